Background: an optimization exercise with open tools, aiming at small area and a short achievable clock period. Do not read the settings as production practice.
RTL that was checked went through simulation tests only; none was proved equivalent to the original.
Runs are listed by start time; runs that overlapped did not see each other's results, and the first one shown may already differ from the original design.
Some runs may be left out. An edit can pass the tests and still lose a function that they never use.
No functional check of the RTL was part of run 1.

==> flow/design.v <==
module instruction_decoder (
    input  logic [31:0] instr,
    output logic is_set_height,
    output logic is_set_weight,
    output logic is_calc_bmi,
    output logic is_calc_bmr,
    output logic [31:25] funct7,  
    output logic [31:20] imm,  
    output logic [24:20] rs2,    
    output logic [19:15] rs1,   
    output logic [11:7] rd  
);
    logic [6:0] opcode;
    assign opcode = instr[6:0];
    logic [14:12] w_h;
    assign w_h = instr[14:12];
    assign is_set_height = (opcode == 7'b0001011) & (w_h == 3'b000);
    assign is_set_weight = (opcode == 7'b0001011) & (w_h == 3'b001);
    assign is_calc_bmi   = (opcode == 7'b0001101);
    assign is_calc_bmr   = (opcode == 7'b0001110);
    assign imm = instr[31:20];
    assign rd = instr[11:7];
    assign rs2 = instr[24:20];
    assign rs1 = instr[19:15];
    assign funct7 = (is_calc_bmr)?instr[31:25]:7'b0;
endmodule
module memory (
    input  logic        clk,
    input  logic        reset,
    input  logic        we_height,
    input  logic        we_weight,
    input  logic [4:0]  user_index,
    input  logic [31:0] data_in,
    output logic [31:0] height_out,
    output logic [31:0] weight_out
);
    reg [31:0] mem_height [0:31];
    reg [31:0] mem_weight [0:31];
    always @(posedge clk or posedge reset) begin
         if (reset) begin
           for (int i = 0; i < 32; i++) begin
                mem_height[i] <= 32'd0;     
                mem_weight[i] <= 32'd0;      
            end
        end else begin
            if (we_height) mem_height[user_index] <= data_in;
            if (we_weight) mem_weight[user_index] <= data_in;
        end
    end
    assign height_out = mem_height[user_index];
    assign weight_out = mem_weight[user_index];
endmodule
module alu (
    input logic is_calc_bmi,
    input logic is_calc_bmr,
    input logic [31:0] height,   
    input logic [31:0] weight,   
    input logic [6:0] funct7,    
    output logic [31:0] result
);
    logic [31:0] bmi;
    logic [31:0] bmr;
    logic [31:0] height_mm;
    logic [31:0] height_m2;
    logic [31:0] weight_x10000;  
    logic [5:0] age;
    logic gender;  
    assign gender = funct7[6];
    assign age = funct7[5:0];
    always@(*)begin
        height_mm = height * 10;  
        height_m2 = (height_mm * height_mm) / 10000;  
        weight_x10000 = weight * 10000;
        bmi = 0;
        bmr = 0;
        if (is_calc_bmi) begin
            if (height_m2 != 0)
                bmi = weight_x10000 / height_m2;   
            else
                bmi = 0;
            result = bmi;
        end
        else if (is_calc_bmr) begin
            bmr = (10 * weight) + (625 * height / 100) - (5 * age);
            if (gender)
                bmr = bmr + 5;
            else
                bmr = bmr - 161;
            result = bmr;
        end
        else begin
            result = 0;   
        end
    end
endmodule
module top (
    input  logic        clk,
    input  logic        reset,
    input  logic [31:0] instr,
    output logic [31:0] result
);
    logic is_set_height;
    logic is_set_weight;
    logic is_calc_bmi;
    logic is_calc_bmr;
    logic [31:25] gender_age;
    logic [31:20] imm;  
    logic [24:20] rs2;    
    logic [19:15] rs1;   
    logic [11:7] rd;  
    logic [31:0] height_out;
    logic [31:0] weight_out;
    logic [31:0] alu_result;
    logic [4:0]  user_index;
    instruction_decoder u_decoder(.instr(instr),
        .is_set_height(is_set_height),
        .is_set_weight(is_set_weight),
        .is_calc_bmi(is_calc_bmi),
        .is_calc_bmr(is_calc_bmr),
        .funct7(gender_age),  
        .imm(imm),  
        .rs2(rs2),    
        .rs1(rs1),   
        .rd(rd)  
        );
    logic [31:0] imm_extended;
    assign imm_extended = {{20{imm[31]}}, imm};  
    assign user_index = (is_set_height | is_set_weight) ? rd : rs1;
    memory user_memory(.clk(clk),
        .reset(reset),
        .we_height(is_set_height),
        .we_weight(is_set_weight),
        .user_index(user_index),
        .data_in(imm_extended),
        .height_out(height_out),
        .weight_out(weight_out));
    alu health_alu (
        .is_calc_bmi(is_calc_bmi),
        .is_calc_bmr(is_calc_bmr),
        .height(height_out),
        .weight(weight_out),
        .funct7(gender_age),
        .result(alu_result)
    );
    always @(posedge clk or posedge reset) begin
        if (reset)
            result <= 32'd0;
        else
            result <= alu_result;
    end
endmodule
==> flow/run.sh <==
#!/bin/bash
# synth_recipe.tcl (not shown) runs the flow's synth.tcl, then flattens the netlist and writes it again
# the make line also repeats each setting of config.mk as NAME=value (left out here)
make -C /OpenROAD-flow-scripts/flow DESIGN_CONFIG=/design/flow/config.mk WORK_HOME=/design/flow/orfs CLKGATE_MAP_FILE= SYNTH_SCRIPT=/design/flow/synth_recipe.tcl finish
==> flow/config.mk <==
export PLATFORM = sky130hd
export DESIGN_NAME = top
export DESIGN_NICKNAME = top
export VERILOG_FILES = /design/flow/design.v
export SDC_FILE = /design/flow/constraint.sdc
export NUM_CORES = 4
export LEC_CHECK = 0
export CAP_MARGIN = 20
export CORE_MARGIN = 2
export CORE_UTILIZATION = 40
export SLEW_MARGIN = 20
==> flow/constraint.sdc <==
create_clock -name core_clock -period 250.0 [get_ports {clk}]
set_input_delay 50.0000 -clock core_clock [delete_from_list [all_inputs] [get_ports {clk}]]
set_output_delay 50.0000 -clock core_clock [all_outputs]
set_load 0.01 [all_outputs]
==> results of run 1 <==
==> cell families (layout without fill, tap and decap cells) <==
group	Yosys count	count (layout)	synth area share, %
buffers and inverters	1567	1399	6.35
muxes	987	987	9.09
and+or+nand+nor	4568	4568	19.9
adders and majority gates	1189	1189	14.5
xor gates and xnor gates	1258	1258	9.62
AOI/OAI and AO/OA	4018	4018	24.2
DFF	800	800	16.3
other	0	7	0
==> per-layer routing <==
layer	vias up	part of all wire, %	track usage [%]
li1	52300	-	-
met1	55000	44	36.9
met2	4156	45	43.2
met3	760	7.1	3.69
met4	12	3.8	9.21
met5	-	0.018	0
==> state kept, by name, indices dropped and copies added (netlist names) <==
signal                  flops
user_memory.mem_height    384
user_memory.mem_weight    384
result                     32
==> layout by cell type, fill, tap and decap left out, drive strengths merged, types with 85 or more instances in the layout <==
cell type	netlist	layout
and3	141	141
nor2	1314	1314
mux2i	108	108
dfrtp	800	800
xnor2	876	876
o21ai	559	559
o21bai	185	185
nor3	403	403
nand4	289	289
and2	140	140
a22o	85	85
nor4	132	132
clkbuf	406	132
a31oi	150	150
a21oi	1148	1148
nand2	965	965
a221oi	112	112
nor2b	99	99
xor2	379	379
or3	129	129
ha	782	782
nand2b	130	130
mux2	878	878
o21a	147	147
a22oi	158	158
nand3	357	357
or2	93	93
o211ai	94	94
inv	900	905
buf	234	264
fa	395	395
a21o	373	373
a211oi	119	119
==> cell type report <==
cell class	instances	area [um^2]
Antenna cell	7	17.5
Timing Repair Buffer	317	2570
Fill cell	30900	175000
Clock inverter	37	452
Tap cell	4100	5130
Sequential cell	800	20000
Multi-Input combinational cell	12000	95400
Clock buffer	132	2780
Inverter	913	3530
==> stage by stage <==
stage	std cells	setup WS (ps)	utilization, %
finish	18300	39430	42.5
global route	18300	27180	42.5
CTS	18300	41220	42.5
detailed placement	18100	40930	41.5
global placement	18100	43390	41.5
floorplan	14400	56450	-
==> results by group, run 1 <==
Yosys
  • Warnings, synthesis: 5
  • Register bit total from synthesis: 800
  • Leading area contributor after synthesis: dfrtp_1
  • EDFF count, synth: 0
  • Most common cell in the netlist: nor2_1
  • Synth cell count leaders: nor2_1 (1262), a21oi_1 (1102), nand2_1 (931)
  • Syn_nets: 15600
  • Syn Inst Count: 14400
  • Syn_area_per_cell: 8.52 um^2
  • Async SR Flop Fraction: 100%
  • Primary FF master, synth: dfrtp_1
  • Cell variety after synth: 235
  • Sequential share of the synthesized area: 16.3%
  • Synth Cell Area: 123000 um^2
  • Area share of the largest cell type after synthesis: 16.3%
  • Top area cells in the synthesized netlist: dfrtp_1 (16%), ha_1 (8.0%), mux2_2 (7.8%)

Worst hold path
  • Worst Hold Path Cells: 1
  • Hold Path Class: flop to flop
  • HP Start: user_memory.mem_weight[24][2]
  • WHS Endpoint: user_memory.mem_weight[24][2]

Clock tree
  • CTS Buffer Depth: 4
  • CTS tree: built
  • Clock-pin slew on the worst setup and hold paths: 80 ps
  • Hold-fix buffers at CTS: 0
  • Clock root buffer: clkbuf_16
  • Clk sink count: 800
  • Worst-Skew Late Latency: 880 ps
  • Post-CTS resize count: 0
  • Num CTS Buffers: 95
  • Postcts setup bufs: 0
  • H-tree depth: 3

Drt
  • WL/cell: 23.6 um
  • Drt drc: 0
  • Post-Route WL: 432 mm
  • Via density: 6.13
  • Iteration-0 DRC Markers: 11100
  • Drt pass-1 iters: 9
  • Routed Antenna Nets: 0
  • Via count: 112000

Setup path
  • WP depth: 668
  • Crit path to: result[0]
  • Critical R2R Capture: result[0]
  • Crit-path most repeated cell: a21oi_1
  • Reg2reg setup slack: 91090 ps
  • Crit path max fanout: 60
  • Worst Reg2Reg Path Length in Cells: 660
  • Crit path capture type: flop
  • CP Data Arrival Time: 211320 ps
  • Startpoint Class: input pin
  • Slowest stage delay, CP: 920 ps
  • Critical-path top delay cell: or3_2
  • Crit Path Category: input pin to flop
  • Worst path required time: 250750 ps
  • Worst reg2reg startpoint: user_memory.mem_height[4][3]
  • CP Launch Point: instr[1]
  • Worst path bufs/invs: 71
  • Worst path top cell family by delay: compound AO/OA/AOI/OAI gates

Place
  • Cell area after placement: 127000 um^2
  • Port bufs: 65
  • GP Congestion: 0.992
  • DP HPWL: 331 mm

Timing
  • Final hold vios: 0
  • Tmin final: 210570 ps
  • Worst clock skew: 166 ps
  • Hold Slack: 506 ps
  • Final period util: 84.2%
  • Slew headroom: 18.2%
  • Worst-Margin Slew: 1220 ps
  • Final setup fails: 0
  • RSZ-0062 raised after global routing: false
  • Final Slew Violations: 0
  • TNS Setup: 0 ps
  • Achievable frequency: 4.75 MHz

Floorplan
  • Initial core utilization: 40.1%
  • Die Height: 557 um
  • # IOs: 66
  • Die area: 311000 um^2
  • Row cnt: 203
  • Chip width: 557 um
  • Core Region: 305000 um^2

Final layout
  • Nets@finish: 15400
  • Proportion of layout cells with a drive suffix above 1: 17.6%
  • Area Overhead vs Synth: 5.99%
  • Design area: 130000 um^2

Global route
  • Initial antenna violation count: 22
  • First-pass GRT wire length: 659 mm
  • Pin count of the biggest net entering global routing: 188
  • Gr ovfl total: 0
  • GRT Overall Usage: 26.9%
  • Vias in the first global route: 108000

Status
  • Status: timing/DRC/antenna clean

Job
  • Maxcap violations: 0
Power of run 1 is not shown: the default activity estimate is doubtful for this run.
==> run 2, diff against run 1 <==
==> flow/design.v (replaced) <==
module instruction_decoder (
    input  logic [31:0] instr,
    output logic        set_h,
    output logic        set_w,
    output logic        is_bmi,
    output logic        is_bmr
);
    logic set_op;
    assign set_op = (instr[6:0] == 7'b0001011);
    assign set_h  = set_op & (instr[14:12] == 3'b000);
    assign set_w  = set_op & (instr[14:12] == 3'b001);
    assign is_bmi = (instr[6:0] == 7'b0001101);
    assign is_bmr = (instr[6:0] == 7'b0001110);
endmodule
module memory (
    input  logic        clk,
    input  logic        reset,
    input  logic        set_h,
    input  logic        set_w,
    input  logic [4:0]  wr_idx,
    input  logic [4:0]  rd_idx,
    input  logic [11:0] imm,
    output logic [11:0] h,
    output logic [11:0] w
);
    logic [31:0] valid;
    logic [32*12-1:0] hflat, wflat;
    logic [11:0] hd, wd;
    logic        set_any;
    assign set_any = set_h | set_w;
    assign hd = set_h ? imm : 12'd0;
    assign wd = set_w ? imm : 12'd0;
    always @(posedge clk or posedge reset) begin
        if (reset)
            valid <= 32'd0;
        else if (set_any)
            valid[wr_idx] <= 1'b1;
    end
    genvar i;
    generate
        for (i = 0; i < 32; i = i + 1) begin : rec
            logic [11:0] hq, wq;
            always @(posedge clk) begin
                if (set_any && wr_idx == i) begin
                    if (set_h || !valid[i]) hq <= hd;
                    if (set_w || !valid[i]) wq <= wd;
                end
            end
            assign hflat[i*12 +: 12] = hq;
            assign wflat[i*12 +: 12] = wq;
        end
    endgenerate
    assign h = valid[rd_idx] ? hflat[rd_idx*12 +: 12] : 12'd0;
    assign w = valid[rd_idx] ? wflat[rd_idx*12 +: 12] : 12'd0;
endmodule
module alu (
    input  logic        is_bmi,
    input  logic        is_bmr,
    input  logic [11:0] h,
    input  logic [11:0] w,
    input  logic [6:0]  funct7,
    output logic [31:0] y
);
    logic        neg;
    logic [16:0] t, t3;
    logic [31:0] p, w32, bmr, bmi, n;
    logic [10:0] ap;
    logic [22:0] x;
    logic [15:0] d;
    logic        dz;
    assign neg = h[11];
    assign w32 = {{20{w[11]}}, w};
    assign t   = {{5{h[11]}}, h} * 17'd25;
    assign t3  = t + (neg ? 17'd3 : 17'd0);
    assign p   = (neg ? 32'd42949672 : 32'd0) + {{17{t3[16]}}, t3[16:2]};
    assign bmr = w32 * 32'd10 + p - {26'd0, funct7[5:0]} * 32'd5
               + (funct7[6] ? 32'd5 : 32'hFFFFFF5F);
    assign ap  = h[10:0] ^ {11{neg}};
    assign dz  = (~neg & (h < 12'd10)) | (neg & (h > 12'hFF6));   
    logic sq_1;
    logic sq_2;
    assign sq_1 = (ap[0] & ap[9]) ^ (ap[1] & ap[8]);
    assign sq_2 = (ap[0] & ap[9]) & (ap[1] & ap[8]);
    logic sq_3;
    logic sq_4;
    assign sq_3 = (ap[0] & ap[10]) ^ (ap[1] & ap[9]);
    assign sq_4 = (ap[0] & ap[10]) & (ap[1] & ap[9]);
    logic sq_5;
    logic sq_6;
    assign sq_5 = (ap[1] & ap[10]) ^ (ap[2] & ap[9]);
    assign sq_6 = (ap[1] & ap[10]) & (ap[2] & ap[9]);
    logic sq_7;
    logic sq_8;
    assign sq_7 = (ap[0] & ap[5]) ^ (ap[1] & ap[4]);
    assign sq_8 = (ap[0] & ap[5]) & (ap[1] & ap[4]);
    logic sq_9;
    logic sq_10;
    assign sq_9 = (ap[0] & ap[6]) ^ (ap[1] & ap[5]);
    assign sq_10 = (ap[0] & ap[6]) & (ap[1] & ap[5]);
    logic sq_11;
    logic sq_12;
    assign sq_11 = (ap[0] & ap[7]) ^ (ap[1] & ap[6]) ^ (ap[2] & ap[5]);
    assign sq_12 = ((ap[0] & ap[7]) & (ap[1] & ap[6])) | ((ap[2] & ap[5]) & ((ap[0] & ap[7]) ^ (ap[1] & ap[6])));
    logic sq_13;
    logic sq_14;
    assign sq_13 = (ap[3] & ap[4]) ^ ap[4];
    assign sq_14 = (ap[3] & ap[4]) & ap[4];
    logic sq_15;
    logic sq_16;
    assign sq_15 = (ap[0] & ap[8]) ^ (ap[1] & ap[7]) ^ (ap[2] & ap[6]);
    assign sq_16 = ((ap[0] & ap[8]) & (ap[1] & ap[7])) | ((ap[2] & ap[6]) & ((ap[0] & ap[8]) ^ (ap[1] & ap[7])));
    logic sq_17;
    logic sq_18;
    assign sq_17 = (ap[3] & ap[5]) ^ (neg & ap[8]);
    assign sq_18 = (ap[3] & ap[5]) & (neg & ap[8]);
    logic sq_19;
    logic sq_20;
    assign sq_19 = (ap[2] & ap[7]) ^ (ap[3] & ap[6]) ^ (ap[4] & ap[5]);
    assign sq_20 = ((ap[2] & ap[7]) & (ap[3] & ap[6])) | ((ap[4] & ap[5]) & ((ap[2] & ap[7]) ^ (ap[3] & ap[6])));
    logic sq_21;
    logic sq_22;
    assign sq_21 = ap[5] ^ (neg & ap[9]) ^ sq_1;
    assign sq_22 = (ap[5] & (neg & ap[9])) | (sq_1 & (ap[5] ^ (neg & ap[9])));
    logic sq_23;
    logic sq_24;
    assign sq_23 = (ap[2] & ap[8]) ^ (ap[3] & ap[7]) ^ (ap[4] & ap[6]);
    assign sq_24 = ((ap[2] & ap[8]) & (ap[3] & ap[7])) | ((ap[4] & ap[6]) & ((ap[2] & ap[8]) ^ (ap[3] & ap[7])));
    logic sq_25;
    logic sq_26;
    assign sq_25 = (neg & ap[10]) ^ sq_2 ^ sq_3;
    assign sq_26 = ((neg & ap[10]) & sq_2) | (sq_3 & ((neg & ap[10]) ^ sq_2));
    logic sq_27;
    logic sq_28;
    assign sq_27 = (ap[3] & ap[8]) ^ (ap[4] & ap[7]) ^ (ap[5] & ap[6]);
    assign sq_28 = ((ap[3] & ap[8]) & (ap[4] & ap[7])) | ((ap[5] & ap[6]) & ((ap[3] & ap[8]) ^ (ap[4] & ap[7])));
    logic sq_29;
    logic sq_30;
    assign sq_29 = ap[6] ^ sq_4 ^ sq_5;
    assign sq_30 = (ap[6] & sq_4) | (sq_5 & (ap[6] ^ sq_4));
    logic sq_31;
    logic sq_32;
    assign sq_31 = (ap[2] & ap[10]) ^ (ap[3] & ap[9]) ^ (ap[4] & ap[8]);
    assign sq_32 = ((ap[2] & ap[10]) & (ap[3] & ap[9])) | ((ap[4] & ap[8]) & ((ap[2] & ap[10]) ^ (ap[3] & ap[9])));
    logic sq_33;
    logic sq_34;
    assign sq_33 = (ap[5] & ap[7]) ^ sq_6;
    assign sq_34 = (ap[5] & ap[7]) & sq_6;
    logic sq_35;
    logic sq_36;
    assign sq_35 = (ap[3] & ap[10]) ^ (ap[4] & ap[9]) ^ (ap[5] & ap[8]);
    assign sq_36 = ((ap[3] & ap[10]) & (ap[4] & ap[9])) | ((ap[5] & ap[8]) & ((ap[3] & ap[10]) ^ (ap[4] & ap[9])));
    logic sq_37;
    logic sq_38;
    assign sq_37 = (ap[6] & ap[7]) ^ ap[7];
    assign sq_38 = (ap[6] & ap[7]) & ap[7];
    logic sq_39;
    logic sq_40;
    assign sq_39 = (ap[4] & ap[10]) ^ (ap[5] & ap[9]);
    assign sq_40 = (ap[4] & ap[10]) & (ap[5] & ap[9]);
    logic sq_41;
    logic sq_42;
    assign sq_41 = (ap[5] & ap[10]) ^ (ap[6] & ap[9]);
    assign sq_42 = (ap[5] & ap[10]) & (ap[6] & ap[9]);
    logic sq_43;
    logic sq_44;
    assign sq_43 = (ap[0] & ap[3]) ^ (ap[1] & ap[2]);
    assign sq_44 = (ap[0] & ap[3]) & (ap[1] & ap[2]);
    logic sq_45;
    logic sq_46;
    assign sq_45 = (ap[0] & ap[4]) ^ (ap[1] & ap[3]);
    assign sq_46 = (ap[0] & ap[4]) & (ap[1] & ap[3]);
    logic sq_47;
    logic sq_48;
    assign sq_47 = (ap[2] & ap[3]) ^ ap[3] ^ (neg & ap[5]);
    assign sq_48 = ((ap[2] & ap[3]) & ap[3]) | ((neg & ap[5]) & ((ap[2] & ap[3]) ^ ap[3]));
    logic sq_49;
    logic sq_50;
    assign sq_49 = (ap[2] & ap[4]) ^ (neg & ap[6]) ^ sq_8;
    assign sq_50 = ((ap[2] & ap[4]) & (neg & ap[6])) | (sq_8 & ((ap[2] & ap[4]) ^ (neg & ap[6])));
    logic sq_51;
    logic sq_52;
    assign sq_51 = (neg & ap[7]) ^ sq_10 ^ sq_11;
    assign sq_52 = ((neg & ap[7]) & sq_10) | (sq_11 & ((neg & ap[7]) ^ sq_10));
    logic sq_53;
    logic sq_54;
    assign sq_53 = sq_12 ^ sq_14 ^ sq_15;
    assign sq_54 = (sq_12 & sq_14) | (sq_15 & (sq_12 ^ sq_14));
    logic sq_55;
    logic sq_56;
    assign sq_55 = sq_16 ^ sq_18 ^ sq_19;
    assign sq_56 = (sq_16 & sq_18) | (sq_19 & (sq_16 ^ sq_18));
    logic sq_57;
    logic sq_58;
    assign sq_57 = sq_20 ^ sq_22 ^ sq_23;
    assign sq_58 = (sq_20 & sq_22) | (sq_23 & (sq_20 ^ sq_22));
    logic sq_59;
    logic sq_60;
    assign sq_59 = sq_24 ^ sq_26 ^ sq_27;
    assign sq_60 = (sq_24 & sq_26) | (sq_27 & (sq_24 ^ sq_26));
    logic sq_61;
    logic sq_62;
    assign sq_61 = sq_28 ^ sq_30 ^ sq_31;
    assign sq_62 = (sq_28 & sq_30) | (sq_31 & (sq_28 ^ sq_30));
    logic sq_63;
    logic sq_64;
    assign sq_63 = sq_32 ^ sq_34 ^ sq_35;
    assign sq_64 = (sq_32 & sq_34) | (sq_35 & (sq_32 ^ sq_34));
    logic sq_65;
    logic sq_66;
    assign sq_65 = (ap[6] & ap[8]) ^ sq_36 ^ sq_38;
    assign sq_66 = ((ap[6] & ap[8]) & sq_36) | (sq_38 & ((ap[6] & ap[8]) ^ sq_36));
    logic sq_67;
    logic sq_68;
    assign sq_67 = (ap[7] & ap[8]) ^ ap[8] ^ sq_40;
    assign sq_68 = ((ap[7] & ap[8]) & ap[8]) | (sq_40 & ((ap[7] & ap[8]) ^ ap[8]));
    logic sq_69;
    logic sq_70;
    assign sq_69 = (ap[6] & ap[10]) ^ (ap[7] & ap[9]);
    assign sq_70 = (ap[6] & ap[10]) & (ap[7] & ap[9]);
    logic sq_71;
    logic sq_72;
    assign sq_71 = (ap[7] & ap[10]) ^ (ap[8] & ap[9]);
    assign sq_72 = (ap[7] & ap[10]) & (ap[8] & ap[9]);
    logic sq_73;
    logic sq_74;
    assign sq_73 = (ap[0] & ap[1]) ^ ap[1];
    assign sq_74 = (ap[0] & ap[1]) & ap[1];
    logic sq_75;
    logic sq_76;
    assign sq_75 = (ap[0] & ap[2]) ^ (neg & ap[2]);
    assign sq_76 = (ap[0] & ap[2]) & (neg & ap[2]);
    logic sq_77;
    logic sq_78;
    assign sq_77 = ap[2] ^ (neg & ap[3]) ^ sq_43;
    assign sq_78 = (ap[2] & (neg & ap[3])) | (sq_43 & (ap[2] ^ (neg & ap[3])));
    logic sq_79;
    logic sq_80;
    assign sq_79 = (neg & ap[4]) ^ sq_44 ^ sq_45;
    assign sq_80 = ((neg & ap[4]) & sq_44) | (sq_45 & ((neg & ap[4]) ^ sq_44));
    logic sq_81;
    logic sq_82;
    assign sq_81 = sq_7 ^ sq_46 ^ sq_47;
    assign sq_82 = (sq_7 & sq_46) | (sq_47 & (sq_7 ^ sq_46));
    logic sq_83;
    logic sq_84;
    assign sq_83 = sq_9 ^ sq_48 ^ sq_49;
    assign sq_84 = (sq_9 & sq_48) | (sq_49 & (sq_9 ^ sq_48));
    logic sq_85;
    logic sq_86;
    assign sq_85 = sq_13 ^ sq_50 ^ sq_51;
    assign sq_86 = (sq_13 & sq_50) | (sq_51 & (sq_13 ^ sq_50));
    logic sq_87;
    logic sq_88;
    assign sq_87 = sq_17 ^ sq_52 ^ sq_53;
    assign sq_88 = (sq_17 & sq_52) | (sq_53 & (sq_17 ^ sq_52));
    logic sq_89;
    logic sq_90;
    assign sq_89 = sq_21 ^ sq_54 ^ sq_55;
    assign sq_90 = (sq_21 & sq_54) | (sq_55 & (sq_21 ^ sq_54));
    logic sq_91;
    logic sq_92;
    assign sq_91 = sq_25 ^ sq_56 ^ sq_57;
    assign sq_92 = (sq_25 & sq_56) | (sq_57 & (sq_25 ^ sq_56));
    logic sq_93;
    logic sq_94;
    assign sq_93 = sq_29 ^ sq_58 ^ sq_59;
    assign sq_94 = (sq_29 & sq_58) | (sq_59 & (sq_29 ^ sq_58));
    logic sq_95;
    logic sq_96;
    assign sq_95 = sq_33 ^ sq_60 ^ sq_61;
    assign sq_96 = (sq_33 & sq_60) | (sq_61 & (sq_33 ^ sq_60));
    logic sq_97;
    logic sq_98;
    assign sq_97 = sq_37 ^ sq_62 ^ sq_63;
    assign sq_98 = (sq_37 & sq_62) | (sq_63 & (sq_37 ^ sq_62));
    logic sq_99;
    logic sq_100;
    assign sq_99 = sq_39 ^ sq_64 ^ sq_65;
    assign sq_100 = (sq_39 & sq_64) | (sq_65 & (sq_39 ^ sq_64));
    logic sq_101;
    logic sq_102;
    assign sq_101 = sq_41 ^ sq_66 ^ sq_67;
    assign sq_102 = (sq_41 & sq_66) | (sq_67 & (sq_41 ^ sq_66));
    logic sq_103;
    logic sq_104;
    assign sq_103 = sq_42 ^ sq_68 ^ sq_69;
    assign sq_104 = (sq_42 & sq_68) | (sq_69 & (sq_42 ^ sq_68));
    logic sq_105;
    logic sq_106;
    assign sq_105 = ap[9] ^ sq_70 ^ sq_71;
    assign sq_106 = (ap[9] & sq_70) | (sq_71 & (ap[9] ^ sq_70));
    logic sq_107;
    logic sq_108;
    assign sq_107 = (ap[8] & ap[10]) ^ sq_72;
    assign sq_108 = (ap[8] & ap[10]) & sq_72;
    logic sq_109;
    logic sq_110;
    assign sq_109 = (ap[9] & ap[10]) ^ ap[10];
    assign sq_110 = (ap[9] & ap[10]) & ap[10];
    logic [22:0] sq_ra, sq_rb, sq_sum;
    assign sq_ra = {1'b0, sq_110, sq_108, sq_106, sq_104, sq_102, sq_100, sq_98, sq_96, sq_94, sq_92, sq_90, sq_88, sq_86, sq_84, sq_82, sq_80, sq_78, sq_76, sq_74, (neg & ap[1]), (neg & ap[0]), ap[0]};
    assign sq_rb = {1'b0, 1'b0, sq_109, sq_107, sq_105, sq_103, sq_101, sq_99, sq_97, sq_95, sq_93, sq_91, sq_89, sq_87, sq_85, sq_83, sq_81, sq_79, sq_77, sq_75, sq_73, 1'b0, neg};
    assign sq_sum = sq_ra + sq_rb;
    assign x = sq_sum[22:0];
    logic dv_1;
    logic dv_2;
    assign dv_1 = (~x[15]) ^ (~x[12]);
    assign dv_2 = (~x[15]) & (~x[12]);
    logic dv_3;
    logic dv_4;
    assign dv_3 = (~x[16]) ^ (~x[13]);
    assign dv_4 = (~x[16]) & (~x[13]);
    logic dv_5;
    logic dv_6;
    assign dv_5 = (~x[17]) ^ (~x[14]) ^ (~x[12]);
    assign dv_6 = ((~x[17]) & (~x[14])) | ((~x[12]) & ((~x[17]) ^ (~x[14])));
    logic dv_7;
    logic dv_8;
    assign dv_7 = (~x[18]) ^ (~x[15]);
    assign dv_8 = (~x[18]) & (~x[15]);
    logic dv_9;
    logic dv_10;
    assign dv_9 = (~x[19]) ^ (~x[16]);
    assign dv_10 = (~x[19]) & (~x[16]);
    logic dv_11;
    logic dv_12;
    assign dv_11 = (~x[20]) ^ (~x[17]);
    assign dv_12 = (~x[20]) & (~x[17]);
    logic dv_13;
    logic dv_14;
    assign dv_13 = (~x[21]) ^ (~x[18]);
    assign dv_14 = (~x[21]) & (~x[18]);
    logic dv_15;
    logic dv_16;
    assign dv_15 = (~x[22]) ^ (~x[19]);
    assign dv_16 = (~x[22]) & (~x[19]);
    logic dv_17;
    logic dv_18;
    assign dv_17 = (~x[20]) ^ (~x[18]);
    assign dv_18 = (~x[20]) & (~x[18]);
    logic dv_19;
    logic dv_20;
    assign dv_19 = (~x[21]) ^ (~x[19]);
    assign dv_20 = (~x[21]) & (~x[19]);
    logic dv_21;
    logic dv_22;
    assign dv_21 = (~x[22]) ^ (~x[20]);
    assign dv_22 = (~x[22]) & (~x[20]);
    logic dv_23;
    logic dv_24;
    assign dv_23 = (~x[10]) ^ (~x[7]);
    assign dv_24 = (~x[10]) & (~x[7]);
    logic dv_25;
    logic dv_26;
    assign dv_25 = (~x[11]) ^ (~x[8]) ^ (~x[6]);
    assign dv_26 = ((~x[11]) & (~x[8])) | ((~x[6]) & ((~x[11]) ^ (~x[8])));
    logic dv_27;
    logic dv_28;
    assign dv_27 = (~x[12]) ^ (~x[9]);
    assign dv_28 = (~x[12]) & (~x[9]);
    logic dv_29;
    logic dv_30;
    assign dv_29 = (~x[13]) ^ (~x[10]) ^ (~x[8]);
    assign dv_30 = ((~x[13]) & (~x[10])) | ((~x[8]) & ((~x[13]) ^ (~x[10])));
    logic dv_31;
    logic dv_32;
    assign dv_31 = (~x[14]) ^ (~x[11]) ^ (~x[9]);
    assign dv_32 = ((~x[14]) & (~x[11])) | ((~x[9]) & ((~x[14]) ^ (~x[11])));
    logic dv_33;
    logic dv_34;
    assign dv_33 = (~x[10]) ^ x[5] ^ x[2];
    assign dv_34 = ((~x[10]) & x[5]) | (x[2] & ((~x[10]) ^ x[5]));
    logic dv_35;
    logic dv_36;
    assign dv_35 = x[0] ^ 1'b1;
    assign dv_36 = x[0] & 1'b1;
    logic dv_37;
    logic dv_38;
    assign dv_37 = (~x[11]) ^ x[6] ^ x[3];
    assign dv_38 = ((~x[11]) & x[6]) | (x[3] & ((~x[11]) ^ x[6]));
    logic dv_39;
    logic dv_40;
    assign dv_39 = x[1] ^ dv_2 ^ dv_3;
    assign dv_40 = (x[1] & dv_2) | (dv_3 & (x[1] ^ dv_2));
    logic dv_41;
    logic dv_42;
    assign dv_41 = x[7] ^ x[4] ^ x[2];
    assign dv_42 = (x[7] & x[4]) | (x[2] & (x[7] ^ x[4]));
    logic dv_43;
    logic dv_44;
    assign dv_43 = 1'b1 ^ dv_4 ^ dv_5;
    assign dv_44 = (1'b1 & dv_4) | (dv_5 & (1'b1 ^ dv_4));
    logic dv_45;
    logic dv_46;
    assign dv_45 = (~x[13]) ^ x[8] ^ x[5];
    assign dv_46 = ((~x[13]) & x[8]) | (x[5] & ((~x[13]) ^ x[8]));
    logic dv_47;
    logic dv_48;
    assign dv_47 = x[3] ^ dv_6 ^ dv_7;
    assign dv_48 = (x[3] & dv_6) | (dv_7 & (x[3] ^ dv_6));
    logic dv_49;
    logic dv_50;
    assign dv_49 = (~x[14]) ^ x[9] ^ x[6];
    assign dv_50 = ((~x[14]) & x[9]) | (x[6] & ((~x[14]) ^ x[9]));
    logic dv_51;
    logic dv_52;
    assign dv_51 = x[4] ^ dv_8 ^ dv_9;
    assign dv_52 = (x[4] & dv_8) | (dv_9 & (x[4] ^ dv_8));
    logic dv_53;
    logic dv_54;
    assign dv_53 = (~x[15]) ^ x[10] ^ x[7];
    assign dv_54 = ((~x[15]) & x[10]) | (x[7] & ((~x[15]) ^ x[10]));
    logic dv_55;
    logic dv_56;
    assign dv_55 = x[5] ^ dv_10 ^ dv_11;
    assign dv_56 = (x[5] & dv_10) | (dv_11 & (x[5] ^ dv_10));
    logic dv_57;
    logic dv_58;
    assign dv_57 = (~x[16]) ^ x[11] ^ x[8];
    assign dv_58 = ((~x[16]) & x[11]) | (x[8] & ((~x[16]) ^ x[11]));
    logic dv_59;
    logic dv_60;
    assign dv_59 = x[6] ^ dv_12 ^ dv_13;
    assign dv_60 = (x[6] & dv_12) | (dv_13 & (x[6] ^ dv_12));
    logic dv_61;
    logic dv_62;
    assign dv_61 = (~x[17]) ^ x[12] ^ x[9];
    assign dv_62 = ((~x[17]) & x[12]) | (x[9] & ((~x[17]) ^ x[12]));
    logic dv_63;
    logic dv_64;
    assign dv_63 = x[7] ^ dv_14 ^ dv_15;
    assign dv_64 = (x[7] & dv_14) | (dv_15 & (x[7] ^ dv_14));
    logic dv_65;
    logic dv_66;
    assign dv_65 = x[13] ^ x[10] ^ x[8];
    assign dv_66 = (x[13] & x[10]) | (x[8] & (x[13] ^ x[10]));
    logic dv_67;
    logic dv_68;
    assign dv_67 = 1'b1 ^ dv_16 ^ dv_17;
    assign dv_68 = (1'b1 & dv_16) | (dv_17 & (1'b1 ^ dv_16));
    logic dv_69;
    logic dv_70;
    assign dv_69 = x[14] ^ x[11] ^ x[9];
    assign dv_70 = (x[14] & x[11]) | (x[9] & (x[14] ^ x[11]));
    logic dv_71;
    logic dv_72;
    assign dv_71 = 1'b1 ^ dv_18 ^ dv_19;
    assign dv_72 = (1'b1 & dv_18) | (dv_19 & (1'b1 ^ dv_18));
    logic dv_73;
    logic dv_74;
    assign dv_73 = x[15] ^ x[12] ^ x[10];
    assign dv_74 = (x[15] & x[12]) | (x[10] & (x[15] ^ x[12]));
    logic dv_75;
    logic dv_76;
    assign dv_75 = 1'b1 ^ dv_20 ^ dv_21;
    assign dv_76 = (1'b1 & dv_20) | (dv_21 & (1'b1 ^ dv_20));
    logic dv_77;
    logic dv_78;
    assign dv_77 = (~x[21]) ^ x[16] ^ x[13];
    assign dv_78 = ((~x[21]) & x[16]) | (x[13] & ((~x[21]) ^ x[16]));
    logic dv_79;
    logic dv_80;
    assign dv_79 = x[11] ^ dv_22;
    assign dv_80 = x[11] & dv_22;
    logic dv_81;
    logic dv_82;
    assign dv_81 = (~x[22]) ^ x[17] ^ x[14];
    assign dv_82 = ((~x[22]) & x[17]) | (x[14] & ((~x[22]) ^ x[17]));
    logic dv_83;
    logic dv_84;
    assign dv_83 = x[12] ^ 1'b1;
    assign dv_84 = x[12] & 1'b1;
    logic dv_85;
    logic dv_86;
    assign dv_85 = x[18] ^ x[15];
    assign dv_86 = x[18] & x[15];
    logic dv_87;
    logic dv_88;
    assign dv_87 = x[19] ^ x[16];
    assign dv_88 = x[19] & x[16];
    logic dv_89;
    logic dv_90;
    assign dv_89 = x[20] ^ x[17];
    assign dv_90 = x[20] & x[17];
    logic dv_91;
    logic dv_92;
    assign dv_91 = x[21] ^ x[18];
    assign dv_92 = x[21] & x[18];
    logic dv_93;
    logic dv_94;
    assign dv_93 = x[22] ^ x[19];
    assign dv_94 = x[22] & x[19];
    logic dv_95;
    logic dv_96;
    assign dv_95 = (~x[7]) ^ (~x[4]);
    assign dv_96 = (~x[7]) & (~x[4]);
    logic dv_97;
    logic dv_98;
    assign dv_97 = (~x[8]) ^ (~x[5]);
    assign dv_98 = (~x[8]) & (~x[5]);
    logic dv_99;
    logic dv_100;
    assign dv_99 = (~x[9]) ^ (~x[6]);
    assign dv_100 = (~x[9]) & (~x[6]);
    logic dv_101;
    logic dv_102;
    assign dv_101 = (~x[5]) ^ x[0] ^ 1'b1;
    assign dv_102 = ((~x[5]) & x[0]) | (1'b1 & ((~x[5]) ^ x[0]));
    logic dv_103;
    logic dv_104;
    assign dv_103 = x[1] ^ 1'b1 ^ dv_24;
    assign dv_104 = (x[1] & 1'b1) | (dv_24 & (x[1] ^ 1'b1));
    logic dv_105;
    logic dv_106;
    assign dv_105 = (~x[7]) ^ x[2] ^ dv_26;
    assign dv_106 = ((~x[7]) & x[2]) | (dv_26 & ((~x[7]) ^ x[2]));
    logic dv_107;
    logic dv_108;
    assign dv_107 = x[3] ^ x[0] ^ dv_28;
    assign dv_108 = (x[3] & x[0]) | (dv_28 & (x[3] ^ x[0]));
    logic dv_109;
    logic dv_110;
    assign dv_109 = x[4] ^ x[1] ^ dv_30;
    assign dv_110 = (x[4] & x[1]) | (dv_30 & (x[4] ^ x[1]));
    logic dv_111;
    logic dv_112;
    assign dv_111 = dv_1 ^ dv_32 ^ dv_33;
    assign dv_112 = (dv_1 & dv_32) | (dv_33 & (dv_1 ^ dv_32));
    logic dv_113;
    logic dv_114;
    assign dv_113 = dv_34 ^ dv_36 ^ dv_37;
    assign dv_114 = (dv_34 & dv_36) | (dv_37 & (dv_34 ^ dv_36));
    logic dv_115;
    logic dv_116;
    assign dv_115 = dv_38 ^ dv_40 ^ dv_41;
    assign dv_116 = (dv_38 & dv_40) | (dv_41 & (dv_38 ^ dv_40));
    logic dv_117;
    logic dv_118;
    assign dv_117 = dv_42 ^ dv_44 ^ dv_45;
    assign dv_118 = (dv_42 & dv_44) | (dv_45 & (dv_42 ^ dv_44));
    logic dv_119;
    logic dv_120;
    assign dv_119 = dv_46 ^ dv_48 ^ dv_49;
    assign dv_120 = (dv_46 & dv_48) | (dv_49 & (dv_46 ^ dv_48));
    logic dv_121;
    logic dv_122;
    assign dv_121 = dv_50 ^ dv_52 ^ dv_53;
    assign dv_122 = (dv_50 & dv_52) | (dv_53 & (dv_50 ^ dv_52));
    logic dv_123;
    logic dv_124;
    assign dv_123 = dv_54 ^ dv_56 ^ dv_57;
    assign dv_124 = (dv_54 & dv_56) | (dv_57 & (dv_54 ^ dv_56));
    logic dv_125;
    logic dv_126;
    assign dv_125 = dv_58 ^ dv_60 ^ dv_61;
    assign dv_126 = (dv_58 & dv_60) | (dv_61 & (dv_58 ^ dv_60));
    logic dv_127;
    logic dv_128;
    assign dv_127 = dv_62 ^ dv_64 ^ dv_65;
    assign dv_128 = (dv_62 & dv_64) | (dv_65 & (dv_62 ^ dv_64));
    logic dv_129;
    logic dv_130;
    assign dv_129 = dv_66 ^ dv_68 ^ dv_69;
    assign dv_130 = (dv_66 & dv_68) | (dv_69 & (dv_66 ^ dv_68));
    logic dv_131;
    logic dv_132;
    assign dv_131 = dv_70 ^ dv_72 ^ dv_73;
    assign dv_132 = (dv_70 & dv_72) | (dv_73 & (dv_70 ^ dv_72));
    logic dv_133;
    logic dv_134;
    assign dv_133 = dv_74 ^ dv_76 ^ dv_77;
    assign dv_134 = (dv_74 & dv_76) | (dv_77 & (dv_74 ^ dv_76));
    logic dv_135;
    logic dv_136;
    assign dv_135 = dv_78 ^ dv_80 ^ dv_81;
    assign dv_136 = (dv_78 & dv_80) | (dv_81 & (dv_78 ^ dv_80));
    logic dv_137;
    logic dv_138;
    assign dv_137 = x[13] ^ dv_82 ^ dv_84;
    assign dv_138 = (x[13] & dv_82) | (dv_84 & (x[13] ^ dv_82));
    logic dv_139;
    logic dv_140;
    assign dv_139 = x[14] ^ 1'b1 ^ dv_86;
    assign dv_140 = (x[14] & 1'b1) | (dv_86 & (x[14] ^ 1'b1));
    logic dv_141;
    logic dv_142;
    assign dv_141 = x[15] ^ 1'b1 ^ dv_88;
    assign dv_142 = (x[15] & 1'b1) | (dv_88 & (x[15] ^ 1'b1));
    logic dv_143;
    logic dv_144;
    assign dv_143 = x[16] ^ 1'b1 ^ dv_90;
    assign dv_144 = (x[16] & 1'b1) | (dv_90 & (x[16] ^ 1'b1));
    logic dv_145;
    logic dv_146;
    assign dv_145 = x[17] ^ 1'b1 ^ dv_92;
    assign dv_146 = (x[17] & 1'b1) | (dv_92 & (x[17] ^ 1'b1));
    logic dv_147;
    logic dv_148;
    assign dv_147 = x[20] ^ x[18] ^ 1'b1;
    assign dv_148 = (x[20] & x[18]) | (1'b1 & (x[20] ^ x[18]));
    logic dv_149;
    logic dv_150;
    assign dv_149 = x[21] ^ x[19];
    assign dv_150 = x[21] & x[19];
    logic dv_151;
    logic dv_152;
    assign dv_151 = x[22] ^ x[20];
    assign dv_152 = x[22] & x[20];
    logic dv_153;
    logic dv_154;
    assign dv_153 = (~x[5]) ^ (~x[2]);
    assign dv_154 = (~x[5]) & (~x[2]);
    logic dv_155;
    logic dv_156;
    assign dv_155 = (~x[6]) ^ (~x[3]) ^ (~x[1]);
    assign dv_156 = ((~x[6]) & (~x[3])) | ((~x[1]) & ((~x[6]) ^ (~x[3])));
    logic dv_157;
    logic dv_158;
    assign dv_157 = (~x[2]) ^ 1'b1 ^ dv_95;
    assign dv_158 = ((~x[2]) & 1'b1) | (dv_95 & ((~x[2]) ^ 1'b1));
    logic dv_159;
    logic dv_160;
    assign dv_159 = (~x[3]) ^ dv_96 ^ dv_97;
    assign dv_160 = ((~x[3]) & dv_96) | (dv_97 & ((~x[3]) ^ dv_96));
    logic dv_161;
    logic dv_162;
    assign dv_161 = (~x[4]) ^ dv_98 ^ dv_99;
    assign dv_162 = ((~x[4]) & dv_98) | (dv_99 & ((~x[4]) ^ dv_98));
    logic dv_163;
    logic dv_164;
    assign dv_163 = dv_23 ^ dv_100 ^ dv_101;
    assign dv_164 = (dv_23 & dv_100) | (dv_101 & (dv_23 ^ dv_100));
    logic dv_165;
    logic dv_166;
    assign dv_165 = dv_25 ^ dv_102 ^ dv_103;
    assign dv_166 = (dv_25 & dv_102) | (dv_103 & (dv_25 ^ dv_102));
    logic dv_167;
    logic dv_168;
    assign dv_167 = dv_27 ^ dv_104 ^ dv_105;
    assign dv_168 = (dv_27 & dv_104) | (dv_105 & (dv_27 ^ dv_104));
    logic dv_169;
    logic dv_170;
    assign dv_169 = dv_29 ^ dv_106 ^ dv_107;
    assign dv_170 = (dv_29 & dv_106) | (dv_107 & (dv_29 ^ dv_106));
    logic dv_171;
    logic dv_172;
    assign dv_171 = dv_31 ^ dv_108 ^ dv_109;
    assign dv_172 = (dv_31 & dv_108) | (dv_109 & (dv_31 ^ dv_108));
    logic dv_173;
    logic dv_174;
    assign dv_173 = dv_35 ^ dv_110 ^ dv_111;
    assign dv_174 = (dv_35 & dv_110) | (dv_111 & (dv_35 ^ dv_110));
    logic dv_175;
    logic dv_176;
    assign dv_175 = dv_39 ^ dv_112 ^ dv_113;
    assign dv_176 = (dv_39 & dv_112) | (dv_113 & (dv_39 ^ dv_112));
    logic dv_177;
    logic dv_178;
    assign dv_177 = dv_43 ^ dv_114 ^ dv_115;
    assign dv_178 = (dv_43 & dv_114) | (dv_115 & (dv_43 ^ dv_114));
    logic dv_179;
    logic dv_180;
    assign dv_179 = dv_47 ^ dv_116 ^ dv_117;
    assign dv_180 = (dv_47 & dv_116) | (dv_117 & (dv_47 ^ dv_116));
    logic dv_181;
    logic dv_182;
    assign dv_181 = dv_51 ^ dv_118 ^ dv_119;
    assign dv_182 = (dv_51 & dv_118) | (dv_119 & (dv_51 ^ dv_118));
    logic dv_183;
    logic dv_184;
    assign dv_183 = dv_55 ^ dv_120 ^ dv_121;
    assign dv_184 = (dv_55 & dv_120) | (dv_121 & (dv_55 ^ dv_120));
    logic dv_185;
    logic dv_186;
    assign dv_185 = dv_59 ^ dv_122 ^ dv_123;
    assign dv_186 = (dv_59 & dv_122) | (dv_123 & (dv_59 ^ dv_122));
    logic dv_187;
    logic dv_188;
    assign dv_187 = dv_63 ^ dv_124 ^ dv_125;
    assign dv_188 = (dv_63 & dv_124) | (dv_125 & (dv_63 ^ dv_124));
    logic dv_189;
    logic dv_190;
    assign dv_189 = dv_67 ^ dv_126 ^ dv_127;
    assign dv_190 = (dv_67 & dv_126) | (dv_127 & (dv_67 ^ dv_126));
    logic dv_191;
    logic dv_192;
    assign dv_191 = dv_71 ^ dv_128 ^ dv_129;
    assign dv_192 = (dv_71 & dv_128) | (dv_129 & (dv_71 ^ dv_128));
    logic dv_193;
    logic dv_194;
    assign dv_193 = dv_75 ^ dv_130 ^ dv_131;
    assign dv_194 = (dv_75 & dv_130) | (dv_131 & (dv_75 ^ dv_130));
    logic dv_195;
    logic dv_196;
    assign dv_195 = dv_79 ^ dv_132 ^ dv_133;
    assign dv_196 = (dv_79 & dv_132) | (dv_133 & (dv_79 ^ dv_132));
    logic dv_197;
    logic dv_198;
    assign dv_197 = dv_83 ^ dv_134 ^ dv_135;
    assign dv_198 = (dv_83 & dv_134) | (dv_135 & (dv_83 ^ dv_134));
    logic dv_199;
    logic dv_200;
    assign dv_199 = dv_85 ^ dv_136 ^ dv_137;
    assign dv_200 = (dv_85 & dv_136) | (dv_137 & (dv_85 ^ dv_136));
    logic dv_201;
    logic dv_202;
    assign dv_201 = dv_87 ^ dv_138 ^ dv_139;
    assign dv_202 = (dv_87 & dv_138) | (dv_139 & (dv_87 ^ dv_138));
    logic dv_203;
    logic dv_204;
    assign dv_203 = dv_89 ^ dv_140 ^ dv_141;
    assign dv_204 = (dv_89 & dv_140) | (dv_141 & (dv_89 ^ dv_140));
    logic dv_205;
    logic dv_206;
    assign dv_205 = dv_91 ^ dv_142 ^ dv_143;
    assign dv_206 = (dv_91 & dv_142) | (dv_143 & (dv_91 ^ dv_142));
    logic dv_207;
    logic dv_208;
    assign dv_207 = dv_93 ^ dv_144 ^ dv_145;
    assign dv_208 = (dv_93 & dv_144) | (dv_145 & (dv_93 ^ dv_144));
    logic dv_209;
    logic dv_210;
    assign dv_209 = dv_94 ^ dv_146 ^ dv_147;
    assign dv_210 = (dv_94 & dv_146) | (dv_147 & (dv_94 ^ dv_146));
    logic dv_211;
    logic dv_212;
    assign dv_211 = 1'b1 ^ dv_148 ^ dv_149;
    assign dv_212 = (1'b1 & dv_148) | (dv_149 & (1'b1 ^ dv_148));
    logic dv_213;
    logic dv_214;
    assign dv_213 = 1'b1 ^ dv_150 ^ dv_151;
    assign dv_214 = (1'b1 & dv_150) | (dv_151 & (1'b1 ^ dv_150));
    logic dv_215;
    logic dv_216;
    assign dv_215 = x[21] ^ 1'b1 ^ dv_152;
    assign dv_216 = (x[21] & 1'b1) | (dv_152 & (x[21] ^ 1'b1));
    logic dv_217;
    logic dv_218;
    assign dv_217 = x[22] ^ 1'b1;
    assign dv_218 = x[22] & 1'b1;
    logic [37:0] dv_ra, dv_rb, dv_sum;
    assign dv_ra = {dv_216, dv_214, dv_212, dv_210, dv_208, dv_206, dv_204, dv_202, dv_200, dv_198, dv_196, dv_194, dv_192, dv_190, dv_188, dv_186, dv_184, dv_182, dv_180, dv_178, dv_176, dv_174, dv_172, dv_170, dv_168, dv_166, dv_164, dv_162, dv_160, dv_158, dv_156, dv_154, (~x[0]), (~x[4]), (~x[3]), (~x[2]), (~x[1]), (~x[0])};
    assign dv_rb = {dv_217, dv_215, dv_213, dv_211, dv_209, dv_207, dv_205, dv_203, dv_201, dv_199, dv_197, dv_195, dv_193, dv_191, dv_189, dv_187, dv_185, dv_183, dv_181, dv_179, dv_177, dv_175, dv_173, dv_171, dv_169, dv_167, dv_165, dv_163, dv_161, dv_159, dv_157, dv_155, dv_153, (~x[1]), (~x[0]), 1'b0, 1'b0, 1'b1};
    assign dv_sum = dv_ra + dv_rb;
    assign d = dv_sum[37:22];
    logic nm_1;
    logic nm_2;
    assign nm_1 = (~w[11]) ^ (~w[7]);
    assign nm_2 = (~w[11]) & (~w[7]);
    logic nm_3;
    logic nm_4;
    assign nm_3 = (~w[8]) ^ w[5];
    assign nm_4 = (~w[8]) & w[5];
    logic nm_5;
    logic nm_6;
    assign nm_5 = (~w[9]) ^ w[6];
    assign nm_6 = (~w[9]) & w[6];
    logic nm_7;
    logic nm_8;
    assign nm_7 = (~w[10]) ^ w[7];
    assign nm_8 = (~w[10]) & w[7];
    logic nm_9;
    logic nm_10;
    assign nm_9 = w[9] ^ (~w[5]);
    assign nm_10 = w[9] & (~w[5]);
    logic nm_11;
    logic nm_12;
    assign nm_11 = w[10] ^ (~w[6]) ^ w[3];
    assign nm_12 = (w[10] & (~w[6])) | (w[3] & (w[10] ^ (~w[6])));
    logic nm_13;
    logic nm_14;
    assign nm_13 = w[4] ^ w[2] ^ 1'b1;
    assign nm_14 = (w[4] & w[2]) | (1'b1 & (w[4] ^ w[2]));
    logic nm_15;
    logic nm_16;
    assign nm_15 = w[3] ^ 1'b1 ^ nm_2;
    assign nm_16 = (w[3] & 1'b1) | (nm_2 & (w[3] ^ 1'b1));
    logic nm_17;
    logic nm_18;
    assign nm_17 = w[4] ^ 1'b1 ^ nm_4;
    assign nm_18 = (w[4] & 1'b1) | (nm_4 & (w[4] ^ 1'b1));
    logic nm_19;
    logic nm_20;
    assign nm_19 = w[5] ^ 1'b1 ^ nm_6;
    assign nm_20 = (w[5] & 1'b1) | (nm_6 & (w[5] ^ 1'b1));
    logic nm_21;
    logic nm_22;
    assign nm_21 = (~(~w[11])) ^ w[8] ^ w[6];
    assign nm_22 = ((~(~w[11])) & w[8]) | (w[6] & ((~(~w[11])) ^ w[8]));
    logic nm_23;
    logic nm_24;
    assign nm_23 = w[9] ^ w[7];
    assign nm_24 = w[9] & w[7];
    logic nm_25;
    logic nm_26;
    assign nm_25 = w[10] ^ w[8];
    assign nm_26 = w[10] & w[8];
    logic nm_27;
    logic nm_28;
    assign nm_27 = w[4] ^ (~w[0]);
    assign nm_28 = w[4] & (~w[0]);
    logic nm_29;
    logic nm_30;
    assign nm_29 = w[5] ^ (~w[1]);
    assign nm_30 = w[5] & (~w[1]);
    logic nm_31;
    logic nm_32;
    assign nm_31 = w[6] ^ (~w[2]);
    assign nm_32 = w[6] & (~w[2]);
    logic nm_33;
    logic nm_34;
    assign nm_33 = w[7] ^ (~w[3]) ^ w[0];
    assign nm_34 = (w[7] & (~w[3])) | (w[0] & (w[7] ^ (~w[3])));
    logic nm_35;
    logic nm_36;
    assign nm_35 = w[8] ^ (~w[4]) ^ w[1];
    assign nm_36 = (w[8] & (~w[4])) | (w[1] & (w[8] ^ (~w[4])));
    logic nm_37;
    logic nm_38;
    assign nm_37 = w[2] ^ w[0] ^ nm_9;
    assign nm_38 = (w[2] & w[0]) | (nm_9 & (w[2] ^ w[0]));
    logic nm_39;
    logic nm_40;
    assign nm_39 = w[1] ^ nm_10 ^ nm_11;
    assign nm_40 = (w[1] & nm_10) | (nm_11 & (w[1] ^ nm_10));
    logic nm_41;
    logic nm_42;
    assign nm_41 = nm_1 ^ nm_12 ^ nm_13;
    assign nm_42 = (nm_1 & nm_12) | (nm_13 & (nm_1 ^ nm_12));
    logic nm_43;
    logic nm_44;
    assign nm_43 = nm_3 ^ nm_14 ^ nm_15;
    assign nm_44 = (nm_3 & nm_14) | (nm_15 & (nm_3 ^ nm_14));
    logic nm_45;
    logic nm_46;
    assign nm_45 = nm_5 ^ nm_16 ^ nm_17;
    assign nm_46 = (nm_5 & nm_16) | (nm_17 & (nm_5 ^ nm_16));
    logic nm_47;
    logic nm_48;
    assign nm_47 = nm_7 ^ nm_18 ^ nm_19;
    assign nm_48 = (nm_7 & nm_18) | (nm_19 & (nm_7 ^ nm_18));
    logic nm_49;
    logic nm_50;
    assign nm_49 = nm_8 ^ nm_20 ^ nm_21;
    assign nm_50 = (nm_8 & nm_20) | (nm_21 & (nm_8 ^ nm_20));
    logic nm_51;
    logic nm_52;
    assign nm_51 = 1'b1 ^ nm_22 ^ nm_23;
    assign nm_52 = (1'b1 & nm_22) | (nm_23 & (1'b1 ^ nm_22));
    logic nm_53;
    logic nm_54;
    assign nm_53 = 1'b1 ^ nm_24 ^ nm_25;
    assign nm_54 = (1'b1 & nm_24) | (nm_25 & (1'b1 ^ nm_24));
    logic nm_55;
    logic nm_56;
    assign nm_55 = (~w[11]) ^ w[9] ^ nm_26;
    assign nm_56 = ((~w[11]) & w[9]) | (nm_26 & ((~w[11]) ^ w[9]));
    logic nm_57;
    logic nm_58;
    assign nm_57 = w[10] ^ 1'b1;
    assign nm_58 = w[10] & 1'b1;
    logic [31:0] nm_ra, nm_rb, nm_sum;
    assign nm_ra = {1'b1, 1'b1, 1'b1, 1'b1, 1'b1, 1'b1, 1'b1, (~w[11]), nm_56, nm_54, nm_52, nm_50, nm_48, nm_46, nm_44, nm_42, nm_40, nm_38, nm_36, nm_34, nm_32, nm_30, nm_28, 1'b1, w[3], w[2], w[1], w[0], 1'b0, 1'b0, 1'b0, 1'b0};
    assign nm_rb = {1'b0, 1'b0, 1'b0, 1'b0, 1'b0, 1'b0, 1'b0, nm_58, nm_57, nm_55, nm_53, nm_51, nm_49, nm_47, nm_45, nm_43, nm_41, nm_39, nm_37, nm_35, nm_33, nm_31, nm_29, nm_27, 1'b0, 1'b0, 1'b0, 1'b0, 1'b0, 1'b0, 1'b0, 1'b0};
    assign nm_sum = nm_ra + nm_rb;
    assign n = nm_sum[31:0];
    logic [31:0] q;
    logic [17:0] d3;
    assign d3 = {2'b0, d} + {1'b0, d, 1'b0};
    logic [31:0] r30;
    logic [18:0] a30, b30, c30;
    logic ge1_30, ge2_30, ge3_30;
    assign a30 = 19'(n[31:30]) - 19'(d);
    assign b30 = 19'(n[31:30]) - 19'({d, 1'b0});
    assign c30 = 19'(n[31:30]) - 19'(d3);
    assign ge1_30 = ~a30[18];
    assign ge2_30 = ~b30[18];
    assign ge3_30 = ~c30[18];
    assign q[31] = ge2_30;
    assign q[30] = ge3_30 | (ge1_30 & ~ge2_30);
    assign r30 = {(ge3_30 ? c30[1:0] : ge2_30 ? b30[1:0] : ge1_30 ? a30[1:0] : n[31:30]), n[29:0]};
    logic [31:0] r28;
    logic [18:0] a28, b28, c28;
    logic ge1_28, ge2_28, ge3_28;
    assign a28 = 19'(r30[31:28]) - 19'(d);
    assign b28 = 19'(r30[31:28]) - 19'({d, 1'b0});
    assign c28 = 19'(r30[31:28]) - 19'(d3);
    assign ge1_28 = ~a28[18];
    assign ge2_28 = ~b28[18];
    assign ge3_28 = ~c28[18];
    assign q[29] = ge2_28;
    assign q[28] = ge3_28 | (ge1_28 & ~ge2_28);
    assign r28 = {(ge3_28 ? c28[3:0] : ge2_28 ? b28[3:0] : ge1_28 ? a28[3:0] : r30[31:28]), r30[27:0]};
    logic [31:0] r26;
    logic [18:0] a26, b26, c26;
    logic ge1_26, ge2_26, ge3_26;
    assign a26 = 19'(r28[31:26]) - 19'(d);
    assign b26 = 19'(r28[31:26]) - 19'({d, 1'b0});
    assign c26 = 19'(r28[31:26]) - 19'(d3);
    assign ge1_26 = ~a26[18];
    assign ge2_26 = ~b26[18];
    assign ge3_26 = ~c26[18];
    assign q[27] = ge2_26;
    assign q[26] = ge3_26 | (ge1_26 & ~ge2_26);
    assign r26 = {(ge3_26 ? c26[5:0] : ge2_26 ? b26[5:0] : ge1_26 ? a26[5:0] : r28[31:26]), r28[25:0]};
    logic [31:0] r24;
    logic [18:0] a24, b24, c24;
    logic ge1_24, ge2_24, ge3_24;
    assign a24 = 19'(r26[31:24]) - 19'(d);
    assign b24 = 19'(r26[31:24]) - 19'({d, 1'b0});
    assign c24 = 19'(r26[31:24]) - 19'(d3);
    assign ge1_24 = ~a24[18];
    assign ge2_24 = ~b24[18];
    assign ge3_24 = ~c24[18];
    assign q[25] = ge2_24;
    assign q[24] = ge3_24 | (ge1_24 & ~ge2_24);
    assign r24 = {(ge3_24 ? c24[7:0] : ge2_24 ? b24[7:0] : ge1_24 ? a24[7:0] : r26[31:24]), r26[23:0]};
    logic [31:0] r22;
    logic [18:0] a22, b22, c22;
    logic ge1_22, ge2_22, ge3_22;
    assign a22 = 19'(r24[31:22]) - 19'(d);
    assign b22 = 19'(r24[31:22]) - 19'({d, 1'b0});
    assign c22 = 19'(r24[31:22]) - 19'(d3);
    assign ge1_22 = ~a22[18];
    assign ge2_22 = ~b22[18];
    assign ge3_22 = ~c22[18];
    assign q[23] = ge2_22;
    assign q[22] = ge3_22 | (ge1_22 & ~ge2_22);
    assign r22 = {(ge3_22 ? c22[9:0] : ge2_22 ? b22[9:0] : ge1_22 ? a22[9:0] : r24[31:22]), r24[21:0]};
    logic [31:0] r20;
    logic [18:0] a20, b20, c20;
    logic ge1_20, ge2_20, ge3_20;
    assign a20 = 19'(r22[31:20]) - 19'(d);
    assign b20 = 19'(r22[31:20]) - 19'({d, 1'b0});
    assign c20 = 19'(r22[31:20]) - 19'(d3);
    assign ge1_20 = ~a20[18];
    assign ge2_20 = ~b20[18];
    assign ge3_20 = ~c20[18];
    assign q[21] = ge2_20;
    assign q[20] = ge3_20 | (ge1_20 & ~ge2_20);
    assign r20 = {(ge3_20 ? c20[11:0] : ge2_20 ? b20[11:0] : ge1_20 ? a20[11:0] : r22[31:20]), r22[19:0]};
    logic [31:0] r18;
    logic [18:0] a18, b18, c18;
    logic ge1_18, ge2_18, ge3_18;
    assign a18 = 19'(r20[31:18]) - 19'(d);
    assign b18 = 19'(r20[31:18]) - 19'({d, 1'b0});
    assign c18 = 19'(r20[31:18]) - 19'(d3);
    assign ge1_18 = ~a18[18];
    assign ge2_18 = ~b18[18];
    assign ge3_18 = ~c18[18];
    assign q[19] = ge2_18;
    assign q[18] = ge3_18 | (ge1_18 & ~ge2_18);
    assign r18 = {(ge3_18 ? c18[13:0] : ge2_18 ? b18[13:0] : ge1_18 ? a18[13:0] : r20[31:18]), r20[17:0]};
    logic [31:0] r16;
    logic [18:0] a16, b16, c16;
    logic ge1_16, ge2_16, ge3_16;
    assign a16 = 19'(r18[31:16]) - 19'(d);
    assign b16 = 19'(r18[31:16]) - 19'({d, 1'b0});
    assign c16 = 19'(r18[31:16]) - 19'(d3);
    assign ge1_16 = ~a16[18];
    assign ge2_16 = ~b16[18];
    assign ge3_16 = ~c16[18];
    assign q[17] = ge2_16;
    assign q[16] = ge3_16 | (ge1_16 & ~ge2_16);
    assign r16 = {(ge3_16 ? c16[15:0] : ge2_16 ? b16[15:0] : ge1_16 ? a16[15:0] : r18[31:16]), r18[15:0]};
    logic [31:0] r14;
    logic [18:0] a14, b14, c14;
    logic ge1_14, ge2_14, ge3_14;
    assign a14 = 19'(r16[31:14]) - 19'(d);
    assign b14 = 19'(r16[31:14]) - 19'({d, 1'b0});
    assign c14 = 19'(r16[31:14]) - 19'(d3);
    assign ge1_14 = ~a14[18];
    assign ge2_14 = ~b14[18];
    assign ge3_14 = ~c14[18];
    assign q[15] = ge2_14;
    assign q[14] = ge3_14 | (ge1_14 & ~ge2_14);
    assign r14 = {(ge3_14 ? c14[17:0] : ge2_14 ? b14[17:0] : ge1_14 ? a14[17:0] : r16[31:14]), r16[13:0]};
    logic [31:0] r12;
    logic [18:0] a12, b12, c12;
    logic ge1_12, ge2_12, ge3_12;
    assign a12 = 19'(r14[29:12]) - 19'(d);
    assign b12 = 19'(r14[29:12]) - 19'({d, 1'b0});
    assign c12 = 19'(r14[29:12]) - 19'(d3);
    assign ge1_12 = ~a12[18];
    assign ge2_12 = ~b12[18];
    assign ge3_12 = ~c12[18];
    assign q[13] = ge2_12;
    assign q[12] = ge3_12 | (ge1_12 & ~ge2_12);
    assign r12 = {r14[31:30], (ge3_12 ? c12[17:0] : ge2_12 ? b12[17:0] : ge1_12 ? a12[17:0] : r14[29:12]), r14[11:0]};
    logic [31:0] r10;
    logic [18:0] a10, b10, c10;
    logic ge1_10, ge2_10, ge3_10;
    assign a10 = 19'(r12[27:10]) - 19'(d);
    assign b10 = 19'(r12[27:10]) - 19'({d, 1'b0});
    assign c10 = 19'(r12[27:10]) - 19'(d3);
    assign ge1_10 = ~a10[18];
    assign ge2_10 = ~b10[18];
    assign ge3_10 = ~c10[18];
    assign q[11] = ge2_10;
    assign q[10] = ge3_10 | (ge1_10 & ~ge2_10);
    assign r10 = {r12[31:28], (ge3_10 ? c10[17:0] : ge2_10 ? b10[17:0] : ge1_10 ? a10[17:0] : r12[27:10]), r12[9:0]};
    logic [31:0] r8;
    logic [18:0] a8, b8, c8;
    logic ge1_8, ge2_8, ge3_8;
    assign a8 = 19'(r10[25:8]) - 19'(d);
    assign b8 = 19'(r10[25:8]) - 19'({d, 1'b0});
    assign c8 = 19'(r10[25:8]) - 19'(d3);
    assign ge1_8 = ~a8[18];
    assign ge2_8 = ~b8[18];
    assign ge3_8 = ~c8[18];
    assign q[9] = ge2_8;
    assign q[8] = ge3_8 | (ge1_8 & ~ge2_8);
    assign r8 = {r10[31:26], (ge3_8 ? c8[17:0] : ge2_8 ? b8[17:0] : ge1_8 ? a8[17:0] : r10[25:8]), r10[7:0]};
    logic [31:0] r6;
    logic [18:0] a6, b6, c6;
    logic ge1_6, ge2_6, ge3_6;
    assign a6 = 19'(r8[23:6]) - 19'(d);
    assign b6 = 19'(r8[23:6]) - 19'({d, 1'b0});
    assign c6 = 19'(r8[23:6]) - 19'(d3);
    assign ge1_6 = ~a6[18];
    assign ge2_6 = ~b6[18];
    assign ge3_6 = ~c6[18];
    assign q[7] = ge2_6;
    assign q[6] = ge3_6 | (ge1_6 & ~ge2_6);
    assign r6 = {r8[31:24], (ge3_6 ? c6[17:0] : ge2_6 ? b6[17:0] : ge1_6 ? a6[17:0] : r8[23:6]), r8[5:0]};
    logic [31:0] r4;
    logic [18:0] a4, b4, c4;
    logic ge1_4, ge2_4, ge3_4;
    assign a4 = 19'(r6[21:4]) - 19'(d);
    assign b4 = 19'(r6[21:4]) - 19'({d, 1'b0});
    assign c4 = 19'(r6[21:4]) - 19'(d3);
    assign ge1_4 = ~a4[18];
    assign ge2_4 = ~b4[18];
    assign ge3_4 = ~c4[18];
    assign q[5] = ge2_4;
    assign q[4] = ge3_4 | (ge1_4 & ~ge2_4);
    assign r4 = {r6[31:22], (ge3_4 ? c4[17:0] : ge2_4 ? b4[17:0] : ge1_4 ? a4[17:0] : r6[21:4]), r6[3:0]};
    logic [31:0] r2;
    logic [18:0] a2, b2, c2;
    logic ge1_2, ge2_2, ge3_2;
    assign a2 = 19'(r4[19:2]) - 19'(d);
    assign b2 = 19'(r4[19:2]) - 19'({d, 1'b0});
    assign c2 = 19'(r4[19:2]) - 19'(d3);
    assign ge1_2 = ~a2[18];
    assign ge2_2 = ~b2[18];
    assign ge3_2 = ~c2[18];
    assign q[3] = ge2_2;
    assign q[2] = ge3_2 | (ge1_2 & ~ge2_2);
    assign r2 = {r4[31:20], (ge3_2 ? c2[17:0] : ge2_2 ? b2[17:0] : ge1_2 ? a2[17:0] : r4[19:2]), r4[1:0]};
    logic [31:0] r0;
    logic [18:0] a0, b0, c0;
    logic ge1_0, ge2_0, ge3_0;
    assign a0 = 19'(r2[17:0]) - 19'(d);
    assign b0 = 19'(r2[17:0]) - 19'({d, 1'b0});
    assign c0 = 19'(r2[17:0]) - 19'(d3);
    assign ge1_0 = ~a0[18];
    assign ge2_0 = ~b0[18];
    assign ge3_0 = ~c0[18];
    assign q[1] = ge2_0;
    assign q[0] = ge3_0 | (ge1_0 & ~ge2_0);
    assign r0 = {r2[31:18], (ge3_0 ? c0[17:0] : ge2_0 ? b0[17:0] : ge1_0 ? a0[17:0] : r2[17:0])};
    assign bmi = dz ? 32'd0 : q;
    assign y = is_bmi ? bmi : (is_bmr ? bmr : 32'd0);
endmodule
module top (
    input  logic        clk,
    input  logic        reset,
    input  logic [31:0] instr,
    output logic [31:0] result
);
    logic set_h, set_w, is_bmi, is_bmr;
    logic [11:0] h, w;
    logic [31:0] alu_y;
    instruction_decoder u_decoder (
        .instr(instr),
        .set_h(set_h),
        .set_w(set_w),
        .is_bmi(is_bmi),
        .is_bmr(is_bmr)
    );
    memory u_mem (
        .clk(clk),
        .reset(reset),
        .set_h(set_h),
        .set_w(set_w),
        .wr_idx(instr[11:7]),
        .rd_idx(instr[19:15]),
        .imm(instr[31:20]),
        .h(h),
        .w(w)
    );
    alu u_alu (
        .is_bmi(is_bmi),
        .is_bmr(is_bmr),
        .h(h),
        .w(w),
        .funct7(instr[31:25]),
        .y(alu_y)
    );
    always @(posedge clk or posedge reset) begin
        if (reset)
            result <= 32'd0;
        else
            result <= alu_y;
    end
endmodule
==> run 2 against run 1 <==
Compared with the run above:
- register-to-register slack improved by 86000 ps
- sequential cell count rose by 32
- first-iteration DRC count fell by 54%
- area after synthesis fell by 40%
- worst setup slack improved by 87000 ps
- core utilization rose by 1.7 points
- critical path depth fell by 346
==> results by group, run 2 <==
Timing
  • Worst clock skew: 77.9 ps (-88.5 ps)
  • Final period util: 49.3% (-35 points)
  • Slew headroom: 21.0% (+2.8 points)
  • Final hold vios: 0 (unchanged)
  • Worst-Margin Slew: 1170 ps (-47.6 ps)
  • Achievable frequency: 8.11 MHz (+71%)
  • RSZ-0062 raised after global routing: false
  • Final Slew Violations: 0 (unchanged)
  • TNS Setup: 0 ps (unchanged)
  • Tmin final: 123320 ps (-87240 ps)
  • Final setup fails: 0 (unchanged)

Drt
  • Via count: 55400 (-51%)
  • WL/cell: 23.4 um (-0.50%)
  • Post-Route WL: 225 mm (-48%)
  • Routed Antenna Nets: 0 (unchanged)
  • Top routing layer used: met5
  • Wl on met1: 93.6 mm (-51%)
  • Via density: 5.78 (-5.7%)
  • Drt pass-1 iters: 6 (-3)
  • Wire length on met2: 109 mm (-44%)
  • Iteration-0 DRC Markers: 5063 (-54%)
  • Drt drc: 0 (unchanged)
  • Met3 WL: 12.6 mm (-59%)

Yosys
  • Leading area contributor after synthesis: edfxtp_1
  • Top area cells in the synthesized netlist: edfxtp_1 (31%), ha_1 (15%), mux4_2 (7.0%)
  • Compound-Gate Fraction of Synth Area: 18.1% (-6.1 points)
  • Post-synthesis mux area share: 8.58% (-0.52 points)
  • Syn Inst Count: 6957 (-52%)
  • Syn_nets: 8080 (-48%)
  • Register bit total from synthesis: 832 (+4.0%)
  • Post-Synth Simple-Gate Area: 8.94% (-11 points)
  • Area share of the largest cell type after synthesis: 31.1% (+15 points)
  • Synth cell count leaders: ha_1 (884), edfxtp_1 (768), inv_1 (643)
  • Main combinational cell family by area after synthesis: adder cells
  • Async SR Flop Fraction: 7.69% (-92 points)
  • Most common cell in the netlist: ha_1
  • Cell variety after synth: 133 (-43%)
  • Synth Cell Area: 74100 um^2 (-40%)
  • EDFF count, synth: 768 (+768)
  • Warnings, synthesis: 2 (-3)
  • Synth Area in Adders: 20.6% (+6.0 points)
  • Synth Area in XOR/XNOR: 5.96% (-3.7 points)
  • Syn_area_per_cell: 10.6 um^2 (+25%)
  • Sequential share of the synthesized area: 33.3% (+17 points)
  • Primary FF master, synth: edfxtp_1

Floorplan
  • # IOs: 66 (unchanged)
  • Row cnt: 157 (-23%)
  • Die area: 189000 um^2 (-39%)
  • Initial core utilization: 40.4% (+0.23 points)
  • Core Region: 183000 um^2 (-40%)
  • Chip width: 434 um (-22%)
  • Die Height: 434 um (-22%)

Clock tree
  • CTS tree: built
  • Clock root buffer: clkbuf_16
  • Clk sink count: 832 (+4.0%)
  • Hold-fix buffers at CTS: 0 (unchanged)
  • Postcts setup bufs: 0 (unchanged)
  • Post-CTS resize count: 0 (unchanged)
  • Worst-Skew Late Latency: 710 ps (-170 ps)
  • Num CTS Buffers: 83 (-13%)
  • CTS Buffer Depth: 3 (-1)
  • H-tree depth: 3 (unchanged)
  • Clock-pin slew on the worst setup and hold paths: 70 ps (about the same)

Setup path
  • Worst path required time: 250600 ps (-150 ps)
  • Reg2reg setup slack: 176910 ps (+85820 ps)
  • Worst Reg2Reg Path Length in Cells: 320 (-52%)
  • Critical R2R Capture: result[0]
  • Startpoint Class: input pin
  • Worst path top cell family by delay: compound AO/OA/AOI/OAI gates
  • Worst path bufs/invs: 13 (-82%)
  • Worst reg2reg startpoint: u_mem.valid[12]
  • Crit path max fanout: 67 (+12%)
  • Slowest stage delay, CP: 800 ps (-120 ps)
  • CP Data Arrival Time: 123920 ps (-87400 ps)
  • Crit-path most repeated cell: a21oi_1
  • Critical-path top delay cell: nor4_4
  • Crit Path Category: input pin to flop
  • Crit path capture type: flop

Place
  • DP HPWL: 167 mm (-50%)
  • Port bufs: 65 (unchanged)
  • GP Congestion: 0.936 (-5.7%)

Status
  • Status: timing/DRC/antenna clean

Final layout
  • Most frequent cells in the layout: ha_1 (884), edfxtp_1 (768), inv_1 (641), a21oi_1 (559), nand2_1 (350)
  • Most common cell after layout, fill and taps aside: ha_1
  • Top flop regs: u_mem.rec.hq x384, u_mem.rec.wq x384
  • Nets@finish: 8179 (-47%)
  • Proportion of layout cells with a drive suffix above 1: 9.90% (-7.7 points)
  • Area Overhead vs Synth: 9.51%

Worst hold path
  • HP Start: u_mem.valid[8]
  • Hold Path Class: flop to flop
  • Worst Hold Path Cells: 1 (unchanged)
  • WHS Endpoint: u_mem.valid[8]

Global route
  • Gr ovfl total: 0 (unchanged)
  • Initial antenna violation count: 3 (-86%)
  • Pin count of the biggest net entering global routing: 97 (-48%)
  • First-pass GRT wire length: 340 mm (-48%)
  • Vias in the first global route: 55900 (-48%)
  • GRT Overall Usage: 23.7% (-3.2 points)

Job
  • Maxcap violations: 0 (unchanged)
## run 2: changes by cell type in the layout (fill, tap and decap cells not counted), moves of 260 or more
| cell | before | now |
|---|---|---|
| nor3_1 | 342 | 64 |
| edfxtp_1 | 0 | 768 |
| a21oi_1 | 1102 | 559 |
| nand3_1 | 338 | 78 |
| xnor2_1 | 814 | 339 |
| dfrtp_1 | 800 | 64 |
| nor2_1 | 1248 | 304 |
| nand2_1 | 930 | 350 |
| mux2_2 | 852 | 23 |
## run 2: through the flow
step	worst slack, ps	instances	util [%]	area, um^2	hold slack, ps
2_1_floorplan	133790	6957	-	74100	470
3_3_place_gp	128200	9435	42.7	78300	486
3_5_place_dp	127290	9435	42.7	78400	503
4_1_cts	127590	9585	44.2	81100	513
5_1_grt	119730	9586	44.2	81100	534
6_report	126680	9588	44.2	81100	512
## run 2: kinds of logic after synthesis
group / after synthesis
muxes: 344
adders and majority gates: 1095
buffers and inverters: 852
DFF: 832
xor gates and xnor gates: 501
AOI/OAI and AO/OA: 2017
and+or+nand+nor: 1316
## run 2: worst max-delay path by stage
stage,start,to,slack (ps),cells after the start
floorplan,instr[15],result[0],133790,347
global placement,instr[15],result[0],128200,322
detailed placement,instr[15],result[0],127290,324
CTS,instr[15],result[0],127590,322
global route,instr[15],result[0],119730,334
finish,instr[15],result[0],126680,322
## run 2: worst reg2reg max path: cells and delay by family, from the launching register on
| kind | cells | cell delay [ps] |
|---|---|---|
| XOR/XNOR | 2 | 710 |
| flip-flops | 1 | 480 |
| multiplexers | 13 | 6470 |
| AND/OR/NAND/NOR | 82 | 16470 |
| AO/OA/AOI/OAI | 185 | 37200 |
| adder cells (fa/ha/maj) | 27 | 10170 |
| buffers and inverters | 11 | 1510 |
## run 2: layout make-up
class	count	area, um^2
Fill cell	17300	102000
Multi-Input combinational cell	5273	46400
Sequential cell	832	24700
Tap cell	2464	3080
Inverter	652	2460
Clock buffer	110	2220
Timing Repair Buffer	214	1770
Clock inverter	40	485
Antenna cell	3	7.51
## run 2: layer usage
| metal | GRT usage (%) | up-vias |
|---|---|---|
| li1 | - | 26000 |
| met1 | 30.3 | 27200 |
| met2 | 40.6 | 1733 |
| met3 | 2.89 | 416 |
| met4 | 9.64 | 2 |
| met5 | 0 | - |
Power of run 2 is left out: the tool's default activity adds up to more than one toggle a clock period on the data nets, which glitch-free logic cannot reach.
==> run 3, diff against run 2 <==
--- a/flow/config.mk
+++ b/flow/config.mk
@@ -8,4 +8,7 @@
 export CAP_MARGIN = 20
 export CORE_MARGIN = 2
-export CORE_UTILIZATION = 40
+export CORE_UTILIZATION = 60
+export CTS_BUF_LIST = sky130_fd_sc_hd__clkbuf_8
+export CTS_CLUSTER_SIZE = 30
+export PLACE_DENSITY = 0.7
 export SLEW_MARGIN = 20
==> run 3 against run 2 <==
Compared with the run above:
- core utilization increased by 21 points
- via count increased by 2.4%
- register-to-register slack improved by 1200 ps
- critical endpoint unchanged
- fmax increased by 0.42%
- synthesized cell count unchanged
- clock skew decreased by 1.1 ps
- count of clock-buffer cells in the layout increased by 29
- sequential share of layout area increased by 0.47 points
- sequential cell count unchanged
- critical path depth increased by 3
- global-route usage increased by 11 points
==> results by group, run 3 <==
Clock tree
  • Clk sink count: 832 (unchanged)
  • Clock root buffer: clkbuf_8
  • CTS tree: built
  • Clock-pin slew on the worst setup and hold paths: 60 ps (about the same)
  • H-tree depth: 4 (+1)
  • Post-CTS resize count: 0 (unchanged)
  • Worst-Skew Late Latency: 870 ps (+160 ps)
  • Postcts setup bufs: 0 (unchanged)
  • Num CTS Buffers: 136 (+64%)
  • CTS Buffer Depth: 3 (unchanged)
  • Hold-fix buffers at CTS: 0 (unchanged)

Setup path
  • Slowest stage delay, CP: 910 ps (+110 ps)
  • Startpoint Class: input pin
  • Critical R2R Capture: result[0]
  • Crit path capture type: flop
  • Crit path max fanout: 70 (+4.5%)
  • Worst path required time: 250730 ps (+130 ps)
  • Crit Path Category: input pin to flop
  • Worst reg2reg startpoint: u_mem.valid[7]
  • Critical-path top delay cell: buf_4
  • CP Data Arrival Time: 123530 ps (-390 ps)
  • Reg2reg setup slack: 178060 ps (+1150 ps)
  • Worst Reg2Reg Path Length in Cells: 322 (+0.63%)
  • Crit-path most repeated cell: a21oi_1

Global route
  • Initial antenna violation count: 4 (+1)
  • Gr ovfl total: 0 (unchanged)
  • First-pass GRT wire length: 337 mm (-0.92%)
  • GRT Overall Usage: 35.2% (+11 points)
  • Vias in the first global route: 56700 (+1.3%)
  • Pin count of the biggest net entering global routing: 85 (-12%)

Final layout
  • Area Overhead vs Synth: 7.85%
  • Fillers: 9616 (-44%)
  • Most common cell after layout, fill and taps aside: ha_1
  • Nets@finish: 8231 (+0.64%)
  • Proportion of layout cells with a drive suffix above 1: 10.5% (+0.57 points)
  • Top flop regs: u_mem.rec.hq x384, u_mem.rec.wq x384
  • Most frequent cells in the layout: ha_1 (884), edfxtp_1 (768), inv_1 (687), a21oi_1 (559), nand2_1 (350)

Place
  • GP Congestion: 0.994 (+6.3%)
  • DP HPWL: 164 mm (-1.8%)
  • Port bufs: 65 (unchanged)

Yosys
  • Area share of the largest cell type after synthesis: 31.1% (unchanged)
  • Synth cell count leaders: ha_1 (884), edfxtp_1 (768), inv_1 (643)
  • Cell variety after synth: 133 (unchanged)
  • Syn Inst Count: 6957 (unchanged)
  • Warnings, synthesis: 2 (unchanged)
  • Top area cells in the synthesized netlist: edfxtp_1 (31%), ha_1 (15%), mux4_2 (7.0%)
  • Syn_area_per_cell: 10.6 um^2 (unchanged)
  • Most common cell in the netlist: ha_1
  • Primary FF master, synth: edfxtp_1
  • Sequential share of the synthesized area: 33.3% (unchanged)
  • Register bit total from synthesis: 832 (unchanged)
  • Synth Cell Area: 74100 um^2 (unchanged)
  • EDFF count, synth: 768 (unchanged)
  • Leading area contributor after synthesis: edfxtp_1
  • Async SR Flop Fraction: 7.69% (unchanged)
  • Syn_nets: 8080 (unchanged)

Timing
  • TNS Setup: 0 ps (unchanged)
  • Final Slew Violations: 0 (unchanged)
  • RSZ-0062 raised after global routing: false
  • Worst-Margin Slew: 1190 ps (+26.1 ps)
  • Tmin final: 122800 ps (-521 ps)
  • Final hold vios: 0 (unchanged)
  • Worst clock skew: 76.8 ps (-1.12 ps)
  • Final setup fails: 0 (unchanged)
  • Achievable frequency: 8.14 MHz (+0.42%)
  • Final period util: 49.1% (-0.21 points)
  • Slew headroom: 20.2% (-0.81 points)

Floorplan
  • Die area: 126000 um^2 (-33%)
  • Row cnt: 128 (-18%)
  • Die Height: 355 um (-18%)
  • Initial core utilization: 60.6% (+20 points)
  • Chip width: 355 um (-18%)
  • Core Region: 122000 um^2 (-33%)
  • # IOs: 66 (unchanged)

Worst hold path
  • Worst Hold Path Cells: 1 (unchanged)
  • HP Start: u_mem.valid[17]
  • Hold Path Class: flop to flop
  • WHS Endpoint: u_mem.valid[17]

Drt
  • Iteration-0 DRC Markers: 5429 (+7.2%)
  • Drt drc: 0 (unchanged)
  • Post-Route WL: 223 mm (-0.96%)
  • Routed Antenna Nets: 0 (unchanged)
  • Via density: 6.42 (+11%)
  • WL/cell: 25.2 um (+7.4%)
  • Via count: 56800 (+2.4%)
  • Drt pass-1 iters: 6 (unchanged)

Job
  • Maxcap violations: 0 (unchanged)

Status
  • Status: timing/DRC/antenna clean
run 3: cell count changes in the layout (fill, tap and decap cells not counted), moves of 3 or more:
cell and delta:
clkbuf_8 +135, clkbuf_1 -23, inv_12 +3, buf_4 -3, clkinv_1 +14, clkbuf_16 -83
inv_1 +46, clkinv_16 -6
run 3: cells by family after synthesis:
logic type                 after synthesis  synth area share, %
DFF                                    832                 33.3
AOI/OAI and AO/OA                     2017                 18.1
and+or+nand+nor                       1316                 8.94
xor gates and xnor gates               501                 5.96
muxes                                  344                 8.58
adders and majority gates             1095                 20.6
buffers and inverters                  852                 4.60
run 3: layout make-up:
type / count / area [um^2] / share of cell area [%]
Sequential cell: 832 / 24700 / 30.9
Tap cell: 1625 / 2030 / 2.55
Antenna cell: 3 / 7.51 / 0.00940
Multi-Input combinational cell: 5273 / 46400 / 58.1
Clock buffer: 139 / 1910 / 2.39
Inverter: 652 / 2460 / 3.07
Timing Repair Buffer: 213 / 1790 / 2.24
Clock inverter: 101 / 599 / 0.750
run 3: routing by layer:
| metal | routed length, um | GRT usage [%] |
|---|---|---|
| met1 | 89500 | 45.0 |
| met2 | 105000 | 58.4 |
| met3 | 17700 | 7.05 |
| met4 | 10100 | 14.5 |
| met5 | 0 | 0 |
run 3: worst max-delay path by stage:
stage	from	endpoint	slack, ps	depth (start not counted)
after floorplan	instr[15]	result[0]	133790	347
after global placement	instr[16]	result[0]	129020	326
after CTS	instr[16]	result[0]	127990	326
after global routing	instr[16]	result[0]	120700	331
final	instr[16]	result[0]	127200	325
after detailed placement	instr[16]	result[0]	127510	326
run 3: per-stage QoR:
step | instance area (um^2) | std cells | hold WS [ps] | util [%] | setup WS [ps]
global placement | 77300 | 8593 | 495 | 63.3 | 129020
finish | 79900 | 8838 | 517 | 65.4 | 127200
global route | 79900 | 8838 | 546 | 65.4 | 120700
CTS | 79800 | 8833 | 513 | 65.3 | 127990
detailed placement | 77300 | 8593 | 500 | 63.3 | 127510
floorplan | 74100 | 6957 | 470 | - | 133790
run 3: critical path: cells and delay by family:
kind / cells / cell delay (ps)
AO/OA/AOI/OAI: 188 / 37430
buffers and inverters: 15 / 4190
XOR/XNOR: 2 / 530
adder cells (fa/ha/maj): 27 / 10550
AND/OR/NAND/NOR: 79 / 13940
multiplexers: 14 / 6590
Power of run 3 is left out for the same reason.
==> run 4, diff against run 3 <==
--- a/flow/design.v
+++ b/flow/design.v
@@ -51,6 +51,14 @@
         end
     endgenerate
-    assign h = valid[rd_idx] ? hflat[rd_idx*12 +: 12] : 12'd0;
-    assign w = valid[rd_idx] ? wflat[rd_idx*12 +: 12] : 12'd0;
+    logic [31:0] sel;
+    always @(*) begin
+        h = 12'd0;
+        w = 12'd0;
+        for (int r = 0; r < 32; r++) begin
+            sel[r] = valid[r] & (rd_idx == r);
+            h = h | ({12{sel[r]}} & hflat[r*12 +: 12]);
+            w = w | ({12{sel[r]}} & wflat[r*12 +: 12]);
+        end
+    end
 endmodule
 module alu (
@@ -868,40 +876,157 @@
     logic [17:0] d3;
     assign d3 = {2'b0, d} + {1'b0, d, 1'b0};
-    logic [31:0] r30;
-    logic [18:0] a30, b30, c30;
-    logic ge1_30, ge2_30, ge3_30;
-    assign a30 = 19'(n[31:30]) - 19'(d);
-    assign b30 = 19'(n[31:30]) - 19'({d, 1'b0});
-    assign c30 = 19'(n[31:30]) - 19'(d3);
-    assign ge1_30 = ~a30[18];
-    assign ge2_30 = ~b30[18];
-    assign ge3_30 = ~c30[18];
-    assign q[31] = ge2_30;
-    assign q[30] = ge3_30 | (ge1_30 & ~ge2_30);
-    assign r30 = {(ge3_30 ? c30[1:0] : ge2_30 ? b30[1:0] : ge1_30 ? a30[1:0] : n[31:30]), n[29:0]};
-    logic [31:0] r28;
-    logic [18:0] a28, b28, c28;
-    logic ge1_28, ge2_28, ge3_28;
-    assign a28 = 19'(r30[31:28]) - 19'(d);
-    assign b28 = 19'(r30[31:28]) - 19'({d, 1'b0});
-    assign c28 = 19'(r30[31:28]) - 19'(d3);
-    assign ge1_28 = ~a28[18];
-    assign ge2_28 = ~b28[18];
-    assign ge3_28 = ~c28[18];
-    assign q[29] = ge2_28;
-    assign q[28] = ge3_28 | (ge1_28 & ~ge2_28);
-    assign r28 = {(ge3_28 ? c28[3:0] : ge2_28 ? b28[3:0] : ge1_28 ? a28[3:0] : r30[31:28]), r30[27:0]};
+    logic        hsmall;
+    logic [5:0]  tq, tr, qtop, rtop;
+    assign hsmall = neg ? (ap < 11'd79) : (ap < 11'd80);
+    always @(*) begin
+        case ({neg, ap[6:0]})
+            8'd10: begin tq = 6'd63; tr = 6'd0; end
+            8'd11: begin tq = 6'd63; tr = 6'd0; end
+            8'd12: begin tq = 6'd63; tr = 6'd0; end
+            8'd13: begin tq = 6'd63; tr = 6'd0; end
+            8'd14: begin tq = 6'd63; tr = 6'd0; end
+            8'd15: begin tq = 6'd31; tr = 6'd1; end
+            8'd16: begin tq = 6'd31; tr = 6'd1; end
+            8'd17: begin tq = 6'd31; tr = 6'd1; end
+            8'd18: begin tq = 6'd21; tr = 6'd0; end
+            8'd19: begin tq = 6'd21; tr = 6'd0; end
+            8'd20: begin tq = 6'd15; tr = 6'd3; end
+            8'd21: begin tq = 6'd15; tr = 6'd3; end
+            8'd22: begin tq = 6'd15; tr = 6'd3; end
+            8'd23: begin tq = 6'd12; tr = 6'd3; end
+            8'd24: begin tq = 6'd12; tr = 6'd3; end
+            8'd25: begin tq = 6'd10; tr = 6'd3; end
+            8'd26: begin tq = 6'd10; tr = 6'd3; end
+            8'd27: begin tq = 6'd9; tr = 6'd0; end
+            8'd28: begin tq = 6'd9; tr = 6'd0; end
+            8'd29: begin tq = 6'd7; tr = 6'd7; end
+            8'd30: begin tq = 6'd7; tr = 6'd0; end
+            8'd31: begin tq = 6'd7; tr = 6'd0; end
+            8'd32: begin tq = 6'd6; tr = 6'd3; end
+            8'd33: begin tq = 6'd6; tr = 6'd3; end
+            8'd34: begin tq = 6'd5; tr = 6'd8; end
+            8'd35: begin tq = 6'd5; tr = 6'd3; end
+            8'd36: begin tq = 6'd5; tr = 6'd3; end
+            8'd37: begin tq = 6'd4; tr = 6'd11; end
+            8'd38: begin tq = 6'd4; tr = 6'd7; end
+            8'd39: begin tq = 6'd4; tr = 6'd3; end
+            8'd40: begin tq = 6'd3; tr = 6'd15; end
+            8'd41: begin tq = 6'd3; tr = 6'd15; end
+            8'd42: begin tq = 6'd3; tr = 6'd12; end
+            8'd43: begin tq = 6'd3; tr = 6'd9; end
+            8'd44: begin tq = 6'd3; tr = 6'd6; end
+            8'd45: begin tq = 6'd3; tr = 6'd3; end
+            8'd46: begin tq = 6'd3; tr = 6'd0; end
+            8'd47: begin tq = 6'd2; tr = 6'd19; end
+            8'd48: begin tq = 6'd2; tr = 6'd17; end
+            8'd49: begin tq = 6'd2; tr = 6'd15; end
+            8'd50: begin tq = 6'd2; tr = 6'd13; end
+            8'd51: begin tq = 6'd2; tr = 6'd11; end
+            8'd52: begin tq = 6'd2; tr = 6'd9; end
+            8'd53: begin tq = 6'd2; tr = 6'd7; end
+            8'd54: begin tq = 6'd2; tr = 6'd5; end
+            8'd55: begin tq = 6'd2; tr = 6'd3; end
+            8'd56: begin tq = 6'd2; tr = 6'd1; end
+            8'd57: begin tq = 6'd1; tr = 6'd31; end
+            8'd58: begin tq = 6'd1; tr = 6'd30; end
+            8'd59: begin tq = 6'd1; tr = 6'd29; end
+            8'd60: begin tq = 6'd1; tr = 6'd27; end
+            8'd61: begin tq = 6'd1; tr = 6'd26; end
+            8'd62: begin tq = 6'd1; tr = 6'd25; end
+            8'd63: begin tq = 6'd1; tr = 6'd24; end
+            8'd64: begin tq = 6'd1; tr = 6'd23; end
+            8'd65: begin tq = 6'd1; tr = 6'd21; end
+            8'd66: begin tq = 6'd1; tr = 6'd20; end
+            8'd67: begin tq = 6'd1; tr = 6'd19; end
+            8'd68: begin tq = 6'd1; tr = 6'd17; end
+            8'd69: begin tq = 6'd1; tr = 6'd16; end
+            8'd70: begin tq = 6'd1; tr = 6'd14; end
+            8'd71: begin tq = 6'd1; tr = 6'd13; end
+            8'd72: begin tq = 6'd1; tr = 6'd12; end
+            8'd73: begin tq = 6'd1; tr = 6'd10; end
+            8'd74: begin tq = 6'd1; tr = 6'd9; end
+            8'd75: begin tq = 6'd1; tr = 6'd7; end
+            8'd76: begin tq = 6'd1; tr = 6'd6; end
+            8'd77: begin tq = 6'd1; tr = 6'd4; end
+            8'd78: begin tq = 6'd1; tr = 6'd3; end
+            8'd79: begin tq = 6'd1; tr = 6'd1; end
+            8'd137: begin tq = 6'd63; tr = 6'd0; end
+            8'd138: begin tq = 6'd63; tr = 6'd0; end
+            8'd139: begin tq = 6'd63; tr = 6'd0; end
+            8'd140: begin tq = 6'd63; tr = 6'd0; end
+            8'd141: begin tq = 6'd63; tr = 6'd0; end
+            8'd142: begin tq = 6'd31; tr = 6'd1; end
+            8'd143: begin tq = 6'd31; tr = 6'd1; end
+            8'd144: begin tq = 6'd31; tr = 6'd1; end
+            8'd145: begin tq = 6'd21; tr = 6'd0; end
+            8'd146: begin tq = 6'd21; tr = 6'd0; end
+            8'd147: begin tq = 6'd15; tr = 6'd3; end
+            8'd148: begin tq = 6'd15; tr = 6'd3; end
+            8'd149: begin tq = 6'd15; tr = 6'd3; end
+            8'd150: begin tq = 6'd12; tr = 6'd3; end
+            8'd151: begin tq = 6'd12; tr = 6'd3; end
+            8'd152: begin tq = 6'd10; tr = 6'd3; end
+            8'd153: begin tq = 6'd10; tr = 6'd3; end
+            8'd154: begin tq = 6'd9; tr = 6'd0; end
+            8'd155: begin tq = 6'd9; tr = 6'd0; end
+            8'd156: begin tq = 6'd7; tr = 6'd7; end
+            8'd157: begin tq = 6'd7; tr = 6'd0; end
+            8'd158: begin tq = 6'd7; tr = 6'd0; end
+            8'd159: begin tq = 6'd6; tr = 6'd3; end
+            8'd160: begin tq = 6'd6; tr = 6'd3; end
+            8'd161: begin tq = 6'd5; tr = 6'd8; end
+            8'd162: begin tq = 6'd5; tr = 6'd3; end
+            8'd163: begin tq = 6'd5; tr = 6'd3; end
+            8'd164: begin tq = 6'd4; tr = 6'd11; end
+            8'd165: begin tq = 6'd4; tr = 6'd7; end
+            8'd166: begin tq = 6'd4; tr = 6'd3; end
+            8'd167: begin tq = 6'd3; tr = 6'd15; end
+            8'd168: begin tq = 6'd3; tr = 6'd15; end
+            8'd169: begin tq = 6'd3; tr = 6'd12; end
+            8'd170: begin tq = 6'd3; tr = 6'd9; end
+            8'd171: begin tq = 6'd3; tr = 6'd6; end
+            8'd172: begin tq = 6'd3; tr = 6'd3; end
+            8'd173: begin tq = 6'd3; tr = 6'd0; end
+            8'd174: begin tq = 6'd2; tr = 6'd19; end
+            8'd175: begin tq = 6'd2; tr = 6'd17; end
+            8'd176: begin tq = 6'd2; tr = 6'd15; end
+            8'd177: begin tq = 6'd2; tr = 6'd13; end
+            8'd178: begin tq = 6'd2; tr = 6'd11; end
+            8'd179: begin tq = 6'd2; tr = 6'd9; end
+            8'd180: begin tq = 6'd2; tr = 6'd7; end
+            8'd181: begin tq = 6'd2; tr = 6'd5; end
+            8'd182: begin tq = 6'd2; tr = 6'd3; end
+            8'd183: begin tq = 6'd2; tr = 6'd1; end
+            8'd184: begin tq = 6'd1; tr = 6'd31; end
+            8'd185: begin tq = 6'd1; tr = 6'd30; end
+            8'd186: begin tq = 6'd1; tr = 6'd29; end
+            8'd187: begin tq = 6'd1; tr = 6'd27; end
+            8'd188: begin tq = 6'd1; tr = 6'd26; end
+            8'd189: begin tq = 6'd1; tr = 6'd25; end
+            8'd190: begin tq = 6'd1; tr = 6'd24; end
+            8'd191: begin tq = 6'd1; tr = 6'd23; end
+            8'd192: begin tq = 6'd1; tr = 6'd21; end
+            8'd193: begin tq = 6'd1; tr = 6'd20; end
+            8'd194: begin tq = 6'd1; tr = 6'd19; end
+            8'd195: begin tq = 6'd1; tr = 6'd17; end
+            8'd196: begin tq = 6'd1; tr = 6'd16; end
+            8'd197: begin tq = 6'd1; tr = 6'd14; end
+            8'd198: begin tq = 6'd1; tr = 6'd13; end
+            8'd199: begin tq = 6'd1; tr = 6'd12; end
+            8'd200: begin tq = 6'd1; tr = 6'd10; end
+            8'd201: begin tq = 6'd1; tr = 6'd9; end
+            8'd202: begin tq = 6'd1; tr = 6'd7; end
+            8'd203: begin tq = 6'd1; tr = 6'd6; end
+            8'd204: begin tq = 6'd1; tr = 6'd4; end
+            8'd205: begin tq = 6'd1; tr = 6'd3; end
+            8'd206: begin tq = 6'd1; tr = 6'd1; end
+            default: begin tq = 6'd0; tr = 6'd63; end
+        endcase
+    end
+    assign qtop = (w[11] & hsmall) ? tq : 6'd0;
+    assign rtop = w[11] ? (hsmall ? tr : 6'd63) : 6'd0;
+    assign q[31:26] = qtop;
     logic [31:0] r26;
-    logic [18:0] a26, b26, c26;
-    logic ge1_26, ge2_26, ge3_26;
-    assign a26 = 19'(r28[31:26]) - 19'(d);
-    assign b26 = 19'(r28[31:26]) - 19'({d, 1'b0});
-    assign c26 = 19'(r28[31:26]) - 19'(d3);
-    assign ge1_26 = ~a26[18];
-    assign ge2_26 = ~b26[18];
-    assign ge3_26 = ~c26[18];
-    assign q[27] = ge2_26;
-    assign q[26] = ge3_26 | (ge1_26 & ~ge2_26);
-    assign r26 = {(ge3_26 ? c26[5:0] : ge2_26 ? b26[5:0] : ge1_26 ? a26[5:0] : r28[31:26]), r28[25:0]};
+    assign r26 = {rtop, n[25:0]};
     logic [31:0] r24;
     logic [18:0] a24, b24, c24;
--- a/flow/config.mk
+++ b/flow/config.mk
@@ -8,7 +8,4 @@
 export CAP_MARGIN = 20
 export CORE_MARGIN = 2
-export CORE_UTILIZATION = 60
-export CTS_BUF_LIST = sky130_fd_sc_hd__clkbuf_8
-export CTS_CLUSTER_SIZE = 30
-export PLACE_DENSITY = 0.7
+export CORE_UTILIZATION = 40
 export SLEW_MARGIN = 20
==> run 4 against run 3 <==
Compared with the run above:
- cell count grew 12%
- routed wire length grew 16%
- hold slack gained 81 ps
- core utilization shrank 21 points
- clock skew shrank 6.4 ps
- non-clock buffer count grew 33
- sequential share of layout area grew 0.18 points
- global-route usage shrank 7.8 points
- via count grew 5.2%
- worst setup slack gained 6500 ps
- critical path depth shrank 18
==> results by group, run 4 <==
Global route
  • First-pass GRT wire length: 380 mm (+13%)
  • Vias in the first global route: 58600 (+3.5%)
  • GRT Overall Usage: 27.4% (-7.8 points)
  • Gr ovfl total: 0 (unchanged)
  • Met3 usage: 3.49% (-3.6 points)
  • Initial antenna violation count: 8 (+4)
  • Pin count of the biggest net entering global routing: 73 (-14%)
  • Gr busiest metal: met2
  • Met2 GRT Util: 45.6% (-13 points)
  • Routing usage on met1: 34.8% (-10 points)

Final layout
  • Nets@finish: 8549 (+3.9%)
  • Most frequent cells in the layout: ha_1 (873), edfxtp_1 (768), inv_1 (687), a21oi_1 (550), nand2_1 (419)
  • Area of the multi-input gates: 44400 um^2 (-4.4%)
  • Proportion of layout cells with a drive suffix above 1: 6.60% (-3.9 points)
  • Top flop regs: u_mem.rec.hq x384, u_mem.rec.wq x384
  • Fillers: 17200 (+78%)
  • Sequential cell area: 24700 um^2 (unchanged)
  • Final Non-Filler Cells: 9873 (+12%)
  • Area Overhead vs Synth: 10.0%
  • Most common cell after layout, fill and taps aside: ha_1

Yosys
  • Primary FF master, synth: edfxtp_1
  • Top area cells in the synthesized netlist: edfxtp_1 (32%), ha_1 (15%), fa_1 (5.6%)
  • EDFF count, synth: 768 (unchanged)
  • Synth cell count leaders: ha_1 (874), edfxtp_1 (768), inv_1 (690)
  • Cell variety after synth: 124 (-6.8%)
  • Synth Cell Area: 72200 um^2 (-2.6%)
  • Sequential share of the synthesized area: 34.2% (+0.88 points)
  • Async SR Flop Fraction: 7.69% (unchanged)
  • Area share of the largest cell type after synthesis: 32.0% (+0.82 points)
  • Most common cell in the netlist: ha_1
  • Syn Inst Count: 7360 (+5.8%)
  • Syn_area_per_cell: 9.81 um^2 (-7.9%)
  • Warnings, synthesis: 3 (+1)
  • Syn_nets: 8469 (+4.8%)
  • Register bit total from synthesis: 832 (unchanged)
  • Leading area contributor after synthesis: edfxtp_1

Drt
  • Post-Route WL: 259 mm (+16%)
  • Via count: 59700 (+5.2%)
  • Drt drc: 0 (unchanged)
  • Drt pass-1 iters: 9 (+3)
  • Via density: 6.05 (-5.8%)
  • Routed Antenna Nets: 0 (unchanged)
  • WL/cell: 26.2 um (+4.2%)
  • Iteration-0 DRC Markers: 5766 (+6.2%)

Setup path
  • Worst reg2reg startpoint: u_mem.valid[6]
  • Reg2reg setup slack: 183840 ps (+5780 ps)
  • Crit path max fanout: 49 (-30%)
  • Crit path capture type: flop
  • Worst path required time: 250560 ps (-170 ps)
  • Critical R2R Capture: result[0]
  • Startpoint Class: input pin
  • CP Launch Point: instr[15]
  • Critical-path top delay cell: and3_1
  • Worst path top cell family by delay: compound AO/OA/AOI/OAI gates
  • Crit Path Category: input pin to flop
  • Crit-path most repeated cell: a21oi_1
  • CP Data Arrival Time: 116840 ps (-6690 ps)
  • WP depth: 307 (-5.5%)
  • Crit path to: result[0]
  • Slowest stage delay, CP: 870 ps (-40 ps)
  • Worst Reg2Reg Path Length in Cells: 304 (-5.6%)
  • Worst path bufs/invs: 17 (+2)

Clock tree
  • Hold-fix buffers at CTS: 0 (unchanged)
  • Postcts setup bufs: 0 (unchanged)
  • Worst-Skew Late Latency: 750 ps (-120 ps)
  • Post-CTS resize count: 0 (unchanged)
  • Num CTS Buffers: 89 (-35%)
  • CTS tree: built
  • Clk sink count: 832 (unchanged)
  • Clock root buffer: clkbuf_16
  • CTS Buffer Depth: 3 (unchanged)
  • Clock-pin slew on the worst setup and hold paths: 60 ps (about the same)
  • H-tree depth: 3 (-1)

Timing
  • Tmin final: 116280 ps (-6520 ps)
  • Final hold vios: 0 (unchanged)
  • Hold Slack: 598 ps (+80.7 ps)
  • Final Slew Violations: 0 (unchanged)
  • Final WS setup: 133720 ps (+6520 ps)
  • TNS Setup: 0 ps (unchanged)
  • Final period util: 46.5% (-2.6 points)
  • Slew headroom: 20.0% (-0.20 points)
  • RSZ-0062 raised after global routing: false
  • Final setup fails: 0 (unchanged)
  • Worst clock skew: 70.4 ps (-6.42 ps)
  • Worst-Margin Slew: 1200 ps (+5.63 ps)
  • Achievable frequency: 8.60 MHz (+5.6%)

Floorplan
  • Die area: 184000 um^2 (+46%)
  • Row cnt: 155 (+21%)
  • Die Height: 429 um (+21%)
  • Initial core utilization: 40.4% (-20 points)
  • Core Region: 179000 um^2 (+46%)
  • Chip width: 429 um (+21%)
  • # IOs: 66 (unchanged)

Job
  • Maxcap violations: 0 (unchanged)

Place
  • Placed cell count: 9702 (+13%)
  • DP HPWL: 184 mm (+12%)
  • Port bufs: 65 (unchanged)
  • GP Congestion: 0.962 (-3.3%)
  • Place WS: 134380 ps (+6870 ps)

Status
  • Status: timing/DRC/antenna clean

Worst hold path
  • Hold Path Class: flop to flop
run 4: changes by cell type in the layout (fill, tap and decap cells not counted), sizes merged, moves of 49 or more:
cell / before / now
nand2: 352 / 421
o21ai: 315 / 374
a22o: 7 / 79
a22oi: 20 / 183
nand4: 29 / 78
a221oi: 11 / 86
a21o: 328 / 234
nor2: 308 / 380
mux4: 230 / 0
run 4: area by class of cell:
class | count | area share (%)
clock buffer | 118 | 2.97
antenna | 6 | 0.0189
timing repair buffer | 246 | 2.54
tap | 2355 | 3.71
inverter | 699 | 3.31
sequential | 832 | 31.1
clock inverter | 45 | 0.536
multi-input combinational | 5572 | 55.9
run 4: how the worst min path moves through the flow:
stage / from / endpoint / cells past startpoint
2_1_floorplan: u_mem.valid[12] / u_mem.valid[12] / 1
3_3_place_gp: u_mem.valid[3] / u_mem.valid[3] / 1
3_5_place_dp: u_mem.valid[3] / u_mem.valid[3] / 1
4_1_cts: u_mem.valid[3] / u_mem.valid[3] / 1
5_1_grt: u_mem.valid[13] / u_mem.valid[13] / 1
6_report: u_mem.valid[9] / u_mem.valid[9] / 1
run 4: per-layer routing:
layer / share of wire (%) / up-vias
li1: - / 27400
met1: 40 / 29200
met2: 47 / 2417
met3: 7.0 / 608
met4: 5.9 / 4
met5: 0.014 / -
run 4: cell families (layout without fill, tap and decap cells):
group	count (synthesis)	after routing	synth area share (%)
xor gates and xnor gates	477	477	5.79
and+or+nand+nor	1569	1569	10.9
DFF	832	832	34.2
buffers and inverters	956	1108	5.03
other	0	6	0
muxes	75	75	1.08
adders and majority gates	1085	1085	20.9
AOI/OAI and AO/OA	2366	2366	22.2
run 4: metrics by stage:
stage / util, % / cell area (um^2)
after global placement: 42.8 / 76500
after CTS: 44.4 / 79300
final: 44.4 / 79400
after detailed placement: 42.8 / 76600
after floorplan: - / 72200
after global routing: 44.4 / 79400
Power of run 4 is left out for the same reason.
==> run 5, diff against run 4 <==
--- a/flow/design.v
+++ b/flow/design.v
@@ -71,6 +71,6 @@
 );
     logic        neg;
-    logic [16:0] t, t3;
-    logic [31:0] p, w32, bmr, bmi, n;
+    logic [16:0] t3;
+    logic [31:0] bmr, bmi, n;
     logic [10:0] ap;
     logic [22:0] x;
@@ -78,10 +78,493 @@
     logic        dz;
     assign neg = h[11];
-    assign w32 = {{20{w[11]}}, w};
-    assign t   = {{5{h[11]}}, h} * 17'd25;
-    assign t3  = t + (neg ? 17'd3 : 17'd0);
-    assign p   = (neg ? 32'd42949672 : 32'd0) + {{17{t3[16]}}, t3[16:2]};
-    assign bmr = w32 * 32'd10 + p - {26'd0, funct7[5:0]} * 32'd5
-               + (funct7[6] ? 32'd5 : 32'hFFFFFF5F);
+    logic tm_1;
+    logic tm_2;
+    assign tm_1 = (~h[11]) ^ (~h[8]);
+    assign tm_2 = (~h[11]) & (~h[8]);
+    logic tm_3;
+    logic tm_4;
+    assign tm_3 = (~h[9]) ^ h[7];
+    assign tm_4 = (~h[9]) & h[7];
+    logic tm_5;
+    logic tm_6;
+    assign tm_5 = (~h[10]) ^ h[8];
+    assign tm_6 = (~h[10]) & h[8];
+    logic tm_7;
+    logic tm_8;
+    assign tm_7 = h[3] ^ (~h[0]);
+    assign tm_8 = h[3] & (~h[0]);
+    logic tm_9;
+    logic tm_10;
+    assign tm_9 = h[4] ^ (~h[1]);
+    assign tm_10 = h[4] & (~h[1]);
+    logic tm_11;
+    logic tm_12;
+    assign tm_11 = h[5] ^ (~h[2]) ^ h[0];
+    assign tm_12 = (h[5] & (~h[2])) | (h[0] & (h[5] ^ (~h[2])));
+    logic tm_13;
+    logic tm_14;
+    assign tm_13 = h[6] ^ (~h[3]) ^ h[1];
+    assign tm_14 = (h[6] & (~h[3])) | (h[1] & (h[6] ^ (~h[3])));
+    logic tm_15;
+    logic tm_16;
+    assign tm_15 = h[7] ^ (~h[4]) ^ h[2];
+    assign tm_16 = (h[7] & (~h[4])) | (h[2] & (h[7] ^ (~h[4])));
+    logic tm_17;
+    logic tm_18;
+    assign tm_17 = h[8] ^ (~h[5]) ^ h[3];
+    assign tm_18 = (h[8] & (~h[5])) | (h[3] & (h[8] ^ (~h[5])));
+    logic tm_19;
+    logic tm_20;
+    assign tm_19 = h[9] ^ (~h[6]) ^ h[4];
+    assign tm_20 = (h[9] & (~h[6])) | (h[4] & (h[9] ^ (~h[6])));
+    logic tm_21;
+    logic tm_22;
+    assign tm_21 = h[10] ^ (~h[7]) ^ h[5];
+    assign tm_22 = (h[10] & (~h[7])) | (h[5] & (h[10] ^ (~h[7])));
+    logic tm_23;
+    logic tm_24;
+    assign tm_23 = h[6] ^ 1'b1 ^ tm_1;
+    assign tm_24 = (h[6] & 1'b1) | (tm_1 & (h[6] ^ 1'b1));
+    logic tm_25;
+    logic tm_26;
+    assign tm_25 = 1'b1 ^ tm_2 ^ tm_3;
+    assign tm_26 = (1'b1 & tm_2) | (tm_3 & (1'b1 ^ tm_2));
+    logic tm_27;
+    logic tm_28;
+    assign tm_27 = 1'b1 ^ tm_4 ^ tm_5;
+    assign tm_28 = (1'b1 & tm_4) | (tm_5 & (1'b1 ^ tm_4));
+    logic tm_29;
+    logic tm_30;
+    assign tm_29 = (~(~h[11])) ^ h[9] ^ tm_6;
+    assign tm_30 = ((~(~h[11])) & h[9]) | (tm_6 & ((~(~h[11])) ^ h[9]));
+    logic tm_31;
+    logic tm_32;
+    assign tm_31 = h[10] ^ 1'b1;
+    assign tm_32 = h[10] & 1'b1;
+    logic [16:0] tm_ra, tm_rb, tm_sum;
+    assign tm_ra = {(~h[11]), tm_30, tm_28, tm_26, tm_24, tm_22, tm_20, tm_18, tm_16, tm_14, tm_12, tm_10, tm_8, 1'b1, h[2], h[1], h[0]};
+    assign tm_rb = {tm_32, tm_31, tm_29, tm_27, tm_25, tm_23, tm_21, tm_19, tm_17, tm_15, tm_13, tm_11, tm_9, tm_7, 1'b0, neg, neg};
+    logic tm_33;
+    logic tm_34;
+    assign tm_33 = tm_ra[0] ^ tm_rb[0] ^ 1'b0;
+    assign tm_34 = (tm_ra[0] & tm_rb[0]) | (1'b0 & (tm_ra[0] ^ tm_rb[0]));
+    assign tm_sum[0] = tm_33;
+    logic tm_35;
+    logic tm_36;
+    assign tm_35 = tm_ra[1] ^ tm_rb[1] ^ tm_34;
+    assign tm_36 = (tm_ra[1] & tm_rb[1]) | (tm_34 & (tm_ra[1] ^ tm_rb[1]));
+    assign tm_sum[1] = tm_35;
+    logic tm_37;
+    logic tm_38;
+    assign tm_37 = tm_ra[2] ^ tm_rb[2] ^ tm_36;
+    assign tm_38 = (tm_ra[2] & tm_rb[2]) | (tm_36 & (tm_ra[2] ^ tm_rb[2]));
+    assign tm_sum[2] = tm_37;
+    logic tm_39;
+    logic tm_40;
+    assign tm_39 = tm_ra[3] ^ tm_rb[3] ^ tm_38;
+    assign tm_40 = (tm_ra[3] & tm_rb[3]) | (tm_38 & (tm_ra[3] ^ tm_rb[3]));
+    assign tm_sum[3] = tm_39;
+    logic tm_41;
+    logic tm_42;
+    assign tm_41 = tm_ra[4] ^ tm_rb[4] ^ tm_40;
+    assign tm_42 = (tm_ra[4] & tm_rb[4]) | (tm_40 & (tm_ra[4] ^ tm_rb[4]));
+    assign tm_sum[4] = tm_41;
+    logic tm_43;
+    logic tm_44;
+    assign tm_43 = tm_ra[5] ^ tm_rb[5] ^ tm_42;
+    assign tm_44 = (tm_ra[5] & tm_rb[5]) | (tm_42 & (tm_ra[5] ^ tm_rb[5]));
+    assign tm_sum[5] = tm_43;
+    logic tm_45;
+    logic tm_46;
+    assign tm_45 = tm_ra[6] ^ tm_rb[6] ^ tm_44;
+    assign tm_46 = (tm_ra[6] & tm_rb[6]) | (tm_44 & (tm_ra[6] ^ tm_rb[6]));
+    assign tm_sum[6] = tm_45;
+    logic tm_47;
+    logic tm_48;
+    assign tm_47 = tm_ra[7] ^ tm_rb[7] ^ tm_46;
+    assign tm_48 = (tm_ra[7] & tm_rb[7]) | (tm_46 & (tm_ra[7] ^ tm_rb[7]));
+    assign tm_sum[7] = tm_47;
+    logic tm_49;
+    logic tm_50;
+    assign tm_49 = tm_ra[8] ^ tm_rb[8] ^ tm_48;
+    assign tm_50 = (tm_ra[8] & tm_rb[8]) | (tm_48 & (tm_ra[8] ^ tm_rb[8]));
+    assign tm_sum[8] = tm_49;
+    logic tm_51;
+    logic tm_52;
+    assign tm_51 = tm_ra[9] ^ tm_rb[9] ^ tm_50;
+    assign tm_52 = (tm_ra[9] & tm_rb[9]) | (tm_50 & (tm_ra[9] ^ tm_rb[9]));
+    assign tm_sum[9] = tm_51;
+    logic tm_53;
+    logic tm_54;
+    assign tm_53 = tm_ra[10] ^ tm_rb[10] ^ tm_52;
+    assign tm_54 = (tm_ra[10] & tm_rb[10]) | (tm_52 & (tm_ra[10] ^ tm_rb[10]));
+    assign tm_sum[10] = tm_53;
+    logic tm_55;
+    logic tm_56;
+    assign tm_55 = tm_ra[11] ^ tm_rb[11] ^ tm_54;
+    assign tm_56 = (tm_ra[11] & tm_rb[11]) | (tm_54 & (tm_ra[11] ^ tm_rb[11]));
+    assign tm_sum[11] = tm_55;
+    logic tm_57;
+    logic tm_58;
+    assign tm_57 = tm_ra[12] ^ tm_rb[12] ^ tm_56;
+    assign tm_58 = (tm_ra[12] & tm_rb[12]) | (tm_56 & (tm_ra[12] ^ tm_rb[12]));
+    assign tm_sum[12] = tm_57;
+    logic tm_59;
+    logic tm_60;
+    assign tm_59 = tm_ra[13] ^ tm_rb[13] ^ tm_58;
+    assign tm_60 = (tm_ra[13] & tm_rb[13]) | (tm_58 & (tm_ra[13] ^ tm_rb[13]));
+    assign tm_sum[13] = tm_59;
+    logic tm_61;
+    logic tm_62;
+    assign tm_61 = tm_ra[14] ^ tm_rb[14] ^ tm_60;
+    assign tm_62 = (tm_ra[14] & tm_rb[14]) | (tm_60 & (tm_ra[14] ^ tm_rb[14]));
+    assign tm_sum[14] = tm_61;
+    logic tm_63;
+    logic tm_64;
+    assign tm_63 = tm_ra[15] ^ tm_rb[15] ^ tm_62;
+    assign tm_64 = (tm_ra[15] & tm_rb[15]) | (tm_62 & (tm_ra[15] ^ tm_rb[15]));
+    assign tm_sum[15] = tm_63;
+    assign tm_sum[16] = tm_ra[16] ^ tm_rb[16] ^ tm_64;
+    assign t3 = tm_sum[16:0];
+    logic bm_1;
+    logic bm_2;
+    assign bm_1 = w[4] ^ w[2] ^ t3[7];
+    assign bm_2 = (w[4] & w[2]) | (t3[7] & (w[4] ^ w[2]));
+    logic bm_3;
+    logic bm_4;
+    assign bm_3 = w[1] ^ t3[4] ^ (~funct7[2]);
+    assign bm_4 = (w[1] & t3[4]) | ((~funct7[2]) & (w[1] ^ t3[4]));
+    logic bm_5;
+    logic bm_6;
+    assign bm_5 = w[2] ^ w[0] ^ t3[5];
+    assign bm_6 = (w[2] & w[0]) | (t3[5] & (w[2] ^ w[0]));
+    logic bm_7;
+    logic bm_8;
+    assign bm_7 = neg ^ (~funct7[3]);
+    assign bm_8 = neg & (~funct7[3]);
+    logic bm_9;
+    logic bm_10;
+    assign bm_9 = w[3] ^ w[1] ^ t3[6];
+    assign bm_10 = (w[3] & w[1]) | (t3[6] & (w[3] ^ w[1]));
+    logic bm_11;
+    logic bm_12;
+    assign bm_11 = (~funct7[4]) ^ (~funct7[2]);
+    assign bm_12 = (~funct7[4]) & (~funct7[2]);
+    logic bm_13;
+    logic bm_14;
+    assign bm_13 = neg ^ (~funct7[5]) ^ (~funct7[3]);
+    assign bm_14 = (neg & (~funct7[5])) | ((~funct7[3]) & (neg ^ (~funct7[5])));
+    logic bm_15;
+    logic bm_16;
+    assign bm_15 = funct7[6] ^ 1'b1 ^ bm_1;
+    assign bm_16 = (funct7[6] & 1'b1) | (bm_1 & (funct7[6] ^ 1'b1));
+    logic bm_17;
+    logic bm_18;
+    assign bm_17 = w[5] ^ w[3] ^ t3[8];
+    assign bm_18 = (w[5] & w[3]) | (t3[8] & (w[5] ^ w[3]));
+    logic bm_19;
+    logic bm_20;
+    assign bm_19 = (~funct7[4]) ^ bm_2;
+    assign bm_20 = (~funct7[4]) & bm_2;
+    logic bm_21;
+    logic bm_22;
+    assign bm_21 = w[6] ^ w[4] ^ t3[9];
+    assign bm_22 = (w[6] & w[4]) | (t3[9] & (w[6] ^ w[4]));
+    logic bm_23;
+    logic bm_24;
+    assign bm_23 = (~funct7[5]) ^ funct7[6];
+    assign bm_24 = (~funct7[5]) & funct7[6];
+    logic bm_25;
+    logic bm_26;
+    assign bm_25 = w[7] ^ w[5];
+    assign bm_26 = w[7] & w[5];
+    logic bm_27;
+    logic bm_28;
+    assign bm_27 = w[8] ^ w[6];
+    assign bm_28 = w[8] & w[6];
+    logic bm_29;
+    logic bm_30;
+    assign bm_29 = w[9] ^ w[7] ^ t3[12];
+    assign bm_30 = (w[9] & w[7]) | (t3[12] & (w[9] ^ w[7]));
+    logic bm_31;
+    logic bm_32;
+    assign bm_31 = w[10] ^ w[8] ^ t3[13];
+    assign bm_32 = (w[10] & w[8]) | (t3[13] & (w[10] ^ w[8]));
+    logic bm_33;
+    logic bm_34;
+    assign bm_33 = (~w[11]) ^ w[9];
+    assign bm_34 = (~w[11]) & w[9];
+    logic bm_35;
+    logic bm_36;
+    assign bm_35 = w[0] ^ t3[3];
+    assign bm_36 = w[0] & t3[3];
+    logic bm_37;
+    logic bm_38;
+    assign bm_37 = (~funct7[0]) ^ funct7[6] ^ 1'b1;
+    assign bm_38 = ((~funct7[0]) & funct7[6]) | (1'b1 & ((~funct7[0]) ^ funct7[6]));
+    logic bm_39;
+    logic bm_40;
+    assign bm_39 = (~funct7[1]) ^ bm_4 ^ bm_5;
+    assign bm_40 = ((~funct7[1]) & bm_4) | (bm_5 & ((~funct7[1]) ^ bm_4));
+    logic bm_41;
+    logic bm_42;
+    assign bm_41 = bm_6 ^ bm_8 ^ bm_9;
+    assign bm_42 = (bm_6 & bm_8) | (bm_9 & (bm_6 ^ bm_8));
+    logic bm_43;
+    logic bm_44;
+    assign bm_43 = bm_10 ^ bm_12 ^ bm_13;
+    assign bm_44 = (bm_10 & bm_12) | (bm_13 & (bm_10 ^ bm_12));
+    logic bm_45;
+    logic bm_46;
+    assign bm_45 = bm_14 ^ bm_16 ^ bm_17;
+    assign bm_46 = (bm_14 & bm_16) | (bm_17 & (bm_14 ^ bm_16));
+    logic bm_47;
+    logic bm_48;
+    assign bm_47 = bm_18 ^ bm_20 ^ bm_21;
+    assign bm_48 = (bm_18 & bm_20) | (bm_21 & (bm_18 ^ bm_20));
+    logic bm_49;
+    logic bm_50;
+    assign bm_49 = t3[10] ^ bm_22 ^ bm_24;
+    assign bm_50 = (t3[10] & bm_22) | (bm_24 & (t3[10] ^ bm_22));
+    logic bm_51;
+    logic bm_52;
+    assign bm_51 = t3[11] ^ 1'b1 ^ bm_26;
+    assign bm_52 = (t3[11] & 1'b1) | (bm_26 & (t3[11] ^ 1'b1));
+    logic bm_53;
+    logic bm_54;
+    assign bm_53 = neg ^ 1'b1 ^ bm_28;
+    assign bm_54 = (neg & 1'b1) | (bm_28 & (neg ^ 1'b1));
+    logic bm_55;
+    logic bm_56;
+    assign bm_55 = neg ^ 1'b1 ^ bm_30;
+    assign bm_56 = (neg & 1'b1) | (bm_30 & (neg ^ 1'b1));
+    logic bm_57;
+    logic bm_58;
+    assign bm_57 = t3[14] ^ neg ^ bm_32;
+    assign bm_58 = (t3[14] & neg) | (bm_32 & (t3[14] ^ neg));
+    logic bm_59;
+    logic bm_60;
+    assign bm_59 = w[10] ^ t3[15] ^ 1'b1;
+    assign bm_60 = (w[10] & t3[15]) | (1'b1 & (w[10] ^ t3[15]));
+    logic bm_61;
+    logic bm_62;
+    assign bm_61 = (~w[11]) ^ (~t3[16]) ^ neg;
+    assign bm_62 = ((~w[11]) & (~t3[16])) | (neg & ((~w[11]) ^ (~t3[16])));
+    logic bm_63;
+    logic bm_64;
+    assign bm_63 = (~funct7[1]) ^ funct7[6];
+    assign bm_64 = (~funct7[1]) & funct7[6];
+    logic bm_65;
+    logic bm_66;
+    assign bm_65 = bm_3 ^ bm_36 ^ bm_37;
+    assign bm_66 = (bm_3 & bm_36) | (bm_37 & (bm_3 ^ bm_36));
+    logic bm_67;
+    logic bm_68;
+    assign bm_67 = bm_7 ^ bm_38 ^ bm_39;
+    assign bm_68 = (bm_7 & bm_38) | (bm_39 & (bm_7 ^ bm_38));
+    logic bm_69;
+    logic bm_70;
+    assign bm_69 = bm_11 ^ bm_40 ^ bm_41;
+    assign bm_70 = (bm_11 & bm_40) | (bm_41 & (bm_11 ^ bm_40));
+    logic bm_71;
+    logic bm_72;
+    assign bm_71 = bm_15 ^ bm_42 ^ bm_43;
+    assign bm_72 = (bm_15 & bm_42) | (bm_43 & (bm_15 ^ bm_42));
+    logic bm_73;
+    logic bm_74;
+    assign bm_73 = bm_19 ^ bm_44 ^ bm_45;
+    assign bm_74 = (bm_19 & bm_44) | (bm_45 & (bm_19 ^ bm_44));
+    logic bm_75;
+    logic bm_76;
+    assign bm_75 = bm_23 ^ bm_46 ^ bm_47;
+    assign bm_76 = (bm_23 & bm_46) | (bm_47 & (bm_23 ^ bm_46));
+    logic bm_77;
+    logic bm_78;
+    assign bm_77 = bm_25 ^ bm_48 ^ bm_49;
+    assign bm_78 = (bm_25 & bm_48) | (bm_49 & (bm_25 ^ bm_48));
+    logic bm_79;
+    logic bm_80;
+    assign bm_79 = bm_27 ^ bm_50 ^ bm_51;
+    assign bm_80 = (bm_27 & bm_50) | (bm_51 & (bm_27 ^ bm_50));
+    logic bm_81;
+    logic bm_82;
+    assign bm_81 = bm_29 ^ bm_52 ^ bm_53;
+    assign bm_82 = (bm_29 & bm_52) | (bm_53 & (bm_29 ^ bm_52));
+    logic bm_83;
+    logic bm_84;
+    assign bm_83 = bm_31 ^ bm_54 ^ bm_55;
+    assign bm_84 = (bm_31 & bm_54) | (bm_55 & (bm_31 ^ bm_54));
+    logic bm_85;
+    logic bm_86;
+    assign bm_85 = bm_33 ^ bm_56 ^ bm_57;
+    assign bm_86 = (bm_33 & bm_56) | (bm_57 & (bm_33 ^ bm_56));
+    logic bm_87;
+    logic bm_88;
+    assign bm_87 = bm_34 ^ bm_58 ^ bm_59;
+    assign bm_88 = (bm_34 & bm_58) | (bm_59 & (bm_34 ^ bm_58));
+    logic bm_89;
+    logic bm_90;
+    assign bm_89 = 1'b1 ^ bm_60 ^ bm_61;
+    assign bm_90 = (1'b1 & bm_60) | (bm_61 & (1'b1 ^ bm_60));
+    logic [31:0] bm_ra, bm_rb, bm_sum;
+    assign bm_ra = {1'b1, 1'b1, 1'b1, 1'b1, 1'b1, 1'b1, neg, 1'b1, neg, 1'b1, 1'b1, 1'b1, neg, neg, neg, neg, bm_62, bm_88, bm_86, bm_84, bm_82, bm_80, bm_78, bm_76, bm_74, bm_72, bm_70, bm_68, bm_66, bm_64, bm_35, t3[2]};
+    assign bm_rb = {1'b0, 1'b0, 1'b0, 1'b0, 1'b0, 1'b0, 1'b1, 1'b0, 1'b1, 1'b0, 1'b0, 1'b0, 1'b1, 1'b1, 1'b1, 1'b1, bm_90, bm_89, bm_87, bm_85, bm_83, bm_81, bm_79, bm_77, bm_75, bm_73, bm_71, bm_69, bm_67, bm_65, bm_63, (~funct7[0])};
+    logic bm_91;
+    logic bm_92;
+    assign bm_91 = bm_ra[0] ^ bm_rb[0] ^ 1'b0;
+    assign bm_92 = (bm_ra[0] & bm_rb[0]) | (1'b0 & (bm_ra[0] ^ bm_rb[0]));
+    assign bm_sum[0] = bm_91;
+    logic bm_93;
+    logic bm_94;
+    assign bm_93 = bm_ra[1] ^ bm_rb[1] ^ bm_92;
+    assign bm_94 = (bm_ra[1] & bm_rb[1]) | (bm_92 & (bm_ra[1] ^ bm_rb[1]));
+    assign bm_sum[1] = bm_93;
+    logic bm_95;
+    logic bm_96;
+    assign bm_95 = bm_ra[2] ^ bm_rb[2] ^ bm_94;
+    assign bm_96 = (bm_ra[2] & bm_rb[2]) | (bm_94 & (bm_ra[2] ^ bm_rb[2]));
+    assign bm_sum[2] = bm_95;
+    logic bm_97;
+    logic bm_98;
+    assign bm_97 = bm_ra[3] ^ bm_rb[3] ^ bm_96;
+    assign bm_98 = (bm_ra[3] & bm_rb[3]) | (bm_96 & (bm_ra[3] ^ bm_rb[3]));
+    assign bm_sum[3] = bm_97;
+    logic bm_99;
+    logic bm_100;
+    assign bm_99 = bm_ra[4] ^ bm_rb[4] ^ bm_98;
+    assign bm_100 = (bm_ra[4] & bm_rb[4]) | (bm_98 & (bm_ra[4] ^ bm_rb[4]));
+    assign bm_sum[4] = bm_99;
+    logic bm_101;
+    logic bm_102;
+    assign bm_101 = bm_ra[5] ^ bm_rb[5] ^ bm_100;
+    assign bm_102 = (bm_ra[5] & bm_rb[5]) | (bm_100 & (bm_ra[5] ^ bm_rb[5]));
+    assign bm_sum[5] = bm_101;
+    logic bm_103;
+    logic bm_104;
+    assign bm_103 = bm_ra[6] ^ bm_rb[6] ^ bm_102;
+    assign bm_104 = (bm_ra[6] & bm_rb[6]) | (bm_102 & (bm_ra[6] ^ bm_rb[6]));
+    assign bm_sum[6] = bm_103;
+    logic bm_105;
+    logic bm_106;
+    assign bm_105 = bm_ra[7] ^ bm_rb[7] ^ bm_104;
+    assign bm_106 = (bm_ra[7] & bm_rb[7]) | (bm_104 & (bm_ra[7] ^ bm_rb[7]));
+    assign bm_sum[7] = bm_105;
+    logic bm_107;
+    logic bm_108;
+    assign bm_107 = bm_ra[8] ^ bm_rb[8] ^ bm_106;
+    assign bm_108 = (bm_ra[8] & bm_rb[8]) | (bm_106 & (bm_ra[8] ^ bm_rb[8]));
+    assign bm_sum[8] = bm_107;
+    logic bm_109;
+    logic bm_110;
+    assign bm_109 = bm_ra[9] ^ bm_rb[9] ^ bm_108;
+    assign bm_110 = (bm_ra[9] & bm_rb[9]) | (bm_108 & (bm_ra[9] ^ bm_rb[9]));
+    assign bm_sum[9] = bm_109;
+    logic bm_111;
+    logic bm_112;
+    assign bm_111 = bm_ra[10] ^ bm_rb[10] ^ bm_110;
+    assign bm_112 = (bm_ra[10] & bm_rb[10]) | (bm_110 & (bm_ra[10] ^ bm_rb[10]));
+    assign bm_sum[10] = bm_111;
+    logic bm_113;
+    logic bm_114;
+    assign bm_113 = bm_ra[11] ^ bm_rb[11] ^ bm_112;
+    assign bm_114 = (bm_ra[11] & bm_rb[11]) | (bm_112 & (bm_ra[11] ^ bm_rb[11]));
+    assign bm_sum[11] = bm_113;
+    logic bm_115;
+    logic bm_116;
+    assign bm_115 = bm_ra[12] ^ bm_rb[12] ^ bm_114;
+    assign bm_116 = (bm_ra[12] & bm_rb[12]) | (bm_114 & (bm_ra[12] ^ bm_rb[12]));
+    assign bm_sum[12] = bm_115;
+    logic bm_117;
+    logic bm_118;
+    assign bm_117 = bm_ra[13] ^ bm_rb[13] ^ bm_116;
+    assign bm_118 = (bm_ra[13] & bm_rb[13]) | (bm_116 & (bm_ra[13] ^ bm_rb[13]));
+    assign bm_sum[13] = bm_117;
+    logic bm_119;
+    logic bm_120;
+    assign bm_119 = bm_ra[14] ^ bm_rb[14] ^ bm_118;
+    assign bm_120 = (bm_ra[14] & bm_rb[14]) | (bm_118 & (bm_ra[14] ^ bm_rb[14]));
+    assign bm_sum[14] = bm_119;
+    logic bm_121;
+    logic bm_122;
+    assign bm_121 = bm_ra[15] ^ bm_rb[15] ^ bm_120;
+    assign bm_122 = (bm_ra[15] & bm_rb[15]) | (bm_120 & (bm_ra[15] ^ bm_rb[15]));
+    assign bm_sum[15] = bm_121;
+    logic bm_123;
+    logic bm_124;
+    assign bm_123 = bm_ra[16] ^ bm_rb[16] ^ bm_122;
+    assign bm_124 = (bm_ra[16] & bm_rb[16]) | (bm_122 & (bm_ra[16] ^ bm_rb[16]));
+    assign bm_sum[16] = bm_123;
+    logic bm_125;
+    logic bm_126;
+    assign bm_125 = bm_ra[17] ^ bm_rb[17] ^ bm_124;
+    assign bm_126 = (bm_ra[17] & bm_rb[17]) | (bm_124 & (bm_ra[17] ^ bm_rb[17]));
+    assign bm_sum[17] = bm_125;
+    logic bm_127;
+    logic bm_128;
+    assign bm_127 = bm_ra[18] ^ bm_rb[18] ^ bm_126;
+    assign bm_128 = (bm_ra[18] & bm_rb[18]) | (bm_126 & (bm_ra[18] ^ bm_rb[18]));
+    assign bm_sum[18] = bm_127;
+    logic bm_129;
+    logic bm_130;
+    assign bm_129 = bm_ra[19] ^ bm_rb[19] ^ bm_128;
+    assign bm_130 = (bm_ra[19] & bm_rb[19]) | (bm_128 & (bm_ra[19] ^ bm_rb[19]));
+    assign bm_sum[19] = bm_129;
+    logic bm_131;
+    logic bm_132;
+    assign bm_131 = bm_ra[20] ^ bm_rb[20] ^ bm_130;
+    assign bm_132 = (bm_ra[20] & bm_rb[20]) | (bm_130 & (bm_ra[20] ^ bm_rb[20]));
+    assign bm_sum[20] = bm_131;
+    logic bm_133;
+    logic bm_134;
+    assign bm_133 = bm_ra[21] ^ bm_rb[21] ^ bm_132;
+    assign bm_134 = (bm_ra[21] & bm_rb[21]) | (bm_132 & (bm_ra[21] ^ bm_rb[21]));
+    assign bm_sum[21] = bm_133;
+    logic bm_135;
+    logic bm_136;
+    assign bm_135 = bm_ra[22] ^ bm_rb[22] ^ bm_134;
+    assign bm_136 = (bm_ra[22] & bm_rb[22]) | (bm_134 & (bm_ra[22] ^ bm_rb[22]));
+    assign bm_sum[22] = bm_135;
+    logic bm_137;
+    logic bm_138;
+    assign bm_137 = bm_ra[23] ^ bm_rb[23] ^ bm_136;
+    assign bm_138 = (bm_ra[23] & bm_rb[23]) | (bm_136 & (bm_ra[23] ^ bm_rb[23]));
+    assign bm_sum[23] = bm_137;
+    logic bm_139;
+    logic bm_140;
+    assign bm_139 = bm_ra[24] ^ bm_rb[24] ^ bm_138;
+    assign bm_140 = (bm_ra[24] & bm_rb[24]) | (bm_138 & (bm_ra[24] ^ bm_rb[24]));
+    assign bm_sum[24] = bm_139;
+    logic bm_141;
+    logic bm_142;
+    assign bm_141 = bm_ra[25] ^ bm_rb[25] ^ bm_140;
+    assign bm_142 = (bm_ra[25] & bm_rb[25]) | (bm_140 & (bm_ra[25] ^ bm_rb[25]));
+    assign bm_sum[25] = bm_141;
+    logic bm_143;
+    logic bm_144;
+    assign bm_143 = bm_ra[26] ^ bm_rb[26] ^ bm_142;
+    assign bm_144 = (bm_ra[26] & bm_rb[26]) | (bm_142 & (bm_ra[26] ^ bm_rb[26]));
+    assign bm_sum[26] = bm_143;
+    logic bm_145;
+    logic bm_146;
+    assign bm_145 = bm_ra[27] ^ bm_rb[27] ^ bm_144;
+    assign bm_146 = (bm_ra[27] & bm_rb[27]) | (bm_144 & (bm_ra[27] ^ bm_rb[27]));
+    assign bm_sum[27] = bm_145;
+    logic bm_147;
+    logic bm_148;
+    assign bm_147 = bm_ra[28] ^ bm_rb[28] ^ bm_146;
+    assign bm_148 = (bm_ra[28] & bm_rb[28]) | (bm_146 & (bm_ra[28] ^ bm_rb[28]));
+    assign bm_sum[28] = bm_147;
+    logic bm_149;
+    logic bm_150;
+    assign bm_149 = bm_ra[29] ^ bm_rb[29] ^ bm_148;
+    assign bm_150 = (bm_ra[29] & bm_rb[29]) | (bm_148 & (bm_ra[29] ^ bm_rb[29]));
+    assign bm_sum[29] = bm_149;
+    logic bm_151;
+    logic bm_152;
+    assign bm_151 = bm_ra[30] ^ bm_rb[30] ^ bm_150;
+    assign bm_152 = (bm_ra[30] & bm_rb[30]) | (bm_150 & (bm_ra[30] ^ bm_rb[30]));
+    assign bm_sum[30] = bm_151;
+    assign bm_sum[31] = bm_ra[31] ^ bm_rb[31] ^ bm_152;
+    assign bmr = bm_sum[31:0];
     assign ap  = h[10:0] ^ {11{neg}};
     assign dz  = (~neg & (h < 12'd10)) | (neg & (h > 12'hFF6));   
@@ -752,4 +1235,5 @@
     assign dv_sum = dv_ra + dv_rb;
     assign d = dv_sum[37:22];
+    assign n[31:25] = {7{w[11]}};   
     logic nm_1;
     logic nm_2;
@@ -868,9 +1352,9 @@
     assign nm_57 = w[10] ^ 1'b1;
     assign nm_58 = w[10] & 1'b1;
-    logic [31:0] nm_ra, nm_rb, nm_sum;
-    assign nm_ra = {1'b1, 1'b1, 1'b1, 1'b1, 1'b1, 1'b1, 1'b1, (~w[11]), nm_56, nm_54, nm_52, nm_50, nm_48, nm_46, nm_44, nm_42, nm_40, nm_38, nm_36, nm_34, nm_32, nm_30, nm_28, 1'b1, w[3], w[2], w[1], w[0], 1'b0, 1'b0, 1'b0, 1'b0};
-    assign nm_rb = {1'b0, 1'b0, 1'b0, 1'b0, 1'b0, 1'b0, 1'b0, nm_58, nm_57, nm_55, nm_53, nm_51, nm_49, nm_47, nm_45, nm_43, nm_41, nm_39, nm_37, nm_35, nm_33, nm_31, nm_29, nm_27, 1'b0, 1'b0, 1'b0, 1'b0, 1'b0, 1'b0, 1'b0, 1'b0};
+    logic [24:0] nm_ra, nm_rb, nm_sum;
+    assign nm_ra = {(~w[11]), nm_56, nm_54, nm_52, nm_50, nm_48, nm_46, nm_44, nm_42, nm_40, nm_38, nm_36, nm_34, nm_32, nm_30, nm_28, 1'b1, w[3], w[2], w[1], w[0], 1'b0, 1'b0, 1'b0, 1'b0};
+    assign nm_rb = {nm_58, nm_57, nm_55, nm_53, nm_51, nm_49, nm_47, nm_45, nm_43, nm_41, nm_39, nm_37, nm_35, nm_33, nm_31, nm_29, nm_27, 1'b0, 1'b0, 1'b0, 1'b0, 1'b0, 1'b0, 1'b0, 1'b0};
     assign nm_sum = nm_ra + nm_rb;
-    assign n = nm_sum[31:0];
+    assign n[24:0] = nm_sum[24:0];
     logic [31:0] q;
     logic [17:0] d3;
--- a/flow/config.mk
+++ b/flow/config.mk
@@ -6,6 +6,9 @@
 export NUM_CORES = 4
 export LEC_CHECK = 0
+export ABC_AREA = 1
 export CAP_MARGIN = 20
 export CORE_MARGIN = 2
-export CORE_UTILIZATION = 40
+export CORE_UTILIZATION = 60
+export CTS_BUF_LIST = sky130_fd_sc_hd__clkbuf_8
+export PLACE_DENSITY = 0.7
 export SLEW_MARGIN = 20
==> run 5 against run 4 <==
Compared with the run above:
- still clean on timing, DRC and antenna
- worst setup slack improved by 11000 ps
- non-clock buffer count fell by 3
- die area is 34% lower
- via count rose by 2.5%
- global-route usage increased by 13 points
- sequential cell count unchanged
- cell count hardly changed
- sequential share of layout area rose by 1.1 points
- highest routed layer unchanged
==> results by group, run 5 <==
Status
  • Status: timing/DRC/antenna clean

Global route
  • Initial antenna violation count: 12 (+4)
  • GRT Overall Usage: 40.5% (+13 points)
  • First-pass GRT wire length: 366 mm (-3.6%)
  • Gr ovfl total: 0 (unchanged)
  • Vias in the first global route: 59700 (+1.7%)
  • Pin count of the biggest net entering global routing: 58 (-21%)

Final layout
  • Area Overhead vs Synth: 8.49%
  • Proportion of layout cells with a drive suffix above 1: 9.55% (+3.0 points)
  • Most frequent cells in the layout: nand2_1 (1265), inv_1 (1172), edfxtp_1 (768), ha_1 (751), a21oi_1 (734)
  • Sequential cell area: 24700 um^2 (unchanged)
  • Area of the multi-input gates: 40900 um^2 (-7.8%)
  • Fillers: 9621 (-44%)
  • Design area: 76700 um^2 (-3.5%)
  • Top flop regs: u_mem.rec.hq x384, u_mem.rec.wq x384
  • Most common cell after layout, fill and taps aside: nand2_1
  • Nets@finish: 9227 (+7.9%)

Yosys
  • Syn_area_per_cell: 8.81 um^2 (-10%)
  • Syn Inst Count: 8026 (+9.0%)
  • Register bit total from synthesis: 832 (unchanged)
  • Cell variety after synth: 90 (-27%)
  • Most common cell in the netlist: nand2_1
  • Primary FF master, synth: edfxtp_1
  • Async SR Flop Fraction: 7.69% (unchanged)
  • Warnings, synthesis: 3 (unchanged)
  • Sequential share of the synthesized area: 34.9% (+0.72 points)
  • Leading area contributor after synthesis: edfxtp_1
  • Area share of the largest cell type after synthesis: 32.6% (+0.67 points)
  • Synth cell count leaders: nand2_1 (1267), inv_1 (1138), edfxtp_1 (768)
  • EDFF count, synth: 768 (unchanged)
  • Top area cells in the synthesized netlist: edfxtp_1 (33%), ha_1 (13%), nand2_1 (6.7%)
  • Syn_nets: 9016 (+6.5%)
  • Synth Cell Area: 70700 um^2 (-2.1%)

Drt
  • Routed Antenna Nets: 0 (unchanged)
  • Wl on met1: 94.7 mm (-9.7%)
  • Via density: 6.20 (+2.6%)
  • Wire length on met2: 110 mm (-8.7%)
  • Drt drc: 0 (unchanged)
  • WL/cell: 25.0 um (-4.9%)
  • Via count: 61200 (+2.5%)
  • Iteration-0 DRC Markers: 7041 (+22%)
  • Met3 WL: 25.2 mm (+40%)
  • Post-Route WL: 246 mm (-4.9%)
  • Drt pass-1 iters: 7 (-2)
  • Top routing layer used: met5

Clock tree
  • Postcts setup bufs: 0 (unchanged)
  • Hold-fix buffers at CTS: 0 (unchanged)
  • Clk sink count: 832 (unchanged)
  • CTS Buffer Depth: 3 (unchanged)
  • CTS tree: built
  • Worst-Skew Late Latency: 870 ps (+120 ps)
  • Clock root buffer: clkbuf_8
  • Clock-pin slew on the worst setup and hold paths: 60 ps (about the same)
  • Post-CTS resize count: 0 (unchanged)
  • H-tree depth: 4 (+1)
  • Num CTS Buffers: 137 (+54%)

Timing
  • Final Slew Violations: 0 (unchanged)
  • Achievable frequency: 9.47 MHz (+10%)
  • Final period util: 42.2% (-4.3 points)
  • Worst clock skew: 73.6 ps (+3.17 ps)
  • Tmin final: 105580 ps (-10700 ps)
  • TNS Setup: 0 ps (unchanged)
  • Hold Slack: 529 ps (-69.0 ps)
  • Final hold vios: 0 (unchanged)
  • RSZ-0062 raised after global routing: false
  • Final setup fails: 0 (unchanged)
  • Worst-Margin Slew: 1190 ps (-11.8 ps)
  • Slew headroom: 20.8% (+0.79 points)

Setup path
  • Crit-path most repeated cell: a21oi_1
  • WP depth: 319 (+3.9%)
  • Worst path top cell family by delay: compound AO/OA/AOI/OAI gates
  • Crit path capture type: flop
  • CP Data Arrival Time: 106340 ps (-10500 ps)
  • Crit Path Category: input pin to flop
  • Worst path bufs/invs: 40 (+23)
  • Reg2reg setup slack: 194140 ps (+10300 ps)
  • Slowest stage delay, CP: 770 ps (-100 ps)
  • Worst path required time: 250760 ps (+200 ps)
  • Worst Reg2Reg Path Length in Cells: 318 (+4.6%)
  • Critical-path top delay cell: nor2_1
  • Crit path to: result[0]
  • Crit path max fanout: 29 (-41%)
  • Startpoint Class: input pin
  • Critical R2R Capture: result[0]
  • Worst reg2reg startpoint: u_mem.valid[28]
  • CP Launch Point: instr[16]

Place
  • DP HPWL: 177 mm (-3.7%)
  • Cell area after placement: 73900 um^2 (-3.4%)
  • GP Congestion: 0.995 (+3.4%)
  • Port bufs: 65 (unchanged)

Job
  • Maxcap violations: 0 (unchanged)

Worst hold path
  • Hold Path Class: flop to flop

Floorplan
  • # IOs: 66 (unchanged)
  • Die area: 121000 um^2 (-34%)
  • Row cnt: 125 (-19%)
  • Chip width: 347 um (-19%)
  • Die Height: 347 um (-19%)
  • Core Region: 117000 um^2 (-35%)
  • Initial core utilization: 60.7% (+20 points)
-- run 5: per-layer routing --
| layer | vias to the layer above | global-route usage [%] |
|---|---|---|
| li1 | 28100 | - |
| met1 | 29000 | 51.3 |
| met2 | 3255 | 64.6 |
| met3 | 809 | 8.68 |
| met4 | 14 | 23.1 |
| met5 | - | 0 |
-- run 5: logic make-up after synthesis --
logic type | Yosys count | synth area share (%)
flip-flops | 832 | 34.9
adder cells (fa/ha/maj) | 956 | 19.1
AND/OR/NAND/NOR | 2651 | 17.6
multiplexers | 6 | 0.0885
buffers and inverters | 1373 | 7.66
AO/OA/AOI/OAI | 1816 | 15.7
XOR/XNOR | 392 | 4.89
-- run 5: final cells by class --
cell class	count	share of cell area, %
clock inverter	105	0.966
clock buffer	139	2.49
antenna	5	0.0163
sequential	832	32.2
inverter	1202	5.91
multi-input combinational	5821	53.3
timing repair buffer	243	2.61
tap	1524	2.49
-- run 5: worst min-delay path by stage --
stage | slack (ps) | cells after the start | startpoint | end
finish | 530 | 2 | u_mem.valid[15] | u_mem.valid[15]
detailed placement | 510 | 2 | u_mem.valid[10] | u_mem.valid[10]
global route | 540 | 2 | u_mem.valid[10] | u_mem.valid[10]
floorplan | 470 | 2 | u_mem.valid[0] | u_mem.valid[0]
global placement | 500 | 2 | u_mem.valid[15] | u_mem.valid[15]
CTS | 520 | 2 | u_mem.valid[10] | u_mem.valid[10]
-- run 5: per-stage QoR --
| step | utilization, % | cells | worst slack (ps) |
|---|---|---|---|
| after floorplan | - | 8026 | 152490 |
| after global placement | 63.4 | 9619 | 146020 |
| after detailed placement | 63.5 | 9620 | 144720 |
| after CTS | 65.7 | 9864 | 145470 |
| after global routing | 65.8 | 9868 | 138450 |
| final | 65.8 | 9871 | 144420 |
-- run 5: worst min-delay path, cell delays in order (launching register included) --
cell and delay [ps]:
dfrtp_1 360, inv_1 60, o21ai_0 70
Power of run 5 is left out for the same reason.
--- run 6: outline of the changes from run 5 ---
flow/design.v: 1715 -> 7552 lines; modules unchanged: 3
  alu: edited, 1610 -> 7447 lines, shown in part
==> module alu, changes in run 6, first 49 of 6539 lines <==
@@ -781,10 +781,10 @@
     logic dv_25;
     logic dv_26;
-    assign dv_25 = (~x[11]) ^ (~x[8]) ^ (~x[6]);
-    assign dv_26 = ((~x[11]) & (~x[8])) | ((~x[6]) & ((~x[11]) ^ (~x[8])));
+    assign dv_25 = (~x[11]) ^ (~x[8]);
+    assign dv_26 = (~x[11]) & (~x[8]);
     logic dv_27;
     logic dv_28;
-    assign dv_27 = (~x[12]) ^ (~x[9]);
-    assign dv_28 = (~x[12]) & (~x[9]);
+    assign dv_27 = (~x[12]) ^ (~x[9]) ^ (~x[7]);
+    assign dv_28 = ((~x[12]) & (~x[9])) | ((~x[7]) & ((~x[12]) ^ (~x[9])));
     logic dv_29;
     logic dv_30;
@@ -921,253 +921,221 @@
     logic dv_95;
     logic dv_96;
-    assign dv_95 = (~x[7]) ^ (~x[4]);
-    assign dv_96 = (~x[7]) & (~x[4]);
+    assign dv_95 = (~x[5]) ^ x[0];
+    assign dv_96 = (~x[5]) & x[0];
     logic dv_97;
     logic dv_98;
-    assign dv_97 = (~x[8]) ^ (~x[5]);
-    assign dv_98 = (~x[8]) & (~x[5]);
+    assign dv_97 = (~x[6]) ^ x[1] ^ dv_24;
+    assign dv_98 = ((~x[6]) & x[1]) | (dv_24 & ((~x[6]) ^ x[1]));
     logic dv_99;
     logic dv_100;
-    assign dv_99 = (~x[9]) ^ (~x[6]);
-    assign dv_100 = (~x[9]) & (~x[6]);
+    assign dv_99 = x[2] ^ 1'b1 ^ dv_26;
+    assign dv_100 = (x[2] & 1'b1) | (dv_26 & (x[2] ^ 1'b1));
     logic dv_101;
     logic dv_102;
-    assign dv_101 = (~x[5]) ^ x[0] ^ 1'b1;
-    assign dv_102 = ((~x[5]) & x[0]) | (1'b1 & ((~x[5]) ^ x[0]));
+    assign dv_101 = x[3] ^ x[0] ^ dv_28;
+    assign dv_102 = (x[3] & x[0]) | (dv_28 & (x[3] ^ x[0]));
     logic dv_103;
     logic dv_104;
-    assign dv_103 = x[1] ^ 1'b1 ^ dv_24;
-    assign dv_104 = (x[1] & 1'b1) | (dv_24 & (x[1] ^ 1'b1));
+    assign dv_103 = x[4] ^ x[1] ^ dv_30;
+    assign dv_104 = (x[4] & x[1]) | (dv_30 & (x[4] ^ x[1]));
     logic dv_105;
     logic dv_106;
-    assign dv_105 = (~x[7]) ^ x[2] ^ dv_26;
==> run 6 against run 5 <==
Compared with the run above:
- still clean
- die area rose by 3.9%
- sequential share of layout area fell by 0.72 points
- global-route usage rose by 5.7 points
- largest cell class unchanged
==> results by group, run 6 <==
Status
  • Status: timing/DRC/antenna clean

Global route
  • Pin count of the biggest net entering global routing: 61 (+5.2%)
  • First-pass GRT wire length: 438 mm (+20%)
  • Initial antenna violation count: 12 (unchanged)
  • GRT Overall Usage: 46.2% (+5.7 points)
  • Gr ovfl total: 0 (unchanged)
  • Vias in the first global route: 72300 (+21%)

Setup path
  • Crit-path most repeated cell: nand2_1
  • CP Data Arrival Time: 91180 ps (-15160 ps)
  • Worst reg2reg startpoint: u_mem.valid[31]
  • Critical R2R Capture: result[0]
  • Crit path max fanout: 35 (+21%)
  • Slowest stage delay, CP: 740 ps (-30 ps)
  • CP Launch Point: instr[19]
  • Crit path to: result[0]
  • Startpoint Class: input pin
  • Crit Path Category: input pin to flop
  • Reg2reg setup slack: 209250 ps (+15110 ps)
  • Crit path capture type: flop
  • Worst Reg2Reg Path Length in Cells: 184 (-42%)
  • Worst path required time: 250810 ps (+50 ps)
  • Critical-path top delay cell: xor2_1

Yosys
  • Sequential share of the synthesized area: 33.6% (-1.3 points)
  • Post-synthesis mux area share: 0% (-0.089 points)
  • Main combinational cell family by area after synthesis: simple AND/OR/NAND/NOR gates
  • Leading area contributor after synthesis: edfxtp_1
  • Synth Cell Area: 73400 um^2 (+3.9%)
  • Synth Area in XOR/XNOR: 3.06% (-1.8 points)
  • Synth Area in Adders: 8.11% (-11 points)
  • Top area cells in the synthesized netlist: edfxtp_1 (31%), nand2_1 (17%), nand3_1 (8.9%)
  • Area share of the largest cell type after synthesis: 31.4% (-1.2 points)
  • Warnings, synthesis: 3 (unchanged)
  • Cell variety after synth: 72 (-20%)
  • Register bit total from synthesis: 832 (unchanged)
  • Syn_nets: 10700 (+18%)
  • Post-Synth Simple-Gate Area: 37.7% (+20 points)
  • Syn_area_per_cell: 7.17 um^2 (-19%)
  • Syn Inst Count: 10300 (+28%)
  • Most common cell in the netlist: nand2_1
  • Compound-Gate Fraction of Synth Area: 7.96% (-7.8 points)
  • Async SR Flop Fraction: 7.69% (unchanged)
  • Synth cell count leaders: nand2_1 (3267), nand3_1 (1312), inv_1 (1158)
  • Primary FF master, synth: edfxtp_1
  • EDFF count, synth: 768 (unchanged)

Final layout
  • Nets@finish: 10700 (+16%)
  • Proportion of layout cells with a drive suffix above 1: 8.53% (-1.0 points)
  • Fillers: 10600 (+10%)
  • Area Overhead vs Synth: 6.80%
  • Design area: 78400 um^2 (+2.3%)
  • Most frequent cells in the layout: nand2_1 (3257), nand3_1 (1312), inv_1 (1193), nor2_1 (784), edfxtp_1 (768)
  • Most common cell after layout, fill and taps aside: nand2_1
  • Top flop regs: u_mem.rec.hq x384, u_mem.rec.wq x384

Drt
  • Via density: 6.36 (+2.6%)
  • WL/cell: 24.6 um (-1.5%)
  • Post-Route WL: 296 mm (+20%)
  • Iteration-0 DRC Markers: 11200 (+59%)
  • Drt drc: 0 (unchanged)
  • Via count: 76700 (+25%)
  • Drt pass-1 iters: 9 (+2)
  • Routed Antenna Nets: 0 (unchanged)

Clock tree
  • Post-CTS resize count: 0 (unchanged)
  • Postcts setup bufs: 0 (unchanged)
  • CTS tree: built
  • Clk sink count: 832 (unchanged)
  • Clock root buffer: clkbuf_8
  • Hold-fix buffers at CTS: 0 (unchanged)
  • Clock-pin slew on the worst setup and hold paths: 60 ps (about the same)
  • H-tree depth: 4 (unchanged)
  • Num CTS Buffers: 136 (-0.73%)
  • CTS Buffer Depth: 3 (unchanged)
  • Worst-Skew Late Latency: 940 ps (+70 ps)

Floorplan
  • Core Region: 122000 um^2 (+4.3%)
  • Initial core utilization: 60.4% (-0.24 points)
  • # IOs: 66 (unchanged)
  • Die area: 125000 um^2 (+3.9%)
  • Row cnt: 128 (+2.4%)
  • Chip width: 354 um (+1.9%)
  • Die Height: 354 um (+1.9%)

Timing
  • Worst clock skew: 96.0 ps (+22.5 ps)
  • Final hold vios: 0 (unchanged)
  • Hold Slack: 537 ps (+7.89 ps)
  • Final Slew Violations: 0 (unchanged)
  • Worst-Margin Slew: 1230 ps (+38.6 ps)
  • Achievable frequency: 11.1 MHz (+17%)
  • Tmin final: 90370 ps (-15210 ps)
  • Final setup fails: 0 (unchanged)
  • TNS Setup: 0 ps (unchanged)
  • Slew headroom: 18.2% (-2.6 points)
  • Final period util: 36.1% (-6.1 points)
  • RSZ-0062 raised after global routing: false

Worst hold path
  • Hold Path Class: flop to flop

Place
  • Cell area after placement: 75700 um^2 (+2.4%)
  • Port bufs: 65 (unchanged)
  • DP HPWL: 210 mm (+19%)
  • GP Congestion: 1.04 (+4.9%)

Job
  • Maxcap violations: 0 (unchanged)
-- run 6: how the worst min path moves through the flow --
stage	to	cells after the start	from
after global routing	u_mem.valid[29]	1	u_mem.valid[29]
after floorplan	u_mem.valid[0]	2	u_mem.valid[0]
after global placement	u_mem.valid[10]	2	u_mem.valid[10]
after CTS	u_mem.valid[10]	2	u_mem.valid[10]
final	u_mem.valid[10]	2	u_mem.valid[10]
after detailed placement	u_mem.valid[10]	2	u_mem.valid[10]
-- run 6: cell families after synthesis --
kind of cell             Yosys count
AO/OA/AOI/OAI                    937
XOR/XNOR                         257
adder cells (fa/ha/maj)          375
buffers and inverters           1605
flip-flops                       832
AND/OR/NAND/NOR                 6244
-- run 6: critical path, delay by kind of cell --
kind,cells,cell delay [ps]
buffers and inverters,21,4720
adder cells (fa/ha/maj),12,5060
AND/OR/NAND/NOR,130,24190
XOR/XNOR,4,2070
AO/OA/AOI/OAI,18,4890
-- run 6: metal layers --
layer,track usage [%],vias to the layer above,routed length (um)
met5,0,-,61
met4,33.8,10,26600
met3,12.4,1610,39800
met2,71.7,5824,128000
met1,55.4,35100,102000
li1,-,34100,-
-- run 6: area by class of cell --
type                       instances  area, um^2  area share, %
antenna                            9        22.5         0.0287
clock inverter                    99         751          0.957
multi-input combinational       7813       42200           53.7
timing repair buffer             256        2090           2.66
sequential                       832       24700           31.4
clock buffer                     137        1890           2.40
tap                             1625        2030           2.59
inverter                        1286        4840           6.17
-- run 6: through the flow --
| step | instances | worst slack [ps] | utilization, % |
|---|---|---|---|
| after floorplan | 10300 | 173270 | - |
| after global placement | 11800 | 160730 | 62.3 |
| after detailed placement | 11800 | 160300 | 62.3 |
| after CTS | 12000 | 161130 | 64.5 |
| after global routing | 12100 | 157430 | 64.5 |
| final | 12100 | 159630 | 64.5 |
Power of run 6 is left out for the same reason.
==> run 7, diff against run 6 <==
--- a/flow/config.mk
+++ b/flow/config.mk
@@ -11,4 +11,6 @@
 export CORE_UTILIZATION = 60
 export CTS_BUF_LIST = sky130_fd_sc_hd__clkbuf_8
+export CTS_CLUSTER_DIAMETER = 50
+export CTS_CLUSTER_SIZE = 12
 export PLACE_DENSITY = 0.7
 export SLEW_MARGIN = 20
==> run 7 against run 6 <==
Compared with the run above:
- die area stayed put
- area after synthesis stayed put
- fmax down 0.17%
- via count is 0.82% lower
- core utilization down 0.73 points
- design area decreased by 1.1%
- largest cell class unchanged
- register-to-register slack lost 160 ps
- sequential cell count is the same
- still clean on timing, DRC and antenna
- routed wire length shrank 0.52%
- first-iteration DRC count shrank 0.54%
==> results by group, run 7 <==
Drt
  • Iteration-0 DRC Markers: 11100 (-0.54%)
  • Via count: 76100 (-0.82%)
  • Post-Route WL: 295 mm (-0.52%)
  • Routed Antenna Nets: 0 (unchanged)
  • Drt drc: 0 (unchanged)
  • WL/cell: 24.7 um (+0.30%)
  • Drt pass-1 iters: 7 (-2)
  • Via density: 6.36 (about the same)

Yosys
  • Warnings, synthesis: 3 (unchanged)
  • Syn_area_per_cell: 7.17 um^2 (unchanged)
  • Async SR Flop Fraction: 7.69% (unchanged)
  • Sequential share of the synthesized area: 33.6% (unchanged)
  • EDFF count, synth: 768 (unchanged)
  • Cell variety after synth: 72 (unchanged)
  • Leading area contributor after synthesis: edfxtp_1
  • Primary FF master, synth: edfxtp_1
  • Top area cells in the synthesized netlist: edfxtp_1 (31%), nand2_1 (17%), nand3_1 (8.9%)
  • Syn_nets: 10700 (unchanged)
  • Synth cell count leaders: nand2_1 (3267), nand3_1 (1312), inv_1 (1158)
  • Area share of the largest cell type after synthesis: 31.4% (unchanged)
  • Most common cell in the netlist: nand2_1
  • Synth Cell Area: 73400 um^2 (unchanged)
  • Syn Inst Count: 10300 (unchanged)
  • Register bit total from synthesis: 832 (unchanged)

Clock tree
  • CTS Buffer Depth: 3 (unchanged)
  • Postcts setup bufs: 0 (unchanged)
  • CTS tree: built
  • Num CTS Buffers: 92 (-32%)
  • Hold-fix buffers at CTS: 0 (unchanged)
  • H-tree depth: 3 (-1)
  • Clock-pin slew on the worst setup and hold paths: 80 ps (+20 ps)
  • Post-CTS resize count: 0 (unchanged)
  • Clock root buffer: clkbuf_8
  • Worst-Skew Late Latency: 870 ps (-70 ps)
  • Clk sink count: 832 (unchanged)

Timing
  • Worst clock skew: 80.8 ps (-15.2 ps)
  • TNS Setup: 0 ps (unchanged)
  • Achievable frequency: 11.0 MHz (-0.17%)
  • Final Slew Violations: 0 (unchanged)
  • Slew headroom: 23.5% (+5.2 points)
  • Tmin final: 90520 ps (+151 ps)
  • Final setup fails: 0 (unchanged)
  • Final WS setup: 159480 ps (-151 ps)
  • Final period util: 36.2% (+0.060 points)
  • RSZ-0062 raised after global routing: false
  • Worst-Margin Slew: 1150 ps (-78.5 ps)
  • Final hold vios: 0 (unchanged)

Setup path
  • Crit Path Category: input pin to flop
  • Critical-path top delay cell: xor2_1
  • Startpoint Class: input pin
  • Worst path required time: 250740 ps (-70 ps)
  • Crit path capture type: flop
  • Crit path max fanout: 35 (unchanged)
  • CP Data Arrival Time: 91260 ps (+80 ps)
  • Crit-path most repeated cell: nand2_1
  • Slowest stage delay, CP: 740 ps (about the same)

Job
  • Maxcap violations: 0 (unchanged)

Status
  • Status: timing/DRC/antenna clean

Floorplan
  • # IOs: 66 (unchanged)
  • Chip width: 354 um (unchanged)
  • Initial core utilization: 60.4% (unchanged)
  • Row cnt: 128 (unchanged)
  • Die area: 125000 um^2 (unchanged)
  • Core Region: 122000 um^2 (unchanged)
  • Die Height: 354 um (unchanged)

Final layout
  • Fillers: 10800 (+1.3%)
  • Top flop regs: u_mem.rec.hq x384, u_mem.rec.wq x384
  • Area Overhead vs Synth: 5.59%
  • Most frequent cells in the layout: nand2_1 (3257), nand3_1 (1312), inv_1 (1172), nor2_1 (784), edfxtp_1 (768)
  • Most common cell after layout, fill and taps aside: nand2_1
  • Proportion of layout cells with a drive suffix above 1: 8.14% (-0.39 points)
  • Nets@finish: 10700 (-0.41%)

Place
  • Place WS: 160300 ps (unchanged)
  • GP Congestion: 1.04 (unchanged)
  • Port bufs: 65 (unchanged)
  • DP HPWL: 210 mm (unchanged)

Global route
  • GRT Overall Usage: 45.9% (-0.33 points)
  • Pin count of the biggest net entering global routing: 61 (unchanged)
  • Gr ovfl total: 0 (unchanged)
  • Vias in the first global route: 71700 (-0.78%)
  • Initial antenna violation count: 10 (-2)
  • First-pass GRT wire length: 435 mm (-0.65%)

Worst hold path
  • Hold Path Class: flop to flop
[run 7: cell count changes in the layout (fill, tap and decap cells not counted), sizes merged]
cell,delta
clkinv,-38
clkbuf,-43
bufinv,-1
inv,-13
clkinvlp,-1
diode,-3
[run 7: worst paths after layout]
| kind | from | end | slack (ps) | cells after the start |
|---|---|---|---|---|
| max in group asynchronous | reset | u_mem.valid[15] | 199170 | 3 |
| worst min register to register | u_mem.valid[10] | u_mem.valid[10] | 530 | 2 |
| worst max-delay path | instr[19] | result[0] | 159480 | 188 |
| min in group asynchronous | reset | result[22] | 49590 | 2 |
| worst min-delay path | u_mem.valid[10] | u_mem.valid[10] | 530 | 2 |
| worst max register to register | u_mem.valid[4] | result[0] | 209090 | 188 |
[run 7: logic make-up (layout without fill, tap and decap cells)]
| kind of cell | count (synthesis) | after routing | share of synthesized area, % |
|---|---|---|---|
| AND/OR/NAND/NOR | 6244 | 6244 | 37.7 |
| buffers and inverters | 1605 | 1682 | 9.60 |
| AO/OA/AOI/OAI | 937 | 937 | 7.96 |
| flip-flops | 832 | 832 | 33.6 |
| adder cells (fa/ha/maj) | 375 | 375 | 8.11 |
| XOR/XNOR | 257 | 257 | 3.06 |
| other | 0 | 6 | 0 |
[run 7: layer usage]
metal	track usage [%]	routed length (um)	vias to the layer above
li1	-	-	34000
met1	55.1	102000	34900
met2	71.0	127000	5595
met3	12.2	40100	1502
met4	33.9	26400	12
met5	0	134	-
[run 7: stage by stage]
stage | instances | area [um^2] | util, % | hold WS (ps)
2_1_floorplan | 10300 | 73400 | - | 468
3_3_place_gp | 11800 | 75700 | 62.3 | 498
3_5_place_dp | 11800 | 75700 | 62.3 | 508
4_1_cts | 12000 | 77500 | 63.7 | 526
5_1_grt | 12000 | 77500 | 63.8 | 556
6_report | 12000 | 77600 | 63.8 | 533
[run 7: layout make-up]
type / count / area, um^2 / share of cell area (%)
antenna: 6 / 15.0 / 0.0194
clock buffer: 94 / 1290 / 1.67
clock inverter: 46 / 463 / 0.597
inverter: 1286 / 4840 / 6.24
multi-input combinational: 7813 / 42200 / 54.4
sequential: 832 / 24700 / 31.8
tap: 1625 / 2030 / 2.62
timing repair buffer: 256 / 2090 / 2.69
[run 7: critical path: cells and delay by family]
family / cells / cell delay, ps
xor+xnor: 4 / 2110
fa+ha+maj: 12 / 5070
simple gates: 133 / 24420
buf+inv: 22 / 4730
compound gates: 17 / 4770
Power of run 7 is left out for the same reason.
==> run 8, diff against run 7 <==
--- a/flow/config.mk
+++ b/flow/config.mk
@@ -13,4 +13,4 @@
 export CTS_CLUSTER_DIAMETER = 50
 export CTS_CLUSTER_SIZE = 12
-export PLACE_DENSITY = 0.7
+export PLACE_DENSITY = 0.85
 export SLEW_MARGIN = 20
==> run 8 against run 7 <==
Compared with the run above:
- routed wire length grew 1.0%
- synthesized cell count is the same
- critical path type unchanged
- clock skew shrank 32 ps
- count of clock-buffer cells in the layout shrank 9
- design area shrank 0.41%
- hold slack gained 14 ps
- die area is the same
- worst setup slack gained 6.0 ps
- fmax is essentially flat
- critical path depth shrank 5
- still clean on timing, DRC and antenna
==> results by group, run 8 <==
Status
  • Status: timing/DRC/antenna clean

Yosys
  • Synth Cell Area: 73400 um^2 (unchanged)
  • Syn_nets: 10700 (unchanged)
  • Async SR Flop Fraction: 7.69% (unchanged)
  • Primary FF master, synth: edfxtp_1
  • Sequential share of the synthesized area: 33.6% (unchanged)
  • Syn_area_per_cell: 7.17 um^2 (unchanged)
  • Synth cell count leaders: nand2_1 (3267), nand3_1 (1312), inv_1 (1158)
  • Top area cells in the synthesized netlist: edfxtp_1 (31%), nand2_1 (17%), nand3_1 (8.9%)
  • EDFF count, synth: 768 (unchanged)
  • Most common cell in the netlist: nand2_1
  • Area share of the largest cell type after synthesis: 31.4% (unchanged)
  • Cell variety after synth: 72 (unchanged)
  • Leading area contributor after synthesis: edfxtp_1
  • Register bit total from synthesis: 832 (unchanged)
  • Warnings, synthesis: 3 (unchanged)
  • Syn Inst Count: 10300 (unchanged)

Timing
  • Final Slew Violations: 0 (unchanged)
  • Worst clock skew: 49.0 ps (-31.8 ps)
  • Final period util: 36.2% (about the same)
  • Final hold vios: 0 (unchanged)
  • RSZ-0062 raised after global routing: false
  • TNS Setup: 0 ps (unchanged)
  • Achievable frequency: 11.0 MHz (about the same)
  • Final setup fails: 0 (unchanged)
  • Slew headroom: 22.5% (-0.97 points)
  • Tmin final: 90510 ps (-6.00 ps)
  • Worst-Margin Slew: 1160 ps (+13.3 ps)

Clock tree
  • Clock-pin slew on the worst setup and hold paths: 90 ps (about the same)
  • H-tree depth: 3 (unchanged)
  • Postcts setup bufs: 0 (unchanged)
  • Worst-Skew Late Latency: 800 ps (-70 ps)
  • CTS tree: built
  • CTS Buffer Depth: 3 (unchanged)
  • Post-CTS resize count: 0 (unchanged)
  • Clock root buffer: clkbuf_8
  • Num CTS Buffers: 85 (-7.6%)
  • Hold-fix buffers at CTS: 0 (unchanged)
  • Clk sink count: 832 (unchanged)

Setup path
  • Critical-path top delay cell: nor3_1
  • Startpoint Class: input pin
  • Worst reg2reg startpoint: u_mem.valid[5]
  • Crit Path Category: input pin to flop
  • CP Data Arrival Time: 91200 ps (-60 ps)
  • CP Launch Point: instr[19]
  • Slowest stage delay, CP: 880 ps (+140 ps)
  • Reg2reg setup slack: 209010 ps (-80 ps)
  • Crit path capture type: flop
  • Crit-path most repeated cell: nand2_1
  • Crit path max fanout: 35 (unchanged)
  • Worst path required time: 250690 ps (-50 ps)

Global route
  • Met2 GRT Util: 68.6% (-2.4 points)
  • Met3 usage: 15.7% (+3.5 points)
  • Initial antenna violation count: 12 (+2)
  • Pin count of the biggest net entering global routing: 64 (+4.9%)
  • Vias in the first global route: 71500 (-0.27%)
  • Routing usage on met1: 59.0% (+3.8 points)
  • GRT Overall Usage: 46.2% (+0.31 points)
  • Gr busiest metal: met2
  • Gr ovfl total: 0 (unchanged)
  • First-pass GRT wire length: 437 mm (+0.56%)

Drt
  • Drt pass-1 iters: 9 (+2)
  • Via density: 6.42 (+0.91%)
  • Iteration-0 DRC Markers: 12400 (+11%)
  • Routed Antenna Nets: 0 (unchanged)
  • WL/cell: 24.9 um (+1.1%)
  • Via count: 76800 (+0.90%)
  • Drt drc: 0 (unchanged)
  • Post-Route WL: 298 mm (+1.0%)

Floorplan
  • # IOs: 66 (unchanged)
  • Initial core utilization: 60.4% (unchanged)
  • Row cnt: 128 (unchanged)
  • Core Region: 122000 um^2 (unchanged)
  • Die Height: 354 um (unchanged)
  • Die area: 125000 um^2 (unchanged)
  • Chip width: 354 um (unchanged)

Final layout
  • Fin util: 63.5% (-0.26 points)
  • Most common cell after layout, fill and taps aside: nand2_1
  • Nets@finish: 10700 (-0.11%)
  • Top flop regs: u_mem.rec.hq x384, u_mem.rec.wq x384
  • Most frequent cells in the layout: nand2_1 (3259), nand3_1 (1312), inv_1 (1191), nor2_1 (789), edfxtp_1 (768)
  • Area Overhead vs Synth: 5.16%
  • Proportion of layout cells with a drive suffix above 1: 7.74% (-0.40 points)

Place
  • GP Congestion: 0.998 (-4.3%)
  • Port bufs: 65 (unchanged)
  • DP HPWL: 211 mm (+0.51%)

Worst hold path
  • Hold Path Class: flop to flop
  • HP Start: u_mem.valid[3]

Job
  • Maxcap violations: 0 (unchanged)
run 8: cell type report:
cell class	count	area [um^2]
fill	10700	44300
multi-input combinational	7813	42100
sequential	832	24700
inverter	1286	4840
timing repair buffer	251	2060
tap	1625	2030
clock buffer	85	1170
clock inverter	54	353
antenna	10	25.0
run 8: path summary, 6_finish.rpt:
| check | to | cells past startpoint |
|---|---|---|
| max in group asynchronous | u_mem.valid[0] | 3 |
| hold reg to reg | u_mem.valid[3] | 2 |
| min in group asynchronous | result[18] | 2 |
| setup reg to reg | result[0] | 182 |
| hold / removal | u_mem.valid[3] | 2 |
| setup / recovery | result[0] | 183 |
run 8: per-layer routing:
metal  vias to the layer above  wire length (um)
met1                     35100            105000
met5                         -                71
met2                      6206            124000
met3                      1401             48700
li1                      34000                 -
met4                         8             20400
run 8: through the flow:
stage | cells | instance area [um^2] | setup WS, ps | hold WS [ps]
final | 12000 | 77200 | 159490 | 548
after global routing | 11900 | 77200 | 157050 | 569
after CTS | 11900 | 77200 | 160880 | 539
after detailed placement | 11800 | 75600 | 160150 | 519
after global placement | 11800 | 75600 | 160690 | 504
after floorplan | 10300 | 73400 | 173270 | 468
run 8: worst max-delay path, delay by kind of cell:
family                     cells  cell delay, ps
buffers and inverters         20            4250
AOI/OAI and AO/OA             24            5970
adders and majority gates     11            4800
and+or+nand+nor              125           24520
xor gates and xnor gates       3            1440
run 8: cells by family after synthesis:
| group | Yosys count | synth area share (%) |
|---|---|---|
| AOI/OAI and AO/OA | 937 | 7.96 |
| adders and majority gates | 375 | 8.11 |
| DFF | 832 | 33.6 |
| buffers and inverters | 1605 | 9.60 |
| xor gates and xnor gates | 257 | 3.06 |
| and+or+nand+nor | 6244 | 37.7 |
Power of run 8 is left out for the same reason.

==> re-timing with driven ports <==
Ports are ideal in the flow. The routed layouts listed here were re-timed in OpenROAD. Step 1 sets driving cells, clkbuf_16 on the clock port and buf_2 on the other inputs (assumed; they add their load-dependent delay and slew). Step 2 adds t to the input delays and takes it off the output delays; t is the mean of the earliest and latest rising clock arrival at the registers after step 1. Input paths then give back, and output paths get back, about the clock's delay inside the block. a / b / c = no drivers / after step 1 / after step 2; a / b = the first two.
run | shift t [ns] | slack for setup (ns) | latest minus earliest clock arrival (ns)
run 1 | 0.893 | 39.434 / 39.290 / 38.397 | 0.166 / 0.167
run 2 | 0.742 | 126.679 / 126.703 / 125.961 | 0.078 / 0.078
run 3 | 0.905 | 127.200 / 127.243 / 126.338 | 0.076 / 0.077
run 4 | 0.785 | 133.719 / 133.753 / 132.967 | 0.079 / 0.079
run 5 | 0.920 | 144.423 / 144.453 / 143.533 | 0.073 / 0.074
run 6 | 0.976 | 159.634 / 159.696 / 158.720 | 0.096 / 0.096
run 7 | 0.906 | 159.483 / 159.539 / 158.633 | 0.083 / 0.082
run 8 | 0.859 | 159.489 / 159.555 / 158.696 | 0.055 / 0.055
After both steps setup and hold are still met in every run listed. For run 1, which loses most, drivers alone change the setup slack by -0.144 ns; drivers and shift together by -1.037 ns.
